Background: an optimization exercise with open tools, aiming at small area, a short achievable clock period and few clock cycles per item. Do not read the settings as production practice.
Only simulation tests tie the RTL to the original design; equivalence was not proved.
Runs are listed by start time; runs that overlapped did not see each other's results, and the first one shown may already differ from the original design.
The series may have gaps, and a smaller design here may also do less where the tests do not look.

<file path="flow/design.v">
module carry_save_adder(
   input [31:0] X,
   input [31:0] Y,
   input [31:0] Z,
   output [31:0] VS,
   output [31:0] VC
);
assign VS = X ^ Y ^ Z;
assign VC = {((X[30:0] & Y[30:0]) | ((X[30:0] ^ Y[30:0]) & Z[30:0])),1'b0};
endmodule
module rom(clk, K, RD, addr, iv_control, control, opt_en);
input clk;
input RD;
input [5:0] addr;
input opt_en;
input iv_control;
input [1:0] control; 
output reg [31:0] K;
wire [31:0] k_opt;
assign k_opt = (iv_control && control == 2'b00 && opt_en) ? 32'hc19bf3f4 : 32'hc19bf174;   
always @(posedge clk) begin
	if (RD) begin
		case (addr)
		    6'd0    : K <= 32'h428a2f98; 
		    6'd1    : K <= 32'h71374491; 
		    6'd2    : K <= 32'hb5c0fbcf; 
		    6'd3    : K <= 32'he9b5dba5; 
		    6'd4    : K <= 32'h3956c25b; 
		    6'd5    : K <= 32'h59f111f1; 
		    6'd6    : K <= 32'h923f82a4; 
		    6'd7    : K <= 32'hab1c5ed5; 
		    6'd8    : K <= 32'hd807aa98; 
		    6'd9    : K <= 32'h12835b01; 
		    6'd10   : K <= 32'h243185be;
		    6'd11   : K <= 32'h550c7dc3;
		    6'd12   : K <= 32'h72be5d74;
		    6'd13   : K <= 32'h80deb1fe;
		    6'd14   : K <= 32'h9bdc06a7;
		    6'd15   : K <= k_opt;
		    6'd16   : K <= 32'he49b69c1;
		    6'd17   : K <= 32'hefbe4786;
		    6'd18   : K <= 32'h0fc19dc6;
		    6'd19   : K <= 32'h240ca1cc;
		    6'd20   : K <= 32'h2de92c6f;
		    6'd21   : K <= 32'h4a7484aa;
		    6'd22   : K <= 32'h5cb0a9dc;
		    6'd23   : K <= 32'h76f988da;
		    6'd24   : K <= 32'h983e5152;
		    6'd25   : K <= 32'ha831c66d;
		    6'd26   : K <= 32'hb00327c8;
		    6'd27   : K <= 32'hbf597fc7;
		    6'd28   : K <= 32'hc6e00bf3;
		    6'd29   : K <= 32'hd5a79147;
		    6'd30   : K <= 32'h06ca6351;
		    6'd31   : K <= 32'h14292967;
		    6'd32   : K <= 32'h27b70a85;
		    6'd33   : K <= 32'h2e1b2138;
		    6'd34   : K <= 32'h4d2c6dfc;
		    6'd35   : K <= 32'h53380d13;
		    6'd36   : K <= 32'h650a7354;
		    6'd37   : K <= 32'h766a0abb;
		    6'd38   : K <= 32'h81c2c92e;
		    6'd39   : K <= 32'h92722c85;
		    6'd40   : K <= 32'ha2bfe8a1;
		    6'd41   : K <= 32'ha81a664b;
		    6'd42   : K <= 32'hc24b8b70;
		    6'd43   : K <= 32'hc76c51a3;
		    6'd44   : K <= 32'hd192e819;
		    6'd45   : K <= 32'hd6990624;
		    6'd46   : K <= 32'hf40e3585;
		    6'd47   : K <= 32'h106aa070;
		    6'd48   : K <= 32'h19a4c116;
		    6'd49   : K <= 32'h1e376c08;
		    6'd50   : K <= 32'h2748774c;
		    6'd51   : K <= 32'h34b0bcb5;
		    6'd52   : K <= 32'h391c0cb3;
		    6'd53   : K <= 32'h4ed8aa4a;
		    6'd54   : K <= 32'h5b9cca4f;
		    6'd55   : K <= 32'h682e6ff3;
		    6'd56   : K <= 32'h748f82ee;
		    6'd57   : K <= 32'h78a5636f;
		    6'd58   : K <= 32'h84c87814;
		    6'd59   : K <= 32'h8cc70208;
		    6'd60   : K <= 32'h90befffa;
		    6'd61   : K <= 32'ha4506ceb;
		    6'd62   : K <= 32'hbef9a3f7;
		    6'd63   : K <= 32'hc67178f2;
		    default : K <= 32'h00000000;
	    	endcase
    	end
end
endmodule
`timescale 1ns / 1ps
module current_target(
    input clk,
    input rst,
    input [31:0] target32,
    output reg [255:0] target256
    );
    reg [7:0] exponent;
    reg [23:0] mantissa;
    always @(posedge clk)begin
        if(rst)begin
            exponent <= 1;
            mantissa <= 1;
        end
        else if((target32 > 0) && (exponent == 1))begin
            exponent <= target32[31:24] - 2'h03;
            mantissa <= target32[23:0];    
        end
    end
    always @(posedge clk)begin
        if(rst)
            target256 <= 1;
        else if((target32 > 0) && (exponent > 1) && (target256 == 1))begin
            target256 <= {target256[255:24],mantissa[23:0]};
        end    
        else if((target32 > 0) && (exponent > 1) && (target256 == mantissa))begin
            target256 <= target256 << (exponent*8);
        end
    end
endmodule
module sha256_core(
	input clk,	
	input rst,
	input EN,	
    input init,
    input [6:0] i,
    input iv_control,
    input [1:0] control,
    input [1:0] compare_control,
    input [31:0] nonce,
	input [31:0] idata,
	input [31:0] iv0,
	input [31:0] iv1,
	input [31:0] iv2,
	input [31:0] iv3,
	input [31:0] iv4,
	input [31:0] iv5,
	input [31:0] iv6,
	input [31:0] iv7,
	output [31:0] Hash0,
	output [31:0] Hash1,
	output [31:0] Hash2,
	output [31:0] Hash3,
	output [31:0] Hash4,
	output [31:0] Hash5,
	output [31:0] Hash6,
	output [31:0] Hash7,
	output reg [31:0] a,
	output reg [31:0] e,
	output reg out,
    output busy
);
reg [31:0] Hash0_r;
reg [31:0] Hash1_r;
reg [31:0] Hash2_r;
reg [31:0] Hash3_r;
reg [31:0] Hash4_r;
reg [31:0] Hash5_r;
reg [31:0] Hash6_r;
reg [31:0] Hash7_r;
reg busy_r;	
reg [31:0]  b,c, f,g,r7,r8,r9,r10;
wire [31:0] ch,sig0,sig1,maj,wire2,wire3,wire4,wire_in;
wire [31:0] vs1,vc1,vc2,vs2,vc3,vs3,vs4,vc4,plus;
reg [31:0] w0,w1,w2,w3,w4,w5,w6,w7,w8,w9,w10_r,w11_r,w12_r,w13_r,w14 ;
reg [31:0] w16,w15;
wire [31:0] wt,vc_w1,vs_w1,sig_w0,sig_w1,vs_w2,vc_w2,w_in1,w_in2,k_in; 
reg [31:0] w10,w11,w12 ;
reg [7:0]round;	
reg opt_en;
reg [31:0] k; 
wire [31:0] k_delay;
wire [5:0] addr;
wire rd;
wire [2:0] constant;
assign constant = (rst) ? 3'b000 : (iv_control && (control == 2'b00)) ? 3'b101 : 3'b001;
rom rom(.clk(clk), .K(k_delay), .RD(rd), .addr(addr), .opt_en(opt_en), .control(control), .iv_control(iv_control));     
carry_save_adder CSA1(.X(r7), .Y(maj), .Z(sig0), .VS(vs1), .VC(vc1));
carry_save_adder CSA2(.X(r10), .Y(sig1), .Z(ch), .VS(vs2), .VC(vc2));
carry_save_adder CSA3(.X(k_in), .Y(wt), .Z(wire_in), .VS(vs3), .VC(vc3));
carry_save_adder CSA4(.X(r8), .Y(ch), .Z(sig1), .VS(vs4), .VC(vc4));
carry_save_adder CSA_w1(.X(w_in1), .Y(w_in2), .Z(sig_w0), .VS(vs_w1), .VC(vc_w1));
carry_save_adder CSA_w2(.X(vs_w1), .Y(vc_w1), .Z(sig_w1), .VS(vs_w2), .VC(vc_w2));
assign rd = (init || EN) ? 1'b1 : 1'b0;     
assign addr = (iv_control && control == 2'b00 && (init || round > 'd63))? constant : (((iv_control && ~opt_en) || ~iv_control) && init || (round > 'd63)) ? constant - 1 : (iv_control && (control == 2'b00) && opt_en) ? round[5:0] + 'd2 : round[5:0] + 'd1;
always @(posedge clk)begin
    if(rst)
        opt_en <= 0;
    else if(iv_control && (control == 2'b00) && constant == 3'b101 && round == 67)
        opt_en <= 1;
end
assign k_in = (iv_control && control == 2'b00 && opt_en && round < 15) ? k : k_delay;
assign wire_in = (iv_control && control == 2'b00 && opt_en && round >= 15) ? f : wire4;
assign w_in1 = (iv_control && control == 2'b00 && opt_en && round < 27) ? w1 : w0;
assign w_in2 = (iv_control && control == 2'b00 && opt_en && round < 18) ? w10_r : w9;
always @(posedge clk)begin
    if(rst)
        k <= 32'h00000000;
    else if(init && iv_control && control == 2'b00)
        k <= 32'hb956c25b;
    else if(iv_control && control == 2'b00 && rd)
        k <= k_delay; 
end
always @(posedge clk)begin
    if(rst)
        w10 <= 32'h00000000;
    else if(i==34)
        w10 <= idata;
end
always @(posedge clk)begin
    if(rst)
        w11 <= 32'h00000000;
    else if(i==36)
        w11 <= idata;
end
always @(posedge clk)begin
    if(rst)
        w12 <= 32'h00000000;
    else if(i==38)
        w12 <= idata;
end
always @(posedge clk)begin
	if (rst) round <= 0;
   else begin
      if (init) round <= constant - 1;
      else if (EN) begin
         if(out) round <= 0;   
         else if (round < 'd67) round <= round + 1;
         else if (round == 'd67) round <= 0;
         else round <= round;
      end
   	else round <= round;
   end
end
always @(posedge clk)begin
    if(rst) out <= 0;
    else if(round == 'd66) out <= 1;
    else out <= 0; 
end
assign busy = (iv_control && control == 2'b00 && opt_en && EN && ((round >= 'd14) && (round <= 'd65)))? 1: (((iv_control && ~opt_en) || ~iv_control) && EN && ((round >= 'd15) && (round <= 'd66))) ? 1 : 0;                                  
assign Hash0 = Hash0_r;
assign Hash1 = Hash1_r;
assign Hash2 = Hash2_r;
assign Hash3 = Hash3_r;
assign Hash4 = Hash4_r;
assign Hash5 = Hash5_r;
assign Hash6 = Hash6_r;
assign Hash7 = Hash7_r; 
always @(posedge clk)begin
	if (rst) Hash0_r <= 0;
   else begin
      if (init) Hash0_r <= iv0; 
      else if(iv_control && (control == 2'b00) && (i==57)) Hash0_r <= iv0;
      else if(iv_control && (control == 2'b00) && opt_en && round == 66) Hash0_r <= a + Hash0_r; 
      else if(((iv_control && ~opt_en) || ~iv_control) && round == 67) Hash0_r <= a + Hash0_r;
      else Hash0_r <= Hash0_r;
   end
end
always @(posedge clk)begin
	if (rst) Hash1_r <= 0;
   else begin
      if (init) Hash1_r <= iv1; 
      else if(iv_control && (control == 2'b00) && (i==57)) Hash1_r <= iv1;
      else if(iv_control && (control == 2'b00) && opt_en && round == 65) Hash1_r <= a + Hash1_r;
      else if(((iv_control && ~opt_en) || ~iv_control) && round == 66) Hash1_r <= a + Hash1_r;
      else Hash1_r <= Hash1_r;
   end
end
always @(posedge clk)begin
	if (rst) Hash2_r <= 0;
   else begin
      if (init) Hash2_r <= iv2; 
      else if(iv_control && (control == 2'b00) && (i==57)) Hash2_r <= iv2;
      else if(iv_control && (control == 2'b00) && opt_en && round == 64) Hash2_r <= a + Hash2_r;
      else if(((iv_control && ~opt_en) || ~iv_control) && round == 65) Hash2_r <= a + Hash2_r;
      else Hash2_r <= Hash2_r;
   end
end
always @(posedge clk)begin
	if (rst) Hash3_r <= 0;
   else begin
      if (init) Hash3_r <= iv3; 
      else if(iv_control && (control == 2'b00) && (i==57)) Hash3_r <= iv3; 
      else if(iv_control && (control == 2'b00) && opt_en && round == 63) Hash3_r <= a + Hash3_r;
      else if(((iv_control && ~opt_en) || ~iv_control) && round == 64) Hash3_r <= a + Hash3_r;
      else Hash3_r <= Hash3_r;
   end
end
always @(posedge clk)begin
	if (rst) Hash4_r <= 0;
   else begin
      if (init) Hash4_r <= iv4; 
      else if(iv_control && (control == 2'b00) && (i==57)) Hash4_r <= iv4;
      else if(iv_control && (control == 2'b00) && opt_en && round == 65) Hash4_r <= e + Hash4_r;
      else if(((iv_control && ~opt_en) || ~iv_control) && round == 66) Hash4_r <= e + Hash4_r;
      else Hash4_r <= Hash4_r;
   end
end
always @(posedge clk)begin
	if (rst) Hash5_r <= 0;
   else begin
      if (init) Hash5_r <= iv5; 
      else if(iv_control && (control == 2'b00) && (i==57)) Hash5_r <= iv5;
      else if(iv_control && (control == 2'b00) && opt_en && round == 64) Hash5_r <= e + Hash5_r;
      else if(((iv_control && ~opt_en) || ~iv_control) && round == 65) Hash5_r <= e + Hash5_r;
      else Hash5_r <= Hash5_r;
   end
end
always @(posedge clk)begin
	if (rst) Hash6_r <= 0;
   else begin
      if (init) Hash6_r <= iv6; 
      else if(iv_control && (control == 2'b00) && (i==57)) Hash6_r <= iv6;
      else if(iv_control && (control == 2'b00) && opt_en && round == 63) Hash6_r <= e + Hash6_r;
      else if(((iv_control && ~opt_en) || ~iv_control) && round == 64) Hash6_r <= e + Hash6_r;
      else Hash6_r <= Hash6_r;
   end
end
always @(posedge clk)begin
	if (rst) Hash7_r <= 0;
   else begin
      if (init) Hash7_r <= iv7; 
      else if(iv_control && (control == 2'b00) && (i==57)) Hash7_r <= iv7;
      else if(iv_control && (control == 2'b00) && opt_en && round == 62) Hash7_r <= e + Hash7_r;
      else if(((iv_control && ~opt_en) || ~iv_control) && round == 63) Hash7_r <= e + Hash7_r;
      else Hash7_r <= Hash7_r;
   end
end
assign plus = (iv_control && control == 2'b00 && opt_en && round <= 15) ? wire2 + k + wire4 : wire2 + r9;
assign maj = (a & b) ^ (a & c) ^ (b & c);
assign ch = (e & f) ^ (~e & g);
assign sig0 = {a[1:0],a[31:2]} ^ {a[12:0],a[31:13]} ^ {a[21:0],a[31:22]};
assign sig1 = {e[5:0],e[31:6]} ^ {e[10:0],e[31:11]} ^ {e[24:0],e[31:25]};
assign wire4 = (round == constant - 1)? Hash7 : (iv_control && control == 2'b00 && opt_en) ? g : f;
assign wire3 = (iv_control && control == 2'b00 && opt_en && round == constant-1) ? Hash5 : (((iv_control && ~opt_en) || ~iv_control) && round == constant) ? Hash5 : e;
assign wire2 = (iv_control && control == 2'b00 && opt_en && round == constant-1) ? Hash3 : (((iv_control && ~opt_en) || ~iv_control) && round == constant) ? Hash3 : b;
always @(posedge clk) begin
	if(rst) a <= 0;
    else if (EN) begin
      if(iv_control && control == 2'b00 && opt_en)begin
        if(round == constant) a <= Hash0;
        else if (round <= 67) a <= vs1 + vc1;
        else a <= a;
      end
      else begin
        if (round == constant + 1) a <= Hash0;
        else if (round <= 67) a <= vs1 + vc1;
        else a <= a;
      end
    end
    else a <= a;
end
always @(posedge clk) begin
	if (rst) b <= 0; 
    else if (EN) begin
        if(iv_control && control == 2'b00 && opt_en)begin
           if (round == constant - 1) b <= Hash2; 
           else if (round == constant) b <= Hash1;
           else if (round <= 67) b <= a;
           else b <= b;
	    end
	    else begin 
           if (round == constant) b <= Hash2; 
           else if (round == constant + 1) b <= Hash1;
           else if (round <= 67) b <= a;
           else b <= b;
        end
    end
    else b <= b;
end
always @(posedge clk) begin
	if (rst) c <= 0;
   else if (EN) begin
      if (round <= 67) c <= b;
	   else c <= c;
   end
   else c <= c;
end
always @(posedge clk) begin
	if (rst) e <= 0;
    else if (EN) begin
	   if(iv_control && control == 2'b00 && opt_en)begin
           if (round == constant - 1) e <= Hash4;
           else if (round <= 67) e <= vs2 + vc2;
           else e <= e;
	   end
	   else begin
           if (round == constant) e <= Hash4;
           else if (round <= 67) e <= vs2 + vc2;
           else e <= e;
       end
    end
    else e <= e;
end
always @(posedge clk) begin
	if (rst) f <= 0;
    else if (EN) begin
      if(iv_control && control == 2'b00 && opt_en)begin
          if (round <= 67) f <= wire3;
          else f <= f;
      end
      else begin
          if (round == constant - 1) f <= Hash6;
          else if (round <= 67) f <= wire3;
          else f <= f;
      end
    end
    else if (iv_control && control == 2'b00 && opt_en && round == constant - 1) f <= Hash6;
    else f <= f;
end
always @(posedge clk) begin
	if (rst) g <= 0;
   else if (EN) begin
      if (round <= 67) g <= f;
      else g <= g;
   end
   else g <= g;
end
always @(posedge clk) begin
	if (rst) r7 <= 0;
   else if (EN) begin
      if (round <= 67) r7 <= vs4 + vc4;
	   else r7 <= r7;
   end
   else r7 <= r7;
end
always @(posedge clk) begin
	if (rst) r8 <= 0;
    else if (EN) begin
       if(iv_control && control == 2'b00 && opt_en)begin
           if (round <= 15) r8 <= k + wire4;
           else if(round >= 16) r8 <= r9;
           else r8 <= r8;
       end
       else begin 
           if (round <= 67) r8 <= r9;
           else r8 <= r8;
       end
    end
    else r8 <= r8;
end
always @(posedge clk) begin
	if (rst) r9 <= 0;
   else if (EN) begin
      if (round <= 67) r9 <= vs3 + vc3;
      else r9 <= r9;
   end
   else r9 <= r9;
end
always @(posedge clk) begin
	if (rst) r10 <= 0;
   else if (EN) begin
      if (round <= 67) r10 <= plus;
      else r10 <= r10;
   end
   else r10 <= r10;
end
always @(posedge clk) begin
	if (rst) w0 <= 0;
   else begin
      if (init) w0 <= 0;
      else if (EN) w0 <= w1;
      else w0 <= w0;
   end
end
always @(posedge clk) begin
	if (rst) w1 <= 0;
   else begin
      if (init) w1 <= 0;
      else if (EN) w1 <= w2;
      else w1 <= w1;
   end
end
always @(posedge clk) begin
	if (rst) w2 <= 0;
   else begin
      if (init) w2 <= 0;
      else if (EN) w2 <= w3;
      else w2 <= w2;
   end
end
always @(posedge clk) begin
	if (rst) w3 <= 0;
   else begin
      if (init) w3 <= 0;
      else if (EN) w3 <= w4;
      else w3 <= w3;
   end
end
always @(posedge clk) begin
	if (rst) w4 <= 0;
   else begin
      if (init) w4 <= 0;
      else if (EN) w4 <= w5;
      else w4 <= w4;
   end
end
always @(posedge clk) begin
	if (rst) w5 <= 0;
   else begin
      if (init) w5 <= 0;
      else if (EN) w5 <= w6;
      else w5 <= w5;
   end
end
always @(posedge clk) begin
	if (rst) w6 <= 0;
   else begin
      if (init) w6 <= 0;
      else if (EN) w6 <= w7;
      else w6 <= w6;
   end
end
always @(posedge clk) begin
	if (rst) w7 <= 0;
   else begin
      if (init) w7 <= 0;
	   else if (EN) w7 <= w8;
	   else w7 <= w7;
   end
end
always @(posedge clk) begin
   if (rst) w8 <= 0;
   else begin
      if (init) w8 <= 0;
      else if (EN) w8 <= w9;
      else w8 <= w8;
   end
end
always @(posedge clk) begin
   if (rst) w9 <= 0;
   else begin
      if (init) w9 <= 0;
      else if (EN) w9 <= w10_r;
      else w9 <= w9;
   end
end
always @(posedge clk) begin
   if (rst) w10_r <= 0;
   else begin
      if (init)begin 
        if(iv_control && (control == 2'b00))
            w10_r <= w10;
        else 
            w10_r <= 0;
      end
      else if (EN) w10_r <= w11_r;
      else w10_r <= w10_r;
   end
end
always @(posedge clk) begin
   if (rst) w11_r <= 0;
   else begin
      if (init)begin 
        if(iv_control && (control == 2'b00))
            w11_r <= w11;
        else 
            w11_r <= 0;
      end
      else if (EN) w11_r <= w12_r;
      else w11_r <= w11_r;
   end
end
always @(posedge clk) begin
   if (rst) w12_r <= 0;
   else begin
      if (init)begin 
        if(iv_control && (control == 2'b00))
            w12_r <= w12;
        else 
            w12_r <= 0;
      end
      else if (EN) w12_r <= w13_r;
      else w12_r <= w12_r;
   end
end
always @(posedge clk) begin
   if (rst) w13_r <= 0;
   else begin
      if (init)begin 
        if(iv_control && (control == 2'b00))
            w13_r <= nonce;
        else 
            w13_r <= 0;
      end
      else if (EN) w13_r <= wt;
      else w13_r <= w13_r;
   end
end
always @(posedge clk) begin
   if (rst) w14 <= 0;
   else begin
      if (init) w14 <= 0;
      else if (EN) w14 <= w15 + w16;
      else w14 <= w14;
   end
end
always @(posedge clk) begin
   if (rst) w15 <= 0;
   else begin
      if (init) w15 <= 0;
      else if (EN) w15 <= vs_w2; 
      else w15 <= w15;
   end
end
always @(posedge clk) begin
   if (rst) w16 <= 0;
   else begin
      if (init) w16 <= 0;
      else if (EN) w16 <= vc_w2; 
      else w16 <= w16; 
   end
end
assign sig_w0 = (iv_control && control == 2'b00 && opt_en && round < 26) ? {w2[6:0],w2[31:7]} ^ {w2[17:0],w2[31:18]} ^ {3'b000,w2[31:3]} : {w1[6:0],w1[31:7]} ^ {w1[17:0],w1[31:18]} ^ {3'b000,w1[31:3]};
assign sig_w1 = {wt[16:0],wt[31:17]} ^ {wt[18:0],wt[31:19]} ^ {10'b00_0000_0000,wt[31:10]};
assign wt = (iv_control && control == 2'b00 && opt_en && round <= 13) ? idata : (iv_control && control == 2'b00 && opt_en && round == 14) ? 32'h00000280 : (((iv_control && ~opt_en) || ~iv_control) && round <= 15) ? idata : w14;
endmodule
module sha256_interface(
	input clk,           
	input rst,  
	input load, 
	input init,
	input iv_control,
	input [1:0] control,
	input [31:0] Hash_end0, 
    input [31:0] Hash_end1,
    input [31:0] Hash_end2, 
    input [31:0] Hash_end3,
    input [31:0] Hash_end4,
    input [31:0] Hash_end5, 
    input [31:0] Hash_end6, 
    input [31:0] Hash_end7,
	output EN,
	output reg [6:0] i,
    input busy, 
    output [31:0] nonce,
    output [31:0] nonce_cur,
    input [31:0] nonce_start,
    input [607:0] header,
    output [31:0] idata32 
);  
reg [2:0] state;
reg [2:0] next_state;
reg [15:0] idata;
reg [4:0] Dnum;
reg [31:0] nonce_r;
reg [6:0] counter;
reg load_delay;
reg [2:0] id;
wire [4:0] constant;
assign constant = (rst) ? 5'b00000 : (iv_control && (control == 2'b00)) ? 5'b10110 : 5'b00000;
    assign EN = ((state == 3'b010) && (~Dnum[0]))? 1'b1 : 1'b0; 
    always @(posedge clk)
    begin
        if(rst) load_delay<=0;
        else load_delay <= load;
    end
    always @(posedge clk)
        begin
            if(rst) counter<=0;
            else if(counter == 95 - constant) counter<=0;
            else if(load_delay) counter<=counter + 1;
        end
    always @(posedge clk)
        begin
            if(rst) id<=0;
            else if(i == 'd32) id <= 1;
            else if(i == 'd64) id <= 2;
            else if((id == 2) && (i==96)) id <= 1;
        end
    always @(posedge clk)
        begin
            if(rst) i<=0;
            else if(init)begin 
                if(iv_control && (control == 2'b00))
                    i<= id*32 + 9;
                else    
                    i<= id*32 + 1;
            end
            else if(counter % 3 == 1) i<= i + 1;
            else if((i == 32) || (i == 64) || (i == 96)) i<=0;
        end
    always @(posedge clk)
    begin
        if(rst) nonce_r <= nonce_start;
        else if((id == 2) && (i == 96)) nonce_r <= nonce_r + 1;
    end
    assign nonce_cur = nonce_r;
    assign nonce = {nonce_r[7:0],nonce_r[15:8],nonce_r[23:16],nonce_r[31:24]};
    always @(posedge clk)
        begin
            case(i)
               7'b0000001: idata <= header[607:592];  
               7'b0000010: idata <= header[591:576];
               7'b0000011: idata <= header[575:560];
               7'b0000100: idata <= header[559:544];
               7'b0000101: idata <= header[543:528];
               7'b0000110: idata <= header[527:512];
               7'b0000111: idata <= header[511:496];
               7'b0001000: idata <= header[495:480];
               7'b0001001: idata <= header[479:464];
               7'b0001010: idata <= header[463:448];
               7'b0001011: idata <= header[447:432];
               7'b0001100: idata <= header[431:416];
               7'b0001101: idata <= header[415:400];
               7'b0001110: idata <= header[399:384];
               7'b0001111: idata <= header[383:368];
               7'b0010000: idata <= header[367:352];
               7'b0010001: idata <= header[351:336];
               7'b0010010: idata <= header[335:320];
               7'b0010011: idata <= header[319:304]; 
               7'b0010100: idata <= header[303:288];
               7'b0010101: idata <= header[287:272];
               7'b0010110: idata <= header[271:256];
               7'b0010111: idata <= header[255:240];
               7'b0011000: idata <= header[239:224];
               7'b0011001: idata <= header[223:208];
               7'b0011010: idata <= header[207:192];
               7'b0011011: idata <= header[191:176];
               7'b0011100: idata <= header[175:160];
               7'b0011101: idata <= header[159:144];
               7'b0011110: idata <= header[143:128];
               7'b0011111: idata <= header[127:112];
               7'b0100000: idata <= header[111:96];
               7'b0100001: idata <= header[95:80];
               7'b0100010: idata <= header[79:64];
               7'b0100011: idata <= header[63:48];
               7'b0100100: idata <= header[47:32];
               7'b0100101: idata <= header[31:16];
               7'b0100110: idata <= header[15:0];
               7'b0100111: idata <= nonce[31:16];
               7'b0101000: idata <= nonce[15:0];
               7'b0101001: idata <= 16'h8000;
               7'b0101010: idata <= 16'h0000;
               7'b0101011: idata <= 16'h0000;
               7'b0101100: idata <= 16'h0000;
               7'b0101101: idata <= 16'h0000;
               7'b0101110: idata <= 16'h0000;
               7'b0101111: idata <= 16'h0000;
               7'b0110000: idata <= 16'h0000;
               7'b0110001: idata <= 16'h0000;
               7'b0110010: idata <= 16'h0000;
               7'b0110011: idata <= 16'h0000;
               7'b0110100: idata <= 16'h0000;
               7'b0110101: idata <= 16'h0000;
               7'b0110110: idata <= 16'h0000;
               7'b0110111: idata <= 16'h0000;
               7'b0111000: idata <= 16'h0000;
               7'b0111001: idata <= 16'h0000;
               7'b0111010: idata <= 16'h0000;
               7'b0111011: idata <= 16'h0000;
               7'b0111100: idata <= 16'h0000;
               7'b0111101: idata <= 16'h0000;
               7'b0111110: idata <= 16'h0000;
               7'b0111111: idata <= 16'h0000;
               7'b1000000: idata <= 16'h0280;
               7'b1000001: idata <= Hash_end0[31:16];
               7'b1000010: idata <= Hash_end0[15:0];
               7'b1000011: idata <= Hash_end1[31:16];
               7'b1000100: idata <= Hash_end1[15:0];
               7'b1000101: idata <= Hash_end2[31:16];
               7'b1000110: idata <= Hash_end2[15:0];
               7'b1000111: idata <= Hash_end3[31:16];
               7'b1001000: idata <= Hash_end3[15:0];
               7'b1001001: idata <= Hash_end4[31:16];
               7'b1001010: idata <= Hash_end4[15:0];
               7'b1001011: idata <= Hash_end5[31:16];
               7'b1001100: idata <= Hash_end5[15:0];
               7'b1001101: idata <= Hash_end6[31:16];
               7'b1001110: idata <= Hash_end6[15:0];
               7'b1001111: idata <= Hash_end7[31:16];
               7'b1010000: idata <= Hash_end7[15:0];
               7'b1010001: idata <= 16'h8000;
               7'b1010010: idata <= 16'h0000;
               7'b1010011: idata <= 16'h0000;
               7'b1010100: idata <= 16'h0000;
               7'b1010101: idata <= 16'h0000;
               7'b1010110: idata <= 16'h0000;
               7'b1010111: idata <= 16'h0000;
               7'b1011000: idata <= 16'h0000;
               7'b1011001: idata <= 16'h0000;
               7'b1011010: idata <= 16'h0000;
               7'b1011011: idata <= 16'h0000;
               7'b1011100: idata <= 16'h0000;
               7'b1011101: idata <= 16'h0000;
               7'b1011110: idata <= 16'h0000;
               7'b1011111: idata <= 16'h0000;
               7'b1100000: idata <= 16'h0100;
            endcase
         end
reg [31:0] idata_r; 
always @(posedge clk) begin
   if (rst) Dnum <= 5'd0;                              
   else if ((state == 3'b001) || (state == 3'b100)) Dnum <= Dnum + 1;  
   else if (Dnum == 'd32) Dnum <= 5'd0;
	else Dnum <= Dnum;
end
assign idata32 = idata_r;
always @(posedge clk) begin
	if (rst) idata_r <= 32'h00000000;
	else if (state == 3'b001) idata_r <= {idata_r[15:0],idata};
	else idata_r <= idata_r;
end
always @(posedge clk)begin
	if (rst) state <= 3'b000;
   else state <= next_state;
end
always @(load or state or busy) begin   
   case (state)
      3'b000      : begin                         
         if (load) next_state <= 3'b001;               
         else next_state <= 3'b000;
      end
      3'b001  : next_state <= 3'b010;             
      3'b010  : begin                            
         if (~busy) next_state <= 3'b000;        
         else next_state <= 3'b010;
      end         
      3'b100  : next_state <= 3'b000;
      default: next_state <= 3'b000;
   endcase
end
endmodule
module sha256(
   input clk,
   input rst,
   input init_start,
   input [607:0] header,
   input [31:0] nonce_start,
   output found,
   output reg [31:0] nonce_out,
   output [255:0] hash_out
);   
wire [31:0] iv0;
wire [31:0] iv1;
wire [31:0] iv2;
wire [31:0] iv3;
wire [31:0] iv4;
wire [31:0] iv5;
wire [31:0] iv6;
wire [31:0] iv7;
reg [31:0] iv0_opt;
reg [31:0] iv1_opt;
reg [31:0] iv2_opt;
reg [31:0] iv3_opt;
reg [31:0] iv4_opt;
reg [31:0] iv5_opt;
reg [31:0] iv6_opt;
reg [31:0] iv7_opt;
reg [31:0] iv0_start;
reg [31:0] iv1_start;
reg [31:0] iv2_start;
reg [31:0] iv3_start;
reg [31:0] iv4_start;
reg [31:0] iv5_start;
reg [31:0] iv6_start;
reg [31:0] iv7_start;
reg [31:0] iv0_r;
reg [31:0] iv1_r;
reg [31:0] iv2_r;
reg [31:0] iv3_r;
reg [31:0] iv4_r;
reg [31:0] iv5_r;
reg [31:0] iv6_r;
reg [31:0] iv7_r;
wire [31:0] Hash0;
wire [31:0] Hash1;
wire [31:0] Hash2;
wire [31:0] Hash3;
wire [31:0] Hash4;
wire [31:0] Hash5;
wire [31:0] Hash6;
wire [31:0] Hash7;
reg [31:0] Hash0_in;
reg [31:0] Hash1_in;
reg [31:0] Hash2_in;
reg [31:0] Hash3_in;
reg [31:0] Hash4_in;
reg [31:0] Hash5_in;
reg [31:0] Hash6_in;
reg [31:0] Hash7_in;
wire out;
reg out_delay;
reg out_delay2;
wire busy;
wire EN;
wire [31:0] a,e;
wire [6:0] i;
wire [255:0] difficulty;
reg [31:0] compact;
reg [255:0] compare_hash;
reg [1:0] compare_control;
reg stop;
wire [31:0] idata32;
reg [1:0] control;
reg iv_control;
reg load;
reg [6:0] counter;
reg [1:0] input_control;
wire [31:0] nonce;
wire [31:0] nonce_cur;
wire [31:0] nonce_next;
wire [31:0] w3_delta;
assign nonce_next = nonce_cur + 1;
assign w3_delta = {nonce_next[7:0],nonce_next[15:8],nonce_next[23:16],nonce_next[31:24]} - {nonce_cur[7:0],nonce_cur[15:8],nonce_cur[23:16],nonce_cur[31:24]};
wire init;
reg init_delay;
wire [4:0] constant;
assign constant = (rst) ? 5'b00000 : (iv_control && (control == 2'b00)) ? 5'b10110 : 5'b00000;
assign found = stop;
assign hash_out = compare_hash;
    always @(posedge clk)begin
        if(rst)
            out_delay <= 0;
        else
            out_delay <= out;
        end
    always @(posedge clk)begin
        if(rst)
            out_delay2 <= 0;
        else
            out_delay2 <= out_delay;
        end
    always @(posedge clk)begin
        if(rst)
            control <= 2'b01;
        else if(out && (control > 2'b00))
            control <= 2'b10;
        else if((counter == 95) && iv_control)
            control <= 2'b00;
    end
    always @(posedge clk)begin
        if(rst)
            iv_control <= 0;
        else if(out_delay)
            iv_control <= ~iv_control;    
        end
    always @(posedge clk)begin
        init_delay <= init_start;
    end
    assign init = init_delay && (init_delay ^ init_start);
    always @(posedge clk)begin
        if(rst)begin
            iv0_r <= 32'h00000000;
            iv1_r <= 32'h00000000;
            iv2_r <= 32'h00000000;
            iv3_r <= 32'h00000000;
            iv4_r <= 32'h00000000;
            iv5_r <= 32'h00000000;
            iv6_r <= 32'h00000000;
            iv7_r <= 32'h00000000;
         end
         else if(out_delay && (control == 2'b10))begin
            iv0_r <= Hash0;
            iv1_r <= Hash1;
            iv2_r <= Hash2;
            iv3_r <= Hash3;
            iv4_r <= Hash4;
            iv5_r <= Hash5;
            iv6_r <= Hash6;
            iv7_r <= Hash7;
         end   
         else if(out_delay && (control == 2'b00))begin
            iv0_r <= iv0_opt;
            iv1_r <= iv1_opt;
            iv2_r <= iv2_opt;
            iv3_r <= iv3_opt;
            iv4_r <= iv4_opt;
            iv5_r <= iv5_opt;
            iv6_r <= iv6_opt;
            iv7_r <= iv7_opt;
         end
         else if((control == 2'b00) && (i==56))begin
            iv0_r <= iv0_start;
            iv1_r <= iv1_start;
            iv2_r <= iv2_start;
            iv3_r <= iv3_start;
            iv4_r <= iv4_start;
            iv5_r <= iv5_start;
            iv6_r <= iv6_start;
            iv7_r <= iv7_start;
         end 
    end
    assign iv0 = (init) ? 32'h6a09e667 : (iv_control) ? iv0_r : 32'h6a09e667;
    assign iv1 = (init) ? 32'hbb67ae85 : (iv_control) ? iv1_r : 32'hbb67ae85;
    assign iv2 = (init) ? 32'h3c6ef372 : (iv_control) ? iv2_r : 32'h3c6ef372;
    assign iv3 = (init) ? 32'ha54ff53a : (iv_control) ? iv3_r : 32'ha54ff53a;
    assign iv4 = (init) ? 32'h510e527f : (iv_control) ? iv4_r : 32'h510e527f;
    assign iv5 = (init) ? 32'h9b05688c : (iv_control) ? iv5_r : 32'h9b05688c;
    assign iv6 = (init) ? 32'h1f83d9ab : (iv_control) ? iv6_r : 32'h1f83d9ab;
    assign iv7 = (init) ? 32'h5be0cd19 : (iv_control) ? iv7_r : 32'h5be0cd19;
    always @(posedge clk)begin
        if(rst)
            counter <= 0;
        else if(counter == 95 - constant)
            counter <= 0;    
        else if(init || out_delay2 || (counter > 0))
            counter <= counter + 1;     
    end 
    always @(posedge clk)begin
        if(rst)
            load <= 0;
        else if(init || out_delay2)
            load <= 1;
        else if(counter == 95 - constant)
            load <= 0;    
    end
    always @(posedge clk)begin
        if(rst)
            input_control <= 0;
        else if(out)
            input_control <= input_control + 1;
        else if(input_control == 2)
            input_control <= 0;
    end
    always @(posedge clk)begin
        if(input_control == 2)begin
            Hash0_in <= Hash0;
            Hash1_in <= Hash1;
            Hash2_in <= Hash2;
            Hash3_in <= Hash3;
            Hash4_in <= Hash4;
            Hash5_in <= Hash5;
            Hash6_in <= Hash6;
            Hash7_in <= Hash7;
        end
    end
    always @(posedge clk)begin
        if(rst)
            iv0_opt <= 32'h00000000;
        else if(iv_control && control == 2'b10 && i==47)
            iv0_opt <= a + w3_delta;
        else if(iv_control && control == 2'b00 && i==46)
            iv0_opt <= a + w3_delta;
    end
    always @(posedge clk)begin
        if(rst)
            iv1_opt <= 32'h00000000;
        else if((i==45) && (control == 2'b10))
            iv1_opt <= a;
    end
    always @(posedge clk)begin
        if(rst)
            iv2_opt <= 32'h00000000;
        else if((i==43) && (control == 2'b10))
            iv2_opt <= a;
    end
    always @(posedge clk)begin
        if(rst)
            iv3_opt <= 32'h00000000;
        else if((i==41) && (control == 2'b10))
            iv3_opt <= a;
    end
    always @(posedge clk)begin
        if(rst)
            iv4_opt <= 32'h00000000;
        else if(iv_control && control == 2'b10 && i==45)
            iv4_opt <= e + w3_delta;
        else if(iv_control && control == 2'b00 && i==44)
            iv4_opt <= e + w3_delta;
    end
    always @(posedge clk)begin
        if(rst)
            iv5_opt <= 32'h00000000;
        else if((i==43) && (control == 2'b10))
            iv5_opt <= e;
    end
    always @(posedge clk)begin
        if(rst)
            iv6_opt <= 32'h00000000;
        else if((i==41) && (control == 2'b10))
            iv6_opt <= e;
    end
    always @(posedge clk)begin
        if(rst)
            iv7_opt <= 32'h00000000;
        else if((i==39) && (control == 2'b10))
            iv7_opt <= e;
    end
    always @(posedge clk)begin
        if(rst)
            iv0_start <= 32'h00000000;
        else if(out_delay && (control == 2'b10))
            iv0_start <= Hash0;
    end
    always @(posedge clk)begin
        if(rst)
            iv1_start <= 32'h00000000;
        else if(out_delay && (control == 2'b10))
            iv1_start <= Hash1;
    end
    always @(posedge clk)begin
        if(rst)
            iv2_start <= 32'h00000000;
        else if(out_delay && (control == 2'b10))
            iv2_start <= Hash2;
    end
    always @(posedge clk)begin
        if(rst)
            iv3_start <= 32'h00000000;
        else if(out_delay && (control == 2'b10))
            iv3_start <= Hash3;
    end
    always @(posedge clk)begin
        if(rst)
            iv4_start <= 32'h00000000;
        else if(out_delay && (control == 2'b10))
            iv4_start <= Hash4;
    end
    always @(posedge clk)begin
        if(rst)
            iv5_start <= 32'h00000000;
        else if(out_delay && (control == 2'b10))
            iv5_start <= Hash5;
    end
    always @(posedge clk)begin
        if(rst)
            iv6_start <= 32'h00000000;
        else if(out_delay && (control == 2'b10))
            iv6_start <= Hash6;
    end
    always @(posedge clk)begin
        if(rst)
            iv7_start <= 32'h00000000;
        else if(out_delay && (control == 2'b10))
            iv7_start <= Hash7;
    end
always @(posedge clk)begin
    if(rst)
        compact <= 0;
    else if(i==39)
        compact <= {idata32[7:0],idata32[15:8],idata32[23:16],idata32[31:24]};    
end
always @(posedge clk)begin
    if(rst)
        compare_control <= 0;
    else if(out)
        compare_control <= compare_control + 1;
    else if((compare_control == 3))
        compare_control <= 1;
end
always @(posedge clk)begin
    if(rst)
        compare_hash <= 256'hffffffffffffffffffffffffffffffffffffffffffffffffffffffffffffffff;
    else if((control == 2'b00) && (compare_control == 2'b11))
        compare_hash <= {Hash7[7:0],Hash7[15:8],Hash7[23:16],Hash7[31:24],Hash6[7:0],Hash6[15:8],Hash6[23:16],Hash6[31:24],Hash5[7:0],Hash5[15:8],Hash5[23:16],Hash5[31:24],Hash4[7:0],Hash4[15:8],Hash4[23:16],Hash4[31:24],
        Hash3[7:0],Hash3[15:8],Hash3[23:16],Hash3[31:24],Hash2[7:0],Hash2[15:8],Hash2[23:16],Hash2[31:24],Hash1[7:0],Hash1[15:8],Hash1[23:16],Hash1[31:24],Hash0[7:0],Hash0[15:8],Hash0[23:16],Hash0[31:24]};
end
always @(posedge clk)begin
    if(rst)
        stop <= 0;
    else if((control == 2'b00) && (compare_control == 2'b01) && (compare_hash < difficulty))
        stop <= 1;
end
always @(posedge clk)begin
    if(rst)
        nonce_out <= 0;
    else if(~stop && (control == 2'b00) && (compare_control == 2'b01) && (compare_hash < difficulty))
        nonce_out <= nonce_cur - 1;
end
current_target current_target(
    .clk(clk),
    .rst(rst),
    .target32(compact),
    .target256(difficulty)
);
sha256_interface sha256_interface(
   .clk(clk),
   .rst(rst),
   .load(load), 
   .busy(busy),
   .init(init || out_delay2),
   .iv_control(iv_control),
   .control(control),
   .EN(EN),
   .Hash_end0(Hash0_in),
   .Hash_end1(Hash1_in),
   .Hash_end2(Hash2_in),
   .Hash_end3(Hash3_in),
   .Hash_end4(Hash4_in),
   .Hash_end5(Hash5_in),
   .Hash_end6(Hash6_in),
   .Hash_end7(Hash7_in),
   .i(i),
   .nonce(nonce),
   .nonce_cur(nonce_cur),
   .nonce_start(nonce_start),
   .header(header),
   .idata32(idata32)
);
sha256_core sha256_core(
   .clk(clk), 
   .rst(rst || stop),
   .busy(busy), 
   .EN(EN),
   .init(init || out_delay2),
   .i(i),
   .nonce(nonce),
   .iv_control(iv_control),
   .control(control),
   .compare_control(compare_control),
   .iv0(iv0),
   .iv1(iv1),
   .iv2(iv2),
   .iv3(iv3),
   .iv4(iv4),
   .iv5(iv5),
   .iv6(iv6),
   .iv7(iv7),
   .Hash0(Hash0),
   .Hash1(Hash1), 
   .Hash2(Hash2), 
   .Hash3(Hash3),
   .Hash4(Hash4), 
   .Hash5(Hash5), 
   .Hash6(Hash6), 
   .Hash7(Hash7),
   .a(a),
   .e(e),
   .out(out),
   .idata(idata32) 
);
endmodule
</file>
<file path="flow/run.sh">
#!/bin/bash
# synth_recipe.tcl (not shown) runs the flow's synth.tcl, then flattens the netlist and writes it again
# the make line also repeats each setting of config.mk as NAME=value (left out here)
make -C /OpenROAD-flow-scripts/flow DESIGN_CONFIG=/design/flow/config.mk WORK_HOME=/design/flow/orfs CLKGATE_MAP_FILE= SYNTH_SCRIPT=/design/flow/synth_recipe.tcl finish
</file>
<file path="flow/config.mk">
export PLATFORM = sky130hd
export DESIGN_NAME = sha256
export DESIGN_NICKNAME = sha256
export VERILOG_FILES = /design/flow/design.v
export SDC_FILE = /design/flow/constraint.sdc
export NUM_CORES = 8
export LEC_CHECK = 0
export CAP_MARGIN = 20
export CORE_MARGIN = 2
export CORE_UTILIZATION = 25
export PLACE_DENSITY = 0.35
export SLEW_MARGIN = 20
</file>
<file path="flow/constraint.sdc">
create_clock -name core_clock -period 10.0 [get_ports {clk}]
set_input_delay 2.0000 -clock core_clock [delete_from_list [all_inputs] [get_ports {clk}]]
set_output_delay 2.0000 -clock core_clock [all_outputs]
set_load 0.01 [all_outputs]
</file>
==> impl_results.md, run 1 <==
- Skew final: 0.152 ns
- Synth cell types: 96
- Antenna violations before repair: 348
- ANT nets after route: 0
- Detailed Route WL: 1330000 um
- Post-DP Area: 203000 um2
- Worst setup EP type: flop
- Finished Cell Area: 218000 um2
- All-Layer GR Usage: 34.9%
- Yosys warnings: 5
- Root Buffer: clkbuf_16
- CP peak stage delay: 0.68 ns
- Post-route DRC: 0
- DRT iter0 DRCs: 24300
- Number of global-route vias before repair: 173000
- DR pass1 iterations: 7
- CTS Buffer Depth: 4
- Slew margin rel.: 6.67%
- Avg Vias per Cell: 5.62
- CTS tree: done
- Fin nets: 25200
- Critical path class: flop to flop
- Area leader, netlist: dfxtp_1
- Drt wl/cell: 39.7 um
- Dominant cells by area after synthesis: dfxtp_1 30%, nand2_1 8.8%, a21oi_1 7.8%, ha_1 6.0%, edfxtp_1 5.6%
- Share of cells above drive strength 1: 8.02%
- CP startpoint kind: flop
- Top_reg_cell synth: dfxtp_1
- CP arrival: 9.68 ns
- CTS sink cnt: 3040
- Vias: 189000
- Top cell type's share of synthesized area: 29.9%
- Top flop regs: compare_hash: 256 flops, current_target.target256: 256 flops
- Met2 wire length: 582000 um
- Reg-to-reg slack, setup: 1.32 ns
- WL met3: 97600 um
- Async S/R FF share, synth: 0%
- HP Class: flop to flop
- Post-Synthesis Cells: 23100
- RSZ-0062 raised after global routing: no
- Min cycle time layout: 8.68 ns
- Core area: 722000 um2
- CP required: 11.01 ns
- Number of setup buffers added after CTS: 0
- Worst-Margin Slew: 1.40 ns
- Post-synth EDFFs: 336
- Hold-fix buffers, CTS: 0
- Setup TNS: 0 ns
- Crit share post-route: 86.8%
- Total CTS buffers: 400
- Reg clk slew, reported paths: 0.06 ns
- Row count: 312
- Crit-path max FO: 7
- Largest net degree at the start of global routing: 201
- Register area share after synthesis: 35.4%
- Final Wtd Congestion: 0.991
- Syn_area_per_cell: 7.86 um2
- CP max-delay cell: a2111oi_0
- Count leader, synth: nand2_1
- Max Used Layer: met5
- Fin util: 30.2%
- Synthesized cell area: 181000 um2
- Setup Viol. Count Final: 0
- Cts repair resizes: 0
- Full die area: 732000 um2
- IO Pins: 932
- Status: no timing/DRC/antenna violations
- Port Buf Inserts: 931
- Met1 WL: 547000 um
- Initial Util: 25.1%
- DP HPWL: 1010000 um
- Die Span Y: 856 um
- Post-synthesis register bit count: 3040
- Clock Latency Late Sink: 1.13 ns
- First-pass GRT wire length: 1720000 um
- Syn-to-layout area delta: 20.1%
- Hold Vio Cnt, Final: 0
- Overflow after GRT: 0
- Die X: 856 um
- Synth top cells by count: 4259 x nand2_1, 2839 x a21oi_1, 2704 x dfxtp_1
- H-Tree Depth: 5
- Maximum clock rate: 115 MHz
- Final Max Tran Viols: 0
- Max-Cap Viols: 0
## cells by family after synthesis
family,share of synthesized area [%]
flops,35.4
xor+xnor,4.43
fa+ha+maj,8.70
simple gates,19.6
buf+inv,5.38
compound gates,21.2
mux,5.27
## stage by stage
stage,hold WS (ns),setup WS (ns),instances
6_report,0.444,1.32,33600
5_1_grt,0.461,0.656,33500
4_1_cts,0.445,1.34,33300
3_5_place_dp,0.444,0.525,32600
3_3_place_gp,0.438,0.373,32600
2_1_floorplan,0.430,1.04,23100
## area by class of cell
type / instances / area, um2
inverters: 890 / 3350
fillers: 78100 / 504000
clock inverters: 155 / 2020
diodes: 259 / 648
flip-flops and latches: 3040 / 64300
multi-input cells: 17400 / 108000
repair buffers: 1670 / 15300
well taps: 9577 / 12000
clock buffers: 594 / 11900
## placed cells by master, fill, tap and decap left out, drive strengths merged, types with 125 or more instances in the layout
| cell | synthesis | routed |
|---|---|---|
| nand4 | 206 | 206 |
| nand3 | 467 | 467 |
| mux4 | 139 | 139 |
| nand3b | 272 | 272 |
| a22oi | 280 | 280 |
| clkdlybuf4s50 | 0 | 930 |
| inv | 886 | 896 |
| o21ai | 1142 | 1142 |
| diode | 0 | 259 |
| a211oi | 498 | 498 |
| fa | 234 | 234 |
| nor4 | 150 | 150 |
| clkbuf | 1530 | 594 |
| o211ai | 125 | 125 |
| nor3 | 312 | 312 |
| ha | 862 | 862 |
| a21o | 315 | 315 |
| a221oi | 187 | 187 |
| dfxtp | 2704 | 2704 |
| a21oi | 2839 | 2839 |
| buf | 171 | 740 |
| edfxtp | 336 | 336 |
| nor2 | 1996 | 1996 |
| xor2 | 289 | 289 |
| nand2 | 4259 | 4259 |
| mux2i | 525 | 525 |
| a31oi | 189 | 189 |
| xnor2 | 628 | 628 |
## critical path, delay by kind of cell (launching register included)
family / cells / cell delay (ns)
compound gates: 14 / 3.81
xor+xnor: 2 / 0.30
fa+ha+maj: 3 / 0.93
flops: 1 / 0.50
simple gates: 12 / 3.03
## final timing paths
path	from	cells after the start	end
hold / removal	sha256_core.w8[15]	2	sha256_core.w7[15]
setup / recovery	sha256_interface.nonce_r[1]	31	iv0_opt[28]
setup reg to reg	sha256_interface.nonce_r[1]	31	iv0_opt[28]
hold reg to reg	sha256_core.w8[15]	2	sha256_core.w7[15]
## routing by layer
| metal | vias up | track usage [%] |
|---|---|---|
| met1 | 95500 | 44.7 |
| met4 | 62 | 24.9 |
| met3 | 2192 | 5.88 |
| met5 | - | 0 |
| met2 | 9403 | 53.2 |
| li1 | 81900 | - |
Testbench counts, summed over its fixed seeds: cycles 1,689,701, nonces 6,203.
Power of run 1 is not shown: the default activity estimate is doubtful for this run.
==> run 2, diff against run 1 <==
==> flow/design.v (replaced) <==
module sha256(
   input clk,
   input rst,
   input init_start,
   input [607:0] header,
   input [31:0] nonce_start,
   output found,
   output [31:0] nonce_out,
   output [255:0] hash_out
);
localparam [3:0] P_IDLE = 4'd0, P_S = 4'd1, P_J = 4'd2, P_B1 = 4'd3, P_F = 4'd4,
                 P_B2 = 4'd5, P_E = 4'd6, P_I = 4'd7, P_B3 = 4'd8, P_L = 4'd9,
                 P_DONE = 4'd10;
function [31:0] bswap(input [31:0] x);
   bswap = {x[7:0], x[15:8], x[23:16], x[31:24]};
endfunction
function [31:0] iv(input [2:0] k);
   case (k)
      3'd0: iv = 32'h6a09e667;
      3'd1: iv = 32'hbb67ae85;
      3'd2: iv = 32'h3c6ef372;
      3'd3: iv = 32'ha54ff53a;
      3'd4: iv = 32'h510e527f;
      3'd5: iv = 32'h9b05688c;
      3'd6: iv = 32'h1f83d9ab;
      default: iv = 32'h5be0cd19;
   endcase
endfunction
function [31:0] kc(input [5:0] t);
   case (t)
      6'd0: kc = 32'h428a2f98; 6'd1: kc = 32'h71374491; 6'd2: kc = 32'hb5c0fbcf; 6'd3: kc = 32'he9b5dba5;
      6'd4: kc = 32'h3956c25b; 6'd5: kc = 32'h59f111f1; 6'd6: kc = 32'h923f82a4; 6'd7: kc = 32'hab1c5ed5;
      6'd8: kc = 32'hd807aa98; 6'd9: kc = 32'h12835b01; 6'd10: kc = 32'h243185be; 6'd11: kc = 32'h550c7dc3;
      6'd12: kc = 32'h72be5d74; 6'd13: kc = 32'h80deb1fe; 6'd14: kc = 32'h9bdc06a7; 6'd15: kc = 32'hc19bf174;
      6'd16: kc = 32'he49b69c1; 6'd17: kc = 32'hefbe4786; 6'd18: kc = 32'h0fc19dc6; 6'd19: kc = 32'h240ca1cc;
      6'd20: kc = 32'h2de92c6f; 6'd21: kc = 32'h4a7484aa; 6'd22: kc = 32'h5cb0a9dc; 6'd23: kc = 32'h76f988da;
      6'd24: kc = 32'h983e5152; 6'd25: kc = 32'ha831c66d; 6'd26: kc = 32'hb00327c8; 6'd27: kc = 32'hbf597fc7;
      6'd28: kc = 32'hc6e00bf3; 6'd29: kc = 32'hd5a79147; 6'd30: kc = 32'h06ca6351; 6'd31: kc = 32'h14292967;
      6'd32: kc = 32'h27b70a85; 6'd33: kc = 32'h2e1b2138; 6'd34: kc = 32'h4d2c6dfc; 6'd35: kc = 32'h53380d13;
      6'd36: kc = 32'h650a7354; 6'd37: kc = 32'h766a0abb; 6'd38: kc = 32'h81c2c92e; 6'd39: kc = 32'h92722c85;
      6'd40: kc = 32'ha2bfe8a1; 6'd41: kc = 32'ha81a664b; 6'd42: kc = 32'hc24b8b70; 6'd43: kc = 32'hc76c51a3;
      6'd44: kc = 32'hd192e819; 6'd45: kc = 32'hd6990624; 6'd46: kc = 32'hf40e3585; 6'd47: kc = 32'h106aa070;
      6'd48: kc = 32'h19a4c116; 6'd49: kc = 32'h1e376c08; 6'd50: kc = 32'h2748774c; 6'd51: kc = 32'h34b0bcb5;
      6'd52: kc = 32'h391c0cb3; 6'd53: kc = 32'h4ed8aa4a; 6'd54: kc = 32'h5b9cca4f; 6'd55: kc = 32'h682e6ff3;
      6'd56: kc = 32'h748f82ee; 6'd57: kc = 32'h78a5636f; 6'd58: kc = 32'h84c87814; 6'd59: kc = 32'h8cc70208;
      6'd60: kc = 32'h90befffa; 6'd61: kc = 32'ha4506ceb; 6'd62: kc = 32'hbef9a3f7; default: kc = 32'hc67178f2;
   endcase
endfunction
function [31:0] rotr(input [31:0] x, input integer n);
   rotr = (x >> n) | (x << (32 - n));
endfunction
function [31:0] bsig0(input [31:0] x);
   bsig0 = rotr(x, 2) ^ rotr(x, 13) ^ rotr(x, 22);
endfunction
function [31:0] bsig1(input [31:0] x);
   bsig1 = rotr(x, 6) ^ rotr(x, 11) ^ rotr(x, 25);
endfunction
function [31:0] ssig0(input [31:0] x);
   ssig0 = rotr(x, 7) ^ rotr(x, 18) ^ (x >> 3);
endfunction
function [31:0] ssig1(input [31:0] x);
   ssig1 = rotr(x, 17) ^ rotr(x, 19) ^ (x >> 10);
endfunction
function [31:0] csa_s(input [31:0] x, input [31:0] y, input [31:0] z);
   csa_s = x ^ y ^ z;
endfunction
function [31:0] csa_c(input [31:0] x, input [31:0] y, input [31:0] z);
   csa_c = {(x[30:0] & y[30:0]) | (x[30:0] & z[30:0]) | (y[30:0] & z[30:0]), 1'b0};
endfunction
function [31:0] tword(input [2:0] w, input [7:0] ex, input [23:0] m);
   integer bb;
   reg [8:0] o;
   begin
      for (bb = 0; bb < 4; bb = bb + 1) begin
         o = {4'd0, w, 2'd0} + bb + 9'd3 - {1'b0, ex};
         tword[8*bb +: 8] = (o == 9'd0) ? m[7:0] : (o == 9'd1) ? m[15:8] :
                            (o == 9'd2) ? m[23:16] : 8'h00;
      end
   end
endfunction
reg [3:0] ph;
reg [5:0] cnt;
reg init_d;
always @(posedge clk) init_d <= init_start;
wire start = init_d & ~init_start;
wire isB  = (ph == P_B1) | (ph == P_B2) | (ph == P_B3);
wire inE  = (ph == P_E);
wire inL  = (ph == P_L);
wire inF  = (ph == P_F);
reg found_r;
reg cap_r;
reg first;
reg [31:0] N;
wire found_now;
wire cap_now;
wire cap_eff = (cnt[1:0] == 2'd0) ? cap_now : cap_r;
always @(posedge clk) begin
   if (rst) begin
      ph <= P_IDLE;
      cnt <= 6'd0;
   end else begin
      cnt <= cnt + 6'd1;
      case (ph)
         P_IDLE: begin cnt <= 6'd0; if (start) ph <= P_S; end
         P_S:  if (cnt == 6'd5) begin ph <= P_J; cnt <= 6'd0; end
         P_J:  if (cnt == 6'd3) begin ph <= P_B1; cnt <= 6'd0; end
         P_B1: if (cnt == 6'd63) ph <= P_F;
         P_F:  if (cnt == 6'd3) begin ph <= P_B2; cnt <= 6'd0; end
         P_B2: if (cnt == 6'd63) ph <= P_E;
         P_E:  if (cnt == 6'd3) begin ph <= P_I; cnt <= 6'd0; end
         P_I:  if (cnt == 6'd1) begin ph <= P_B3; cnt <= 6'd0; end
         P_B3: if (cnt == 6'd63) ph <= P_L;
         P_L:  if (cnt == 6'd3) begin
                  cnt <= 6'd0;
                  ph <= found_now ? P_DONE : cap_eff ? P_S : P_B2;
               end
         default: cnt <= 6'd0;
      endcase
   end
end
reg [4:0] ic;
reg [1:0] iblk;
always @(posedge clk) begin
   if (rst) begin
      ic <= 5'd16;
      iblk <= 2'd0;
   end else if ((ph == P_IDLE && start) || (inL && cnt == 6'd3 && !found_now && cap_eff)) begin
      ic <= 5'd0;
      iblk <= 2'd1;
   end else if ((ph == P_B1 || ph == P_B3) && cnt == 6'd57) begin
      ic <= 5'd0;
      iblk <= 2'd2;
   end else if (ph == P_B2 && cnt == 6'd59) begin
      ic <= 5'd0;
      iblk <= 2'd3;
   end else if (!ic[4])
      ic <= ic + 5'd1;
end
wire [31:0] Nplus = N + {31'd0, ~first};
always @(posedge clk) begin
   if (rst) begin
      N <= nonce_start;
      first <= 1'b1;
      found_r <= 1'b0;
   end else begin
      if (iblk == 2'd2 && ic == 5'd3) first <= 1'b0;
      if (inL && cnt == 6'd3) begin
         if (found_now) found_r <= 1'b1;
         else begin
            N <= Nplus;
            if (cap_eff) first <= 1'b1;
         end
      end
   end
end
always @(posedge clk) if (inL && cnt == 6'd0) cap_r <= cap_now;
reg [31:0] a, b, c, d, e, f, g, h;
reg [31:0] w [0:15];
reg [31:0] ma0, ma1, ma2, ma3, me0, me1, me2, me3;
wire [31:0] S1 = bsig1(e);
wire [31:0] CH = (e & f) ^ (~e & g);
wire [31:0] S0 = bsig0(a);
wire [31:0] MJ = (a & b) | (a & c) | (b & c);
wire [31:0] t1s = csa_s(h, S1, CH);
wire [31:0] t1c = csa_c(h, S1, CH);
wire [31:0] es = csa_s(d, t1s, t1c);
wire [31:0] ec = csa_c(d, t1s, t1c);
wire [31:0] enew = es + ec;
wire [31:0] as1 = csa_s(t1s, t1c, S0);
wire [31:0] ac1 = csa_c(t1s, t1c, S0);
wire [31:0] as2 = csa_s(as1, ac1, MJ);
wire [31:0] ac2 = csa_c(as1, ac1, MJ);
wire [31:0] anew = as2 + ac2;
wire kwen = (isB && cnt != 6'd63) ||
            (cnt[1:0] == 2'd3 && (ph == P_J || inF || inL)) ||
            (ph == P_I && cnt[0]);
wire [5:0] kidx = isB ? cnt + 6'd1 : 6'd0;
wire [31:0] kv = kwen ? kc(kidx) : 32'd0;
wire [31:0] wv = kwen ? w[7] : 32'd0;
wire [31:0] hn = csa_s(g, kv, wv) + csa_c(g, kv, wv);
wire [1:0] nc = ~cnt[1:0];
wire [31:0] xa = inE ? (cnt[0] ? c : a) : d;
wire [31:0] ya = inE ? (cnt[0] ? ma2 : ma0) : iv({1'b0, nc});
wire [31:0] addA = xa + ya;
wire [31:0] xe = inE ? (cnt[0] ? g : e) : h;
wire [31:0] ye = inE ? (cnt[0] ? me2 : me0) : iv({1'b1, nc});
wire [31:0] addE = xe + ye;
wire [1:0] ivi = (ph == P_J) ? nc : {inE, ~cnt[0]};
wire aload_iv = (ph == P_J) || (ph == P_I) || (inE && cnt[1]);
always @(posedge clk) begin
   if (isB) begin
      a <= anew;
      e <= enew;
   end else if (aload_iv) begin
      a <= iv({1'b0, ivi});
      e <= iv({1'b1, ivi});
   end else if (inF) begin
      a <= addA;
      e <= addE;
   end else if (inE) begin
      a <= d;
      e <= h;
   end else begin
      a <= ma3;
      e <= me3;
   end
   b <= a; c <= b; d <= c;
   f <= e; g <= f; h <= hn;
end
wire [31:0] sched = ssig1(w[14]) + w[9] + ssig0(w[1]) + w[0];
wire [31:0] hw [0:18];
genvar gi;
generate for (gi = 0; gi < 19; gi = gi + 1) begin : g_hw
   assign hw[gi] = header[607 - 32*gi -: 32];
end endgenerate
wire [4:0] hidx = (iblk == 2'd2) ? (5'd16 + ic) : ic;
wire [31:0] hword = hw[hidx];
reg [31:0] msg;
always @(*) begin
   msg = 32'd0;
   case (iblk)
      2'd1: msg = hword;
      2'd2: if (ic < 5'd3) msg = hword;
            else if (ic == 5'd3) msg = bswap(Nplus);
            else if (ic == 5'd4) msg = 32'h80000000;
            else if (ic == 5'd15) msg = 32'h00000280;
      2'd3: if (ic[4:2] == 3'd1) msg = addE;
            else if (ic == 5'd8) msg = 32'h80000000;
            else if (ic == 5'd15) msg = 32'h00000100;
      default: msg = 32'd0;
   endcase
end
integer k;
always @(posedge clk) begin
   for (k = 0; k < 15; k = k + 1) w[k] <= w[k+1];
   if (inE) w[11] <= addA;
   w[15] <= ic[4] ? sched : msg;
end
wire rot = inF || inL || inE;
wire ins = inF || (inL && cap_eff);
always @(posedge clk) begin
   if (rot && !found_r) begin
      ma1 <= ma0; ma2 <= ma1; ma3 <= ma2; ma0 <= ins ? addA : ma3;
      me1 <= me0; me2 <= me1; me3 <= me2; me0 <= ins ? addE : me3;
   end
end
wire [7:0]  bexp = header[7:0];
wire [23:0] mant = {header[15:8], header[23:16], header[31:24]};
wire [31:0] th = tword({1'b1, nc}, bexp, mant);
wire [31:0] tl = tword({1'b0, nc}, bexp, mant);
wire [31:0] vh = bswap(addE);
wire [31:0] vl = bswap(addA);
wire hlt_w = vh < th;
wire heq_w = vh == th;
wire llt_w = vl < tl;
wire leq_w = vl == tl;
reg hlt, heq, llt, leq;
wire c0 = (cnt[1:0] == 2'd0);
wire hlt_n = c0 ? hlt_w : (hlt | (heq & hlt_w));
wire heq_n = c0 ? heq_w : (heq & heq_w);
wire llt_n = c0 ? llt_w : (llt | (leq & llt_w));
wire leq_n = c0 ? leq_w : (leq & leq_w);
always @(posedge clk) if (inL) begin
   hlt <= hlt_n; heq <= heq_n; llt <= llt_n; leq <= leq_n;
end
assign cap_now = hlt_w | heq_w;
assign found_now = hlt_n | (heq_n & llt_n);
assign found = found_r;
assign nonce_out = N;
assign hash_out = {bswap(me3), bswap(me2), bswap(me1), bswap(me0),
                   bswap(ma3), bswap(ma2), bswap(ma1), bswap(ma0)};
endmodule
==> run 2 against run 1 <==
Still clean. Clock-buffer cell count decreased by 412. Final cell count fell by 69%. Clock skew shrank 0.065 ns. Global-route usage decreased by 1.2 points. Synthesized cell count fell by 73%. Critical path depth fell by 8. Setup slack got worse by 0.24 ns. Via count decreased by 70%. Cell area decreased by 64%. Synthesized area down 67%. Sequential share of layout area increased by 1.8 points. Wire length decreased by 68%. Largest cell class unchanged.
==> impl_results.md, run 2 <==
- Crit-path max FO: 40 (+33)
- Crit share post-route: 89.2% (+2.4 points)
- Critical Path, Cell by Cell: nor2b_1 > and3_4 > buf_4 > nor3_1 > or2_2 > a21oi_1 > ha_1 > a211oi_1 > o21ai_0 > a41o_1 > o21ai_0 > a21oi_1 > a311oi_1 > xnor2_1 > ha_1 > a41oi_1 > o21ai_0 > a221o_1 > o31a_1 > a2111oi_4 > o22ai_2 > o21ai_4 > mux2_2
- CTS Buffer Depth: 3 (-1)
- Met1 WL: 195000 um (-64%)
- Synth cell types: 98 (+2.1%)
- WL met3: 29300 um (-70%)
- CP arrival: 9.44 ns (-0.24 ns)
- Row count: 180 (-42%)
- Top cell type's share of synthesized area: 26.2% (-3.6 points)
- Max Used Layer: met5
- Buffer and inverter count on the worst path: 1 (+1)
- All-Layer GR Usage: 33.7% (-1.2 points)
- First-pass GRT wire length: 546000 um (-68%)
- Avg Vias per Cell: 5.42 (-3.6%)
- Detailed Route WL: 425000 um (-68%)
- Filler instances: 24900 (-68%)
- Total CTS buffers: 133 (-67%)
- CP delay by family, top: compound AO/OA/AOI/OAI gates
- Async S/R FF share, synth: 0% (unchanged)
- CTS tree: done
- Setup TNS: 0 ns (unchanged)
- DP HPWL: 354000 um (-65%)
- Hold Vio Cnt, Final: 0 (unchanged)
- Die Span Y: 494 um (-42%)
- H-Tree Depth: 4 (-1)
- Share of cells above drive strength 1: 7.67% (-0.35 points)
- Dominant cells by area after synthesis: dfxtp_1 26%, edfxtp_1 15%, fa_1 7.4%, ha_1 6.2%, xnor2_1 4.9%
- Most frequent CP cell: o21ai_0
- Worst setup EP type: flop
- CP startpoint kind: flop
- Count leader, synth: dfxtp_1
- Status: no timing/DRC/antenna violations
- CP peak stage delay: 0.78 ns (+0.10 ns)
- Reg clk slew, reported paths: 0.06 ns (about the same)
- Slew margin rel.: 11.2% (+4.5 points)
- IO Pins: 932 (unchanged)
- Leading cell type in the layout, fill and taps excluded: clkdlybuf4s50_1
- Initial Util: 25.1% (-0.037 points)
- Number of global-route vias before repair: 53900 (-69%)
- Vias: 56100 (-70%)
- Post-route DRC: 0 (unchanged)
- Area leader, netlist: dfxtp_1
- Min cycle time layout: 8.92 ns (+0.243 ns)
- Multi-input logic area: 33300 um2 (-69%)
- Hold WS: 0.277 ns (-0.168 ns)
- Worst-Margin Slew: 1.33 ns (-0.0682 ns)
- Hold-fix buffers, CTS: 0 (unchanged)
- Maximum clock rate: 112 MHz (-2.7%)
- Register area share after synthesis: 40.9% (+5.4 points)
- Syn-to-layout area delta: 30.7%
- Post-synthesis register bit count: 1081 (-64%)
- Antenna violations before repair: 139 (-60%)
- Top_reg_cell synth: dfxtp_1
- Most frequent cells in the layout: 931 x clkdlybuf4s50_1, 787 x dfxtp_1, 599 x nand2_1
- Drt wl/cell: 41.0 um (+3.3%)
- CP max-delay cell: o21ai_4
- Number of setup buffers added after CTS: 0 (unchanged)
- Max-Cap Viols: 0 (unchanged)
- Syn_area_per_cell: 9.80 um2 (+25%)
- Critical path class: flop to flop
- Cts repair resizes: 0 (unchanged)
- Clock Latency Late Sink: 0.83 ns (-0.30 ns)
- Die X: 494 um (-42%)
- CP required: 10.52 ns (-0.49 ns)
- Synth top cells by count: 788 x dfxtp_1, 601 x nand2_1, 427 x a21oi_1
- Reg with most FFs: w
- Reg-to-reg slack, setup: 1.08 ns (-0.24 ns)
- Core area: 240000 um2 (-67%)
- Largest net degree at the start of global routing: 155 (-23%)
- Skew final: 0.0868 ns (-0.0647 ns)
- CTS sink cnt: 1081 (-64%)
- Fin nets: 8178 (-67%)
- Yosys warnings: 2 (-3)
- Root Buffer: clkbuf_16
- Port Buf Inserts: 931 (unchanged)
- Setup Viol. Count Final: 0 (unchanged)
- Overflow after GRT: 0 (unchanged)
- Full die area: 244000 um2 (-67%)
- Met2 wire length: 183000 um (-69%)
- HP Class: flop to flop
- Sequential Area: 24600 um2 (-62%)
- DR pass1 iterations: 13 (+6)
- Synthesized cell area: 60100 um2 (-67%)
- Post-synth EDFFs: 293 (-13%)
- RSZ-0062 raised after global routing: no
- Max FFs per register: 512
- DRT iter0 DRCs: 6582 (-73%)
- Final Wtd Congestion: 1.08 (+8.8%)
- ANT nets after route: 0 (unchanged)
- Final Max Tran Viols: 0 (unchanged)
- Post-Synthesis Cells: 6135 (-73%)
-- run 2: cell type report --
class | count | share of cell area [%]
clock inverter | 58 | 1.09
tap | 3185 | 5.07
sequential | 1081 | 31.3
antenna | 43 | 0.137
timing repair buffer | 1122 | 13.8
inverter | 271 | 1.29
clock buffer | 182 | 4.94
multi-input combinational | 4405 | 42.4
-- run 2: layer usage --
metal,GRT usage [%],vias to the layer above
met2,50.6,2737
met3,5.91,534
met5,0,-
li1,-,24000
met1,48.0,28800
met4,12.2,54
-- run 2: worst paths after layout --
kind	from	end	cells past startpoint
max	ph[2]	me0[25]	23
min	w[4][10]	w[3][10]	0
max reg2reg	ph[2]	me0[25]	23
min reg2reg	w[4][10]	w[3][10]	0
-- run 2: metrics by stage --
step	worst slack [ns]	instance area, um2	cells	util, %
after global placement	1.09	73700	10100	30.7
after CTS	1.26	78500	10300	32.7
final	1.08	78600	10300	32.8
after global routing	0.701	78500	10300	32.7
after detailed placement	0.993	73700	10100	30.7
after floorplan	0.113	60100	6135	-
-- run 2: kinds of logic after synthesis --
kind of cell / Yosys count / share of synthesized area (%)
buffers and inverters: 649 / 4.24
DFF: 1081 / 40.9
and+or+nand+nor: 1511 / 11.5
xor gates and xnor gates: 449 / 6.54
muxes: 238 / 4.08
adders and majority gates: 553 / 14.2
AOI/OAI and AO/OA: 1654 / 18.6
-- run 2: worst reg2reg max path: stages (launching register included) --
cell,delay (ns)
dfxtp_1,0.65
nor2b_1,0.54
and3_4,0.40
buf_4,0.47
nor3_1,0.23
or2_2,0.38
a21oi_1,0.14
ha_1,0.30
a211oi_1,0.32
o21ai_0,0.23
a41o_1,0.33
o21ai_0,0.32
a21oi_1,0.22
a311oi_1,0.35
xnor2_1,0.40
ha_1,0.39
a41oi_1,0.21
o21ai_0,0.13
a221o_1,0.33
o31a_1,0.29
a2111oi_4,0.49
o22ai_2,0.29
o21ai_4,0.78
mux2_2,0.44
Testbench counts for the RTL of run 2, summed over its fixed seeds: cycles 859,854, nonces 6,203.
Power of run 2 is left out: the tool's default activity adds up to more than one toggle a clock period on the data nets, which glitch-free logic cannot reach.
==> run 3, diff against run 2 <==
==> flow/design.v (replaced) <==
module sha256(
   input clk,
   input rst,
   input init_start,
   input [607:0] header,
   input [31:0] nonce_start,
   output found,
   output [31:0] nonce_out,
   output [255:0] hash_out
);
localparam [3:0] P_IDLE = 4'd0, P_S = 4'd1, P_J = 4'd2, P_B1 = 4'd3, P_F = 4'd4,
                 P_B2 = 4'd5, P_E = 4'd6, P_I = 4'd7, P_B3 = 4'd8, P_L = 4'd9,
                 P_DONE = 4'd10;
function [31:0] bswap(input [31:0] x);
   bswap = {x[7:0], x[15:8], x[23:16], x[31:24]};
endfunction
function [31:0] iv(input [2:0] k);
   case (k)
      3'd0: iv = 32'h6a09e667;
      3'd1: iv = 32'hbb67ae85;
      3'd2: iv = 32'h3c6ef372;
      3'd3: iv = 32'ha54ff53a;
      3'd4: iv = 32'h510e527f;
      3'd5: iv = 32'h9b05688c;
      3'd6: iv = 32'h1f83d9ab;
      default: iv = 32'h5be0cd19;
   endcase
endfunction
function [31:0] kc(input [5:0] t);
   case (t)
      6'd0: kc = 32'h428a2f98; 6'd1: kc = 32'h71374491; 6'd2: kc = 32'hb5c0fbcf; 6'd3: kc = 32'he9b5dba5;
      6'd4: kc = 32'h3956c25b; 6'd5: kc = 32'h59f111f1; 6'd6: kc = 32'h923f82a4; 6'd7: kc = 32'hab1c5ed5;
      6'd8: kc = 32'hd807aa98; 6'd9: kc = 32'h12835b01; 6'd10: kc = 32'h243185be; 6'd11: kc = 32'h550c7dc3;
      6'd12: kc = 32'h72be5d74; 6'd13: kc = 32'h80deb1fe; 6'd14: kc = 32'h9bdc06a7; 6'd15: kc = 32'hc19bf174;
      6'd16: kc = 32'he49b69c1; 6'd17: kc = 32'hefbe4786; 6'd18: kc = 32'h0fc19dc6; 6'd19: kc = 32'h240ca1cc;
      6'd20: kc = 32'h2de92c6f; 6'd21: kc = 32'h4a7484aa; 6'd22: kc = 32'h5cb0a9dc; 6'd23: kc = 32'h76f988da;
      6'd24: kc = 32'h983e5152; 6'd25: kc = 32'ha831c66d; 6'd26: kc = 32'hb00327c8; 6'd27: kc = 32'hbf597fc7;
      6'd28: kc = 32'hc6e00bf3; 6'd29: kc = 32'hd5a79147; 6'd30: kc = 32'h06ca6351; 6'd31: kc = 32'h14292967;
      6'd32: kc = 32'h27b70a85; 6'd33: kc = 32'h2e1b2138; 6'd34: kc = 32'h4d2c6dfc; 6'd35: kc = 32'h53380d13;
      6'd36: kc = 32'h650a7354; 6'd37: kc = 32'h766a0abb; 6'd38: kc = 32'h81c2c92e; 6'd39: kc = 32'h92722c85;
      6'd40: kc = 32'ha2bfe8a1; 6'd41: kc = 32'ha81a664b; 6'd42: kc = 32'hc24b8b70; 6'd43: kc = 32'hc76c51a3;
      6'd44: kc = 32'hd192e819; 6'd45: kc = 32'hd6990624; 6'd46: kc = 32'hf40e3585; 6'd47: kc = 32'h106aa070;
      6'd48: kc = 32'h19a4c116; 6'd49: kc = 32'h1e376c08; 6'd50: kc = 32'h2748774c; 6'd51: kc = 32'h34b0bcb5;
      6'd52: kc = 32'h391c0cb3; 6'd53: kc = 32'h4ed8aa4a; 6'd54: kc = 32'h5b9cca4f; 6'd55: kc = 32'h682e6ff3;
      6'd56: kc = 32'h748f82ee; 6'd57: kc = 32'h78a5636f; 6'd58: kc = 32'h84c87814; 6'd59: kc = 32'h8cc70208;
      6'd60: kc = 32'h90befffa; 6'd61: kc = 32'ha4506ceb; 6'd62: kc = 32'hbef9a3f7; default: kc = 32'hc67178f2;
   endcase
endfunction
function [31:0] rotr(input [31:0] x, input integer n);
   rotr = (x >> n) | (x << (32 - n));
endfunction
function [31:0] bsig0(input [31:0] x);
   bsig0 = rotr(x, 2) ^ rotr(x, 13) ^ rotr(x, 22);
endfunction
function [31:0] bsig1(input [31:0] x);
   bsig1 = rotr(x, 6) ^ rotr(x, 11) ^ rotr(x, 25);
endfunction
function [31:0] ssig0(input [31:0] x);
   ssig0 = rotr(x, 7) ^ rotr(x, 18) ^ (x >> 3);
endfunction
function [31:0] ssig1(input [31:0] x);
   ssig1 = rotr(x, 17) ^ rotr(x, 19) ^ (x >> 10);
endfunction
function [31:0] csa_s(input [31:0] x, input [31:0] y, input [31:0] z);
   csa_s = x ^ y ^ z;
endfunction
function [31:0] csa_c(input [31:0] x, input [31:0] y, input [31:0] z);
   csa_c = {(x[30:0] & y[30:0]) | (x[30:0] & z[30:0]) | (y[30:0] & z[30:0]), 1'b0};
endfunction
localparam [3:0] P_D = 4'd11, P_D1 = 4'd12;
reg [3:0] ph;
reg [5:0] cnt;
reg init_d;
always @(posedge clk) init_d <= init_start;
wire start = init_d & ~init_start;
reg found_r;
reg cap_r;
reg first;
reg [31:0] N;
reg hlt, heq, llt, leq;
wire found_d = hlt | (heq & llt);
reg [3:0] phn;
reg [5:0] cntn;
always @(*) begin
   phn = ph;
   cntn = cnt + 6'd1;
   case (ph)
      P_IDLE: begin cntn = 6'd0; if (start) phn = P_S; end
      P_S:  if (cnt == 6'd5) begin phn = P_J; cntn = 6'd0; end
      P_J:  if (cnt == 6'd3) begin phn = P_B1; cntn = 6'd0; end
      P_B1: if (cnt == 6'd63) phn = P_F;
      P_F:  if (cnt == 6'd3) begin phn = P_B2; cntn = 6'd0; end
      P_B2: if (cnt == 6'd63) phn = P_E;
      P_E:  if (cnt == 6'd3) begin phn = P_I; cntn = 6'd0; end
      P_I:  if (cnt == 6'd1) begin phn = P_B3; cntn = 6'd0; end
      P_B3: if (cnt == 6'd63) phn = P_L;
      P_L:  if (cnt == 6'd3) begin phn = cap_r ? P_D : P_B2; cntn = 6'd0; end
      P_D:  begin phn = P_D1; cntn = 6'd0; end
      P_D1: begin phn = found_d ? P_DONE : P_S; cntn = 6'd0; end
      default: cntn = 6'd0;
   endcase
end
wire nB = (phn == P_B1) | (phn == P_B2) | (phn == P_B3);
wire nE = (phn == P_E);
wire nL = (phn == P_L);
wire nF = (phn == P_F);
wire nR61 = (phn == P_B3) & (cntn == 6'd61);
reg c_isB, c_aiv, c_aF, c_aE, c_aL, c_kwen, c_E, c_L, c_L0, c_rot, c_F;
reg [1:0] c_ivi;
reg [31:0] K_r;
reg c_xa_a, c_xa_c, c_xa_d, c_ya_0, c_ya_2, c_ya_iv;
reg c_xe_e, c_xe_g, c_xe_h;
reg [1:0] c_yiv;     
reg [1:0] c_twi;     
reg c_R61;           
always @(posedge clk) begin
   if (rst) begin
      ph <= P_IDLE;
      cnt <= 6'd0;
      c_isB <= 1'b0; c_aiv <= 1'b0; c_aF <= 1'b0; c_aE <= 1'b0; c_aL <= 1'b0;
      c_kwen <= 1'b0; c_E <= 1'b0; c_L <= 1'b0; c_L0 <= 1'b0; c_rot <= 1'b0; c_F <= 1'b0;
      c_R61 <= 1'b0;
   end else begin
      ph <= phn;
      cnt <= cntn;
      c_isB <= nB;
      c_aiv <= (phn == P_J) | (phn == P_I) | (nE & cntn[1]);
      c_aF <= nF;
      c_aE <= nE & ~cntn[1];
      c_aL <= nL;
      c_kwen <= (nB & (cntn != 6'd63)) | ((cntn[1:0] == 2'd3) & ((phn == P_J) | nF | nL)) |
                ((phn == P_I) & cntn[0]);
      c_E <= nE;
      c_L <= nL;
      c_L0 <= nL & (cntn[1:0] == 2'd0);
      c_rot <= nF | nL | nE;
      c_F <= nF;
      c_R61 <= (phn == P_B3) & (cntn == 6'd61);
   end
   c_ivi <= (phn == P_J) ? ~cntn[1:0] : {nE, ~cntn[0]};
   c_xa_a <= nE & ~cntn[0];
   c_xa_c <= nE & cntn[0];
   c_xa_d <= ~nE;
   c_ya_0 <= nE & ~cntn[0];
   c_ya_2 <= nE & cntn[0];
   c_ya_iv <= ~nE;
   c_xe_e <= (nE & ~cntn[0]) | nR61;
   c_xe_g <= nE & cntn[0];
   c_xe_h <= ~nE & ~nR61;
   c_yiv <= nR61 ? 2'd0 : cntn[1:0];
   c_twi <= nR61 ? 2'd3 : ~cntn[1:0];
end
reg [4:0] ic;
reg [1:0] iblk;
reg [4:0] icn;
reg [1:0] iblkn;
always @(*) begin
   icn = ic;
   iblkn = iblk;
   if ((ph == P_IDLE && start) || (ph == P_D1 && !found_d)) begin
      icn = 5'd0; iblkn = 2'd1;
   end else if ((ph == P_B1 || ph == P_B3) && cnt == 6'd57) begin
      icn = 5'd0; iblkn = 2'd2;
   end else if (ph == P_B2 && cnt == 6'd59) begin
      icn = 5'd0; iblkn = 2'd3;
   end else if (!ic[4])
      icn = ic + 5'd1;
end
always @(posedge clk) begin
   if (rst) begin
      ic <= 5'd16;
      iblk <= 2'd0;
   end else begin
      ic <= icn;
      iblk <= iblkn;
   end
end
wire [31:0] Nplus = N + {31'd0, ~first};
always @(posedge clk) begin
   if (rst) begin
      N <= nonce_start;
      first <= 1'b1;
      found_r <= 1'b0;
   end else begin
      if (iblk == 2'd2 && ic == 5'd3) first <= 1'b0;
      if ((ph == P_L && cnt == 6'd3 && !cap_r) || (ph == P_D1 && !found_d)) N <= Nplus;
      if (ph == P_D1) begin
         if (found_d) found_r <= 1'b1;
         else first <= 1'b1;
      end
   end
end
reg [31:0] a, b, c, d, e, f, g, h;
reg [31:0] w [0:15];
reg [31:0] ma0, ma1, ma2, ma3, me0, me1, me2, me3;
wire [31:0] S1 = bsig1(e);
wire [31:0] CH = (e & f) ^ (~e & g);
wire [31:0] S0 = bsig0(a);
wire [31:0] MJ = (a & b) | (a & c) | (b & c);
wire [31:0] t1s = csa_s(h, S1, CH);
wire [31:0] t1c = csa_c(h, S1, CH);
wire [31:0] es = csa_s(d, t1s, t1c);
wire [31:0] ec = csa_c(d, t1s, t1c);
wire [31:0] enew;
cpa32 cpa_e(.x(es), .y(ec), .s(enew));
wire [31:0] as1 = csa_s(t1s, t1c, S0);
wire [31:0] ac1 = csa_c(t1s, t1c, S0);
wire [31:0] as2 = csa_s(as1, ac1, MJ);
wire [31:0] ac2 = csa_c(as1, ac1, MJ);
wire [31:0] anew;
cpa32 cpa_a(.x(as2), .y(ac2), .s(anew));
always @(posedge clk) K_r <= c_isB ? kc(cnt + 6'd2) : c_kwen ? 32'h71374491 : 32'h428a2f98;
wire [31:0] kv = c_kwen ? K_r : 32'd0;
wire [31:0] wv = c_kwen ? w[7] : 32'd0;
wire [31:0] hn = csa_s(g, kv, wv) + csa_c(g, kv, wv);
wire [31:0] xa = ({32{c_xa_a}} & a) | ({32{c_xa_c}} & c) | ({32{c_xa_d}} & d);
wire [31:0] ya = ({32{c_ya_0}} & ma0) | ({32{c_ya_2}} & ma2) | ({32{c_ya_iv}} & iv({1'b0, ~c_yiv}));
wire [31:0] addA = xa + ya;
wire [31:0] xe = ({32{c_xe_e}} & e) | ({32{c_xe_g}} & g) | ({32{c_xe_h}} & h);
wire [31:0] ye = ({32{c_ya_0}} & me0) | ({32{c_ya_2}} & me2) | ({32{c_ya_iv}} & iv({1'b1, ~c_yiv}));
wire [31:0] addE = xe + ye;
reg [31:0] a_oth, e_oth;
always @(*) begin
   if (c_aiv) begin
      a_oth = iv({1'b0, c_ivi});
      e_oth = iv({1'b1, c_ivi});
   end else if (c_aF) begin
      a_oth = addA;
      e_oth = addE;
   end else if (c_aE) begin
      a_oth = d;
      e_oth = h;
   end else begin
      a_oth = ma3;
      e_oth = me3;
   end
end
always @(posedge clk) begin
   a <= c_isB ? anew : a_oth;
   e <= c_isB ? enew : e_oth;
   b <= a; c <= b; d <= c;
   f <= e; g <= f; h <= hn;
end
wire [31:0] sched = ssig1(w[14]) + w[9] + ssig0(w[1]) + w[0];
wire [31:0] hw [0:18];
genvar gi;
generate for (gi = 0; gi < 19; gi = gi + 1) begin : g_hw
   assign hw[gi] = header[607 - 32*gi -: 32];
end endgenerate
reg [18:0] hsel;
wire [4:0] hidxn = (iblkn == 2'd2) ? (5'd16 + icn) : icn;
integer hi;
always @(posedge clk)
   for (hi = 0; hi < 19; hi = hi + 1) hsel[hi] <= (hidxn == hi);
reg [31:0] hword;
always @(*) begin
   hword = 32'd0;
   for (hi = 0; hi < 19; hi = hi + 1) hword = hword | ({32{hsel[hi]}} & hw[hi]);
end
reg [31:0] msg;
always @(*) begin
   msg = 32'd0;
   case (iblk)
      2'd1: msg = hword;
      2'd2: if (ic < 5'd3) msg = hword;
            else if (ic == 5'd3) msg = bswap(Nplus);
            else if (ic == 5'd4) msg = 32'h80000000;
            else if (ic == 5'd15) msg = 32'h00000280;
      2'd3: if (ic[4:2] == 3'd1) msg = addE;
            else if (ic == 5'd8) msg = 32'h80000000;
            else if (ic == 5'd15) msg = 32'h00000100;
      default: msg = 32'd0;
   endcase
end
integer k;
always @(posedge clk) begin
   for (k = 0; k < 15; k = k + 1) w[k] <= w[k+1];
   if (c_E) w[11] <= addA;
   w[15] <= ic[4] ? sched : msg;
end
wire ins = c_F | (c_L & cap_r);
always @(posedge clk) begin
   if (c_rot) begin
      ma1 <= ma0; ma2 <= ma1; ma3 <= ma2; ma0 <= ins ? addA : ma3;
      me1 <= me0; me2 <= me1; me3 <= me2; me0 <= ins ? addE : me3;
   end
end
reg [5:0] qs, qs1;
reg [1:0] rs;
reg [23:0] mant;
wire [7:0] sx = header[7:0] - 8'd3;
always @(posedge clk) begin
   qs <= sx[7:2];
   qs1 <= sx[7:2] + 6'd1;
   rs <= sx[1:0];
   mant <= {header[15:8], header[23:16], header[31:24]};
end
wire [55:0] mm = {32'd0, mant} << {rs, 3'b000};
reg [31:0] vh_r, vl_r;
reg [1:0] cmp_twi;
reg cmp_v, cmp_L0, cmp_cap;
wire [5:0] wh = {4'd1, cmp_twi};
wire [5:0] wl = {4'd0, cmp_twi};
wire [31:0] th = (wh == qs) ? mm[31:0] : (wh == qs1) ? mm[55:32] : 32'd0;
wire [31:0] tl = (wl == qs) ? mm[31:0] : (wl == qs1) ? mm[55:32] : 32'd0;
wire hlt_w, heq_w, llt_w, leq_w;
cmp32 cmph(.x(vh_r), .y(th), .lt(hlt_w), .eq(heq_w));
cmp32 cmpl(.x(vl_r), .y(tl), .lt(llt_w), .eq(leq_w));
always @(posedge clk) begin
   vh_r <= bswap(addE);
   vl_r <= bswap(addA);
   cmp_twi <= c_twi;
   cmp_v <= c_L;
   cmp_L0 <= c_L0;
   cmp_cap <= c_R61;
   if (cmp_cap) cap_r <= hlt_w | heq_w;
   if (cmp_v) begin
      hlt <= cmp_L0 ? hlt_w : (hlt | (heq & hlt_w));
      heq <= cmp_L0 ? heq_w : (heq & heq_w);
      llt <= cmp_L0 ? llt_w : (llt | (leq & llt_w));
      leq <= cmp_L0 ? leq_w : (leq & leq_w);
   end
end
assign found = found_r;
assign nonce_out = N;
assign hash_out = {bswap(me3), bswap(me2), bswap(me1), bswap(me0),
                   bswap(ma3), bswap(ma2), bswap(ma1), bswap(ma0)};
endmodule
module cmp32(input [31:0] x, input [31:0] y, output lt, output eq);
   wire [3:0] bl, be;
   genvar i;
   generate for (i = 0; i < 4; i = i + 1) begin : g_b
      assign bl[i] = x[8*i +: 8] < y[8*i +: 8];
      assign be[i] = x[8*i +: 8] == y[8*i +: 8];
   end endgenerate
   assign lt = bl[3] | (be[3] & bl[2]) | (be[3] & be[2] & bl[1]) | (be[3] & be[2] & be[1] & bl[0]);
   assign eq = &be;
endmodule
module cpa32(input [31:0] x, input [31:0] y, output [31:0] s);
   assign s = x + y;
endmodule
==> flow/flow/run.sh (new file) <==
#!/bin/bash
# Layout flow: the standard synthesis, then the standard ORFS steps with
# small port buffers and a tighter setup-repair margin.  Each step's full
# output goes to a log file in this folder (ORFS's own logs are kept under
# orfs/logs).
set -uo pipefail
EXTRA=$(cat flow/extra_vars.txt)
bash standard.sh synth > synth.log 2>&1 || { echo "synth failed"; exit 1; }
eval "bash standard.sh $EXTRA finish" > layout.log 2>&1 || { echo "layout failed"; exit 1; }
test -f out/final.def || { echo "no final.def"; exit 1; }
==> flow/flow/extra_vars.txt (new file) <==
'BUFFER_PORTS_ARGS=-buffer_cell sky130_fd_sc_hd__buf_1' SETUP_SLACK_MARGIN=5.5
==> flow/standard.sh (new file) <==
#!/bin/bash
# synth_recipe.tcl (not shown) runs the flow's synth.tcl, then flattens the netlist and writes it again
# the make line also repeats each setting of config.mk as NAME=value (left out here)
make -C /OpenROAD-flow-scripts/flow DESIGN_CONFIG=/design/flow/config.mk WORK_HOME=/design/flow/orfs CLKGATE_MAP_FILE= SYNTH_SCRIPT=/design/flow/synth_recipe.tcl "${@:-finish}"
--- a/flow/config.mk
+++ b/flow/config.mk
@@ -7,6 +7,10 @@
 export LEC_CHECK = 0
 export CAP_MARGIN = 20
 export CORE_MARGIN = 2
-export CORE_UTILIZATION = 25
-export PLACE_DENSITY = 0.35
+export CORE_UTILIZATION = 35
+export CTS_BUF_LIST = sky130_fd_sc_hd__clkbuf_4 sky130_fd_sc_hd__clkbuf_8
+export PLACE_DENSITY = 0.5
+export SETUP_SLACK_MARGIN = 5
 export SLEW_MARGIN = 20
+export SYNTH_HIERARCHICAL = 1
+export SYNTH_MINIMUM_KEEP_SIZE = 0
removed: flow/run.sh
==> run 3 against run 2 <==
Critical path depth down 7. Worst hold slack better by 0.019 ns. Cell area down 1.1%. Critical endpoint is now a[28]. Largest cell class unchanged.
==> impl_results.md, run 3 <==
- Status: no timing/DRC/antenna violations
- Met2 global-route usage: 64.8% (+14 points)
- Hold Vio Cnt, Final: 0 (unchanged)
- Post-synth EDFFs: 293 (unchanged)
- Worst-Margin Slew: 1.31 ns (-0.0229 ns)
- Vias: 59100 (+5.4%)
- Top cell type's share of synthesized area: 30.5% (+4.3 points)
- Root Buffer: clkbuf_8
- Setup TNS: 0 ns (unchanged)
- Fin nets: 8321 (+1.7%)
- Worst setup EP type: flop
- DR pass1 iterations: 9 (-4)
- Top_reg_cell synth: dfxtp_1
- RSZ-0062 raised after global routing: yes
- Die Span Y: 430 um (-13%)
- All-Layer GR Usage: 43.0% (+9.3 points)
- Post-synthesis mux area share: 2.98% (-1.1 points)
- ANT nets after route: 0 (unchanged)
- CP arrival: 5.46 ns (-3.98 ns)
- Min cycle time layout: 4.60 ns (-4.32 ns)
- Final Max Tran Viols: 0 (unchanged)
- Most frequent cells in the layout: 930 x buf_1, 854 x dfxtp_1, 487 x nand2_1
- DP HPWL: 334000 um (-5.5%)
- CP required: 10.87 ns (+0.35 ns)
- Reg clk slew, reported paths: 0.07 ns (about the same)
- Final Wtd Congestion: 1.15 (+7.1%)
- Post-synthesis register bit count: 1260 (+17%)
- Area leader, netlist: dfxtp_1
- Adder-cell area share of the yosys netlist: 13.2% (-0.97 points)
- Clock Latency Late Sink: 1.03 ns (+0.20 ns)
- HP Class: flop to flop
- Compound-Gate Fraction of Synth Area: 18.3% (-0.25 points)
- Worst Min Path Start: w[2][0]
- Yosys warnings: 8 (+6)
- Port Buf Inserts: 931 (unchanged)
- Share of cells above drive strength 1: 15.4% (+7.7 points)
- Met1 usage: 47.9% (-0.15 points)
- Critical path class: flop to flop
- Post-route DRC: 0 (unchanged)
- Synth Area in XOR/XNOR: 6.61% (+0.071 points)
- H-Tree Depth: 4 (unchanged)
- Synth top cells by count: 967 x dfxtp_1, 490 x nand2_1, 348 x a21oi_1
- IO Pins: 932 (unchanged)
- Layer with the highest usage: met2
- Max FFs per register: 512 (unchanged)
- Total CTS buffers: 205 (+54%)
- Overflow after GRT: 0 (unchanged)
- Simple-gate portion of the synthesized area: 10.3% (-1.2 points)
- Syn-to-layout area delta: 22.5%
- R2R depth: 16 (-30%)
- Met3 usage: 13.1% (+7.2 points)
- First-pass GRT wire length: 528000 um (-3.2%)
- Number of global-route vias before repair: 56100 (+4.0%)
- Count leader, synth: dfxtp_1
- Synth cell types: 108 (+10%)
- CTS sink cnt: 1260 (+17%)
- Leading cell type in the layout, fill and taps excluded: buf_1
- Setup Viol. Count Final: 0 (unchanged)
- Async S/R FF share, synth: 0% (unchanged)
- Largest family of logic cells by synthesized area: compound AO/OA/AOI/OAI gates
- Crit-path max FO: 6 (-85%)
- Avg Vias per Cell: 6.04 (+11%)
- Largest net degree at the start of global routing: 79 (-49%)
- Max-Cap Viols: 0 (unchanged)
- Crit share post-route: 46.0% (-43 points)
- Die X: 430 um (-13%)
- Post-Synthesis Cells: 6210 (+1.2%)
- Row count: 156 (-13%)
- Antenna violations before repair: 135 (-2.9%)
- Maximum clock rate: 218 MHz (+94%)
- Synthesized cell area: 63400 um2 (+5.5%)
- Register area share after synthesis: 44.4% (+3.5 points)
- Critical R2R Capture: a[28]
- RR Startpoint: e[24]
- Skew final: 0.0722 ns (-0.0147 ns)
- CTS Buffer Depth: 3 (unchanged)
- CP startpoint kind: flop
- Slew margin rel.: 12.7% (+1.5 points)
- Reg-to-reg slack, setup: 5.40 ns (+4.32 ns)
- CP Launch Point: e[24]
- CTS tree: done
- Dominant cells by area after synthesis: dfxtp_1 31%, edfxtp_1 14%, fa_1 6.9%, ha_1 5.7%, xnor2_1 4.8%
- Initial Util: 35.2% (+10 points)
- Detailed Route WL: 409000 um (-3.8%)
- Drt wl/cell: 41.7 um (+1.7%)
- Reg with most FFs: w
- Core area: 180000 um2 (-25%)
- Hold-fix buffers, CTS: 0 (unchanged)
- DRT iter0 DRCs: 7793 (+18%)
- Full die area: 185000 um2 (-24%)
- CP Capture Point: a[28]
- Syn_area_per_cell: 10.2 um2 (+4.2%)
-- run 3: kinds of logic (layout without fill, tap and decap cells) --
family | count (synthesis) | in the layout
adders and majority gates | 544 | 544
DFF | 1260 | 1260
buffers and inverters | 704 | 1838
and+or+nand+nor | 1402 | 1402
xor gates and xnor gates | 478 | 478
AOI/OAI and AO/OA | 1643 | 1643
other | 1 | 79
muxes | 178 | 178
-- run 3: worst min path at each step --
| stage | endpoint | slack (ns) | cells after the start |
|---|---|---|---|
| floorplan | cmp_L0 | 0.31 | 0 |
| global placement | w[4][24] | 0.31 | 0 |
| detailed placement | w[12][11] | 0.31 | 0 |
| CTS | w[1][0] | 0.30 | 0 |
| global route | w[10][12] | 0.30 | 0 |
| finish | w[1][0] | 0.30 | 0 |
-- run 3: Yosys stat by module (local to each module, per instance) --
module	flip-flops and latches	cells	cell area (um2)	copies in the design
sha256	1260	5514	58300	1
cpa32	0	241	1740	2
cmp32	0	107	817	2
-- run 3: worst max-delay path: stages, from the launching register on --
cell	delay, ns
dfxtp_4	0.41
xor2_1	0.20
xnor2_1	0.10
fa_1	0.55
inv_1	0.10
fa_1	0.54
fa_1	0.43
ha_1	0.38
a21oi_2	0.32
o21ai_0	0.15
a221oi_1	0.38
o21ai_0	0.13
a21oi_1	0.26
o21ai_0	0.15
xor2_1	0.15
nor2_1	0.10
o22ai_1	0.08
-- run 3: repair_timing --
item,in CTS,in global routing
pin swaps,44,106
cloned,0,2
endpoints found under the hold margin,0,0
buffers inserted,29,38
gates resized for setup,241,236
endpoints found under the setup margin,169,90
-- run 3: area by class of cell --
type	instances	area (um2)
multi-input combinational	4247	34900
sequential	1260	28400
clock buffer	304	3810
antenna	77	193
tap	2370	2970
fill	17900	103000
inverter	328	1230
clock inverter	79	1040
timing repair buffer	1127	5150
-- run 3: layer usage --
| metal | wire (um) | part of all wire (%) |
|---|---|---|
| met1 | 144000 | 35 |
| met2 | 178000 | 43 |
| met3 | 38300 | 9.4 |
| met4 | 48700 | 12 |
| met5 | 341 | 0.083 |
-- run 3: through the flow --
stage	util (%)	setup WS, ns	instance area, um2	hold slack, ns	instances
after floorplan	-	5.71	63400	0.310	6211
after global placement	38.6	4.20	69600	0.309	9250
after detailed placement	38.7	4.36	69700	0.312	9258
after CTS	42.1	5.36	75900	0.296	9670
after global routing	43.0	5.34	77500	0.299	9727
final	43.1	5.40	77700	0.296	9792
Testbench counts for the RTL of run 3, summed over its fixed seeds: cycles 859,950, nonces 6,203.
Power of run 3 is not shown: the default activity estimate is doubtful for this run.
==> run 4, diff against run 3 <==
--- a/flow/design.v
+++ b/flow/design.v
@@ -67,12 +67,15 @@
 function [31:0] csa_c(input [31:0] x, input [31:0] y, input [31:0] z);
    csa_c = {(x[30:0] & y[30:0]) | (x[30:0] & z[30:0]) | (y[30:0] & z[30:0]), 1'b0};
 endfunction
-localparam [3:0] P_D = 4'd11, P_D1 = 4'd12;
+localparam [3:0] P_D = 4'd11, P_D1 = 4'd12, P_D2 = 4'd13, P_G = 4'd14;
 reg [3:0] ph;
 reg [5:0] cnt;
-reg init_d;
-always @(posedge clk) init_d <= init_start;
-wire start = init_d & ~init_start;
+reg init_r, init_d;
+always @(posedge clk) begin
+   init_r <= init_start;
+   init_d <= init_r;
+end
+wire start = init_d & ~init_r;      
 reg found_r;
 reg cap_r;
 reg first;
@@ -81,74 +84,105 @@
 wire found_d = hlt | (heq & llt);
 reg [3:0] phn;
 reg [5:0] cntn;
+reg last;
 always @(*) begin
-   phn = ph;
-   cntn = cnt + 6'd1;
    case (ph)
-      P_IDLE: begin cntn = 6'd0; if (start) phn = P_S; end
-      P_S:  if (cnt == 6'd5) begin phn = P_J; cntn = 6'd0; end
-      P_J:  if (cnt == 6'd3) begin phn = P_B1; cntn = 6'd0; end
-      P_B1: if (cnt == 6'd63) phn = P_F;
-      P_F:  if (cnt == 6'd3) begin phn = P_B2; cntn = 6'd0; end
-      P_B2: if (cnt == 6'd63) phn = P_E;
-      P_E:  if (cnt == 6'd3) begin phn = P_I; cntn = 6'd0; end
-      P_I:  if (cnt == 6'd1) begin phn = P_B3; cntn = 6'd0; end
-      P_B3: if (cnt == 6'd63) phn = P_L;
-      P_L:  if (cnt == 6'd3) begin phn = cap_r ? P_D : P_B2; cntn = 6'd0; end
-      P_D:  begin phn = P_D1; cntn = 6'd0; end
-      P_D1: begin phn = found_d ? P_DONE : P_S; cntn = 6'd0; end
-      default: cntn = 6'd0;
+      P_S:  last = (cnt[2:0] == 3'd6);
+      P_J, P_F, P_G, P_E, P_L: last = (cnt[1:0] == 2'd3);
+      P_I:  last = cnt[0];
+      P_B1, P_B2, P_B3: last = (cnt == 6'd63);
+      P_IDLE: last = start;
+      P_DONE: last = 1'b0;
+      default: last = 1'b1;
    endcase
+   phn = ph;
+   if (last) case (ph)
+      P_IDLE: phn = P_S;
+      P_S:  phn = P_J;
+      P_J:  phn = P_B1;
+      P_B1: phn = P_F;
+      P_F:  phn = P_G;
+      P_G:  phn = P_B2;
+      P_B2: phn = P_E;
+      P_E:  phn = P_I;
+      P_I:  phn = P_B3;
+      P_B3: phn = P_L;
+      P_L:  phn = cap_r ? P_D : P_B2;
+      P_D:  phn = P_D1;
+      P_D1: phn = P_D2;
+      P_D2: phn = found_d ? P_DONE : P_S;
+      default: phn = P_IDLE;
+   endcase
+   cntn = (last || ph == P_IDLE || ph == P_DONE) ? 6'd0 : cnt + 6'd1;
 end
+wire [1:0] cl = last ? 2'd0 : cnt[1:0] + 2'd1;
+wire inB = (ph == P_B1) | (ph == P_B2) | (ph == P_B3);
 wire nB = (phn == P_B1) | (phn == P_B2) | (phn == P_B3);
 wire nE = (phn == P_E);
 wire nL = (phn == P_L);
 wire nF = (phn == P_F);
-wire nR61 = (phn == P_B3) & (cntn == 6'd61);
-reg c_isB, c_aiv, c_aF, c_aE, c_aL, c_kwen, c_E, c_L, c_L0, c_rot, c_F;
+wire nG = (phn == P_G);
+wire nR61 = (ph == P_B3) & (cnt == 6'd60);
+wire nB63 = inB & (cnt == 6'd62);
+reg c_isB, c_aiv, c_aF, c_aE, c_kwen, c_E, c_L, c_L0, c_rot, c_F;
 reg [1:0] c_ivi;
 reg [31:0] K_r;
 reg c_xa_a, c_xa_c, c_xa_d, c_ya_0, c_ya_2, c_ya_iv;
 reg c_xe_e, c_xe_g, c_xe_h;
-reg [1:0] c_yiv;     
+reg [3:0] c_yoh;     
 reg [1:0] c_twi;     
 reg c_R61;           
 always @(posedge clk) begin
    if (rst) begin
       ph <= P_IDLE;
       cnt <= 6'd0;
-      c_isB <= 1'b0; c_aiv <= 1'b0; c_aF <= 1'b0; c_aE <= 1'b0; c_aL <= 1'b0;
+      c_isB <= 1'b0; c_aiv <= 1'b0; c_aF <= 1'b0; c_aE <= 1'b0;
       c_kwen <= 1'b0; c_E <= 1'b0; c_L <= 1'b0; c_L0 <= 1'b0; c_rot <= 1'b0; c_F <= 1'b0;
       c_R61 <= 1'b0;
    end else begin
       ph <= phn;
       cnt <= cntn;
       c_isB <= nB;
-      c_aiv <= (phn == P_J) | (phn == P_I) | (nE & cntn[1]);
-      c_aF <= nF;
-      c_aE <= nE & ~cntn[1];
-      c_aL <= nL;
-      c_kwen <= (nB & (cntn != 6'd63)) | ((cntn[1:0] == 2'd3) & ((phn == P_J) | nF | nL)) |
-                ((phn == P_I) & cntn[0]);
+      c_aiv <= (phn == P_J) | (phn == P_I) | (nE & cl[1]);
+      c_aF <= 1'b0;
+      c_aE <= nE & ~cl[1];
+      c_kwen <= (nB & ~nB63) | ((cl == 2'd3) & ((phn == P_J) | nG | nL)) |
+                ((phn == P_I) & cl[0]);
       c_E <= nE;
       c_L <= nL;
-      c_L0 <= nL & (cntn[1:0] == 2'd0);
-      c_rot <= nF | nL | nE;
+      c_L0 <= nL & (cl == 2'd0);
+      c_rot <= nF | nG | nL | nE;
       c_F <= nF;
-      c_R61 <= (phn == P_B3) & (cntn == 6'd61);
+      c_R61 <= nR61;
    end
-   c_ivi <= (phn == P_J) ? ~cntn[1:0] : {nE, ~cntn[0]};
-   c_xa_a <= nE & ~cntn[0];
-   c_xa_c <= nE & cntn[0];
+   c_ivi <= (phn == P_J) ? ~cl : {nE, ~cl[0]};
+   c_xa_a <= nE & ~cl[0];
+   c_xa_c <= nE & cl[0];
    c_xa_d <= ~nE;
-   c_ya_0 <= nE & ~cntn[0];
-   c_ya_2 <= nE & cntn[0];
+   c_ya_0 <= nE & ~cl[0];
+   c_ya_2 <= nE & cl[0];
    c_ya_iv <= ~nE;
-   c_xe_e <= (nE & ~cntn[0]) | nR61;
-   c_xe_g <= nE & cntn[0];
+   c_xe_e <= (nE & ~cl[0]) | nR61;
+   c_xe_g <= nE & cl[0];
    c_xe_h <= ~nE & ~nR61;
-   c_yiv <= nR61 ? 2'd0 : cntn[1:0];
-   c_twi <= nR61 ? 2'd3 : ~cntn[1:0];
+   c_yoh <= nR61 ? 4'b0001 : (4'b0001 << cl);
+   c_twi <= nR61 ? 2'd3 : ~cl;
+end
+reg c_isB_a, c_aiv_a, c_aF_a, c_aE_a, c_E_a, c_L_a, c_L0_a, c_rot_a, c_F_a;
+reg [1:0] c_ivi_a, c_twi_a;
+reg [3:0] c_yoh_a;
+reg c_xa_a_a, c_xa_c_a, c_xa_d_a, c_ya_0_a, c_ya_2_a, c_ya_iv_a;
+always @(posedge clk) begin
+   if (rst) begin
+      c_isB_a <= 1'b0; c_aiv_a <= 1'b0; c_aF_a <= 1'b0; c_aE_a <= 1'b0;
+      c_E_a <= 1'b0; c_L_a <= 1'b0; c_L0_a <= 1'b0; c_rot_a <= 1'b0; c_F_a <= 1'b0;
+   end else begin
+      c_isB_a <= c_isB; c_aiv_a <= c_aiv; c_aF_a <= c_aF; c_aE_a <= c_aE;
+      c_E_a <= c_E; c_L_a <= c_L; c_L0_a <= c_L0; c_rot_a <= c_rot; c_F_a <= c_F;
+   end
+   c_ivi_a <= c_ivi; c_yoh_a <= c_yoh; c_twi_a <= c_twi;
+   c_xa_a_a <= c_xa_a; c_xa_c_a <= c_xa_c; c_xa_d_a <= c_xa_d;
+   c_ya_0_a <= c_ya_0; c_ya_2_a <= c_ya_2; c_ya_iv_a <= c_ya_iv;
 end
 reg [4:0] ic;
 reg [1:0] iblk;
@@ -157,9 +191,9 @@
 always @(*) begin
    icn = ic;
    iblkn = iblk;
-   if ((ph == P_IDLE && start) || (ph == P_D1 && !found_d)) begin
+   if (ph == P_S && cnt == 6'd0) begin
       icn = 5'd0; iblkn = 2'd1;
-   end else if ((ph == P_B1 || ph == P_B3) && cnt == 6'd57) begin
+   end else if ((ph == P_B1 && cnt == 6'd61) || (ph == P_B3 && cnt == 6'd57)) begin
       icn = 5'd0; iblkn = 2'd2;
    end else if (ph == P_B2 && cnt == 6'd59) begin
       icn = 5'd0; iblkn = 2'd3;
@@ -183,8 +217,8 @@
       found_r <= 1'b0;
    end else begin
       if (iblk == 2'd2 && ic == 5'd3) first <= 1'b0;
-      if ((ph == P_L && cnt == 6'd3 && !cap_r) || (ph == P_D1 && !found_d)) N <= Nplus;
-      if (ph == P_D1) begin
+      if ((ph == P_L && cnt == 6'd3 && !cap_r) || (ph == P_D2 && !found_d)) N <= Nplus;
+      if (ph == P_D2) begin
          if (found_d) found_r <= 1'b1;
          else first <= 1'b1;
       end
@@ -197,66 +231,86 @@
 wire [31:0] CH = (e & f) ^ (~e & g);
 wire [31:0] S0 = bsig0(a);
 wire [31:0] MJ = (a & b) | (a & c) | (b & c);
-wire [31:0] t1s = csa_s(h, S1, CH);
-wire [31:0] t1c = csa_c(h, S1, CH);
-wire [31:0] es = csa_s(d, t1s, t1c);
-wire [31:0] ec = csa_c(d, t1s, t1c);
+reg [31:0] t1_r, q_r;
+wire [31:0] t1;
+cpa32 cpa_t(.x(csa_s(h, S1, CH)), .y(csa_c(h, S1, CH)), .s(t1));
 wire [31:0] enew;
-cpa32 cpa_e(.x(es), .y(ec), .s(enew));
-wire [31:0] as1 = csa_s(t1s, t1c, S0);
-wire [31:0] ac1 = csa_c(t1s, t1c, S0);
-wire [31:0] as2 = csa_s(as1, ac1, MJ);
-wire [31:0] ac2 = csa_c(as1, ac1, MJ);
+cpa32 cpa_e(.x(csa_s(q_r, S1, CH)), .y(csa_c(q_r, S1, CH)), .s(enew));
 wire [31:0] anew;
-cpa32 cpa_a(.x(as2), .y(ac2), .s(anew));
+cpa32 cpa_a(.x(csa_s(t1_r, S0, MJ)), .y(csa_c(t1_r, S0, MJ)), .s(anew));
 always @(posedge clk) K_r <= c_isB ? kc(cnt + 6'd2) : c_kwen ? 32'h71374491 : 32'h428a2f98;
-wire [31:0] kv = c_kwen ? K_r : 32'd0;
-wire [31:0] wv = c_kwen ? w[7] : 32'd0;
-wire [31:0] hn = csa_s(g, kv, wv) + csa_c(g, kv, wv);
-wire [31:0] xa = ({32{c_xa_a}} & a) | ({32{c_xa_c}} & c) | ({32{c_xa_d}} & d);
-wire [31:0] ya = ({32{c_ya_0}} & ma0) | ({32{c_ya_2}} & ma2) | ({32{c_ya_iv}} & iv({1'b0, ~c_yiv}));
-wire [31:0] addA = xa + ya;
+wire [31:0] us = csa_s(g, K_r, w[7]);
+wire [31:0] uc = csa_c(g, K_r, w[7]);
+wire [31:0] hn, qn;
+cpa32 cpa_h(.x(us), .y(uc), .s(hn));
+cpa32 cpa_q(.x(csa_s(us, uc, b)), .y(csa_c(us, uc, b)), .s(qn));
+always @(posedge clk) begin
+   t1_r <= t1;
+   q_r <= qn;
+end
+wire [31:0] xa = ({32{c_xa_a_a}} & a) | ({32{c_xa_c_a}} & c) | ({32{c_xa_d_a}} & d);
+wire [31:0] iva = ({32{c_yoh_a[0]}} & iv(3'd3)) | ({32{c_yoh_a[1]}} & iv(3'd2)) |
+                  ({32{c_yoh_a[2]}} & iv(3'd1)) | ({32{c_yoh_a[3]}} & iv(3'd0));
+wire [31:0] ya = ({32{c_ya_0_a}} & ma0) | ({32{c_ya_2_a}} & ma2) | ({32{c_ya_iv_a}} & iva);
+wire [31:0] addA;
+cpa32 cpa_sa(.x(xa), .y(ya), .s(addA));
 wire [31:0] xe = ({32{c_xe_e}} & e) | ({32{c_xe_g}} & g) | ({32{c_xe_h}} & h);
-wire [31:0] ye = ({32{c_ya_0}} & me0) | ({32{c_ya_2}} & me2) | ({32{c_ya_iv}} & iv({1'b1, ~c_yiv}));
-wire [31:0] addE = xe + ye;
+wire [31:0] ive = ({32{c_yoh[0]}} & iv(3'd7)) | ({32{c_yoh[1]}} & iv(3'd6)) |
+                  ({32{c_yoh[2]}} & iv(3'd5)) | ({32{c_yoh[3]}} & iv(3'd4));
+wire [31:0] ye = ({32{c_ya_0}} & me0) | ({32{c_ya_2}} & me2) | ({32{c_ya_iv}} & ive);
+wire [31:0] addE;
+cpa32 cpa_se(.x(xe), .y(ye), .s(addE));
 reg [31:0] a_oth, e_oth;
 always @(*) begin
-   if (c_aiv) begin
-      a_oth = iv({1'b0, c_ivi});
-      e_oth = iv({1'b1, c_ivi});
-   end else if (c_aF) begin
-      a_oth = addA;
-      e_oth = addE;
-   end else if (c_aE) begin
-      a_oth = d;
-      e_oth = h;
-   end else begin
-      a_oth = ma3;
-      e_oth = me3;
-   end
+   if (c_aiv_a) a_oth = iv({1'b0, c_ivi_a});
+   else if (c_aE_a) a_oth = d;
+   else a_oth = ma3;
+   if (c_aiv) e_oth = iv({1'b1, c_ivi});
+   else if (c_aE) e_oth = h;
+   else e_oth = me3;
 end
 always @(posedge clk) begin
-   a <= c_isB ? anew : a_oth;
+   a <= c_isB_a ? anew : a_oth;
    e <= c_isB ? enew : e_oth;
    b <= a; c <= b; d <= c;
-   f <= e; g <= f; h <= hn;
+   f <= e; g <= f; h <= c_kwen ? hn : g;
+end
+wire [31:0] ss1 = ssig1(w[15]);
+wire [31:0] ss0 = ssig0(w[2]);
+wire [31:0] q1s = csa_s(ss1, w[10], ss0);
+wire [31:0] q1c = csa_c(ss1, w[10], ss0);
+reg [31:0] sc_s, sc_c;
+always @(posedge clk) begin
+   sc_s <= csa_s(q1s, q1c, w[1]);
+   sc_c <= csa_c(q1s, q1c, w[1]);
 end
-wire [31:0] sched = ssig1(w[14]) + w[9] + ssig0(w[1]) + w[0];
+wire [31:0] sched;
+cpa32 cpa_w(.x(sc_s), .y(sc_c), .s(sched));
 wire [31:0] hw [0:18];
 genvar gi;
 generate for (gi = 0; gi < 19; gi = gi + 1) begin : g_hw
    assign hw[gi] = header[607 - 32*gi -: 32];
 end endgenerate
 reg [18:0] hsel;
-wire [4:0] hidxn = (iblkn == 2'd2) ? (5'd16 + icn) : icn;
 integer hi;
-always @(posedge clk)
-   for (hi = 0; hi < 19; hi = hi + 1) hsel[hi] <= (hidxn == hi);
-reg [31:0] hword;
+wire hev1 = (ph == P_IDLE && start) || (ph == P_D2 && !found_d);
+wire hev2 = (ph == P_B1 && cnt == 6'd60) || (ph == P_B3 && cnt == 6'd56);
+always @(posedge clk) begin
+   if (rst) hsel <= 19'd0;
+   else begin
+      hsel[0] <= hev1;
+      for (hi = 1; hi < 16; hi = hi + 1) hsel[hi] <= hsel[hi-1] & ~hev1;
+      hsel[16] <= hev2;
+      hsel[17] <= hsel[16];
+      hsel[18] <= hsel[17];
+   end
+end
+reg [31:0] hword, hword_n;
 always @(*) begin
-   hword = 32'd0;
-   for (hi = 0; hi < 19; hi = hi + 1) hword = hword | ({32{hsel[hi]}} & hw[hi]);
+   hword_n = 32'd0;
+   for (hi = 0; hi < 19; hi = hi + 1) hword_n = hword_n | ({32{hsel[hi]}} & hw[hi]);
 end
+always @(posedge clk) hword <= hword_n;
 reg [31:0] msg;
 always @(*) begin
    msg = 32'd0;
@@ -266,22 +320,26 @@
             else if (ic == 5'd3) msg = bswap(Nplus);
             else if (ic == 5'd4) msg = 32'h80000000;
             else if (ic == 5'd15) msg = 32'h00000280;
-      2'd3: if (ic[4:2] == 3'd1) msg = addE;
-            else if (ic == 5'd8) msg = 32'h80000000;
+      2'd3: if (ic == 5'd8) msg = 32'h80000000;
             else if (ic == 5'd15) msg = 32'h00000100;
       default: msg = 32'd0;
    endcase
 end
+reg c_selE;         
+always @(posedge clk) c_selE <= (iblkn == 2'd3) && (icn[4:2] == 3'd1);
 integer k;
 always @(posedge clk) begin
    for (k = 0; k < 15; k = k + 1) w[k] <= w[k+1];
-   if (c_E) w[11] <= addA;
-   w[15] <= ic[4] ? sched : msg;
+   if (c_E_a) w[10] <= addA;
+   w[15] <= c_selE ? addE : ic[4] ? sched : msg;
 end
 wire ins = c_F | (c_L & cap_r);
+wire ins_a = c_F_a | (c_L_a & cap_r);
 always @(posedge clk) begin
+   if (c_rot_a) begin
+      ma1 <= ma0; ma2 <= ma1; ma3 <= ma2; ma0 <= ins_a ? addA : ma3;
+   end
    if (c_rot) begin
-      ma1 <= ma0; ma2 <= ma1; ma3 <= ma2; ma0 <= ins ? addA : ma3;
       me1 <= me0; me2 <= me1; me3 <= me2; me0 <= ins ? addE : me3;
    end
 end
@@ -299,8 +357,10 @@
 reg [31:0] vh_r, vl_r;
 reg [1:0] cmp_twi;
 reg cmp_v, cmp_L0, cmp_cap;
+reg [1:0] cmpl_twi;
+reg cmpl_v, cmpl_L0;
 wire [5:0] wh = {4'd1, cmp_twi};
-wire [5:0] wl = {4'd0, cmp_twi};
+wire [5:0] wl = {4'd0, cmpl_twi};
 wire [31:0] th = (wh == qs) ? mm[31:0] : (wh == qs1) ? mm[55:32] : 32'd0;
 wire [31:0] tl = (wl == qs) ? mm[31:0] : (wl == qs1) ? mm[55:32] : 32'd0;
 wire hlt_w, heq_w, llt_w, leq_w;
@@ -313,12 +373,17 @@
    cmp_v <= c_L;
    cmp_L0 <= c_L0;
    cmp_cap <= c_R61;
+   cmpl_twi <= c_twi_a;
+   cmpl_v <= c_L_a;
+   cmpl_L0 <= c_L0_a;
    if (cmp_cap) cap_r <= hlt_w | heq_w;
    if (cmp_v) begin
       hlt <= cmp_L0 ? hlt_w : (hlt | (heq & hlt_w));
       heq <= cmp_L0 ? heq_w : (heq & heq_w);
-      llt <= cmp_L0 ? llt_w : (llt | (leq & llt_w));
-      leq <= cmp_L0 ? leq_w : (leq & leq_w);
+   end
+   if (cmpl_v) begin
+      llt <= cmpl_L0 ? llt_w : (llt | (leq & llt_w));
+      leq <= cmpl_L0 ? leq_w : (leq & leq_w);
    end
 end
 assign found = found_r;
@@ -337,5 +402,17 @@
    assign eq = &be;
 endmodule
 module cpa32(input [31:0] x, input [31:0] y, output [31:0] s);
-   assign s = x + y;
+   wire [31:0] g0 = x & y;
+   wire [31:0] p0 = x ^ y;
+   wire [31:0] g1 = {g0[31] | (p0[31] & g0[30]), g0[30], g0[29] | (p0[29] & g0[28]), g0[28], g0[27] | (p0[27] & g0[26]), g0[26], g0[25] | (p0[25] & g0[24]), g0[24], g0[23] | (p0[23] & g0[22]), g0[22], g0[21] | (p0[21] & g0[20]), g0[20], g0[19] | (p0[19] & g0[18]), g0[18], g0[17] | (p0[17] & g0[16]), g0[16], g0[15] | (p0[15] & g0[14]), g0[14], g0[13] | (p0[13] & g0[12]), g0[12], g0[11] | (p0[11] & g0[10]), g0[10], g0[9] | (p0[9] & g0[8]), g0[8], g0[7] | (p0[7] & g0[6]), g0[6], g0[5] | (p0[5] & g0[4]), g0[4], g0[3] | (p0[3] & g0[2]), g0[2], g0[1] | (p0[1] & g0[0]), g0[0]};
+   wire [31:0] p1 = {(p0[31] & p0[30]), (p0[30]), (p0[29] & p0[28]), (p0[28]), (p0[27] & p0[26]), (p0[26]), (p0[25] & p0[24]), (p0[24]), (p0[23] & p0[22]), (p0[22]), (p0[21] & p0[20]), (p0[20]), (p0[19] & p0[18]), (p0[18]), (p0[17] & p0[16]), (p0[16]), (p0[15] & p0[14]), (p0[14]), (p0[13] & p0[12]), (p0[12]), (p0[11] & p0[10]), (p0[10]), (p0[9] & p0[8]), (p0[8]), (p0[7] & p0[6]), (p0[6]), (p0[5] & p0[4]), (p0[4]), (p0[3] & p0[2]), (p0[2]), (p0[1] & p0[0]), (p0[0])};
+   wire [31:0] g2 = {g1[31] | (p1[31] & g1[29]), g1[30] | (p1[30] & g1[29]), g1[29], g1[28], g1[27] | (p1[27] & g1[25]), g1[26] | (p1[26] & g1[25]), g1[25], g1[24], g1[23] | (p1[23] & g1[21]), g1[22] | (p1[22] & g1[21]), g1[21], g1[20], g1[19] | (p1[19] & g1[17]), g1[18] | (p1[18] & g1[17]), g1[17], g1[16], g1[15] | (p1[15] & g1[13]), g1[14] | (p1[14] & g1[13]), g1[13], g1[12], g1[11] | (p1[11] & g1[9]), g1[10] | (p1[10] & g1[9]), g1[9], g1[8], g1[7] | (p1[7] & g1[5]), g1[6] | (p1[6] & g1[5]), g1[5], g1[4], g1[3] | (p1[3] & g1[1]), g1[2] | (p1[2] & g1[1]), g1[1], g1[0]};
+   wire [31:0] p2 = {(p1[31] & p1[29]), (p1[30] & p1[29]), (p1[29]), (p1[28]), (p1[27] & p1[25]), (p1[26] & p1[25]), (p1[25]), (p1[24]), (p1[23] & p1[21]), (p1[22] & p1[21]), (p1[21]), (p1[20]), (p1[19] & p1[17]), (p1[18] & p1[17]), (p1[17]), (p1[16]), (p1[15] & p1[13]), (p1[14] & p1[13]), (p1[13]), (p1[12]), (p1[11] & p1[9]), (p1[10] & p1[9]), (p1[9]), (p1[8]), (p1[7] & p1[5]), (p1[6] & p1[5]), (p1[5]), (p1[4]), (p1[3] & p1[1]), (p1[2] & p1[1]), (p1[1]), (p1[0])};
+   wire [31:0] g3 = {g2[31] | (p2[31] & g2[27]), g2[30] | (p2[30] & g2[27]), g2[29] | (p2[29] & g2[27]), g2[28] | (p2[28] & g2[27]), g2[27], g2[26], g2[25], g2[24], g2[23] | (p2[23] & g2[19]), g2[22] | (p2[22] & g2[19]), g2[21] | (p2[21] & g2[19]), g2[20] | (p2[20] & g2[19]), g2[19], g2[18], g2[17], g2[16], g2[15] | (p2[15] & g2[11]), g2[14] | (p2[14] & g2[11]), g2[13] | (p2[13] & g2[11]), g2[12] | (p2[12] & g2[11]), g2[11], g2[10], g2[9], g2[8], g2[7] | (p2[7] & g2[3]), g2[6] | (p2[6] & g2[3]), g2[5] | (p2[5] & g2[3]), g2[4] | (p2[4] & g2[3]), g2[3], g2[2], g2[1], g2[0]};
+   wire [31:0] p3 = {(p2[31] & p2[27]), (p2[30] & p2[27]), (p2[29] & p2[27]), (p2[28] & p2[27]), (p2[27]), (p2[26]), (p2[25]), (p2[24]), (p2[23] & p2[19]), (p2[22] & p2[19]), (p2[21] & p2[19]), (p2[20] & p2[19]), (p2[19]), (p2[18]), (p2[17]), (p2[16]), (p2[15] & p2[11]), (p2[14] & p2[11]), (p2[13] & p2[11]), (p2[12] & p2[11]), (p2[11]), (p2[10]), (p2[9]), (p2[8]), (p2[7] & p2[3]), (p2[6] & p2[3]), (p2[5] & p2[3]), (p2[4] & p2[3]), (p2[3]), (p2[2]), (p2[1]), (p2[0])};
+   wire [31:0] g4 = {g3[31] | (p3[31] & g3[23]), g3[30] | (p3[30] & g3[23]), g3[29] | (p3[29] & g3[23]), g3[28] | (p3[28] & g3[23]), g3[27] | (p3[27] & g3[23]), g3[26] | (p3[26] & g3[23]), g3[25] | (p3[25] & g3[23]), g3[24] | (p3[24] & g3[23]), g3[23], g3[22], g3[21], g3[20], g3[19], g3[18], g3[17], g3[16], g3[15] | (p3[15] & g3[7]), g3[14] | (p3[14] & g3[7]), g3[13] | (p3[13] & g3[7]), g3[12] | (p3[12] & g3[7]), g3[11] | (p3[11] & g3[7]), g3[10] | (p3[10] & g3[7]), g3[9] | (p3[9] & g3[7]), g3[8] | (p3[8] & g3[7]), g3[7], g3[6], g3[5], g3[4], g3[3], g3[2], g3[1], g3[0]};
+   wire [31:0] p4 = {(p3[31] & p3[23]), (p3[30] & p3[23]), (p3[29] & p3[23]), (p3[28] & p3[23]), (p3[27] & p3[23]), (p3[26] & p3[23]), (p3[25] & p3[23]), (p3[24] & p3[23]), (p3[23]), (p3[22]), (p3[21]), (p3[20]), (p3[19]), (p3[18]), (p3[17]), (p3[16]), (p3[15] & p3[7]), (p3[14] & p3[7]), (p3[13] & p3[7]), (p3[12] & p3[7]), (p3[11] & p3[7]), (p3[10] & p3[7]), (p3[9] & p3[7]), (p3[8] & p3[7]), (p3[7]), (p3[6]), (p3[5]), (p3[4]), (p3[3]), (p3[2]), (p3[1]), (p3[0])};
+   wire [31:0] g5 = {g4[31] | (p4[31] & g4[15]), g4[30] | (p4[30] & g4[15]), g4[29] | (p4[29] & g4[15]), g4[28] | (p4[28] & g4[15]), g4[27] | (p4[27] & g4[15]), g4[26] | (p4[26] & g4[15]), g4[25] | (p4[25] & g4[15]), g4[24] | (p4[24] & g4[15]), g4[23] | (p4[23] & g4[15]), g4[22] | (p4[22] & g4[15]), g4[21] | (p4[21] & g4[15]), g4[20] | (p4[20] & g4[15]), g4[19] | (p4[19] & g4[15]), g4[18] | (p4[18] & g4[15]), g4[17] | (p4[17] & g4[15]), g4[16] | (p4[16] & g4[15]), g4[15], g4[14], g4[13], g4[12], g4[11], g4[10], g4[9], g4[8], g4[7], g4[6], g4[5], g4[4], g4[3], g4[2], g4[1], g4[0]};
+   wire [31:0] p5 = {(p4[31] & p4[15]), (p4[30] & p4[15]), (p4[29] & p4[15]), (p4[28] & p4[15]), (p4[27] & p4[15]), (p4[26] & p4[15]), (p4[25] & p4[15]), (p4[24] & p4[15]), (p4[23] & p4[15]), (p4[22] & p4[15]), (p4[21] & p4[15]), (p4[20] & p4[15]), (p4[19] & p4[15]), (p4[18] & p4[15]), (p4[17] & p4[15]), (p4[16] & p4[15]), (p4[15]), (p4[14]), (p4[13]), (p4[12]), (p4[11]), (p4[10]), (p4[9]), (p4[8]), (p4[7]), (p4[6]), (p4[5]), (p4[4]), (p4[3]), (p4[2]), (p4[1]), (p4[0])};
+   assign s = p0 ^ {g5[30:0], 1'b0};
 endmodule
==> flow/flow/extra_vars.txt (replaced) <==
'BUFFER_PORTS_ARGS=-buffer_cell sky130_fd_sc_hd__buf_1' SETUP_SLACK_MARGIN=6
==> run 4 against run 3 <==
Still clean. Clock-buffer cell count up 46. Synthesized cell count up 3.4%. First-iteration DRC count down 13%. Final cell count up 4.8%. Core utilization down 1.2 points. Register-to-register slack better by 0.54 ns. Wire length down 6.7%. Largest cell class unchanged.
==> impl_results.md, run 4 <==
- ANT nets after route: 0 (unchanged)
- Overflow after GRT: 0 (unchanged)
- Setup Viol. Count Final: 0 (unchanged)
- Synthesized cell area: 68500 um2 (+8.0%)
- Synth top cells by count: 1119 x dfxtp_1, 500 x inv_1, 388 x xnor2_1
- Critical R2R Capture: me0[31]
- Core area: 195000 um2 (+8.0%)
- All-Layer GR Usage: 37.2% (-5.8 points)
- Post-Synthesis Cells: 6422 (+3.4%)
- HP Class: flop to flop
- WHS Endpoint: w[4][25]
- CP peak stage delay: 1.09 ns (+0.54 ns)
- Dominant cells by area after synthesis: dfxtp_1 33%, edfxtp_1 13%, fa_1 7.5%, ha_1 6.3%, xnor2_1 5.0%
- Count leader, synth: dfxtp_1
- CTS tree: done
- CP arrival: 4.81 ns (-0.65 ns)
- Number of global-route vias before repair: 55900 (-0.20%)
- Yosys warnings: 8 (unchanged)
- Leading cell type in the layout, fill and taps excluded: dfxtp_1
- Hold depth: 0 (unchanged)
- CTS Buffer Depth: 3 (unchanged)
- CP required: 10.75 ns (-0.12 ns)
- Largest net degree at the start of global routing: 91 (+15%)
- Final Wtd Congestion: 1.04 (-10%)
- Skew final: 0.113 ns (+0.0412 ns)
- Initial Util: 35.2% (about the same)
- DRT iter0 DRCs: 6795 (-13%)
- DR pass1 iterations: 10 (+1)
- Die Span Y: 446 um (+3.9%)
- Final Max Tran Viols: 0 (unchanged)
- Most frequent cells in the layout: 1066 x dfxtp_1, 926 x buf_1, 499 x inv_1
- IO Pins: 932 (unchanged)
- Post-route DRC: 0 (unchanged)
- Register area share after synthesis: 45.5% (+1.1 points)
- Reg-to-reg slack, setup: 5.94 ns (+0.54 ns)
- Share of cells above drive strength 1: 13.1% (-2.2 points)
- Maximum clock rate: 246 MHz (+13%)
- R2R depth: 12 (-4)
- RR Startpoint: c_xa_c
- RSZ-0062 raised after global routing: yes
- Crit-path max FO: 35 (+29)
- Worst setup EP type: flop
- Setup TNS: 0 ns (unchanged)
- Top cell type's share of synthesized area: 32.7% (+2.2 points)
- Full die area: 199000 um2 (+7.9%)
- Min cycle time layout: 4.06 ns (-0.538 ns)
- CP startpoint kind: flop
- Total CTS buffers: 235 (+15%)
- Area leader, netlist: dfxtp_1
- Buffer and inverter count on the worst path: 3 (+2)
- Crit share post-route: 40.6% (-5.4 points)
- Syn_area_per_cell: 10.7 um2 (+4.5%)
- CP max-delay cell: a222oi_1
- Vias: 58000 (-1.9%)
- H-Tree Depth: 4 (unchanged)
- Worst Min Path Start: w[5][25]
- Fin nets: 8639 (+3.8%)
- Row count: 162 (+3.8%)
- Avg Vias per Cell: 5.65 (-6.4%)
- Reg clk slew, reported paths: 0.06 ns (about the same)
- First-pass GRT wire length: 498000 um (-5.8%)
- CTS sink cnt: 1412 (+12%)
- Clock Latency Late Sink: 1.09 ns (+0.06 ns)
- Post-synth EDFFs: 293 (unchanged)
- Drt wl/cell: 37.2 um (-11%)
- Detailed Route WL: 382000 um (-6.7%)
- Port Buf Inserts: 931 (unchanged)
- Critical path class: flop to flop
- Worst-Margin Slew: 1.32 ns (+0.0148 ns)
- Critical Path, Cell by Cell: buf_12 > a222oi_1 > inv_1 > buf_6 > ha_4 > a211oi_4 > o211ai_1 > a22oi_2 > a21oi_2 > a221o_2 > mux2i_4 > mux2_2
- Syn-to-layout area delta: 19.1%
- DP HPWL: 313000 um (-6.3%)
- Async S/R FF share, synth: 0% (unchanged)
- Top_reg_cell synth: dfxtp_1
- Root Buffer: clkbuf_8
- Die X: 446 um (+3.9%)
- Hold Vio Cnt, Final: 0 (unchanged)
- Slew margin rel.: 11.8% (-0.98 points)
- Post-synthesis register bit count: 1412 (+12%)
- Max-Cap Viols: 0 (unchanged)
- Reg with most FFs: w
- CP delay by family, top: compound AO/OA/AOI/OAI gates
- Synth cell types: 93 (-14%)
- Max FFs per register: 480 (-6.3%)
- Status: no timing/DRC/antenna violations
- Antenna violations before repair: 125 (-7.4%)
[run 4: cell count changes in the layout (fill, tap and decap cells not counted), moves of 33 or more]
cell | previous run | this run
buf_4 | 169 | 123
nand2_1 | 487 | 355
fa_1 | 211 | 253
ha_1 | 238 | 334
dfxtp_1 | 854 | 1066
clkbuf_8 | 245 | 285
xnor2_1 | 295 | 366
diode_2 | 77 | 44
a21o_1 | 94 | 46
and2_1 | 75 | 26
nor2b_1 | 35 | 85
inv_1 | 308 | 499
mux2_2 | 71 | 191
[run 4: stage by stage]
step / cell area (um2) / utilization, % / cells / hold slack (ns) / setup WS, ns
2_1_floorplan: 68500 / - / 6427 / 0.310 / 6.42
3_3_place_gp: 74900 / 38.4 / 9735 / 0.310 / 5.46
3_5_place_dp: 74900 / 38.4 / 9738 / 0.312 / 5.49
4_1_cts: 81100 / 41.6 / 10200 / 0.275 / 6.00
5_1_grt: 81500 / 41.9 / 10200 / 0.288 / 5.94
6_report: 81600 / 41.9 / 10300 / 0.267 / 5.94
[run 4: what timing repair did]
item,in CTS,in global routing
gates cloned,0,0
buffers inserted,28,14
resized for setup,51,65
hold buffers,0,0
setup endpoints to repair,130,81
pin swaps,14,20
[run 4: metal layers]
layer  vias to the layer above  GRT usage (%)  wire length [um]
met5                         -          0.366               560
met4                        68           25.8             30000
met3                       735           8.87             30400
met2                      3010           57.4            171000
met1                     29100           45.8            150000
li1                      25100              -                 -
[run 4: how the worst max path moves through the flow]
stage	startpoint	end	cells past startpoint
after global placement	rs[1]	hlt	13
after CTS	N[26]	nonce_out[26]	1
after detailed placement	rs[1]	hlt	13
after global routing	qs[3]	hlt	17
after floorplan	c_rot	me0[0]	0
final	c_xa_c	me0[31]	12
[run 4: modules after synthesis, one instance, submodules excluded]
| module | copies in the design | flip-flops and latches | cells inside |
|---|---|---|---|
| cpa32 | 8 | 0 | 185 |
| sha256 | 1 | 1412 | 4728 |
| cmp32 | 2 | 0 | 107 |
[run 4: cells by family after synthesis]
logic type	synth area share [%]
flip-flops	45.5
XOR/XNOR	6.56
multiplexers	4.36
AO/OA/AOI/OAI	16.1
other	0.00547
buffers and inverters	4.60
AND/OR/NAND/NOR	8.62
adder cells (fa/ha/maj)	14.2
[run 4: layout make-up]
| class | instances | area, um2 |
|---|---|---|
| timing repair buffer | 1067 | 4610 |
| inverter | 504 | 1890 |
| antenna | 44 | 110 |
| tap | 2624 | 3280 |
| fill | 19200 | 113000 |
| clock inverter | 86 | 1350 |
| multi-input combinational | 4178 | 34700 |
| clock buffer | 350 | 4410 |
| sequential | 1412 | 31300 |
Testbench counts for the RTL of run 4, summed over its fixed seeds: cycles 860,286, nonces 6,203.
Power of run 4 is not shown: the default activity estimate is doubtful for this run.
==> run 5, diff against run 4 <==
--- a/flow/config.mk
+++ b/flow/config.mk
@@ -8,7 +8,9 @@
 export CAP_MARGIN = 20
 export CORE_MARGIN = 2
 export CORE_UTILIZATION = 35
-export CTS_BUF_LIST = sky130_fd_sc_hd__clkbuf_4 sky130_fd_sc_hd__clkbuf_8
+export CTS_BUF_LIST = sky130_fd_sc_hd__clkbuf_8 sky130_fd_sc_hd__clkbuf_16
+export CTS_CLUSTER_DIAMETER = 50
+export CTS_CLUSTER_SIZE = 20
 export PLACE_DENSITY = 0.5
 export SETUP_SLACK_MARGIN = 5
 export SLEW_MARGIN = 20
==> run 5 against run 4 <==
Setup slack better by 0.089 ns. Synthesized area stayed put. First-iteration DRC count is 1.4% lower. Global-route usage decreased by 0.22 points. Flip-flop and latch count is the same. Clock-buffer cell count down 195. Register-to-register slack gained 0.09 ns. Core utilization shrank 0.35 points. Worst hold slack better by 0.036 ns. Die area unchanged. Sequential share of layout area increased by 0.32 points.
==> impl_results.md, run 5 <==
- Die Span Y: 446 um (unchanged)
- RSZ-0062 raised after global routing: yes
- Final instance count without filler cells: 10100 (-1.7%)
- Reg with most FFs: w
- Setup Viol. Count Final: 0 (unchanged)
- Final Wtd Congestion: 1.04 (unchanged)
- First-pass GRT wire length: 494000 um (-0.70%)
- Drt wl/cell: 37.6 um (+1.1%)
- Worst-Margin Slew: 1.32 ns (-0.00823 ns)
- Met2 wire length: 170000 um (-0.34%)
- Dominant cells by area after synthesis: dfxtp_1 33%, edfxtp_1 13%, fa_1 7.5%, ha_1 6.3%, xnor2_1 5.0%
- Filler instances: 19100 (-0.40%)
- IO Pins: 932 (unchanged)
- Critical path class: flop to flop
- HP Class: flop to flop
- Hold Vio Cnt, Final: 0 (unchanged)
- ANT nets after route: 0 (unchanged)
- CP required: 10.58 ns (-0.17 ns)
- Syn_area_per_cell: 10.7 um2 (unchanged)
- Core area: 195000 um2 (unchanged)
- Count leader, synth: dfxtp_1
- Antenna violations before repair: 121 (-3.2%)
- Total CTS buffers: 150 (-36%)
- Maximum clock rate: 252 MHz (+2.2%)
- Met1 WL: 150000 um (about the same)
- Worst setup EP type: flop
- Synth cell types: 93 (unchanged)
- DRT iter0 DRCs: 6701 (-1.4%)
- Initial Util: 35.2% (unchanged)
- Max-Cap Viols: 0 (unchanged)
- DR pass1 iterations: 10 (unchanged)
- Post-synthesis register bit count: 1412 (unchanged)
- Overflow after GRT: 0 (unchanged)
- CP arrival: 4.55 ns (-0.26 ns)
- Share of cells above drive strength 1: 11.0% (-2.1 points)
- H-Tree Depth: 4 (unchanged)
- CTS sink cnt: 1412 (unchanged)
- Hold-fix buffers, CTS: 0 (unchanged)
- Port Buf Inserts: 931 (unchanged)
- Crit share post-route: 39.7% (-0.89 points)
- Final Max Tran Viols: 0 (unchanged)
- Post-synth EDFFs: 293 (unchanged)
- Async S/R FF share, synth: 0% (unchanged)
- Synthesized cell area: 68500 um2 (unchanged)
- Number of global-route vias before repair: 54900 (-1.8%)
- Post-Synthesis Cells: 6422 (unchanged)
- Top_reg_cell synth: dfxtp_1
- Root Buffer: clkbuf_16
- Fin util: 41.5% (-0.35 points)
- Top cell type's share of synthesized area: 32.7% (unchanged)
- Min cycle time layout: 3.97 ns (-0.0888 ns)
- Most frequent cells in the layout: 1063 x dfxtp_1, 930 x buf_1, 509 x inv_1
- CTS Buffer Depth: 3 (unchanged)
- Fin nets: 8536 (-1.2%)
- Synth top cells by count: 1119 x dfxtp_1, 500 x inv_1, 388 x xnor2_1
- Vias: 57400 (-1.0%)
- Crit-path max FO: 35 (unchanged)
- Yosys warnings: 8 (unchanged)
- CP startpoint kind: flop
- Clock Latency Late Sink: 0.84 ns (-0.25 ns)
- Register area share after synthesis: 45.5% (unchanged)
- DP Cell Count: 9738 (unchanged)
- Setup TNS: 0 ns (unchanged)
- All-Layer GR Usage: 37.0% (-0.22 points)
- Reg clk slew, reported paths: 0.07 ns (about the same)
- Skew final: 0.0537 ns (-0.0597 ns)
- Full die area: 199000 um2 (unchanged)
- Avg Vias per Cell: 5.69 (+0.73%)
- Status: no timing/DRC/antenna violations
- CTS tree: done
- DP HPWL: 313000 um (unchanged)
- WL met3: 28800 um (-5.3%)
- Slew margin rel.: 12.3% (+0.55 points)
- Max Used Layer: met5
- Leading cell type in the layout, fill and taps excluded: dfxtp_1
- Max FFs per register: 480 (unchanged)
- Syn-to-layout area delta: 18.1%
- Die X: 446 um (unchanged)
- Post-route DRC: 0 (unchanged)
- Largest net degree at the start of global routing: 91 (unchanged)
- Hold WS: 0.302 ns (+0.0356 ns)
- Area leader, netlist: dfxtp_1
- Row count: 162 (unchanged)
- Detailed Route WL: 379000 um (-0.69%)
-- run 5: changes by cell type in the layout (fill, tap and decap cells not counted), moves of 14 or more --
cell	previous run	this run
bufinv_16	25	6
clkbuf_16	0	153
clkbuf_4	66	0
clkbuf_8	285	2
clkinv_1	18	4
clkinv_2	30	10
clkinv_4	0	17
clkinv_8	0	24
inv_6	0	17
-- run 5: area by class of cell --
cell class	count	area, um2	area share (%)
Clock inverter	122	1420	1.76
Timing Repair Buffer	1049	4440	5.49
Antenna cell	42	105	0.130
Clock buffer	155	3860	4.76
Inverter	504	1890	2.34
Tap cell	2624	3280	4.06
Multi-Input combinational cell	4178	34600	42.8
Sequential cell	1412	31300	38.7
-- run 5: metal layers --
layer	up-vias	GRT usage, %
li1	24800	-
met1	28900	45.6
met2	2934	57.2
met3	720	8.50
met4	56	25.6
met5	-	0.366
-- run 5: what timing repair did --
action                                  CTS  global route
gates resized for setup                  45            67
setup buffers                            11            14
pin swaps                                12            25
endpoints found under the setup margin  115            99
-- run 5: per-module statistics from Yosys (local to each module, per instance) --
module | times used | area (um2)
cmp32 | 2 | 817
cpa32 | 8 | 1440
sha256 | 1 | 55300
-- run 5: cells by family (layout without fill, tap and decap cells) --
logic type               after synthesis  in the layout  synth area share [%]
AO/OA/AOI/OAI                       1520           1520                  16.1
flip-flops                          1412           1412                  45.5
AND/OR/NAND/NOR                     1236           1236                  8.62
buffers and inverters                837           1830                  4.60
adder cells (fa/ha/maj)              630            630                  14.2
XOR/XNOR                             513            513                  6.56
multiplexers                         273            273                  4.36
other                                  1             48               0.00547
-- run 5: worst paths after layout --
path,start,endpoint,slack (ns),cells after the start
worst max register to register,c_xa_c,me0[17],6.03,12
worst min register to register,c_L0_a,cmpl_L0,0.30,0
worst min-delay path,c_L0_a,cmpl_L0,0.30,0
worst max-delay path,c_xa_c,me0[17],6.03,12
-- run 5: per-stage QoR --
step | instance area, um2 | setup slack, ns
3_5_place_dp | 74900 | 5.49
3_3_place_gp | 74900 | 5.46
2_1_floorplan | 68500 | 6.42
6_report | 80900 | 6.03
4_1_cts | 80400 | 5.99
5_1_grt | 80900 | 5.90
-- run 5: critical path, stage by stage, from the launching register on --
cell	delay, ns
dfxtp_4	0.37
buf_12	0.18
a222oi_1	0.79
inv_1	0.11
ha_2	0.43
nand4_2	0.16
a2111oi_4	0.38
nand2_2	0.16
nand2_1	0.10
inv_1	0.05
fa_1	0.43
xnor2_2	0.23
mux2_2	0.30
Power of run 5 is not shown: the default activity estimate is doubtful for this run.
==> run 6, diff against run 5 <==
--- a/flow/design.v
+++ b/flow/design.v
@@ -46,6 +46,13 @@
       6'd60: kc = 32'h90befffa; 6'd61: kc = 32'ha4506ceb; 6'd62: kc = 32'hbef9a3f7; default: kc = 32'hc67178f2;
    endcase
 endfunction
+function [31:0] kc2(input [5:0] t);
+   reg [5:0] u;
+   begin
+      u = t + 6'd2;
+      kc2 = kc(u);
+   end
+endfunction
 function [31:0] rotr(input [31:0] x, input integer n);
    rotr = (x >> n) | (x << (32 - n));
 endfunction
@@ -67,7 +74,7 @@
 function [31:0] csa_c(input [31:0] x, input [31:0] y, input [31:0] z);
    csa_c = {(x[30:0] & y[30:0]) | (x[30:0] & z[30:0]) | (y[30:0] & z[30:0]), 1'b0};
 endfunction
-localparam [3:0] P_D = 4'd11, P_D1 = 4'd12, P_D2 = 4'd13, P_G = 4'd14;
+localparam [3:0] P_D = 4'd11, P_G = 4'd14;
 reg [3:0] ph;
 reg [5:0] cnt;
 reg init_r, init_d;
@@ -80,8 +87,8 @@
 reg cap_r;
 reg first;
 reg [31:0] N;
-reg hlt, heq, llt, leq;
-wire found_d = hlt | (heq & llt);
+reg lt_acc, eq_acc;
+wire found_d = lt_acc;
 reg [3:0] phn;
 reg [5:0] cntn;
 reg last;
@@ -90,6 +97,7 @@
       P_S:  last = (cnt[2:0] == 3'd6);
       P_J, P_F, P_G, P_E, P_L: last = (cnt[1:0] == 2'd3);
       P_I:  last = cnt[0];
+      P_D:  last = cnt[3];
       P_B1, P_B2, P_B3: last = (cnt == 6'd63);
       P_IDLE: last = start;
       P_DONE: last = 1'b0;
@@ -108,9 +116,7 @@
       P_I:  phn = P_B3;
       P_B3: phn = P_L;
       P_L:  phn = cap_r ? P_D : P_B2;
-      P_D:  phn = P_D1;
-      P_D1: phn = P_D2;
-      P_D2: phn = found_d ? P_DONE : P_S;
+      P_D:  phn = found_d ? P_DONE : P_S;
       default: phn = P_IDLE;
    endcase
    cntn = (last || ph == P_IDLE || ph == P_DONE) ? 6'd0 : cnt + 6'd1;
@@ -124,20 +130,22 @@
 wire nG = (phn == P_G);
 wire nR61 = (ph == P_B3) & (cnt == 6'd60);
 wire nB63 = inB & (cnt == 6'd62);
-reg c_isB, c_aiv, c_aF, c_aE, c_kwen, c_E, c_L, c_L0, c_rot, c_F;
+reg c_isB, c_aiv, c_aF, c_aE, c_kwen, c_E, c_L, c_rot, c_F;
 reg [1:0] c_ivi;
 reg [31:0] K_r;
 reg c_xa_a, c_xa_c, c_xa_d, c_ya_0, c_ya_2, c_ya_iv;
 reg c_xe_e, c_xe_g, c_xe_h;
 reg [3:0] c_yoh;     
-reg [1:0] c_twi;     
+reg [2:0] c_w3;      
+reg c_Dx, c_Dma, c_D0, c_rotE_D, c_rotA_D;
 reg c_R61;           
 always @(posedge clk) begin
    if (rst) begin
       ph <= P_IDLE;
       cnt <= 6'd0;
       c_isB <= 1'b0; c_aiv <= 1'b0; c_aF <= 1'b0; c_aE <= 1'b0;
-      c_kwen <= 1'b0; c_E <= 1'b0; c_L <= 1'b0; c_L0 <= 1'b0; c_rot <= 1'b0; c_F <= 1'b0;
+      c_kwen <= 1'b0; c_E <= 1'b0; c_L <= 1'b0; c_rot <= 1'b0; c_F <= 1'b0;
+      c_Dx <= 1'b0; c_rotE_D <= 1'b0; c_rotA_D <= 1'b0;
       c_R61 <= 1'b0;
    end else begin
       ph <= phn;
@@ -150,7 +158,9 @@
                 ((phn == P_I) & cl[0]);
       c_E <= nE;
       c_L <= nL;
-      c_L0 <= nL & (cl == 2'd0);
+      c_Dx <= (phn == P_D) & ~cntn[3];
+      c_rotE_D <= (phn == P_D) & ~cntn[3] & ~cntn[2];
+      c_rotA_D <= (phn == P_D) & ~cntn[3] & cntn[2];
       c_rot <= nF | nG | nL | nE;
       c_F <= nF;
       c_R61 <= nR61;
@@ -166,21 +176,23 @@
    c_xe_g <= nE & cl[0];
    c_xe_h <= ~nE & ~nR61;
    c_yoh <= nR61 ? 4'b0001 : (4'b0001 << cl);
-   c_twi <= nR61 ? 2'd3 : ~cl;
+   c_w3 <= (phn == P_D) ? ~cntn[2:0] : 3'd7;
+   c_Dma <= cntn[2];
+   c_D0 <= (cntn[2:0] == 3'd0);
 end
-reg c_isB_a, c_aiv_a, c_aF_a, c_aE_a, c_E_a, c_L_a, c_L0_a, c_rot_a, c_F_a;
-reg [1:0] c_ivi_a, c_twi_a;
+reg c_isB_a, c_aiv_a, c_aF_a, c_aE_a, c_E_a, c_L_a, c_rot_a, c_F_a;
+reg [1:0] c_ivi_a;
 reg [3:0] c_yoh_a;
 reg c_xa_a_a, c_xa_c_a, c_xa_d_a, c_ya_0_a, c_ya_2_a, c_ya_iv_a;
 always @(posedge clk) begin
    if (rst) begin
       c_isB_a <= 1'b0; c_aiv_a <= 1'b0; c_aF_a <= 1'b0; c_aE_a <= 1'b0;
-      c_E_a <= 1'b0; c_L_a <= 1'b0; c_L0_a <= 1'b0; c_rot_a <= 1'b0; c_F_a <= 1'b0;
+      c_E_a <= 1'b0; c_L_a <= 1'b0; c_rot_a <= 1'b0; c_F_a <= 1'b0;
    end else begin
       c_isB_a <= c_isB; c_aiv_a <= c_aiv; c_aF_a <= c_aF; c_aE_a <= c_aE;
-      c_E_a <= c_E; c_L_a <= c_L; c_L0_a <= c_L0; c_rot_a <= c_rot; c_F_a <= c_F;
+      c_E_a <= c_E; c_L_a <= c_L; c_rot_a <= c_rot; c_F_a <= c_F;
    end
-   c_ivi_a <= c_ivi; c_yoh_a <= c_yoh; c_twi_a <= c_twi;
+   c_ivi_a <= c_ivi; c_yoh_a <= c_yoh;
    c_xa_a_a <= c_xa_a; c_xa_c_a <= c_xa_c; c_xa_d_a <= c_xa_d;
    c_ya_0_a <= c_ya_0; c_ya_2_a <= c_ya_2; c_ya_iv_a <= c_ya_iv;
 end
@@ -217,8 +229,8 @@
       found_r <= 1'b0;
    end else begin
       if (iblk == 2'd2 && ic == 5'd3) first <= 1'b0;
-      if ((ph == P_L && cnt == 6'd3 && !cap_r) || (ph == P_D2 && !found_d)) N <= Nplus;
-      if (ph == P_D2) begin
+      if ((ph == P_L && cnt == 6'd3 && !cap_r) || (ph == P_D && last && !found_d)) N <= Nplus;
+      if (ph == P_D && last) begin
          if (found_d) found_r <= 1'b1;
          else first <= 1'b1;
       end
@@ -238,7 +250,7 @@
 cpa32 cpa_e(.x(csa_s(q_r, S1, CH)), .y(csa_c(q_r, S1, CH)), .s(enew));
 wire [31:0] anew;
 cpa32 cpa_a(.x(csa_s(t1_r, S0, MJ)), .y(csa_c(t1_r, S0, MJ)), .s(anew));
-always @(posedge clk) K_r <= c_isB ? kc(cnt + 6'd2) : c_kwen ? 32'h71374491 : 32'h428a2f98;
+always @(posedge clk) K_r <= c_isB ? kc2(cnt) : c_kwen ? 32'h71374491 : 32'h428a2f98;
 wire [31:0] us = csa_s(g, K_r, w[7]);
 wire [31:0] uc = csa_c(g, K_r, w[7]);
 wire [31:0] hn, qn;
@@ -293,7 +305,7 @@
 end endgenerate
 reg [18:0] hsel;
 integer hi;
-wire hev1 = (ph == P_IDLE && start) || (ph == P_D2 && !found_d);
+wire hev1 = (ph == P_IDLE && start) || (ph == P_D && last && !found_d);
 wire hev2 = (ph == P_B1 && cnt == 6'd60) || (ph == P_B3 && cnt == 6'd56);
 always @(posedge clk) begin
    if (rst) hsel <= 19'd0;
@@ -336,10 +348,10 @@
 wire ins = c_F | (c_L & cap_r);
 wire ins_a = c_F_a | (c_L_a & cap_r);
 always @(posedge clk) begin
-   if (c_rot_a) begin
+   if (c_rot_a | c_rotA_D) begin
       ma1 <= ma0; ma2 <= ma1; ma3 <= ma2; ma0 <= ins_a ? addA : ma3;
    end
-   if (c_rot) begin
+   if (c_rot | c_rotE_D) begin
       me1 <= me0; me2 <= me1; me3 <= me2; me0 <= ins ? addE : me3;
    end
 end
@@ -354,36 +366,20 @@
    mant <= {header[15:8], header[23:16], header[31:24]};
 end
 wire [55:0] mm = {32'd0, mant} << {rs, 3'b000};
-reg [31:0] vh_r, vl_r;
-reg [1:0] cmp_twi;
-reg cmp_v, cmp_L0, cmp_cap;
-reg [1:0] cmpl_twi;
-reg cmpl_v, cmpl_L0;
-wire [5:0] wh = {4'd1, cmp_twi};
-wire [5:0] wl = {4'd0, cmpl_twi};
-wire [31:0] th = (wh == qs) ? mm[31:0] : (wh == qs1) ? mm[55:32] : 32'd0;
-wire [31:0] tl = (wl == qs) ? mm[31:0] : (wl == qs1) ? mm[55:32] : 32'd0;
-wire hlt_w, heq_w, llt_w, leq_w;
-cmp32 cmph(.x(vh_r), .y(th), .lt(hlt_w), .eq(heq_w));
-cmp32 cmpl(.x(vl_r), .y(tl), .lt(llt_w), .eq(leq_w));
+reg [31:0] vh_r;
+reg cmp_cap;
+wire [5:0] wt = {3'd0, c_w3};
+wire [31:0] tw = (wt == qs) ? mm[31:0] : (wt == qs1) ? mm[55:32] : 32'd0;
+wire [31:0] cx = c_Dx ? bswap(c_Dma ? ma3 : me3) : vh_r;
+wire lt_w, eq_w;
+cmp32 cmph(.x(cx), .y(tw), .lt(lt_w), .eq(eq_w));
 always @(posedge clk) begin
    vh_r <= bswap(addE);
-   vl_r <= bswap(addA);
-   cmp_twi <= c_twi;
-   cmp_v <= c_L;
-   cmp_L0 <= c_L0;
    cmp_cap <= c_R61;
-   cmpl_twi <= c_twi_a;
-   cmpl_v <= c_L_a;
-   cmpl_L0 <= c_L0_a;
-   if (cmp_cap) cap_r <= hlt_w | heq_w;
-   if (cmp_v) begin
-      hlt <= cmp_L0 ? hlt_w : (hlt | (heq & hlt_w));
-      heq <= cmp_L0 ? heq_w : (heq & heq_w);
-   end
-   if (cmpl_v) begin
-      llt <= cmpl_L0 ? llt_w : (llt | (leq & llt_w));
-      leq <= cmpl_L0 ? leq_w : (leq & leq_w);
+   if (cmp_cap) cap_r <= lt_w | eq_w;
+   if (c_Dx) begin
+      lt_acc <= c_D0 ? lt_w : (lt_acc | (eq_acc & lt_w));
+      eq_acc <= c_D0 ? eq_w : (eq_acc & eq_w);
    end
 end
 assign found = found_r;
--- a/flow/config.mk
+++ b/flow/config.mk
@@ -7,11 +7,11 @@
 export LEC_CHECK = 0
 export CAP_MARGIN = 20
 export CORE_MARGIN = 2
-export CORE_UTILIZATION = 35
+export CORE_UTILIZATION = 40
 export CTS_BUF_LIST = sky130_fd_sc_hd__clkbuf_8 sky130_fd_sc_hd__clkbuf_16
 export CTS_CLUSTER_DIAMETER = 50
 export CTS_CLUSTER_SIZE = 20
-export PLACE_DENSITY = 0.5
+export PLACE_DENSITY = 0.55
 export SETUP_SLACK_MARGIN = 5
 export SLEW_MARGIN = 20
 export SYNTH_HIERARCHICAL = 1
==> run 6 against run 5 <==
Still clean. Critical path depth is 1 higher. Sequential share of layout area is 0.41 points lower. Global-route usage is 3.4 points higher. Final cell count is 4.3% lower. Via count is 1.8% higher. Die area is 13% lower. Synthesized cell count is 0.20% lower. Wire length is 4.7% lower. Worst hold slack better by 0.0064 ns. Setup slack worse by 0.049 ns. Critical path type unchanged. Critical endpoint is now w[15][17].
==> impl_results.md, run 6 <==
- Critical R2R Capture: w[15][17]
- Vias: 58400 (+1.8%)
- CP max-delay cell: a222oi_1
- Full die area: 173000 um2 (-13%)
- Largest net degree at the start of global routing: 82 (-9.9%)
- First-pass GRT wire length: 476000 um (-3.7%)
- Post-synthesis register bit count: 1374 (-2.7%)
- Crit share post-route: 40.2% (+0.49 points)
- DP HPWL: 294000 um (-6.0%)
- Critical path class: flop to flop
- Met1 WL: 139000 um (-7.2%)
- Crit-path max FO: 11 (-69%)
- Worst Min Path Start: w[14][14]
- Port Buf Inserts: 931 (unchanged)
- Reg-to-reg slack, setup: 5.98 ns (-0.05 ns)
- Top cell type's share of synthesized area: 32.0% (-0.74 points)
- Overflow after GRT: 0 (unchanged)
- H-Tree Depth: 4 (unchanged)
- Hold WS: 0.309 ns (+0.00637 ns)
- ANT nets after route: 0 (unchanged)
- Synthesized cell area: 67800 um2 (-0.99%)
- Yosys warnings: 8 (unchanged)
- Synth cell types: 96 (+3.2%)
- CTS tree: done
- Total CTS buffers: 151 (+0.67%)
- HP Class: flop to flop
- Skew final: 0.0579 ns (+0.00419 ns)
- Max FFs per register: 480 (unchanged)
- Slew margin rel.: 22.9% (+11 points)
- Fin nets: 8467 (-0.81%)
- Syn-to-layout area delta: 17.6%
- Buffer and inverter count on the worst path: 3 (unchanged)
- Syn_area_per_cell: 10.6 um2 (-0.79%)
- Reg clk slew, reported paths: 0.07 ns (about the same)
- Core area: 169000 um2 (-13%)
- CP arrival: 4.69 ns (+0.14 ns)
- Number of global-route vias before repair: 54800 (-0.25%)
- CTS sink cnt: 1374 (-2.7%)
- Worst-Margin Slew: 1.16 ns (-0.158 ns)
- Critical Path, Cell by Cell: buf_16 > a222oi_1 > inv_1 > ha_1 > nand4_2 > a2111oi_4 > nand2_2 > nand2_1 > inv_1 > fa_2 > xnor2_4 > a222oi_1 > o21ai_1
- Max-Cap Viols: 0 (unchanged)
- Final Wtd Congestion: 1.10 (+6.2%)
- Filler instances: 16000 (-16%)
- Max Used Layer: met5
- Post-route DRC: 0 (unchanged)
- CTS Buffer Depth: 3 (unchanged)
- Hold depth: 0 (unchanged)
- R2R depth: 13 (+1)
- DR pass1 iterations: 9 (-1)
- Dominant cells by area after synthesis: dfxtp_1 32%, edfxtp_1 13%, fa_1 7.5%, ha_1 5.7%, xnor2_1 4.9%
- Post-Synthesis Cells: 6409 (-0.20%)
- Row count: 151 (-6.8%)
- Most frequent cells in the layout: 1031 x dfxtp_1, 930 x buf_1, 489 x inv_1
- Drt wl/cell: 37.4 um (-0.41%)
- Met2 wire length: 157000 um (-7.7%)
- WL met3: 31700 um (+10%)
- Status: no timing/DRC/antenna violations
- IO Pins: 932 (unchanged)
- All-Layer GR Usage: 40.4% (+3.4 points)
- Root Buffer: clkbuf_16
- CP peak stage delay: 0.69 ns (-0.10 ns)
- DRT iter0 DRCs: 8124 (+21%)
- Register area share after synthesis: 44.8% (-0.69 points)
- RSZ-0062 raised after global routing: yes
- WHS Endpoint: w[13][14]
- CP required: 10.67 ns (+0.09 ns)
- Hold Vio Cnt, Final: 0 (unchanged)
- Final Max Tran Viols: 0 (unchanged)
- Post-synth EDFFs: 291 (-0.68%)
- Initial Util: 40.2% (+5.0 points)
- RR Startpoint: c_xe_g
- Share of cells above drive strength 1: 10.4% (-0.65 points)
- Setup Viol. Count Final: 0 (unchanged)
- CP delay by family, top: compound AO/OA/AOI/OAI gates
- Top_reg_cell synth: dfxtp_1
- Antenna violations before repair: 79 (-35%)
- Worst setup EP type: flop
- Leading cell type in the layout, fill and taps excluded: dfxtp_1
- Synth top cells by count: 1083 x dfxtp_1, 477 x inv_1, 383 x xnor2_1
- Die Span Y: 416 um (-6.9%)
- Avg Vias per Cell: 6.06 (+6.4%)
- Setup TNS: 0 ns (unchanged)
- Async S/R FF share, synth: 0% (unchanged)
- Die X: 416 um (-6.9%)
- Maximum clock rate: 249 MHz (-1.2%)
- Min cycle time layout: 4.02 ns (+0.0495 ns)
- Hold-fix buffers, CTS: 0 (unchanged)
- Count leader, synth: dfxtp_1
- Area leader, netlist: dfxtp_1
- Detailed Route WL: 361000 um (-4.7%)
- Clock Latency Late Sink: 0.84 ns (about the same)
- CP startpoint kind: flop
- Reg with most FFs: w
run 6: layer usage:
metal	global-route usage (%)	up-vias
li1	-	24800
met1	49.8	29100
met2	60.2	3704
met3	10.1	864
met4	32.1	30
met5	0	-
run 6: per-module statistics from Yosys, one instance, submodules excluded:
module  times used  flops+latches  cell area, um2
cmp32            1              0             817
sha256           1           1374           55500
cpa32            8              0            1440
run 6: kinds of logic after synthesis:
kind of cell | share of synthesized area (%)
multiplexers | 4.78
flip-flops | 44.8
other | 0.00553
XOR/XNOR | 6.58
AO/OA/AOI/OAI | 16.2
buffers and inverters | 4.68
adder cells (fa/ha/maj) | 13.8
AND/OR/NAND/NOR | 9.14
run 6: layout make-up:
| type | count | area [um2] | area share [%] |
|---|---|---|---|
| clock inverter | 119 | 1540 | 1.93 |
| timing repair buffer | 1040 | 4460 | 5.59 |
| antenna | 46 | 115 | 0.144 |
| sequential | 1374 | 30500 | 38.2 |
| inverter | 479 | 1800 | 2.25 |
| multi-input combinational | 4212 | 34600 | 43.4 |
| clock buffer | 161 | 3970 | 4.98 |
| tap | 2218 | 2780 | 3.48 |
run 6: metrics by stage:
step           setup WS (ns)  util (%)  instances  cell area (um2)
2_1_floorplan           6.11         -       6414            67800
3_3_place_gp            5.31      43.5       9287            73400
3_5_place_dp            5.35      43.5       9287            73400
4_1_cts                 5.94      46.8       9571            79100
5_1_grt                 5.90      47.2       9618            79700
6_report                5.98      47.2       9649            79700
run 6: what timing repair did:
action                                  CTS  global route
pin swaps                                 4            21
endpoints found under the setup margin   55            79
resized for setup                        22            64
endpoints found under the hold margin     0             0
buffers inserted                          3            24
cloned                                    1             2
run 6: worst max path at each step:
stage            from   endpoint  slack, ns  depth (start not counted)
5_1_grt        c_xe_g  w[15][17]       5.90                         13
4_1_cts        c_xe_g  w[15][17]       5.94                         13
2_1_floorplan     rst       N[0]       6.11                          4
3_5_place_dp   c_xe_g  w[15][17]       5.35                         13
6_report       c_xe_g  w[15][17]       5.98                         13
3_3_place_gp   c_xe_g  w[15][17]       5.31                         13
Testbench counts for the RTL of run 6, summed over its fixed seeds: cycles 860,574, nonces 6,203.
Power of run 6 is not shown: the default activity estimate is doubtful for this run.
==> run 7, diff against run 6 <==
--- a/flow/design.v
+++ b/flow/design.v
@@ -88,6 +88,10 @@
 reg first;
 reg [31:0] N;
 reg lt_acc, eq_acc;
+wire lt_w, eq_w;       
+wire lt7, eq7;         
+reg cmp_cap;           
+wire rejnow = cmp_cap & ~(lt7 | eq7);
 wire found_d = lt_acc;
 reg [3:0] phn;
 reg [5:0] cntn;
@@ -98,7 +102,8 @@
       P_J, P_F, P_G, P_E, P_L: last = (cnt[1:0] == 2'd3);
       P_I:  last = cnt[0];
       P_D:  last = cnt[3];
-      P_B1, P_B2, P_B3: last = (cnt == 6'd63);
+      P_B1, P_B2: last = (cnt == 6'd63);
+      P_B3: last = (cnt == 6'd63);
       P_IDLE: last = start;
       P_DONE: last = 1'b0;
       default: last = 1'b1;
@@ -148,20 +153,20 @@
       c_Dx <= 1'b0; c_rotE_D <= 1'b0; c_rotA_D <= 1'b0;
       c_R61 <= 1'b0;
    end else begin
-      ph <= phn;
-      cnt <= cntn;
-      c_isB <= nB;
+      ph <= rejnow ? P_L : phn;
+      cnt <= rejnow ? 6'd1 : cntn;
+      c_isB <= nB & ~rejnow;
       c_aiv <= (phn == P_J) | (phn == P_I) | (nE & cl[1]);
       c_aF <= 1'b0;
       c_aE <= nE & ~cl[1];
       c_kwen <= (nB & ~nB63) | ((cl == 2'd3) & ((phn == P_J) | nG | nL)) |
                 ((phn == P_I) & cl[0]);
       c_E <= nE;
-      c_L <= nL;
+      c_L <= nL | rejnow;
       c_Dx <= (phn == P_D) & ~cntn[3];
       c_rotE_D <= (phn == P_D) & ~cntn[3] & ~cntn[2];
       c_rotA_D <= (phn == P_D) & ~cntn[3] & cntn[2];
-      c_rot <= nF | nG | nL | nE;
+      c_rot <= nF | nG | nL | nE | rejnow;
       c_F <= nF;
       c_R61 <= nR61;
    end
@@ -175,7 +180,7 @@
    c_xe_e <= (nE & ~cl[0]) | nR61;
    c_xe_g <= nE & cl[0];
    c_xe_h <= ~nE & ~nR61;
-   c_yoh <= nR61 ? 4'b0001 : (4'b0001 << cl);
+   c_yoh <= rejnow ? 4'b0010 : nR61 ? 4'b0001 : (4'b0001 << cl);
    c_w3 <= (phn == P_D) ? ~cntn[2:0] : 3'd7;
    c_Dma <= cntn[2];
    c_D0 <= (cntn[2:0] == 3'd0);
@@ -189,8 +194,8 @@
       c_isB_a <= 1'b0; c_aiv_a <= 1'b0; c_aF_a <= 1'b0; c_aE_a <= 1'b0;
       c_E_a <= 1'b0; c_L_a <= 1'b0; c_rot_a <= 1'b0; c_F_a <= 1'b0;
    end else begin
-      c_isB_a <= c_isB; c_aiv_a <= c_aiv; c_aF_a <= c_aF; c_aE_a <= c_aE;
-      c_E_a <= c_E; c_L_a <= c_L; c_rot_a <= c_rot; c_F_a <= c_F;
+      c_isB_a <= c_isB & ~rejnow; c_aiv_a <= c_aiv; c_aF_a <= c_aF; c_aE_a <= c_aE;
+      c_E_a <= c_E; c_L_a <= c_L; c_rot_a <= c_rot | rejnow; c_F_a <= c_F;
    end
    c_ivi_a <= c_ivi; c_yoh_a <= c_yoh;
    c_xa_a_a <= c_xa_a; c_xa_c_a <= c_xa_c; c_xa_d_a <= c_xa_d;
@@ -205,7 +210,7 @@
    iblkn = iblk;
    if (ph == P_S && cnt == 6'd0) begin
       icn = 5'd0; iblkn = 2'd1;
-   end else if ((ph == P_B1 && cnt == 6'd61) || (ph == P_B3 && cnt == 6'd57)) begin
+   end else if ((ph == P_B1 && cnt == 6'd61) || (ph == P_B3 && cnt == 6'd55)) begin
       icn = 5'd0; iblkn = 2'd2;
    end else if (ph == P_B2 && cnt == 6'd59) begin
       icn = 5'd0; iblkn = 2'd3;
@@ -283,9 +288,9 @@
 end
 always @(posedge clk) begin
    a <= c_isB_a ? anew : a_oth;
-   e <= c_isB ? enew : e_oth;
+   e <= (c_isB & ~rejnow) ? enew : e_oth;
    b <= a; c <= b; d <= c;
-   f <= e; g <= f; h <= c_kwen ? hn : g;
+   f <= e; g <= f; h <= (c_kwen & ~rejnow) ? hn : g;
 end
 wire [31:0] ss1 = ssig1(w[15]);
 wire [31:0] ss0 = ssig0(w[2]);
@@ -306,7 +311,7 @@
 reg [18:0] hsel;
 integer hi;
 wire hev1 = (ph == P_IDLE && start) || (ph == P_D && last && !found_d);
-wire hev2 = (ph == P_B1 && cnt == 6'd60) || (ph == P_B3 && cnt == 6'd56);
+wire hev2 = (ph == P_B1 && cnt == 6'd60) || (ph == P_B3 && cnt == 6'd54);
 always @(posedge clk) begin
    if (rst) hsel <= 19'd0;
    else begin
@@ -351,7 +356,7 @@
    if (c_rot_a | c_rotA_D) begin
       ma1 <= ma0; ma2 <= ma1; ma3 <= ma2; ma0 <= ins_a ? addA : ma3;
    end
-   if (c_rot | c_rotE_D) begin
+   if (c_rot | c_rotE_D | rejnow) begin
       me1 <= me0; me2 <= me1; me3 <= me2; me0 <= ins ? addE : me3;
    end
 end
@@ -367,16 +372,17 @@
 end
 wire [55:0] mm = {32'd0, mant} << {rs, 3'b000};
 reg [31:0] vh_r;
-reg cmp_cap;
 wire [5:0] wt = {3'd0, c_w3};
-wire [31:0] tw = (wt == qs) ? mm[31:0] : (wt == qs1) ? mm[55:32] : 32'd0;
-wire [31:0] cx = c_Dx ? bswap(c_Dma ? ma3 : me3) : vh_r;
-wire lt_w, eq_w;
-cmp32 cmph(.x(cx), .y(tw), .lt(lt_w), .eq(eq_w));
+wire [31:0] twd = (wt == qs) ? mm[31:0] : (wt == qs1) ? mm[55:32] : 32'd0;
+reg [31:0] t7_r;
+always @(posedge clk) t7_r <= (qs == 6'd7) ? mm[31:0] : (qs1 == 6'd7) ? mm[55:32] : 32'd0;
+wire [31:0] cx = bswap(c_Dma ? ma3 : me3);
+cmp32 cmpd(.x(cx), .y(twd), .lt(lt_w), .eq(eq_w));
+cmp32 cmp7(.x(vh_r), .y(t7_r), .lt(lt7), .eq(eq7));
 always @(posedge clk) begin
    vh_r <= bswap(addE);
    cmp_cap <= c_R61;
-   if (cmp_cap) cap_r <= lt_w | eq_w;
+   if (cmp_cap) cap_r <= lt7 | eq7;
    if (c_Dx) begin
       lt_acc <= c_D0 ? lt_w : (lt_acc | (eq_acc & lt_w));
       eq_acc <= c_D0 ? eq_w : (eq_acc & eq_w);
==> run 7 against run 6 <==
Still clean. Critical path depth shrank 2. Register-to-register slack improved by 0.02 ns. Worst hold slack worse by 0.0056 ns. Largest cell class unchanged.
==> impl_results.md, run 7 <==
- Dominant cells by area after synthesis: dfxtp_1 32%, edfxtp_1 13%, fa_1 7.4%, ha_1 6.2%, xnor2_1 4.9%
- All-Layer GR Usage: 40.3% (-0.074 points)
- Setup Viol. Count Final: 0 (unchanged)
- Worst setup EP type: flop
- Post-synthesis register bit count: 1406 (+2.3%)
- Port Buf Inserts: 931 (unchanged)
- IO Pins: 932 (unchanged)
- Full die area: 176000 um2 (+1.8%)
- CP required: 10.59 ns (-0.08 ns)
- Core area: 172000 um2 (+1.6%)
- CP max-delay cell: a222oi_1
- Leading cell type in the layout, fill and taps excluded: dfxtp_1
- Root Buffer: clkbuf_16
- DP HPWL: 298000 um (+1.3%)
- DR pass1 iterations: 13 (+4)
- CTS sink cnt: 1406 (+2.3%)
- Fin nets: 8598 (+1.5%)
- RSZ-0062 raised after global routing: no
- CTS Buffer Depth: 3 (unchanged)
- Register area share after synthesis: 45.0% (+0.14 points)
- Worst-Margin Slew: 1.22 ns (+0.0617 ns)
- CP arrival: 4.59 ns (-0.10 ns)
- Critical Path, Cell by Cell: buf_8 > a222oi_1 > inv_1 > ha_2 > a211oi_4 > o211ai_1 > a22oi_2 > a21oi_2 > a221o_2 > mux2i_4 > mux2_2
- Number of global-route vias before repair: 55700 (+1.6%)
- Initial Util: 40.2% (+0.092 points)
- Max-Cap Viols: 0 (unchanged)
- Syn-to-layout area delta: 16.9%
- Die X: 419 um (+0.89%)
- Post-synth EDFFs: 291 (unchanged)
- Top_reg_cell synth: dfxtp_1
- Overflow after GRT: 0 (unchanged)
- Setup TNS: 0 ns (unchanged)
- Area leader, netlist: dfxtp_1
- Status: no timing/DRC/antenna violations
- Avg Vias per Cell: 5.98 (-1.3%)
- Crit share post-route: 40.0% (-0.16 points)
- Slew margin rel.: 18.7% (-4.1 points)
- Share of cells above drive strength 1: 10.6% (+0.24 points)
- Antenna violations before repair: 106 (+34%)
- Synthesized cell area: 69000 um2 (+1.8%)
- Synth top cells by count: 1115 x dfxtp_1, 500 x inv_1, 384 x xnor2_1
- Critical path class: flop to flop
- Yosys warnings: 8 (unchanged)
- Total CTS buffers: 153 (+1.3%)
- Skew final: 0.0477 ns (-0.0102 ns)
- Most frequent cells in the layout: 1079 x dfxtp_1, 930 x buf_1, 517 x inv_1
- Post-Synthesis Cells: 6504 (+1.5%)
- Crit-path max FO: 64 (+53)
- Clock Latency Late Sink: 0.84 ns (about the same)
- Maximum clock rate: 250 MHz (+0.41%)
- H-Tree Depth: 4 (unchanged)
- Die Span Y: 419 um (+0.89%)
- CP peak stage delay: 0.95 ns (+0.26 ns)
- First-pass GRT wire length: 481000 um (+0.99%)
- CTS tree: done
- Min cycle time layout: 4.00 ns (-0.0164 ns)
- Count leader, synth: dfxtp_1
- Largest net degree at the start of global routing: 68 (-17%)
- DRT iter0 DRCs: 7911 (-2.6%)
- Hold-fix buffers, CTS: 0 (unchanged)
- Syn_area_per_cell: 10.6 um2 (+0.31%)
- Final Wtd Congestion: 1.08 (-2.1%)
- Synth cell types: 95 (-1.0%)
- HP Class: flop to flop
- Hold Vio Cnt, Final: 0 (unchanged)
- Post-route DRC: 0 (unchanged)
- Row count: 152 (+0.66%)
- Vias: 58900 (+0.76%)
- Drt wl/cell: 37.0 um (-1.2%)
- Reg with most FFs: w
- CP startpoint kind: flop
- Final Max Tran Viols: 0 (unchanged)
- Async S/R FF share, synth: 0% (unchanged)
- Reg clk slew, reported paths: 0.08 ns (about the same)
- Detailed Route WL: 364000 um (+0.84%)
- Top cell type's share of synthesized area: 32.3% (+0.36 points)
- ANT nets after route: 0 (unchanged)
- Max FFs per register: 480 (unchanged)
==> run 7: changes by cell type in the layout (fill, tap and decap cells not counted), moves of 14 or more <==
cell     change
mux2_2      +42
dfxtp_1     +48
inv_1       +28
ha_1        +35
mux2i_1     -40
o21ai_0     +24
a21oi_1     -14
nor3_1      -21
==> run 7: kinds of logic (layout without fill, tap and decap cells) <==
family	Yosys count	after routing	share of synthesized area [%]
AO/OA/AOI/OAI	1538	1538	16.1
XOR/XNOR	512	512	6.49
adder cells (fa/ha/maj)	631	631	14.1
buffers and inverters	840	1809	4.59
flip-flops	1406	1406	45.0
multiplexers	305	305	4.84
other	1	63	0.00543
AND/OR/NAND/NOR	1271	1273	8.86
==> run 7: final timing paths <==
kind,depth (start not counted),start,endpoint,slack (ns)
setup reg to reg,11,c_xa_a_a,ma0[31],6.00
setup / recovery,11,c_xa_a_a,ma0[31],6.00
hold reg to reg,0,c_R61,cmp_cap,0.30
hold / removal,0,c_R61,cmp_cap,0.30
==> run 7: metrics by stage <==
step	instances	utilization, %	hold WS, ns	cell area [um2]	setup WS, ns
floorplan	6509	-	0.310	69100	6.31
global placement	9487	43.6	0.310	74900	4.95
detailed placement	9489	43.7	0.312	74900	5.73
CTS	9774	46.8	0.297	80300	6.00
global route	9816	47.0	0.302	80700	6.00
finish	9847	47.1	0.303	80700	6.00
==> run 7: worst max-delay path, delay by kind of cell (launching register included) <==
| family | cells | cell delay, ns |
|---|---|---|
| AOI/OAI and AO/OA | 6 | 2.15 |
| muxes | 2 | 0.51 |
| adders and majority gates | 1 | 0.35 |
| DFF | 1 | 0.33 |
| buffers and inverters | 2 | 0.32 |
==> run 7: area by class of cell <==
class	count	area (um2)
Tap cell	2310	2890
Clock buffer	158	3920
Fill cell	16400	90800
Timing Repair Buffer	1028	4290
Multi-Input combinational cell	4265	35200
Sequential cell	1406	31100
Inverter	503	1890
Antenna cell	57	143
Clock inverter	120	1330
==> run 7: per-module statistics from Yosys (local to each module, per instance) <==
module,copies in the design,cell area (um2)
cmp32,2,817
sha256,1,55900
cpa32,8,1440
==> run 7: what timing repair did <==
action / in CTS / in global routing
setup buffers: 6 / 12
resized for setup: 29 / 53
setup endpoints to repair: 112 / 150
pin swaps: 7 / 15
gates cloned: 1 / 1
==> run 7: per-layer routing <==
layer / global-route usage, % / share of wire [%] / wire (um)
met4: 34.2 / 9.9 / 36000
met1: 48.1 / 37 / 135000
met5: 1.22 / 0.14 / 501
met2: 58.7 / 43 / 155000
met3: 12.9 / 10 / 37400
Testbench counts for the RTL of run 7, summed over its fixed seeds: cycles 848,264, nonces 6,203.
Power of run 7 is not shown: the default activity estimate is doubtful for this run.
==> run 8, diff against run 7 <==
==> flow/flow/extra_vars.txt (replaced) <==
'BUFFER_PORTS_ARGS=-buffer_cell sky130_fd_sc_hd__buf_1' SETUP_SLACK_MARGIN=6.3
==> run 8 against run 7 <==
Fmax is 5.1% higher. Highest routed layer unchanged. Sequential share of layout area shrank 0.78 points. Setup slack improved by 0.19 ns. Final cell count grew 0.93%. Critical endpoint is now me0[31]. Clock skew up 0.0014 ns. Largest cell class unchanged. First-iteration DRC count decreased by 0.39%.
==> impl_results.md, run 8 <==
- Number of global-route vias before repair: 56200 (+0.81%)
- Post-Synthesis Cells: 6504 (unchanged)
- Min cycle time layout: 3.81 ns (-0.194 ns)
- Skew final: 0.0491 ns (+0.00142 ns)
- Reg with most FFs: w
- Antenna violations before repair: 95 (-10%)
- DR pass1 iterations: 8 (-5)
- Syn_area_per_cell: 10.6 um2 (unchanged)
- Detailed Route WL: 370000 um (+1.6%)
- Max-Cap Viols: 0 (unchanged)
- Slew margin rel.: 12.4% (-6.3 points)
- Worst setup EP type: flop
- DRT iter0 DRCs: 7880 (-0.39%)
- CP required: 10.60 ns (about the same)
- ANT nets after route: 0 (unchanged)
- Fin nets: 8696 (+1.1%)
- CTS sink cnt: 1406 (unchanged)
- Crit-path max FO: 19 (-70%)
- CP arrival: 4.41 ns (-0.18 ns)
- Synth cell types: 95 (unchanged)
- Final instance count without filler cells: 9939 (+0.93%)
- DP HPWL: 298000 um (unchanged)
- RSZ-0062 raised after global routing: yes
- Final Wtd Congestion: 1.08 (unchanged)
- Avg Vias per Cell: 5.97 (-0.22%)
- CTS tree: done
- HP Class: flop to flop
- Initial Util: 40.2% (unchanged)
- Maximum clock rate: 263 MHz (+5.1%)
- Largest net degree at the start of global routing: 68 (unchanged)
- Reg clk slew, reported paths: 0.08 ns (about the same)
- Setup Viol. Count Final: 0 (unchanged)
- H-Tree Depth: 4 (unchanged)
- Dpl ws: 5.73 ns (unchanged)
- Synth top cells by count: 1115 x dfxtp_1, 500 x inv_1, 384 x xnor2_1
- Post-route DRC: 0 (unchanged)
- Critical path class: flop to flop
- Post-DP Area: 74900 um2 (unchanged)
- Most frequent cells in the layout: 1022 x dfxtp_1, 924 x buf_1, 515 x inv_1
- Dominant cells by area after synthesis: dfxtp_1 32%, edfxtp_1 13%, fa_1 7.4%, ha_1 6.2%, xnor2_1 4.9%
- Crit share post-route: 38.1% (-1.9 points)
- Full die area: 176000 um2 (unchanged)
- Vias: 59300 (+0.71%)
- CTS Buffer Depth: 3 (unchanged)
- Root Buffer: clkbuf_16
- Leading cell type in the layout, fill and taps excluded: dfxtp_1
- Die X: 419 um (unchanged)
- Setup TNS: 0 ns (unchanged)
- DP Cell Count: 9489 (unchanged)
- Syn-to-layout area delta: 19.8%
- Top cell type's share of synthesized area: 32.3% (unchanged)
- Async S/R FF share, synth: 0% (unchanged)
- Final Worst Setup Slack: 6.19 ns (+0.194 ns)
- IO Pins: 932 (unchanged)
- Finished Cell Area: 82700 um2 (+2.5%)
- Status: no timing/DRC/antenna violations
- Post-synth EDFFs: 291 (unchanged)
- Yosys warnings: 8 (unchanged)
- Core area: 172000 um2 (unchanged)
- Post-synthesis register bit count: 1406 (unchanged)
- Total CTS buffers: 153 (unchanged)
- CP startpoint kind: flop
- Final Max Tran Viols: 0 (unchanged)
- Die Span Y: 419 um (unchanged)
- Area leader, netlist: dfxtp_1
- Row count: 152 (unchanged)
- Clock Latency Late Sink: 0.84 ns (about the same)
- Synthesized cell area: 69000 um2 (unchanged)
- Max FFs per register: 480 (unchanged)
- Hold Vio Cnt, Final: 0 (unchanged)
- First-pass GRT wire length: 486000 um (+1.1%)
- Drt wl/cell: 37.2 um (+0.61%)
- Port Buf Inserts: 931 (unchanged)
- Count leader, synth: dfxtp_1
- Top_reg_cell synth: dfxtp_1
- Worst-Margin Slew: 1.31 ns (+0.0946 ns)
- Register area share after synthesis: 45.0% (unchanged)
- Overflow after GRT: 0 (unchanged)
- Share of cells above drive strength 1: 14.0% (+3.4 points)
- All-Layer GR Usage: 40.8% (+0.50 points)
==> run 8: cell type report <==
cell class	instances	area, um2
flip-flops and latches	1406	31200
clock buffers	158	3920
diodes	51	128
inverters	503	1900
clock inverters	120	1330
repair buffers	1126	5410
multi-input cells	4265	35900
fillers	16200	88800
well taps	2310	2890
==> run 8: modules after synthesis, one instance, submodules excluded <==
module,copies in the design,cells inside,flip-flops and latches,area (um2)
cmp32,2,107,0,817
sha256,1,4810,1406,55900
cpa32,8,185,0,1440
==> run 8: worst paths after layout <==
path | depth (start not counted) | slack (ns) | startpoint | to
setup / recovery | 11 | 6.19 | c_xe_g | me0[31]
hold / removal | 0 | 0.30 | c_R61 | cmp_cap
setup reg to reg | 11 | 6.19 | c_xe_g | me0[31]
hold reg to reg | 0 | 0.30 | c_R61 | cmp_cap
==> run 8: repair_timing <==
item                                    CTS  global route
endpoints found under the setup margin  277           244
pin swaps                                40            49
gates resized for setup                 138           190
hold buffers                              0             0
setup buffers                            85            23
cloned                                    7             4
==> run 8: cells by family (layout without fill, tap and decap cells) <==
family / Yosys count / after routing / share of synthesized area, %
other cells: 1 / 57 / 0.00543
xor+xnor: 512 / 512 / 6.49
simple gates: 1271 / 1273 / 8.86
compound gates: 1538 / 1538 / 16.1
mux: 305 / 305 / 4.84
flops: 1406 / 1406 / 45.0
buf+inv: 840 / 1907 / 4.59
fa+ha+maj: 631 / 631 / 14.1
==> run 8: routing by layer <==
layer	wire [um]	vias up	part of all wire, %	track usage [%]
met1	136000	29400	37	48.3
met2	158000	3612	43	59.7
met3	38700	944	10	13.4
met5	312	-	0.084	0.583
met4	36300	46	9.8	34.5
li1	-	25300	-	-
==> run 8: stage by stage <==
step / utilization, % / hold WS (ns)
6_report: 48.2 / 0.298
5_1_grt: 48.2 / 0.304
4_1_cts: 47.5 / 0.297
3_5_place_dp: 43.7 / 0.312
3_3_place_gp: 43.6 / 0.310
2_1_floorplan: - / 0.310
==> run 8: worst max-delay path: stages, from the launching register on <==
cell,delay [ns]
dfxtp_4,0.38
buf_4,0.16
clkbuf_16,0.19
a222oi_1,0.92
inv_1,0.12
ha_1,0.37
inv_1,0.14
o21bai_2,0.11
a21o_1,0.23
a221o_2,0.46
mux2i_4,0.22
mux2_2,0.27
Power of run 8 is not shown: the default activity estimate is doubtful for this run.

-- separate check: timing with driven ports --
Ports are ideal in the flow. The routed layouts listed here were re-timed in OpenROAD. Step 1: set_driving_cell puts a clkbuf_16 on clk and a buf_2 on each other input, an assumption about the parent block. Step 2 also shifts input and output timing later by t, the mid clock arrival at the registers, as if the neighbouring blocks saw the same clock. Slacks: no drivers / after step 1 / after step 2; pairs: no drivers / after step 1.
run	shift t [ns]	slack for setup (ns)	worst setup path after step 2	worst data-port slew with drivers (ns)
run 1	1.200	1.324 / 1.324 / 0.563	input to register	0.58
run 2	0.896	1.081 / 1.081 / 0.928	input to register	0.37
run 3	1.089	5.404 / 5.404 / 4.943	input to register	0.47
run 4	1.111	5.942 / 5.942 / 5.639	input to register	0.36
run 5	0.901	6.030 / 6.001 / 5.712	input to register	0.36
run 6	0.916	5.981 / 5.936 / 5.606	input to register	0.35
run 7	0.894	5.997 / 5.982 / 5.648	input to register	0.35
run 8	0.894	6.192 / 6.192 / 5.624	input to register	0.32
After both steps every run listed still meets setup and hold. For run 1, which loses most, drivers alone change the setup slack by 0.000 ns; drivers and shift together by -0.761 ns.
